Context: an optimization exercise on an open-source flow, tuned for small area. The choices shown serve that exercise and are no tape-out recipe.
RTL that was checked went through simulation tests only; none was proved equivalent to the original.
Runs are listed by start time; runs that overlapped did not see each other's results, and the first one shown may already differ from the original design.
The series may have gaps, and a smaller design here may also do less where the tests do not look.
Only the layout flow was run in runs 8 and 12 to 14; the RTL was not checked for function there.
Power is estimated from default activity; no workload was simulated.

**run.sh**
```bash
#!/bin/bash
# synth_recipe.tcl (not shown) runs the flow's synth.tcl, then flattens the netlist and writes it again
# the make line also repeats each setting of config.mk as NAME=value (left out here)
make -C /OpenROAD-flow-scripts/flow DESIGN_CONFIG=/design/flow/config.mk WORK_HOME=/design/flow/orfs CLKGATE_MAP_FILE= SYNTH_SCRIPT=/design/flow/synth_recipe.tcl finish
```
**config.mk**
```make
export PLATFORM = sky130hd
export DESIGN_NAME = fifo
export DESIGN_NICKNAME = fifo
export VERILOG_FILES = /design/flow/design.v
export SDC_FILE = /design/flow/constraint.sdc
export NUM_CORES = 4
export LEC_CHECK = 0
export CAP_MARGIN = 20
export CORE_MARGIN = 2
export CORE_UTILIZATION = 40
export SLEW_MARGIN = 20
```
**constraint.sdc**
```tcl
create_clock -name core_clock -period 5.0 [get_ports {clk}]
set_input_delay 1.0000 -clock core_clock [delete_from_list [all_inputs] [get_ports {clk}]]
set_output_delay 1.0000 -clock core_clock [all_outputs]
set_load 0.01 [all_outputs]
```
**design.v**
```verilog
module fifo#(parameter DEPTH = 16,
             parameter WIDTH = 16)(
  	input logic clk,
  	input logic rst,
  	input logic push_i,
    input logic [WIDTH-1:0] push_data_i,
  	input logic pop_i,
    output logic [WIDTH-1:0] pop_data_i,
    output logic fifo_full,
    output logic fifo_empty);
  localparam addr_bits = $clog2(DEPTH);
  localparam PUSH_ONLY = 2'b10;
  localparam POP_ONLY = 2'b01;
  localparam PUSH_AND_POP = 2'b11;
  logic [DEPTH-1:0][WIDTH-1:0] mem_queue;
  logic [addr_bits:0] rd_ptr, wr_ptr, nxt_rd_ptr, nxt_wr_ptr;
  logic [addr_bits:0] max_index_ptr, min_index_ptr;
  assign max_index_ptr = {1'b1,{addr_bits{1'b0}}};
  assign min_index_ptr = {addr_bits+1{1'b0}};
  assign fifo_full = (rd_ptr[addr_bits] != wr_ptr[addr_bits] ) && (rd_ptr[addr_bits-1:0] == wr_ptr[addr_bits-1:0] );
  assign fifo_empty = (rd_ptr == wr_ptr);
  assign nxt_rd_ptr = rd_ptr + {{addr_bits{1'b0}},1'b1};
  assign nxt_wr_ptr = wr_ptr + {{addr_bits{1'b0}},1'b1};
  always@(posedge clk) begin
    if (rst) begin
      rd_ptr <= {addr_bits+1{1'b0}};
      wr_ptr <= {addr_bits+1{1'b0}};
    end
    else begin
      case({push_i,pop_i})
        PUSH_ONLY: begin
          mem_queue[wr_ptr[addr_bits-1:0]] <= push_data_i;          
		  wr_ptr <= nxt_wr_ptr;
        end
        POP_ONLY: begin 
          pop_data_i <= mem_queue[rd_ptr[addr_bits-1:0]];
          rd_ptr <= nxt_rd_ptr;
        end
        PUSH_AND_POP: begin
          mem_queue[wr_ptr[addr_bits-1:0]] <= push_data_i;
          pop_data_i <= mem_queue[rd_ptr[addr_bits-1:0]];
          wr_ptr <= nxt_wr_ptr;
          rd_ptr <= nxt_rd_ptr;
        end
      endcase
    end
  end
endmodule
```
==> impl_results.md, run 1 <==
* Largest area contributor in the netlist: edfxtp_1
* Top-area cell type share of the netlist area at between 50% and 60%
* Total core area at roughly 0.035 sq mm
* Unrepaired setup endpoints after global routing: false
* Vias in the first global route at about 7300
* Reg2Reg Capture Point: mem_queue[98]$_DFFE_PP_
* Power per cell area at approximately 340 mW/mm^2
* FF-to-FF Start: wr_ptr[0]$_SDFFE_PP0N_
* Worst setup EP type: flop
* Final Cycle Share at between 60% and 70%
* Drt first pass iters at 4
* Critical Path AT at approximately 3700 ps
* Detailed Place HPWL at around 17000 um
* Crit. Startpoint: wr_ptr[0]$_SDFFE_PP0N_
* Root buf cell: clkbuf_16
* Clock latency (worst-skew pair) at roughly 560 ps
* Die W at between 150 and 200 um
* Worst R2R Setup Slack at about 1600 ps
* Asr flop ratio synth at 0%
* Hold_sp: wr_ptr[4]$_SDFFE_PP0N_
* CTS HTree Levels at 1
* Ant. Diodes at 0
* Crit path launch type: flop
* Status: timing/DRC/antenna clean
* Fin. max-slew vios at 0
* First-pass GRT wire length at 46900 um
* Most frequent cells after synthesis: 272 x edfxtp_1, 246 x mux2_2, 64 x mux4_2
* GRT Overall Usage at 17.3%
* Post-cts sizing count at 0
* Static leakage power at 5.10 nW
* Final Critical Period at 3360 ps
* Most frequent cell after synthesis: edfxtp_1
* Slowest stage delay, CP at 920 ps
* Leading post-synthesis cells by cell area: edfxtp_1 58%, mux2_2 20%, mux4_2 10%
* DR iter-0 viols at ~620
* Post-synth EDFFs at 272
* Fill count at just over 3000
* Nets@finish at approximately 830
* Die area at 0.0367 sq mm
* VDD IR max at 0.264 mV
* Post-Route Skew at approximately 19 ps
* Top_reg_cell synth: edfxtp_1
* DR vias/cell at ~5.7
* IO buf count at 37
* CP Buf/Inv Count at 2
* Post-route insts no fill at around 1300
* # rows at 68
* Worst path cell trace: inv_6, ha_1, inv_1, a2111oi_4, and2_1, mux2_2
* Peak fanout along the critical path at 16
* Distinct cells, synth at 40
* Gr ovfl total at 0
* Routed WL per cell at 24.2 um
* Ratio of cells with drive above 1 in the final layout at 47.2%
* Register area share after synthesis at slightly below 60%
* Post-CTS Setup Inserts at 0
* Initial Util at about two fifths
* Initial antenna violation count at 0
* Num ports at 38
* Vias at between 7000 and 8000
* Worst EP required at ~5300 ps
* Measured slew at the worst slew-check pin at 1120 ps
* Placed insts at around 1200
* CP Class: flop to flop
* Worst Hold Class: flop to flop
* Hold Violations, Final at 0
* # DRC at 0
* Critical path's slowest cell: and2_1
* Drt total wl at a little over 30000 um
* CTS sink count at roughly 280
* Final setup fails at 0
* ANT nets after route at 0
* Hold Crit Endpoint: wr_ptr[4]$_SDFFE_PP0N_
* Achievable Freq at ~300 MHz
* Die Height at 191 um
* Hold depth at 2
* TritonCTS clock tree: built
* Slew HR at 25.3%
* Crit path max-delay family: simple AND/OR/NAND/NOR gates
* Flop and latch count out of synthesis at around 280
* Largest net degree at the start of global routing at 107
* Max Cap Viol at 0
* Yosys warns at 1
* Synth-to-layout area growth at 11.4%
* Clock Pin Slew Worst Setup and Hold Paths at ~60 ps
* Longest Clk Path Bufs at 3
* Cells after synthesis at 798
* Mean instance size in the synthesized netlist at 17.6 sq um
* RD Place Congestion at around 0.72
* Levels on crit path at 6
* Hold Slack at 542 ps
* CTS buffer count at 30
* Post-Syn Area at about 0.014 sq mm
* Hold bufs inserted after CTS at 0
* Worst reg2reg path depth at 6
-- cell families (layout without fill, tap and decap cells) --
logic type	after synthesis	in the layout	synth area share, %
AO/OA/AOI/OAI	36	36	2.19
flip-flops	282	282	59.5
multiplexers	322	322	31.2
buffers and inverters	73	105	2.82
XOR/XNOR	14	14	0.926
adder cells (fa/ha/maj)	4	4	0.356
AND/OR/NAND/NOR	67	67	2.99
-- per-layer routing --
layer	up-vias	share of wire, %	global-route usage [%]
li1	3216	-	-
met1	3891	48	25.9
met2	143	46	27.1
met3	33	4.4	2.66
met4	0	1.4	2.90
met5	-	0	0
-- power by group --
part	leakage (nW)	switching, W	internal, W
Sequential	2.64	0.0000663	0.00271
Combinational	2.03	0.000244	0.000258
Clock	0.435	0.000890	0.00120
Total	5.10	0.00120	0.00417
-- registers in the layout (all words and copies together) (netlist names) --
register and cells:
mem_queue 256, pop_data_i 16, rd_ptr 5, wr_ptr 5
-- layout by cell type (no fill, tap or decap), types with 3 or more instances in the layout --
cell type	instances
nand2_4	3
buf_4	7
nand2_2	6
nand4_1	5
nor2_1	11
mux4_2	64
clkinv_1	4
xor2_1	6
mux2_4	10
and3_1	3
ha_1	4
inv_1	3
clkbuf_16	31
clkbuf_1	15
edfxtp_1	272
nand2_1	18
clkdlybuf4s50_1	37
a22oi_1	32
and2_1	3
mux2_2	246
dfxtp_1	8
xnor2_1	7
-- how the worst max path moves through the flow --
stage,endpoint,slack [ps]
after floorplan,mem_queue[0]$_DFFE_PP_,-390
after global placement,mem_queue[106]$_DFFE_PP_,1710
after detailed placement,mem_queue[111]$_DFFE_PP_,1650
after CTS,fifo_full,1620
after global routing,mem_queue[98]$_DFFE_PP_,1470
final,mem_queue[98]$_DFFE_PP_,1640
-- per-stage QoR --
step                      area [sq um]  setup TNS, ps  worst slack (ps)  utilization [%]  total power (W)
final                            15700              0              1640             45.3          0.00537
after global routing             15700              0              1470             45.3          0.00556
after CTS                        15700              0              1620             45.3          0.00542
after detailed placement         14800              0              1650             42.7          0.00333
after global placement           14700              0              1710             42.7          0.00332
after floorplan                  14100         -98870              -386                -          0.00319
-- cell type report --
class / count / area [sq um] / share of cell area [%]
Tap cell: 455 / 569 / 3.64
Inverter: 4 / 20.0 / 0.128
Multi-Input combinational cell: 443 / 5310 / 33.9
Timing Repair Buffer: 47 / 478 / 3.05
Clock inverter: 7 / 55.1 / 0.352
Sequential cell: 282 / 8380 / 53.5
Clock buffer: 47 / 846 / 5.40
-- worst reg2reg max path, delay by kind of cell (launching register included) --
kind | cells | cell delay, ps
compound gates | 1 | 400
buf+inv | 2 | 250
simple gates | 1 | 920
flops | 1 | 680
mux | 1 | 420
fa+ha+maj | 1 | 440
==> inputs of run 2 (changes only) <==
==> design.v (replaced) <==
module fifo#(parameter DEPTH = 16,
             parameter WIDTH = 16)(
    input logic clk,
    input logic rst,
    input logic push_i,
    input logic [WIDTH-1:0] push_data_i,
    input logic pop_i,
    output logic [WIDTH-1:0] pop_data_i,
    output logic fifo_full,
    output logic fifo_empty);
  localparam AW = $clog2(DEPTH);
  logic [DEPTH-1:0][WIDTH-1:0] mem_queue;
  logic [AW:0] rd_ptr, wr_ptr;
  logic low_eq;
  assign low_eq     = (rd_ptr[AW-1:0] == wr_ptr[AW-1:0]);
  assign fifo_full  = low_eq & (rd_ptr[AW] ^ wr_ptr[AW]);
  assign fifo_empty = low_eq & ~(rd_ptr[AW] ^ wr_ptr[AW]);
  logic push, pop;
  assign push = push_i & ~rst;
  assign pop  = pop_i & ~rst;
  always_ff @(posedge clk) begin
    if (rst) begin
      rd_ptr <= '0;
      wr_ptr <= '0;
    end else begin
      if (push_i) wr_ptr <= wr_ptr + 1'b1;
      if (pop_i)  rd_ptr <= rd_ptr + 1'b1;
    end
  end
  logic [DEPTH-1:0] wsel, we, keep;
  always_comb begin
    for (int w = 0; w < DEPTH; w++) begin
      wsel[w] = (wr_ptr[AW-1:0] == w[AW-1:0]);
      we[w]   = wsel[w] & push;
      keep[w] = ~wsel[w] | (fifo_full & ~push);
    end
  end
  always_ff @(posedge clk) begin
    for (int w = 0; w < DEPTH; w++)
      mem_queue[w] <= (mem_queue[w] & {WIDTH{keep[w]}}) |
                      (push_data_i & {WIDTH{we[w]}});
  end
  logic [DEPTH-1:0] rsel;
  logic [WIDTH-1:0] rdata;
  always_comb begin
    rdata = pop_data_i & {WIDTH{~pop}};
    for (int w = 0; w < DEPTH; w++) begin
      rsel[w] = (rd_ptr[AW-1:0] == w[AW-1:0]) & pop;
      rdata   = rdata | (mem_queue[w] & {WIDTH{rsel[w]}});
    end
  end
  always_ff @(posedge clk)
    pop_data_i <= rdata;
endmodule
--- a/config.mk
+++ b/config.mk
@@ -5,6 +5,7 @@
 export SDC_FILE = /design/flow/constraint.sdc
 export NUM_CORES = 4
 export LEC_CHECK = 0
+export ABC_AREA = 1
 export CAP_MARGIN = 20
 export CORE_MARGIN = 2
 export CORE_UTILIZATION = 40
==> impl_results.md, run 2 <==
* Vias at between 10000 and 15000
* Worst reg2reg path depth at 5
* # rows at 63
* Fill count at roughly 3000
* Clock latency (worst-skew pair) at between 500 and 600 ps
* Yosys warns at 1
* DR iter-0 viols at around 1100
* First-pass GRT wire length at roughly 56000 um
* VDD IR max at ~0.21 mV
* Initial Util at about two fifths
* Asr flop ratio synth at 0%
* Most frequent cells in the layout: 1018 x nand2_1, 282 x dfxtp_1, 148 x nand3_1, 116 x nor2_1, 40 x inv_1
* Leading post-synthesis cells by cell area: dfxtp_1 47%, nand2_1 32%, nand3_1 6.2%
* Initial antenna violation count at 1
* Total core area at 0.0296 sq mm
* Post-Route Skew at around 12 ps
* Distinct cells, synth at 28
* Flop and latch count out of synthesis at roughly 280
* Drt total wl at between 30000 and 40000 um
* Post-CTS Setup Inserts at 0
* Worst EP required at 5490 ps
* CTS buffer count at 30
* Fin Setup TNS at 0 ps
* Commonest non-fill, non-tap cell in the layout: nand2_1
* Status: timing/DRC/antenna clean
* Hold bufs inserted after CTS at 0
* FF-to-FF Start: rd_ptr[3]$_SDFFE_PP0P_
* Detailed Place HPWL at ~24000 um
* Num ports at 38
* Nets@finish at between 1500 and 2000
* Final setup fails at 0
* Static leakage power at between 6 and 7 nW
* Routed WL per cell at between 15 and 20 um
* Clock Pin Slew Worst Setup and Hold Paths at 60 ps
* Unrepaired setup endpoints after global routing: false
* Worst setup EP type: flop
* CTS sink count at about 280
* Achievable Freq at just over 300 MHz
* Most frequent cell after synthesis: nand2_1
* Root buf cell: clkbuf_16
* Register area share after synthesis at a little under half
* Slew HR at 25.7%
* Final Critical Period at around 3300 ps
* Final Cycle Share at between 60% and 70%
* Measured slew at the worst slew-check pin at 1110 ps
* Fin. max-slew vios at 0
* Largest net degree at the start of global routing at between 40 and 50
* Top-area cell type share of the netlist area at 47.0%
* RD Place Congestion at ~0.87
* Cells after synthesis at ~1800
* Worst R2R Setup Slack at about 2500 ps
* Worst Hold Class: flop to flop
* Hold depth at 2
* Critical Path AT at 3770 ps
* Vias in the first global route at ~9400
* Synth-to-layout area growth at 12.6%
* Ant. Diodes at 0
* Top_reg_cell synth: dfxtp_1
* Drt first pass iters at 5
* DR vias/cell at 4.90
* Longest Clk Path Bufs at 3
* Power per cell area at between 300 and 400 mW/mm^2
* Max Cap Viol at 0
* Final Power at 0.00519 W
* IO buf count at 37
* Mean instance size in the synthesized netlist at around 6.7 sq um
* CP Class: primary input to flop
* Largest area contributor in the netlist: dfxtp_1
* Die Height at about 180 um
* Hold Crit Endpoint: mem_queue[124]$_DFF_P_
* Post-cts sizing count at 0
* Hold_sp: mem_queue[124]$_DFF_P_
* Hold Violations, Final at 0
* # DRC at 0
* Crit path launch type: primary input
* ANT nets after route at 0
* Post-Syn Area at 0.0120 sq mm
* Peak fanout along the critical path at 16
* Ratio of cells with drive above 1 in the final layout at 5.64%
* CTS HTree Levels at 1
* Most frequent cells after synthesis: 1018 x nand2_1, 282 x dfxtp_1, 148 x nand3_1
* Die W at ~180 um
* Max FFs per register at approximately 260
* Reg2Reg Capture Point: pop_data_i[14]$_DFF_P_
* Area of the multi-input gates at between 0.005 and 0.006 sq mm
* Post-synth EDFFs at 0
* Die area at 0.0314 sq mm
* TritonCTS clock tree: built
* Gr ovfl total at 0
* GRT Overall Usage at 23.3%
* Register area at between 0.005 and 0.006 sq mm
[run 2: cell types whose count changed in the layout (fill, tap and decap cells not counted), sizes merged, moves of 39 or more]
cell    delta
nand2   +1003
mux2     -256
dfxtp    +272
edfxtp   -272
inv       +39
nand3    +146
mux4      -64
nor2     +110
[run 2: kinds of logic (layout without fill, tap and decap cells)]
family	after synthesis	count (layout)	synth area share, %
flip-flops	282	282	47.0
buffers and inverters	139	148	5.43
adder cells (fa/ha/maj)	8	8	0.834
XOR/XNOR	3	3	0.219
AO/OA/AOI/OAI	13	13	0.583
AND/OR/NAND/NOR	1337	1337	45.9
[run 2: where the power goes]
group / switching, W / internal, W
logic: 0.000244 / 0.000138
clock network: 0.000933 / 0.00136
registers: 0.0000984 / 0.00243
[run 2: how the worst max path moves through the flow]
stage                            from                endpoint
5_1_grt                           rst   mem_queue[89]$_DFF_P_
3_5_place_dp                      rst   mem_queue[94]$_DFF_P_
2_1_floorplan                     rst  mem_queue[229]$_DFF_P_
4_1_cts        rd_ptr[1]$_SDFFE_PP0P_               fifo_full
6_report                          rst   mem_queue[94]$_DFF_P_
3_3_place_gp                      rst   mem_queue[82]$_DFF_P_
[run 2: per-layer routing]
| metal | vias to the layer above | global-route usage [%] | wire length (um) |
|---|---|---|---|
| met5 | - | 0 | 0 |
| met4 | 0 | 5.19 | 625 |
| met3 | 42 | 3.87 | 2400 |
| met2 | 324 | 35.2 | 15500 |
| met1 | 4867 | 34.6 | 17800 |
| li1 | 5453 | - | - |
[run 2: metrics by stage]
step | setup slack, ps | hold WS, ps | instance area, sq um | std cells | util [%]
after detailed placement | 1180 | 432 | 12500 | 2125 | 42.1
after floorplan | 2800 | 419 | 12000 | 1782 | -
after global placement | 1250 | 427 | 12500 | 2125 | 42.1
after CTS | 1750 | 447 | 13500 | 2180 | 45.6
final | 1720 | 443 | 13500 | 2181 | 45.6
after global routing | 1490 | 458 | 13500 | 2181 | 45.6
[run 2: area by class of cell]
| type | count | area share [%] |
|---|---|---|
| Clock inverter | 11 | 0.879 |
| Inverter | 42 | 1.17 |
| Timing Repair Buffer | 51 | 3.54 |
| Sequential cell | 282 | 41.7 |
| Multi-Input combinational cell | 1361 | 42.4 |
| Clock buffer | 44 | 6.69 |
| Tap cell | 390 | 3.61 |
[run 2: critical path, cell delays in order]
cell	delay, ps
clkdlybuf4s50_1	790
inv_2	180
nand2_4	370
nand4_2	500
nand2_1	700
nand2_1	120
nand2_1	80
==> inputs of run 3 (changes only) <==
--- a/config.mk
+++ b/config.mk
@@ -5,8 +5,8 @@
 export SDC_FILE = /design/flow/constraint.sdc
 export NUM_CORES = 4
 export LEC_CHECK = 0
-export ABC_AREA = 1
 export CAP_MARGIN = 20
 export CORE_MARGIN = 2
 export CORE_UTILIZATION = 40
+export CTS_BUF_LIST = sky130_fd_sc_hd__clkbuf_4
 export SLEW_MARGIN = 20
==> impl_results.md, run 3 <==
* Fill count at 2522
* Gr ovfl total at 0
* RD Place Congestion at between 0.8 and 0.9
* Root buf cell: clkbuf_4
* Post-CTS Setup Inserts at 0
* Register area share after synthesis at between 50% and 60%
* Achievable Freq at roughly 270 MHz
* CTS HTree Levels at 3
* Hold Violations, Final at 0
* Max FFs per register at around 260
* Total core area at ~0.027 sq mm
* Post-Syn Area at ~0.011 sq mm
* Max Cap Viol at 0
* Vias in the first global route at 8684
* DR vias/cell at between 6 and 7
* ANT nets after route at 0
* DR iter-0 viols at 1105
* Largest area contributor in the netlist: dfxtp_1
* Distinct cells, synth at 45
* CTS buffer count at 72
* Worst R2R Setup Slack at slightly above 2000 ps
* Hold_sp: mem_queue[169]$_DFF_P_
* Initial antenna violation count at 1
* Critical path's slowest cell: dfxtp_1
* Post-Route Skew at 30.2 ps
* Measured slew at the worst slew-check pin at 1080 ps
* VDD IR max at 0.173 mV
* Slew HR at between 20 and 30%
* Asr flop ratio synth at 0%
* Peak fanout along the critical path at 17
* Worst setup EP type: output port
* Clock latency (worst-skew pair) at approximately 700 ps
* # rows at 60
* Top-area cell type share of the netlist area at between 50% and 60%
* Worst path cell trace: xnor2_1, nand4_1, nand2b_4, inv_1, clkdlybuf4s50_1
* Top_reg_cell synth: dfxtp_1
* Most frequent cells after synthesis: 282 x dfxtp_1, 245 x o2bb2ai_1, 58 x a22oi_1
* Worst reg2reg path depth at 6
* GRT Overall Usage at a little over a quarter
* Final Cycle Share at 74.0%
* Commonest non-fill, non-tap cell in the layout: dfxtp_1
* Critical Path AT at 2700 ps
* Unrepaired setup endpoints after global routing: false
* Num ports at 38
* # DRC at 0
* Post-synth EDFFs at 0
* Reg2Reg Capture Point: pop_data_i[7]$_DFF_P_
* Most frequent cells in the layout: 282 x dfxtp_1, 245 x o2bb2ai_1, 112 x clkbuf_4, 58 x a22oi_1, 37 x clkdlybuf4s50_1
* First-pass GRT wire length at 56500 um
* Hold bufs inserted after CTS at 0
* Flop and latch count out of synthesis at ~280
* Final setup fails at 0
* Post-cts sizing count at 0
* Drt first pass iters at 8
* Die W at roughly 170 um
* Slowest stage delay, CP at around 630 ps
* Clock Pin Slew Worst Setup and Hold Paths at around 70 ps
* Routed WL per cell at about 28 um
* IO buf count at 37
* Synth-to-layout area growth at 13.5%
* Drt total wl at approximately 38000 um
* Yosys warns at 1
* Ratio of cells with drive above 1 in the final layout at about 18%
* TritonCTS clock tree: built
* Die area at ~0.028 sq mm
* Static leakage power at between 4 and 5 nW
* Hold depth at 1
* FF-to-FF Start: rd_ptr[1]$_SDFFE_PP0P_
* Status: timing/DRC/antenna clean
* Largest net degree at the start of global routing at 24
* Setup WS pre-CTS at ~1300 ps
* Crit path max-delay family: buffers and inverters
* Worst Hold Class: flop to flop
* Crit path launch type: flop
* Cells after synthesis at 930
* Mean instance size in the synthesized netlist at 11.6 sq um
* Vias at just under 9000
* Fin Setup TNS at 0 ps
* Leading post-synthesis cells by cell area: dfxtp_1 52%, o2bb2ai_1 20%, a22oi_1 4.0%
* Detailed Place HPWL at about 22000 um
* Worst EP required at approximately 4000 ps
* Fin. max-slew vios at 0
* Hold Crit Endpoint: mem_queue[169]$_DFF_P_
* Die Height at ~170 um
* Nets@finish at about 1000
* Final Critical Period at 3700 ps
* CTS sink count at ~280
* CP Buf/Inv Count at 2
* Final worst slack at 1300 ps
* Initial Util at around 40%
* Longest Clk Path Bufs at 3
* Power per cell area at between 400 and 500 mW/mm^2
* Most frequent cell after synthesis: dfxtp_1
* CP Class: flop to output port
-- run 3: cell count changes after synthesis, sizes merged, moves of 8 or more --
| cell | change |
|---|---|
| a221oi | +12 |
| a222oi | +25 |
| a22o | +20 |
| a22oi | +58 |
| and2 | +12 |
| buf | -12 |
| inv | -35 |
| mux2i | +8 |
| nand2 | -995 |
| nand3 | -143 |
| nor2 | -109 |
| nor3 | -17 |
| o21bai | +16 |
| o2bb2ai | +259 |
-- run 3: layout make-up --
type	count	area [sq um]	share of cell area, %
flip-flops and latches	282	5650	46.1
multi-input cells	550	4670	38.1
clock buffers	112	841	6.86
repair buffers	61	551	4.49
well taps	341	427	3.48
clock inverters	12	90.1	0.735
inverters	7	26.3	0.214
diodes	1	2.50	0.0204
-- run 3: worst max-delay path by stage --
stage                                 startpoint                endpoint  slack (ps)  cells past startpoint
after CTS                 rd_ptr[2]$_SDFFE_PP0P_               fifo_full        1310                      5
after detailed placement                     rst   pop_data_i[7]$_DFF_P_        1250                      6
after floorplan                            pop_i  pop_data_i[10]$_DFF_P_        2570                      8
after global routing      rd_ptr[2]$_SDFFE_PP0P_               fifo_full        1170                      5
final                     rd_ptr[2]$_SDFFE_PP0P_               fifo_full        1300                      5
after global placement                     pop_i   pop_data_i[7]$_DFF_P_        1290                      7
-- run 3: through the flow --
step | hold slack (ps) | total power [W] | cell area, sq um | cells | util, %
finish | 464 | 0.00505 | 12300 | 1366 | 45.8
global route | 474 | 0.00525 | 12300 | 1366 | 45.8
floorplan | 424 | 0.00286 | 10800 | 930 | -
CTS | 462 | 0.00506 | 12200 | 1365 | 45.8
detailed placement | 444 | 0.00307 | 11300 | 1241 | 42.3
global placement | 440 | 0.00306 | 11300 | 1241 | 42.3
-- run 3: kinds of logic after synthesis --
family | synth area share [%]
adder cells (fa/ha/maj) | 0.927
multiplexers | 1.16
buffers and inverters | 4.71
AO/OA/AOI/OAI | 33.6
flip-flops | 52.3
XOR/XNOR | 1.05
AND/OR/NAND/NOR | 6.29
-- run 3: report_power, final --
group / switching, W / internal [W] / leakage (nW)
sequential: 0.000131 / 0.00244 / 2.31
combinational: 0.000231 / 0.000232 / 1.26
clock: 0.000949 / 0.00107 / 0.542
total: 0.00131 / 0.00374 / 4.12
-- run 3: routing by layer --
layer  up-vias  wire (um)  share of wire, %  global-route usage (%)
li1       3839          -                 -                       -
met1      4460      16900                45                    37.1
met2       471      16700                44                    40.4
met3        85       3420               9.0                    6.63
met4         0        935               2.5                    9.03
met5         -          0                 0                       0
==> inputs of run 4 (changes only) <==
--- a/config.mk
+++ b/config.mk
@@ -7,6 +7,8 @@
 export LEC_CHECK = 0
 export CAP_MARGIN = 20
 export CORE_MARGIN = 2
-export CORE_UTILIZATION = 40
-export CTS_BUF_LIST = sky130_fd_sc_hd__clkbuf_4
+export CORE_UTILIZATION = 65
+export CTS_BUF_LIST = sky130_fd_sc_hd__clkbuf_16
+export CTS_CLUSTER_DIAMETER = 60
+export CTS_CLUSTER_SIZE = 30
 export SLEW_MARGIN = 20
==> impl_results.md, run 4 <==
* Slew HR at between 10% and 20%
* Detailed Place HPWL at 21300 um
* Drt total wl at between 30000 and 40000 um
* Commonest non-fill, non-tap cell in the layout: dfxtp_1
* Critical Path AT at approximately 2700 ps
* Longest Clk Path Bufs at 3
* Leading post-synthesis cells by cell area: dfxtp_1 52%, o2bb2ai_1 20%, a22oi_1 4.0%
* Routed WL per cell at between 30 and 40 um
* Initial Util at between 60% and 70%
* Power share of the combinational group at 10.3%
* Worst path cell trace: xnor2_1, nand4_1, nand2b_4, inv_1, clkdlybuf4s50_1
* Placed insts at 1115
* Post-route insts no fill at between 1000 and 1500
* # rows at 47
* Nets@finish at approximately 940
* Initial antenna violation count at 0
* Top_reg_cell synth: dfxtp_1
* Gr ovfl total at 0
* Hold bufs inserted after CTS at 0
* Synth-to-layout area growth at 7.88%
* Status: timing/DRC/antenna clean
* Measured slew at the worst slew-check pin at 1280 ps
* Max Cap Viol at 0
* Achievable Freq at 273 MHz
* Final Critical Period at around 3700 ps
* Most frequent cells in the layout: 282 x dfxtp_1, 245 x o2bb2ai_1, 58 x a22oi_1, 37 x clkdlybuf4s50_1, 35 x nand2_1
* Asr flop ratio synth at 0%
* First-pass GRT wire length at about 56000 um
* Worst Hold Class: flop to flop
* ANT nets after route at 0
* Post-Syn Area at around 0.011 sq mm
* Clock latency (worst-skew pair) at about 500 ps
* CTS buffer count at 17
* CP Class: flop to output port
* Total core area at 0.0164 sq mm
* Die area at ~0.018 sq mm
* Cells after synthesis at between 900 and 1000
* Dpl cell area at 0.0111 sq mm
* Register area share after synthesis at a little over half
* Sw power at around 0.0012 W
* Vias at approximately 9000
* Top-area cell type share of the netlist area at between 50% and 60%
* Fill count at between 1000 and 1500
* IO buf count at 37
* Ratio of cells with drive above 1 in the final layout at under 10%
* Post-CTS Setup Inserts at 0
* Unrepaired setup endpoints after global routing: false
* CTS HTree Levels at 1
* RD Place Congestion at ~0.91
* Clock Pin Slew Worst Setup and Hold Paths at 80 ps
* Max FFs per register at roughly 260
* DR vias/cell at 7.87
* Peak fanout along the critical path at 17
* Cell area after layout at about 0.012 sq mm
* Post-cts sizing count at 0
* Clock power share at 32.6%
* Post-synth EDFFs at 0
* Fin Setup TNS at 0 ps
* Crit path max-delay family: buffers and inverters
* Sw Share at a little over a quarter
* Drt first pass iters at 8
* Crit path launch type: flop
* Die Height at 133 um
* Final setup fails at 0
* Power Internal at roughly 0.0033 W
* Mean instance size in the synthesized netlist at around 12 sq um
* Num ports at 38
* Worst setup EP type: output port
* Largest area contributor in the netlist: dfxtp_1
* Vias in the first global route at about 8900
* DR iter-0 viols at 1296
* Post-Route Skew at approximately 17 ps
* Die W at roughly 130 um
* Worst EP required at ~4000 ps
* Static leakage power at approximately 3.8 nW
* Distinct cells, synth at between 40 and 50
* Yosys warns at 1
* Critical path's slowest cell: dfxtp_1
* Largest net degree at the start of global routing at 27
* VDD IR max at about 0.4 mV
* CP Buf/Inv Count at 2
* Slowest stage delay, CP at 690 ps
* GRT Overall Usage at approximately 43%
* CTS sink count at roughly 280
* Root buf cell: clkbuf_16
* Fin. max-slew vios at 0
* Hold Violations, Final at 0
* Most frequent cells after synthesis: 282 x dfxtp_1, 245 x o2bb2ai_1, 58 x a22oi_1
* # DRC at 0
* Seq pwr share at a little under three fifths
* Power per cell area at roughly 390 mW/mm^2
* Final Cycle Share at 73.3%
* Most frequent cell after synthesis: dfxtp_1
* TritonCTS clock tree: built
* Ant. Diodes at 0
* Flop and latch count out of synthesis at 282
[run 4: cell counts after synthesis]
No cell type changed its count.
[run 4: worst paths after layout]
path                          start                    end  slack (ps)  cells past startpoint
min reg2reg   mem_queue[59]$_DFF_P_  mem_queue[59]$_DFF_P_         470                      1
min           mem_queue[59]$_DFF_P_  mem_queue[59]$_DFF_P_         470                      1
max          rd_ptr[2]$_SDFFE_PP0P_              fifo_full        1340                      5
max reg2reg  wr_ptr[2]$_SDFFE_PP0P_  mem_queue[94]$_DFF_P_        2090                      4
[run 4: layout make-up]
class / instances / area (sq um) / area share [%]
Sequential cell: 282 / 5650 / 48.5
Clock buffer: 17 / 425 / 3.65
Tap cell: 220 / 275 / 2.36
Inverter: 7 / 26.3 / 0.226
Timing Repair Buffer: 56 / 513 / 4.40
Clock inverter: 11 / 97.6 / 0.838
Multi-Input combinational cell: 550 / 4660 / 40.0
[run 4: routing by layer]
metal  routed length [um]  up-vias  global-route usage [%]
li1                     -     3665                       -
met1                14100     4333                    55.3
met4                 2710        0                    24.9
met5                    0        -                       0
met2                16100      770                    63.2
met3                 5480      226                    13.9
[run 4: logic make-up after synthesis]
group	Yosys count	synth area share [%]
AO/OA/AOI/OAI	399	33.6
buffers and inverters	98	4.71
flip-flops	282	52.3
adder cells (fa/ha/maj)	8	0.927
multiplexers	12	1.16
AND/OR/NAND/NOR	118	6.29
XOR/XNOR	13	1.05
[run 4: power groups by stage]
stage / combinational [W] / clock, W / sequential (W)
5_1_grt: 0.000481 / 0.00153 / 0.00258
3_5_place_dp: 0.000446 / 0 / 0.00260
2_1_floorplan: 0.000281 / 0 / 0.00258
4_1_cts: 0.000448 / 0.00145 / 0.00255
6_report: 0.000460 / 0.00146 / 0.00256
3_3_place_gp: 0.000431 / 0 / 0.00260
[run 4: through the flow]
stage	utilization (%)	hold WS, ps	worst slack [ps]	total power [W]
after floorplan	-	424	2570	0.00286
after global placement	67.7	437	1130	0.00303
after detailed placement	67.8	443	1020	0.00305
after CTS	71.0	468	1370	0.00446
after global routing	71.0	482	1270	0.00458
final	71.0	468	1340	0.00449
==> inputs of run 5 (changes only) <==
--- a/config.mk
+++ b/config.mk
@@ -8,7 +8,7 @@
 export CAP_MARGIN = 20
 export CORE_MARGIN = 2
 export CORE_UTILIZATION = 65
-export CTS_BUF_LIST = sky130_fd_sc_hd__clkbuf_16
-export CTS_CLUSTER_DIAMETER = 60
-export CTS_CLUSTER_SIZE = 30
+export CTS_BUF_LIST = sky130_fd_sc_hd__clkbuf_8
+export CTS_CLUSTER_DIAMETER = 50
+export CTS_CLUSTER_SIZE = 16
 export SLEW_MARGIN = 20
==> impl_results.md, run 5 <==
* Max FFs per register at 256
* Peak fanout along the critical path at 17
* Most frequent cell after synthesis: dfxtp_1
* Vias at slightly above 9000
* Hold Violations, Final at 0
* Slew HR at between 10% and 20%
* Distinct cells, synth at 45
* VDD IR max at 0.298 mV
* Register area share after synthesis at 52.3%
* Root buf cell: clkbuf_8
* Detailed Place HPWL at around 21000 um
* IO buf count at 37
* DR vias/cell at between 7 and 8
* Initial Util at 65.8%
* Nets@finish at 954
* Final Util at 72.0%
* Worst EP required at roughly 4000 ps
* Levels on crit path at 5
* Largest net degree at the start of global routing at 25
* # DRC at 0
* Final Cycle Share at roughly 75%
* Num ports at 38
* Final setup fails at 0
* Multiplexer share of the synthesized area at ~1.2%
* TritonCTS clock tree: built
* Die area at ~0.018 sq mm
* Flop and latch count out of synthesis at between 200 and 300
* Gr ovfl total at 0
* Mean instance size in the synthesized netlist at between 10 and 15 sq um
* CP Class: flop to output port
* Status: timing/DRC/antenna clean
* Vias in the first global route at around 9000
* Clock latency (worst-skew pair) at approximately 610 ps
* Final Critical Period at around 3700 ps
* GRT Overall Usage at 43.1%
* Asr flop ratio synth at 0%
* Slowest stage delay, CP at 690 ps
* CTS buffer count at 29
* Worst Hold Class: flop to flop
* Clock Pin Slew Worst Setup and Hold Paths at ~80 ps
* Initial antenna violation count at 1
* Die Height at 133 um
* Post-synth EDFFs at 0
* Most frequent cells in the layout: 282 x dfxtp_1, 245 x o2bb2ai_1, 58 x a22oi_1, 37 x clkdlybuf4s50_1, 35 x nand2_1
* Fin Setup TNS at 0 ps
* Hold bufs inserted after CTS at 0
* Critical Path AT at approximately 2800 ps
* Longest Clk Path Bufs at 3
* Area of the multi-input gates at roughly 0.0047 sq mm
* Worst setup EP type: output port
* Most frequent cells after synthesis: 282 x dfxtp_1, 245 x o2bb2ai_1, 58 x a22oi_1
* Cells after synthesis at between 900 and 1000
* CTS sink count at ~280
* Crit path launch type: flop
* Critical path's slowest cell: dfxtp_1
* Largest family of logic cells by synthesized area: compound AO/OA/AOI/OAI gates
* Total core area at about 0.016 sq mm
* Largest area contributor in the netlist: dfxtp_1
* DR iter-0 viols at ~1400
* Synth-to-layout area growth at 9.49%
* Ratio of cells with drive above 1 in the final layout at 11.3%
* Commonest non-fill, non-tap cell in the layout: dfxtp_1
* Post-CTS Setup Inserts at 0
* Drt total wl at 38600 um
* Fin. max-slew vios at 0
* Max Cap Viol at 0
* Register area at 0.00565 sq mm
* CTS HTree Levels at 1
* Die W at between 100 and 150 um
* Power per cell area at about 400 mW/mm^2
* Post-cts sizing count at 0
* RD Place Congestion at 0.912
* Fill count at 1157
* Measured slew at the worst slew-check pin at between 1000 and 1500 ps
* Routed WL per cell at about 33 um
* Unrepaired setup endpoints after global routing: false
* Static leakage power at between 3 and 4 nW
* First-pass GRT wire length at between 50000 and 60000 um
* CP Buf/Inv Count at 2
* Leading post-synthesis cells by cell area: dfxtp_1 52%, o2bb2ai_1 20%, a22oi_1 4.0%
* Synth Area in Compound Gates at 33.6%
* Xor/xnor share of the synthesized area at around 1.1%
* Post-Syn Area at 0.0108 sq mm
* Adder-cell share of the synthesized area at less than 1%
* Worst path cell trace: xnor2_1, nand4_1, nand2b_4, inv_1, clkdlybuf4s50_1
* Top_reg_cell synth: dfxtp_1
* Post-Synth Simple-Gate Area at approximately 6.3%
* Drt first pass iters at 8
* ANT nets after route at 0
* Yosys warns at 1
* # rows at 47
* Top-area cell type share of the netlist area at 52.3%
* Worst reg2reg path depth at 6
* Ant. Diodes at 0
* Hold depth at 1
* Achievable Freq at between 200 and 300 MHz
* Crit path max-delay family: buffers and inverters
* Post-Route Skew at 25.7 ps
-- run 5: cell counts after synthesis --
Identical to the previous run, type by type.
-- run 5: stage by stage --
step / setup WS [ps] / hold WS (ps) / area [sq um] / instances / total power [W]
global placement: 1130 / 437 / 11100 / 1115 / 0.00303
floorplan: 2570 / 424 / 10800 / 930 / 0.00286
global route: 1190 / 482 / 11800 / 1163 / 0.00489
detailed placement: 1020 / 443 / 11100 / 1115 / 0.00305
CTS: 1280 / 467 / 11800 / 1163 / 0.00474
finish: 1250 / 467 / 11800 / 1163 / 0.00478
-- run 5: cell families (layout without fill, tap and decap cells) --
family / after synthesis / after routing
compound gates: 399 / 399
xor+xnor: 13 / 13
fa+ha+maj: 8 / 8
buf+inv: 98 / 111
flops: 282 / 282
mux: 12 / 12
simple gates: 118 / 118
-- run 5: worst paths after layout --
kind / slack, ps / from / to
max: 1250 / rd_ptr[2]$_SDFFE_PP0P_ / fifo_full
min: 470 / mem_queue[35]$_DFF_P_ / mem_queue[35]$_DFF_P_
max reg2reg: 2150 / rd_ptr[1]$_SDFFE_PP0P_ / pop_data_i[15]$_DFF_P_
min reg2reg: 470 / mem_queue[35]$_DFF_P_ / mem_queue[35]$_DFF_P_
-- run 5: power breakdown --
group / switching [W] / internal, W
logic: 0.000235 / 0.000226
registers: 0.000123 / 0.00244
clock network: 0.000855 / 0.000900
-- run 5: area by class of cell --
type | count | share of cell area, %
clock buffer | 31 | 3.61
clock inverter | 17 | 2.29
inverter | 7 | 0.222
multi-input combinational | 550 | 39.5
sequential | 282 | 47.8
tap | 220 | 2.33
timing repair buffer | 56 | 4.34
-- run 5: worst reg2reg max path: stages (launching register included) --
cell and delay, ps:
dfxtp_1 460, ha_1 860, and2_1 680, buf_4 360, a222oi_1 140, a21boi_1 200
nand4_1 90
-- run 5: layer usage --
| layer | wire length (um) | vias to the layer above | global-route usage [%] | part of all wire, % |
|---|---|---|---|---|
| met4 | 2750 | 0 | 25.9 | 7.1 |
| met3 | 5450 | 223 | 13.9 | 14 |
| met5 | 0 | - | 0 | 0 |
| met2 | 16200 | 844 | 63.0 | 42 |
| met1 | 14200 | 4367 | 55.7 | 37 |
| li1 | - | 3689 | - | - |
==> inputs of run 6 (changes only) <==
==> flow/run.sh (new file) <==
#!/bin/bash
set -e
export BUFFER_PORTS_ARGS="-buffer_cell sky130_fd_sc_hd__buf_1"
export CTS_ARGS="-sink_clustering_enable -repair_clock_nets -dont_use_dummy_load -buf_list sky130_fd_sc_hd__clkbuf_8 -sink_clustering_size 16 -sink_clustering_max_diameter 50"
bash standard.sh > standard.log 2>&1
==> standard.sh (new file) <==
#!/bin/bash
# synth_recipe.tcl (not shown) runs the flow's synth.tcl, then flattens the netlist and writes it again
# the make line also repeats each setting of config.mk as NAME=value (left out here)
make -C /OpenROAD-flow-scripts/flow DESIGN_CONFIG=/design/flow/config.mk WORK_HOME=/design/flow/orfs CLKGATE_MAP_FILE= SYNTH_SCRIPT=/design/flow/synth_recipe.tcl "${@:-finish}"
--- a/config.mk
+++ b/config.mk
@@ -8,7 +8,4 @@
 export CAP_MARGIN = 20
 export CORE_MARGIN = 2
 export CORE_UTILIZATION = 65
-export CTS_BUF_LIST = sky130_fd_sc_hd__clkbuf_8
-export CTS_CLUSTER_DIAMETER = 50
-export CTS_CLUSTER_SIZE = 16
 export SLEW_MARGIN = 20
removed: run.sh
==> impl_results.md, run 6 <==
* Crit path launch type: flop
* Slew HR at 14.5%
* Peak fanout along the critical path at 17
* Final Util at between 60% and 70%
* Critical Path AT at 2390 ps
* Distinct cells, synth at 45
* Hold Violations, Final at 0
* CTS sink count at approximately 280
* Sw Share at between 20% and 30%
* # rows at 47
* Measured slew at the worst slew-check pin at about 1300 ps
* DR vias/cell at roughly 8
* Largest area contributor in the netlist: dfxtp_1
* Max FFs per register at between 200 and 300
* Clock power share at between 20 and 30%
* # DRC at 0
* Post-Syn Area at 0.0108 sq mm
* Total core area at roughly 0.016 sq mm
* CTS HTree Levels at 1
* Seq pwr share at ~63%
* Longest Clk Path Bufs at 3
* Power share of the combinational group at 10.0%
* Power per cell area at 367 mW/mm^2
* Post-cts sizing count at 0
* TritonCTS clock tree: built
* Most frequent cell after synthesis: dfxtp_1
* Synth-to-layout area growth at 3.41%
* Reg2Reg Capture Point: pop_data_i[7]$_DFF_P_
* Asr flop ratio synth at 0%
* Worst R2R Setup Slack at roughly 2000 ps
* Worst Hold Class: flop to flop
* Most frequent cells after synthesis: 282 x dfxtp_1, 245 x o2bb2ai_1, 58 x a22oi_1
* ANT nets after route at 0
* Root buf cell: clkbuf_8
* Worst reg2reg path depth at 7
* Leading post-synthesis cells by cell area: dfxtp_1 52%, o2bb2ai_1 20%, a22oi_1 4.0%
* Vias in the first global route at around 8600
* Cells after synthesis at between 900 and 1000
* Ant. Diodes at 0
* Fin. max-slew vios at 0
* Fin Setup TNS at 0 ps
* RD Place Congestion at a little under 0.9
* Detailed Place HPWL at roughly 21000 um
* Commonest non-fill, non-tap cell in the layout: dfxtp_1
* Status: timing/DRC/antenna clean
* GRT Overall Usage at roughly two fifths
* Final setup fails at 0
* Post-Route Skew at around 48 ps
* Power Internal at 0.00304 W
* Ratio of cells with drive above 1 in the final layout at under 10%
* Most frequent cells in the layout: 282 x dfxtp_1, 245 x o2bb2ai_1, 58 x a22oi_1, 37 x buf_1, 35 x nand2_1
* Final Cycle Share at about 68%
* Final Critical Period at between 3000 and 4000 ps
* Clock latency (worst-skew pair) at between 500 and 600 ps
* Post-synth EDFFs at 0
* Hold bufs inserted after CTS at 0
* Initial antenna violation count at 0
* Vias at 8902
* Flop and latch count out of synthesis at 282
* Register area share after synthesis at about 52%
* Post-CTS Setup Inserts at 0
* First-pass GRT wire length at between 50000 and 60000 um
* VDD IR max at 0.278 mV
* Critical Path End: fifo_full
* Worst EP required at about 4000 ps
* Worst setup EP type: output port
* FF-to-FF Start: rd_ptr[3]$_SDFFE_PP0P_
* Initial Util at 65.8%
* Largest net degree at the start of global routing at 24
* Yosys warns at 1
* Routed WL per cell at 33.0 um
* Top_reg_cell synth: dfxtp_1
* Top-area cell type share of the netlist area at between 50% and 60%
* Nets@finish at roughly 940
* Num ports at 38
* Gr ovfl total at 0
* Achievable Freq at slightly below 300 MHz
* Static leakage power at roughly 3.6 nW
* Die Height at 133 um
* Drt total wl at between 30000 and 40000 um
* CTS buffer count at 23
* Die area at ~0.018 sq mm
* Mean instance size in the synthesized netlist at ~12 sq um
* Drt first pass iters at 8
* CP Class: flop to output port
* Unrepaired setup endpoints after global routing: false
* Sw power at approximately 0.0011 W
* Max Cap Viol at 0
* DR iter-0 viols at about 1300
* Die W at 133 um
* Clock Pin Slew Worst Setup and Hold Paths at approximately 70 ps
* Crit. Startpoint: rd_ptr[3]$_SDFFE_PP0P_
* IO buf count at 37
## run 6: stage by stage
stage	area (sq um)	hold WS, ps	cells	worst slack [ps]	total power (W)
2_1_floorplan	10800	424	930	2570	0.00286
3_3_place_gp	10800	438	1110	1600	0.00298
3_5_place_dp	10800	446	1110	1500	0.00300
4_1_cts	11200	467	1133	1590	0.00407
5_1_grt	11200	478	1133	1570	0.00420
6_report	11200	468	1133	1610	0.00410
## run 6: worst min-delay path by stage
| stage | startpoint | endpoint | cells after the start |
|---|---|---|---|
| 2_1_floorplan | mem_queue[70]$_DFF_P_ | mem_queue[70]$_DFF_P_ | 1 |
| 3_3_place_gp | mem_queue[228]$_DFF_P_ | mem_queue[228]$_DFF_P_ | 1 |
| 3_5_place_dp | mem_queue[116]$_DFF_P_ | mem_queue[116]$_DFF_P_ | 1 |
| 4_1_cts | mem_queue[22]$_DFF_P_ | mem_queue[22]$_DFF_P_ | 1 |
| 5_1_grt | mem_queue[22]$_DFF_P_ | mem_queue[22]$_DFF_P_ | 1 |
| 6_report | mem_queue[70]$_DFF_P_ | mem_queue[70]$_DFF_P_ | 1 |
## run 6: power groups by stage
| stage | registers [W] | logic (W) | clock network (W) |
|---|---|---|---|
| 2_1_floorplan | 0.00258 | 0.000281 | 0 |
| 3_3_place_gp | 0.00260 | 0.000386 | 0 |
| 3_5_place_dp | 0.00260 | 0.000400 | 0 |
| 4_1_cts | 0.00255 | 0.000401 | 0.00111 |
| 5_1_grt | 0.00258 | 0.000433 | 0.00119 |
| 6_report | 0.00256 | 0.000411 | 0.00112 |
## run 6: kinds of logic after synthesis
| family | Yosys count | synth area share (%) |
|---|---|---|
| simple gates | 118 | 6.29 |
| fa+ha+maj | 8 | 0.927 |
| compound gates | 399 | 33.6 |
| buf+inv | 98 | 4.71 |
| flops | 282 | 52.3 |
| mux | 12 | 1.16 |
| xor+xnor | 13 | 1.05 |
## run 6: layer usage
layer  global-route usage [%]  wire length (um)  vias to the layer above
li1                         -                 -                     3643
met1                     56.7             14000                     4343
met2                     62.5             16200                      740
met3                     10.8              4850                      176
met4                     20.0              2310                        0
met5                        0                 0                        -
## run 6: layout make-up
cell class	count	area, sq um
sequential	282	5650
clock buffer	23	317
inverter	7	26.3
fill	1267	5240
tap	220	275
timing repair buffer	51	244
multi-input combinational	550	4660
## run 6: critical path: stages (launching register included)
cell and delay (ps):
dfxtp_1 810, xnor2_1 200, nand4_1 150, nand2b_4 380
inv_1 150, buf_1 160
==> inputs of run 7 (changes only) <==
==> flow/run.sh (replaced) <==
#!/bin/bash
set -e
export BUFFER_PORTS_ARGS="-buffer_cell sky130_fd_sc_hd__buf_1"
export RECOVER_POWER=100
export CTS_ARGS="-sink_clustering_enable -repair_clock_nets -dont_use_dummy_load -buf_list sky130_fd_sc_hd__clkbuf_8 -sink_clustering_size 16 -sink_clustering_max_diameter 50"
bash standard.sh > standard.log 2>&1
==> impl_results.md, run 7 <==
* FF-to-FF Start: rd_ptr[3]$_SDFFE_PP0P_
* Unrepaired setup endpoints after global routing: false
* Hold bufs inserted after CTS at 0
* Distinct cells, synth at 45
* Hold_sp: mem_queue[216]$_DFF_P_
* Post-synth EDFFs at 0
* Worst setup EP type: flop
* Most frequent cell after synthesis: dfxtp_1
* Worst reg2reg path depth at 5
* Gr ovfl total at 0
* Clock Pin Slew Worst Setup and Hold Paths at roughly 100 ps
* Vias at about 9000
* Fin. max-slew vios at roughly 140
* Fin Setup TNS at 0 ps
* Hold Crit Endpoint: mem_queue[216]$_DFF_P_
* Flop and latch count out of synthesis at roughly 280
* Critical Path AT at around 4700 ps
* RD Place Congestion at a little under 0.9
* DR vias/cell at 7.80
* Die W at roughly 130 um
* Post-Route Skew at 47.1 ps
* Leading post-synthesis cells by cell area: dfxtp_1 52%, o2bb2ai_1 20%, a22oi_1 4.0%
* Post-cts sizing count at 0
* Top_reg_cell synth: dfxtp_1
* CP Class: primary input to flop
* Sw Share at approximately 26%
* Worst EP required at around 5500 ps
* Initial Util at ~66%
* Reg2Reg Capture Point: mem_queue[0]$_DFF_P_
* Final setup fails at 0
* Cells after synthesis at 930
* CP Buf/Inv Count at 2
* GRT Overall Usage at between 40% and 50%
* Die Height at around 130 um
* Worst path cell trace: clkbuf_1, nor2b_1, clkbuf_2, o21bai_1, o2bb2ai_1
* Ant. Diodes at 0
* DR iter-0 viols at roughly 1300
* Slew HR at -46.8%
* Post-CTS Setup Inserts at 0
* CTS buffer count at 23
* Crit path max-delay family: compound AO/OA/AOI/OAI gates
* Longest Clk Path Bufs at 3
* Yosys warns at 1
* Detailed Place HPWL at between 20000 and 25000 um
* Status: complete, but fails checks
* Clock power share at between 20% and 30%
* Vias in the first global route at around 8600
* Hold depth at 1
* TritonCTS clock tree: built
* ANT nets after route at 0
* Violated checks: max-capacitance violations, max-slew violations
* Measured slew at the worst slew-check pin at 2200 ps
* # DRC at 0
* # rows at 47
* Max FFs per register at approximately 260
* Worst R2R Setup Slack at ~840 ps
* Levels on crit path at 5
* Final Cycle Share at ~84%
* Fill count at approximately 1300
* Hold Violations, Final at 0
* Most frequent cells after synthesis: 282 x dfxtp_1, 245 x o2bb2ai_1, 58 x a22oi_1
* Seq pwr share at approximately 63%
* Clock latency (worst-skew pair) at between 500 and 600 ps
* Final Critical Period at 4200 ps
* Largest area contributor in the netlist: dfxtp_1
* CTS HTree Levels at 1
* Routed WL per cell at 33.1 um
* Register area share after synthesis at a little over half
* First-pass GRT wire length at ~55000 um
* Num ports at 38
* Synth-to-layout area growth at 2.24%
* Total core area at ~0.016 sq mm
* Drt total wl at approximately 37000 um
* Peak fanout along the critical path at 23
* VDD IR max at 0.274 mV
* Max Cap Viol at 8
* CTS sink count at 282
* Die area at between 0.015 and 0.02 sq mm
* Initial antenna violation count at 0
* Sw power at roughly 0.0011 W
* Root buf cell: clkbuf_8
* Top-area cell type share of the netlist area at between 50% and 60%
* Power per cell area at roughly 370 mW/mm^2
* Power share of the combinational group at 9.9%
* Final Power at between 0.004 and 0.005 W
* Most frequent cells in the layout: 282 x dfxtp_1, 251 x o2bb2ai_1, 58 x a22oi_1, 36 x buf_1, 35 x nand2_1
* IO buf count at 37
* Asr flop ratio synth at 0%
* Achievable Freq at between 200 and 250 MHz
* Nets@finish at between 900 and 1000
* Crit path launch type: primary input
* Worst Hold Class: flop to flop
* Drt first pass iters at 5
* Ratio of cells with drive above 1 in the final layout at around 6.4%
* Mean instance size in the synthesized netlist at roughly 12 sq um
* Critical path's slowest cell: o21bai_1
* Static leakage power at roughly 3.5 nW
* Power Internal at between 0.003 and 0.004 W
* Commonest non-fill, non-tap cell in the layout: dfxtp_1
* Slowest stage delay, CP at about 1900 ps
* Largest net degree at the start of global routing at 24
* Post-Syn Area at 0.0108 sq mm
## run 7: cell families (layout without fill, tap and decap cells)
kind of cell	Yosys count	count (layout)	synth area share [%]
multiplexers	12	12	1.16
AND/OR/NAND/NOR	118	118	6.29
buffers and inverters	98	81	4.71
AO/OA/AOI/OAI	399	399	33.6
XOR/XNOR	13	13	1.05
adder cells (fa/ha/maj)	8	8	0.927
flip-flops	282	282	52.3
## run 7: through the flow
| step | cells | utilization, % | hold slack, ps | instance area [sq um] | worst slack [ps] |
|---|---|---|---|---|---|
| floorplan | 930 | - | 424 | 10800 | 2570 |
| global placement | 1110 | 66.1 | 438 | 10800 | 1600 |
| detailed placement | 1110 | 66.1 | 446 | 10800 | 1500 |
| CTS | 1133 | 68.0 | 467 | 11200 | 1590 |
| global route | 1133 | 67.3 | 478 | 11000 | 810 |
| finish | 1133 | 67.3 | 466 | 11000 | 800 |
## run 7: worst max path at each step
stage                                       from                endpoint  slack (ps)
after detailed placement                     rst   pop_data_i[7]$_DFF_P_        1500
after global placement                       rst  pop_data_i[10]$_DFF_P_        1600
after floorplan                            pop_i  pop_data_i[10]$_DFF_P_        2570
after global routing                         rst   mem_queue[11]$_DFF_P_         810
after CTS                 rd_ptr[3]$_SDFFE_PP0P_               fifo_full        1590
final                                        rst    mem_queue[0]$_DFF_P_         800
## run 7: layout make-up
cell class	count	area [sq um]	share of cell area, %
clock buffers	23	317	2.87
inverters	7	26.3	0.238
multi-input cells	550	4540	41.2
flip-flops and latches	282	5650	51.2
well taps	220	275	2.49
repair buffers	51	230	2.09
## run 7: power by group through the flow
| stage | Sequential [W] | Combinational, W | Clock, W |
|---|---|---|---|
| floorplan | 0.00258 | 0.000281 | 0 |
| global placement | 0.00260 | 0.000386 | 0 |
| detailed placement | 0.00260 | 0.000400 | 0 |
| CTS | 0.00255 | 0.000401 | 0.00111 |
| global route | 0.00258 | 0.000427 | 0.00119 |
| finish | 0.00256 | 0.000404 | 0.00112 |
## run 7: routing by layer
| metal | GRT usage [%] | share of wire, % | up-vias |
|---|---|---|---|
| met1 | 56.7 | 38 | 4319 |
| met5 | 0 | 0 | - |
| met2 | 62.5 | 43 | 720 |
| met4 | 20.0 | 5.9 | 0 |
| li1 | - | - | 3648 |
| met3 | 10.8 | 13 | 151 |
==> inputs of run 8 (changes only) <==
==> design.v (replaced) <==
module fifo#(parameter DEPTH = 16,
             parameter WIDTH = 16)(
    input logic clk,
    input logic rst,
    input logic push_i,
    input logic [WIDTH-1:0] push_data_i,
    input logic pop_i,
    output logic [WIDTH-1:0] pop_data_i,
    output logic fifo_full,
    output logic fifo_empty);
  logic [15:0][WIDTH-1:0] mem_queue;
  logic [4:0] rd_ptr, wr_ptr;
  logic low_eq;
  assign low_eq     = (rd_ptr[3:0] == wr_ptr[3:0]);
  assign fifo_full  = low_eq & (rd_ptr[4] ^ wr_ptr[4]);
  assign fifo_empty = low_eq & ~(rd_ptr[4] ^ wr_ptr[4]);
  logic push, pop, hold_full;
  assign push = push_i & ~rst;
  assign pop  = pop_i & ~rst;
  assign hold_full = fifo_full & ~push;
  always_ff @(posedge clk) begin
    if (rst) begin
      rd_ptr <= '0;
      wr_ptr <= '0;
    end else begin
      if (push_i) wr_ptr <= wr_ptr + 1'b1;
      if (pop_i)  rd_ptr <= rd_ptr + 1'b1;
    end
  end
  logic [3:0] wa, wb, ra, rb, wa_we, wa_clr, ra_rd;
  always_comb begin
    for (int j = 0; j < 4; j++) begin
      wa[j] = (wr_ptr[1:0] == j[1:0]);
      wb[j] = (wr_ptr[3:2] == j[1:0]);
      ra[j] = (rd_ptr[1:0] == j[1:0]);
      rb[j] = (rd_ptr[3:2] == j[1:0]);
      wa_we[j]  = wa[j] & push;
      wa_clr[j] = wa[j] & ~hold_full;
      ra_rd[j]  = ra[j] & pop;
    end
  end
  logic [15:0] we, keep, rsel;
  always_comb begin
    for (int w = 0; w < 16; w++) begin
      we[w]   = wa_we[w % 4] & wb[w / 4];
      keep[w] = ~(wa_clr[w % 4] & wb[w / 4]);
      rsel[w] = ra_rd[w % 4] & rb[w / 4];
    end
  end
  always_ff @(posedge clk) begin
    for (int w = 0; w < 16; w++)
      mem_queue[w] <= (mem_queue[w] & {WIDTH{keep[w]}}) |
                      (push_data_i & {WIDTH{we[w]}});
  end
  logic [WIDTH-1:0] rdata;
  always_comb begin
    rdata = pop_data_i & {WIDTH{~pop}};
    for (int w = 0; w < 16; w++)
      rdata = rdata | (mem_queue[w] & {WIDTH{rsel[w]}});
  end
  always_ff @(posedge clk)
    pop_data_i <= rdata;
endmodule
==> impl_results.md, run 8 <==
* Num ports at 38
* Longest Clk Path Bufs at 3
* Top-area cell type share of the netlist area at between 40% and 50%
* Clock power share at 29.2%
* CP Class: primary input to flop
* Asr flop ratio synth at 0%
* Flop and latch count out of synthesis at ~280
* Die Height at ~140 um
* Final Cycle Share at between 70% and 80%
* TritonCTS clock tree: built
* Worst reg2reg path depth at 6
* Dpl cell area at approximately 0.011 sq mm
* Drt total wl at 39400 um
* Total core area at between 0.015 and 0.02 sq mm
* Worst R2R Setup Slack at 1960 ps
* Achievable Freq at 260 MHz
* RD Place Congestion at around 0.92
* Nets@finish at between 900 and 1000
* CTS sink count at around 280
* ANT nets after route at 0
* Mean instance size in the synthesized netlist at ~12 sq um
* # rows at 48
* Hold bufs inserted after CTS at 0
* VDD IR max at between 0.2 and 0.3 mV
* Met3 Use GR at 12.8%
* DR iter-0 viols at 1206
* Most frequent cells after synthesis: 282 x dfxtp_1, 186 x o2bb2ai_1, 70 x o2bb2ai_2
* Clock latency (worst-skew pair) at 600 ps
* Distinct cells, synth at between 50 and 60
* Ratio of cells with drive above 1 in the final layout at between 9 and 10%
* Hold Violations, Final at 0
* Seq pwr share at roughly three fifths
* Worst setup EP type: flop
* Worst Hold Class: flop to flop
* Cell area after layout at roughly 0.011 sq mm
* Worst EP required at about 5400 ps
* CTS buffer count at 28
* Crit path launch type: primary input
* Final setup fails at 0
* Fill count at about 1400
* Final Critical Period at between 3000 and 4000 ps
* GRT Overall Usage at between 40% and 50%
* Root buf cell: clkbuf_8
* Sw power at roughly 0.0011 W
* Largest area contributor in the netlist: dfxtp_1
* Sw Share at between 20% and 30%
* Commonest non-fill, non-tap cell in the layout: dfxtp_1
* Leading post-synthesis cells by cell area: dfxtp_1 50%, o2bb2ai_1 14%, o2bb2ai_2 9.3%
* Power share of the combinational group at 10.5%
* Die area at 0.0185 sq mm
* Routed WL per cell at ~33 um
* Most frequent cells in the layout: 282 x dfxtp_1, 214 x o2bb2ai_1, 51 x a22oi_1, 42 x o2bb2ai_2, 39 x nand2_1
* Top_reg_cell synth: dfxtp_1
* Hold_sp: mem_queue[71]$_DFF_P_
* Unrepaired setup endpoints after global routing: false
* Die W at roughly 140 um
* Clock Pin Slew Worst Setup and Hold Paths at 70 ps
* Largest net degree at the start of global routing at 34
* Final Power at approximately 0.0043 W
* Critical Path AT at between 4000 and 5000 ps
* Max FFs per register at about 260
* Register area share after synthesis at between 40% and 50%
* Static leakage power at approximately 3.6 nW
* Violated checks: max-capacitance violations, max-slew violations
* Status: complete, but fails checks
* Post-CTS Setup Inserts at 0
* Peak fanout along the critical path at 26
* Gr ovfl total at 0
* GRT busiest layer: met2
* Yosys warns at 1
* Synth-to-layout area growth at 0.938%
* DR vias/cell at ~7.8
* Hold depth at 1
* Power per cell area at between 300 and 400 mW/mm^2
* Max Cap Viol at 2
* Slew HR at -1.11%
* Most frequent cell after synthesis: dfxtp_1
* Fin. max-slew vios at 34
* Vias at roughly 9200
* FF-to-FF Start: rd_ptr[2]$_SDFFE_PP0P_
* Initial Util at 66.0%
* Drt first pass iters at 6
* Hold Crit Endpoint: mem_queue[71]$_DFF_P_
* Post-Syn Area at ~0.011 sq mm
* Post-Route Skew at between 70 and 80 ps
* First-pass GRT wire length at between 50000 and 60000 um
* # DRC at 0
* Post-synth EDFFs at 0
* Fin Setup TNS at 0 ps
* Measured slew at the worst slew-check pin at between 1500 and 2000 ps
* Post-cts sizing count at 0
* Met2 Use GR at between 60 and 70%
* IO buf count at 37
* Initial antenna violation count at 0
* CTS HTree Levels at 1
* Power Internal at 0.00312 W
* Reg2Reg Capture Point: pop_data_i[2]$_DFF_P_
* Vias in the first global route at ~9100
* Ant. Diodes at 0
* Global routing met1 resource utilization at 58.5%
* Cells after synthesis at about 970
* Detailed Place HPWL at ~23000 um
==> run 8: kinds of logic (layout without fill, tap and decap cells) <==
family	after synthesis	in the layout	synth area share (%)
xor gates and xnor gates	13	13	1.07
muxes	14	14	1.24
DFF	282	282	49.8
AOI/OAI and AO/OA	406	406	34.0
buffers and inverters	102	87	4.96
and+or+nand+nor	146	146	8.06
adders and majority gates	8	8	0.883
==> run 8: per-stage QoR <==
step | util (%) | worst slack, ps | hold WS, ps | cells
after floorplan | - | 2670 | 428 | 971
after global placement | 66.0 | 1330 | 442 | 1152
after detailed placement | 66.2 | 1290 | 442 | 1153
after CTS | 68.5 | 1880 | 466 | 1181
after global routing | 66.6 | 1100 | 479 | 1181
final | 66.6 | 1150 | 467 | 1181
==> run 8: layout make-up <==
cell class,count,area [sq um],area share (%)
sequential,282,5650,49.3
timing repair buffer,54,283,2.47
multi-input combinational,587,4830,42.2
tap,225,282,2.46
inverter,5,18.8,0.164
clock buffer,28,385,3.37
==> run 8: power groups by stage <==
stage | Clock [W] | Combinational, W | Sequential [W]
finish | 0.00124 | 0.000449 | 0.00256
global placement | 0 | 0.000434 | 0.00260
detailed placement | 0 | 0.000448 | 0.00260
floorplan | 0 | 0.000312 | 0.00258
CTS | 0.00123 | 0.000450 | 0.00256
global route | 0.00133 | 0.000474 | 0.00258
==> run 8: layer usage <==
metal  part of all wire (%)  up-vias
met5                      0        -
met4                    5.6        0
met3                     13      176
met2                     42      772
met1                     40     4507
li1                       -     3788
==> run 8: worst max-delay path, cell delays in order <==
cell and delay (ps):
buf_1 70, buf_4 220, nor2b_1 140, clkbuf_1 830, or3b_1 230, buf_4 210, nand3_1 1090, o2bb2ai_1 460
==> run 8: worst max path at each step <==
stage                                         to  cells past startpoint  slack, ps    from
after global placement     pop_data_i[2]$_DFF_P_                      6       1330   pop_i
after floorplan            pop_data_i[9]$_DFF_P_                      7       2670     rst
after detailed placement   pop_data_i[2]$_DFF_P_                      6       1290   pop_i
after CTS                  pop_data_i[2]$_DFF_P_                      6       1880   pop_i
final                     mem_queue[155]$_DFF_P_                      8       1150     rst
after global routing      mem_queue[154]$_DFF_P_                      7       1100  push_i
==> inputs of run 9 (changes only) <==
==> design.v (replaced) <==
module fifo#(parameter DEPTH = 16,
             parameter WIDTH = 16)(
    input logic clk,
    input logic rst,
    input logic push_i,
    input logic [WIDTH-1:0] push_data_i,
    input logic pop_i,
    output logic [WIDTH-1:0] pop_data_i,
    output logic fifo_full,
    output logic fifo_empty);
  localparam AW = $clog2(DEPTH);
  logic [DEPTH-1:0][WIDTH-1:0] mem_queue;
  logic [AW:0] rd_ptr, wr_ptr;
  logic low_eq;
  assign low_eq     = (rd_ptr[AW-1:0] == wr_ptr[AW-1:0]);
  assign fifo_full  = low_eq & (rd_ptr[AW] ^ wr_ptr[AW]);
  assign fifo_empty = low_eq & ~(rd_ptr[AW] ^ wr_ptr[AW]);
  logic push, pop;
  assign push = push_i & ~rst;
  assign pop  = pop_i & ~rst;
  always_ff @(posedge clk) begin
    if (rst) begin
      rd_ptr <= '0;
      wr_ptr <= '0;
    end else begin
      if (push_i) wr_ptr <= wr_ptr + 1'b1;
      if (pop_i)  rd_ptr <= rd_ptr + 1'b1;
    end
  end
  logic [DEPTH-1:0] wsel, we, keep;
  always_comb begin
    for (int w = 0; w < DEPTH; w++) begin
      wsel[w] = (wr_ptr[AW-1:0] == w[AW-1:0]);
      we[w]   = wsel[w] & push;
      keep[w] = ~wsel[w] | (fifo_full & ~push);
    end
  end
  always_ff @(posedge clk) begin
    for (int w = 0; w < DEPTH; w++)
      mem_queue[w] <= (mem_queue[w] & {WIDTH{keep[w]}}) |
                      (push_data_i & {WIDTH{we[w]}});
  end
  logic [DEPTH-1:0] rsel;
  logic [WIDTH-1:0] rdata;
  always_comb begin
    rdata = pop_data_i & {WIDTH{~pop}};
    for (int w = 0; w < DEPTH; w++) begin
      rsel[w] = (rd_ptr[AW-1:0] == w[AW-1:0]) & pop;
      rdata   = rdata | (mem_queue[w] & {WIDTH{rsel[w]}});
    end
  end
  always_ff @(posedge clk)
    pop_data_i <= rdata;
endmodule
==> flow/run.sh (replaced) <==
#!/bin/bash
set -e
here=$(pwd)
export BUFFER_PORTS_ARGS="-buffer_cell sky130_fd_sc_hd__buf_1"
export PRE_RESIZE_TCL="$here/flow/downsize.tcl"
export CTS_ARGS="-sink_clustering_enable -repair_clock_nets -dont_use_dummy_load -buf_list sky130_fd_sc_hd__clkbuf_8 -sink_clustering_size 16 -sink_clustering_max_diameter 50"
bash standard.sh > standard.log 2>&1
==> flow/downsize.tcl (new file) <==
# Before placement repair: set every combinational cell to its smallest
# drive strength. repair_design (run right after this by ORFS) and the
# later timing repair size up only what slew, capacitance or timing need.
set db [ord::get_db]
set n 0
foreach inst [[ord::get_db_block] getInsts] {
  set m [$inst getMaster]
  set name [$m getName]
  if {[$m getType] ne "CORE"} { continue }
  if {![regexp {^(sky130_fd_sc_hd__[a-z0-9]+)_([0-9]+)$} $name -> base size]} { continue }
  if {$size <= 1} { continue }
  if {[regexp {^sky130_fd_sc_hd__(df|edf|sdf|dl|clk)} $name]} { continue }
  set small [$db findMaster ${base}_1]
  if {$small eq "NULL" || $small eq ""} { continue }
  if {[$small getWidth] >= [$m getWidth]} { continue }
  $inst swapMaster $small
  incr n
}
puts "downsize.tcl: $n cells set to drive strength 1"
==> impl_results.md, run 9 <==
* Ratio of cells with drive above 1 in the final layout at between 7 and 8%
* Total core area at about 0.016 sq mm
* Top_reg_cell synth: dfxtp_1
* Crit. Startpoint: rd_ptr[3]$_SDFFE_PP0P_
* First-pass GRT wire length at 55100 um
* Top-area cell type share of the netlist area at 52.3%
* Die Height at 133 um
* Hold Crit Endpoint: mem_queue[228]$_DFF_P_
* Hold_sp: mem_queue[228]$_DFF_P_
* Largest area contributor in the netlist: dfxtp_1
* Worst R2R Setup Slack at roughly 1200 ps
* Final Util at roughly two thirds
* Post-Syn Area at 0.0108 sq mm
* Worst setup EP type: flop
* Nets@finish at approximately 960
* Achievable Freq at approximately 260 MHz
* Distinct cells, synth at 45
* Power per cell area at approximately 370 mW/mm^2
* Post-Route Skew at roughly 45 ps
* Register area share after synthesis at a little over half
* RD Place Congestion at just under 0.9
* GRT Overall Usage at 41.5%
* Die W at ~130 um
* Mean instance size in the synthesized netlist at 11.6 sq um
* Final Power at 0.00412 W
* Reg2Reg Capture Point: pop_data_i[7]$_DFF_P_
* Most frequent cells in the layout: 282 x dfxtp_1, 259 x o2bb2ai_1, 58 x a22oi_1, 41 x buf_1, 35 x nand2_1
* Max Cap Viol at 0
* CP Class: flop to flop
* Final Cycle Share at about three quarters
* Critical Path AT at ~4200 ps
* Synth-to-layout area growth at 3.48%
* Worst EP required at around 5400 ps
* Fin Setup TNS at 0 ps
* TritonCTS clock tree: built
* IO buf count at 37
* Final Critical Period at between 3000 and 4000 ps
* # rows at 47
* Max FFs per register at 256
* CTS HTree Levels at 1
* Post-cts sizing count at 0
* Post-CTS Setup Inserts at 0
* Cells after synthesis at 930
* Measured slew at the worst slew-check pin at between 1000 and 1500 ps
* Vias at between 8000 and 9000
* DR vias/cell at approximately 7.7
* Unrepaired setup endpoints after global routing: false
* Most frequent cell after synthesis: dfxtp_1
* CTS sink count at 282
* Flop and latch count out of synthesis at ~280
* Post-route insts no fill at 1147
* Hold depth at 1
* Hold Violations, Final at 0
* Most frequent cells after synthesis: 282 x dfxtp_1, 245 x o2bb2ai_1, 58 x a22oi_1
* Cell area after layout at around 0.011 sq mm
* Clock latency (worst-skew pair) at around 580 ps
* # DRC at 0
* Initial Util at ~66%
* ANT nets after route at 0
* Drt total wl at around 37000 um
* Worst Hold Class: flop to flop
* Static leakage power at approximately 3.6 nW
* Longest Clk Path Bufs at 3
* Num ports at 38
* Dpl cell area at between 0.01 and 0.015 sq mm
* Vias in the first global route at 8562
* Clock Pin Slew Worst Setup and Hold Paths at 90 ps
* Placed insts at roughly 1100
* Largest net degree at the start of global routing at 24
* Peak fanout along the critical path at 15
* Ant. Diodes at 0
* Final setup fails at 0
* Yosys warns at 1
* Fin. max-slew vios at 0
* CTS buffer count at 24
* Die area at 0.0177 sq mm
* Gr ovfl total at 0
* Status: timing/DRC/antenna clean
* Hold bufs inserted after CTS at 0
* Slew HR at between 20% and 30%
* Routed WL per cell at roughly 32 um
* Commonest non-fill, non-tap cell in the layout: dfxtp_1
* Asr flop ratio synth at 0%
* Worst reg2reg path depth at 7
* FF-to-FF Start: rd_ptr[3]$_SDFFE_PP0P_
* Drt first pass iters at 6
* Initial antenna violation count at 0
* VDD IR max at between 0.2 and 0.3 mV
* DR iter-0 viols at approximately 1300
* Post-synth EDFFs at 0
* Detailed Place HPWL at approximately 22000 um
* Leading post-synthesis cells by cell area: dfxtp_1 52%, o2bb2ai_1 20%, a22oi_1 4.0%
* Crit path launch type: flop
* Root buf cell: clkbuf_8
## run 9: changes by cell type in the layout (fill, tap and decap cells not counted), moves of 11 or more
cell,delta
a222oi_1,+23
o2bb2ai_2,-42
o21bai_2,+11
nand3_1,-19
buf_4,-15
a221oi_1,-15
o2bb2ai_1,+45
o22ai_1,-13
## run 9: area by class of cell
class | count | area (sq um)
fill | 1275 | 5240
tap | 220 | 275
timing repair buffer | 64 | 385
sequential | 282 | 5650
clock buffer | 24 | 330
inverter | 7 | 26.3
multi-input combinational | 550 | 4510
## run 9: through the flow
stage	hold slack, ps	setup slack [ps]
5_1_grt	476	1200
2_1_floorplan	424	2570
4_1_cts	462	1410
3_3_place_gp	438	1600
6_report	460	1230
3_5_place_dp	445	1200
## run 9: cell families after synthesis
kind of cell,synth area share [%]
fa+ha+maj,0.927
simple gates,6.29
mux,1.16
compound gates,33.6
buf+inv,4.71
flops,52.3
xor+xnor,1.05
## run 9: how the worst max path moves through the flow
stage	to	cells after the start
2_1_floorplan	pop_data_i[10]$_DFF_P_	8
3_3_place_gp	pop_data_i[10]$_DFF_P_	7
3_5_place_dp	mem_queue[115]$_DFF_P_	5
4_1_cts	fifo_full	5
5_1_grt	pop_data_i[7]$_DFF_P_	7
6_report	pop_data_i[7]$_DFF_P_	7
## run 9: per-layer routing
layer | global-route usage (%) | up-vias | wire, um
met3 | 10.9 | 178 | 4800
met5 | 0 | - | 0
met1 | 55.4 | 4318 | 14100
met4 | 22.6 | 0 | 2340
li1 | - | 3673 | -
met2 | 61.8 | 694 | 15900
## run 9: power breakdown
part | leakage (nW) | total (W) | switching [W] | internal, W
Sequential | 2.31 | 0.00256 | 0.000122 | 0.00244
Clock | 0.173 | 0.00114 | 0.000713 | 0.000429
Combinational | 1.15 | 0.000413 | 0.000227 | 0.000186
## run 9: critical path: stages, from the launching register on
cell	delay, ps
dfxtp_1	860
buf_1	680
nor4bb_1	160
buf_1	390
and2_1	540
a22o_1	330
a2111oi_0	490
nand4_1	170
==> inputs of run 10 (changes only) <==
==> design.v (replaced) <==
module fifo#(parameter DEPTH = 16,
             parameter WIDTH = 16)(
    input logic clk,
    input logic rst,
    input logic push_i,
    input logic [WIDTH-1:0] push_data_i,
    input logic pop_i,
    output logic [WIDTH-1:0] pop_data_i,
    output logic fifo_full,
    output logic fifo_empty);
  logic [15:0][WIDTH-1:0] mem_queue, mem_next;
  logic [4:0] rd_ptr, wr_ptr, rd_next, wr_next;
  logic [15:0] we, keep, rsel;
  logic hold_out;
  logic [WIDTH-1:0] rdata;
  fifo_ctrl u_ctrl (
    .rst(rst), .push_i(push_i), .pop_i(pop_i),
    .rd_ptr(rd_ptr), .wr_ptr(wr_ptr),
    .rd_next(rd_next), .wr_next(wr_next),
    .we(we), .keep(keep), .rsel(rsel), .hold_out(hold_out),
    .fifo_full(fifo_full), .fifo_empty(fifo_empty));
  for (genvar w = 0; w < 16; w++) begin : g_word
    for (genvar b = 0; b < WIDTH; b++) begin : g_bit
      fifo_store_bit u_bit (
        .q(mem_queue[w][b]), .keep(keep[w]), .d(push_data_i[b]), .we(we[w]),
        .n(mem_next[w][b]));
    end
  end
  for (genvar b = 0; b < WIDTH; b++) begin : g_rd
    logic [15:0] col;
    for (genvar w = 0; w < 16; w++) begin : g_col
      assign col[w] = mem_queue[w][b];
    end
    fifo_read_bit u_rd (
      .m(col), .sel(rsel), .q(pop_data_i[b]), .hold(hold_out), .n(rdata[b]));
  end
  always_ff @(posedge clk) begin
    rd_ptr <= rd_next;
    wr_ptr <= wr_next;
    mem_queue <= mem_next;
    pop_data_i <= rdata;
  end
endmodule
module fifo_store_bit (
    input logic q, keep, d, we,
    output logic n);
  assign n = (q & keep) | (d & we);
endmodule
module fifo_read_bit (
    input logic [15:0] m,
    input logic [15:0] sel,
    input logic q, hold,
    output logic n);
  logic [5:0] t;
  for (genvar k = 0; k < 5; k++) begin : g_aoi
    fifo_aoi222 u_aoi (
      .a1(m[3*k]), .a2(sel[3*k]), .b1(m[3*k+1]), .b2(sel[3*k+1]),
      .c1(m[3*k+2]), .c2(sel[3*k+2]), .y(t[k]));
  end
  fifo_aoi22 u_aoi5 (.a1(m[15]), .a2(sel[15]), .b1(q), .b2(hold), .y(t[5]));
  assign n = ~(t[0] & t[1] & t[2]) | ~(t[3] & t[4] & t[5]);
endmodule
module fifo_aoi222 (
    input logic a1, a2, b1, b2, c1, c2,
    output logic y);
  assign y = ~((a1 & a2) | (b1 & b2) | (c1 & c2));
endmodule
module fifo_aoi22 (
    input logic a1, a2, b1, b2,
    output logic y);
  assign y = ~((a1 & a2) | (b1 & b2));
endmodule
module fifo_ctrl (
    input logic rst, push_i, pop_i,
    input logic [4:0] rd_ptr, wr_ptr,
    output logic [4:0] rd_next, wr_next,
    output logic [15:0] we, keep, rsel,
    output logic hold_out,
    output logic fifo_full, fifo_empty);
  logic low_eq, push, pop, hold_full;
  assign low_eq     = (rd_ptr[3:0] == wr_ptr[3:0]);
  assign fifo_full  = low_eq & (rd_ptr[4] ^ wr_ptr[4]);
  assign fifo_empty = low_eq & ~(rd_ptr[4] ^ wr_ptr[4]);
  assign push = push_i & ~rst;
  assign pop  = pop_i & ~rst;
  assign hold_full = fifo_full & ~push;
  assign hold_out = ~pop;
  fifo_count u_wr (.rst(rst), .inc(push_i), .p(wr_ptr), .n(wr_next));
  fifo_count u_rd (.rst(rst), .inc(pop_i), .p(rd_ptr), .n(rd_next));
  logic [3:0] w_lo_we_n, w_hi_n, w_lo_clr, w_hi, r_lo_n, r_hi_n;
  always_comb begin
    for (int j = 0; j < 4; j++) begin
      w_lo_we_n[j] = ~((wr_ptr[1:0] == j[1:0]) & push);
      w_hi_n[j]    = ~(wr_ptr[3:2] == j[1:0]);
      w_lo_clr[j]  = (wr_ptr[1:0] == j[1:0]) & ~hold_full;
      w_hi[j]      = (wr_ptr[3:2] == j[1:0]);
      r_lo_n[j]    = ~((rd_ptr[1:0] == j[1:0]) & pop);
      r_hi_n[j]    = ~(rd_ptr[3:2] == j[1:0]);
    end
  end
  for (genvar w = 0; w < 16; w++) begin : g_sel
    fifo_nor2 u_we (.a(w_lo_we_n[w % 4]), .b(w_hi_n[w / 4]), .y(we[w]));
    fifo_nand2 u_keep (.a(w_lo_clr[w % 4]), .b(w_hi[w / 4]), .y(keep[w]));
    fifo_nor2 u_rs (.a(r_lo_n[w % 4]), .b(r_hi_n[w / 4]), .y(rsel[w]));
  end
endmodule
module fifo_count (
    input logic rst, inc,
    input logic [4:0] p,
    output logic [4:0] n);
  assign n = rst ? 5'd0 : p + {4'd0, inc};
endmodule
module fifo_nor2 (
    input logic a, b,
    output logic y);
  assign y = ~(a | b);
endmodule
module fifo_nand2 (
    input logic a, b,
    output logic y);
  assign y = ~(a & b);
endmodule
--- a/config.mk
+++ b/config.mk
@@ -9,3 +9,4 @@
 export CORE_MARGIN = 2
 export CORE_UTILIZATION = 65
 export SLEW_MARGIN = 20
+export SYNTH_HIERARCHICAL = 1
==> impl_results.md, run 10 <==
* Status: timing/DRC/antenna clean
* Post-CTS Setup Inserts at 0
* Post-Syn Area at 0.00980 sq mm
* Num ports at 38
* Die W at 127 um
* Routed WL per cell at between 20 and 30 um
* Leading post-synthesis cells by cell area: dfxtp_1 58%, a22o_1 23%, a222oi_1 8.2%
* Power per cell area at between 300 and 400 mW/mm^2
* Fill count at approximately 1000
* Gr ovfl total at 0
* Drt total wl at approximately 28000 um
* Most frequent cells after synthesis: 282 x dfxtp_1, 256 x a22o_1, 80 x a222oi_1
* Final Cycle Share at a little under 70%
* Slowest stage delay, CP at 780 ps
* Most frequent cell after synthesis: dfxtp_1
* Yosys warns at 8
* Power share of the combinational group at between 7 and 8%
* Critical Path AT at ~3800 ps
* Die Height at between 100 and 150 um
* Detailed Place HPWL at about 20000 um
* GRT Overall Usage at a little over a third
* Measured slew at the worst slew-check pin at 1130 ps
* Post-route insts no fill at 1041
* Root buf cell: clkbuf_8
* # DRC at 0
* Hold bufs inserted after CTS at 0
* Max FFs per register at approximately 260
* Largest family of logic cells by synthesized area: compound AO/OA/AOI/OAI gates
* Distinct cells, synth at 27
* Most used cell, CP: buf_1
* Final Critical Period at 3400 ps
* CTS buffer count at 23
* IO buf count at 37
* Mean instance size in the synthesized netlist at around 12 sq um
* Final setup fails at 0
* Most frequent cells in the layout: 282 x dfxtp_1, 256 x a22o_1, 80 x a222oi_1, 48 x buf_1, 26 x nor2_1
* Multiplexer share of the synthesized area at less than 1%
* Post-cts sizing count at 0
* Static leakage power at ~3.8 nW
* # rows at between 40 and 50
* Largest net degree at the start of global routing at 19
* Register area share after synthesis at between 50 and 60%
* Worst path cell trace: buf_1, nor2b_1, inv_1, or3_1, nor2_1, buf_1, a222oi_1, nand3_1
* DR vias/cell at 7.69
* Cells after synthesis at about 800
* Fin. max-slew vios at 0
* Metal-1 WL at around 12000 um
* Worst EP required at between 5000 and 6000 ps
* CTS HTree Levels at 1
* Nets@finish at about 880
* Crit path launch type: primary input
* CTS sink count at between 200 and 300
* Xor/xnor share of the synthesized area at less than 1%
* Adder-cell share of the synthesized area at less than 1%
* Sw power at around 0.00092 W
* Seq pwr share at ~64%
* VDD IR max at ~0.27 mV
* RD Place Congestion at 1.07
* Die area at between 0.015 and 0.02 sq mm
* Asr flop ratio synth at 0%
* Clock Pin Slew Worst Setup and Hold Paths at 90 ps
* Initial Util at roughly 67%
* Worst setup EP type: flop
* Initial antenna violation count at 0
* Hold Violations, Final at 0
* Max Cap Viol at 0
* Flop and latch count out of synthesis at roughly 280
* Worst R2R Setup Slack at ~2400 ps
* Achievable Freq at 294 MHz
* Critical path's slowest cell: a222oi_1
* Ratio of cells with drive above 1 in the final layout at roughly 5.0%
* Power Internal at 0.00291 W
* Longest Clk Path Bufs at 3
* ANT nets after route at 0
* Met2 Wirelength at roughly 12000 um
* DR iter-0 viols at 1429
* Synth Area in Compound Gates at 33.3%
* Peak fanout along the critical path at 18
* Ant. Diodes at 0
* Sw Share at roughly a quarter
* DR top layer: met4
* CP Class: primary input to flop
* Top_reg_cell synth: dfxtp_1
* Post-Synth Simple-Gate Area at just under 7%
* Total core area at about 0.015 sq mm
* Slew HR at between 20 and 25%
* Clock power share at approximately 28%
* Fin Setup TNS at 0 ps
* Met3 WL at just over 4000 um
* Top-area cell type share of the netlist area at between 50% and 60%
* Clock latency (worst-skew pair) at roughly 560 ps
* Synth-to-layout area growth at 6.57%
* Vias in the first global route at ~7300
* Vias at approximately 8000
* TritonCTS clock tree: built
* Worst Hold Class: flop to flop
* Post-synth EDFFs at 0
* Largest area contributor in the netlist: dfxtp_1
* Commonest non-fill, non-tap cell in the layout: dfxtp_1
* Drt first pass iters at 8
* First-pass GRT wire length at between 40000 and 50000 um
* Post-Route Skew at ~72 ps
* Unrepaired setup endpoints after global routing: false
* Placed insts at around 1000
==> run 10: cell types whose count changed in the layout (fill, tap and decap cells not counted), moves of 14 or more <==
cell,delta
a22o_1,+236
nand2_1,-14
a222oi_1,+55
o2bb2ai_1,-259
nand3_1,+17
nor2_2,+15
a22oi_1,-42
nand4_1,-19
==> run 10: routing by layer <==
layer  track usage, %  up-vias
li1                 -     3454
met1             54.1     3848
met2             48.6      652
met3             9.19       48
met4             7.18        0
met5                0        -
==> run 10: power by group through the flow <==
stage                     Sequential (W)  Combinational, W  Clock [W]
after global placement           0.00250          0.000282          0
after floorplan                  0.00248          0.000182          0
after detailed placement         0.00250          0.000283          0
after global routing             0.00247          0.000310    0.00117
final                            0.00246          0.000288    0.00108
after CTS                        0.00245          0.000283    0.00109
==> run 10: cell families after synthesis <==
family,Yosys count
and+or+nand+nor,125
DFF,282
buffers and inverters,7
muxes,4
xor gates and xnor gates,7
AOI/OAI and AO/OA,356
adders and majority gates,4
==> run 10: per-module statistics from Yosys (local to each module, per instance) <==
module	area, sq um	flip-flops and latches
fifo_aoi22	12.5	0
fifo_aoi222	10.0	0
fifo_ctrl	287	0
fifo_read_bit	13.8	0
fifo_nor2	3.75	0
fifo_nand2	3.75	0
fifo	5650	282
fifo_count	110	0
fifo_store_bit	8.76	0
==> run 10: cell type report <==
| class | count | area, sq um | area share (%) |
|---|---|---|---|
| timing repair buffer | 51 | 203 | 1.94 |
| sequential | 282 | 5650 | 54.1 |
| clock buffer | 23 | 317 | 3.03 |
| tap | 184 | 230 | 2.21 |
| multi-input combinational | 496 | 4030 | 38.6 |
| inverter | 5 | 18.8 | 0.180 |
==> run 10: worst paths after layout <==
path	from	end	cells past startpoint
worst max-delay path	rst	pop_data_i[10]$_DFF_P_	8
worst max register to register	wr_ptr[3]$_DFF_P_	mem_queue[17]$_DFF_P_	5
worst min-delay path	mem_queue[71]$_DFF_P_	mem_queue[71]$_DFF_P_	1
worst min register to register	mem_queue[71]$_DFF_P_	mem_queue[71]$_DFF_P_	1
==> run 10: worst max-delay path, delay by kind of cell <==
family | cells | cell delay (ps)
buffers and inverters | 3 | 1360
and+or+nand+nor | 4 | 640
AOI/OAI and AO/OA | 1 | 780
==> run 10: through the flow <==
stage	util, %	total power [W]	worst slack, ps	hold WS [ps]	area, sq um
5_1_grt	71.3	0.00395	1470	502	10400
2_1_floorplan	-	0.00266	2030	453	9800
3_3_place_gp	69.9	0.00278	1320	465	10200
3_5_place_dp	68.8	0.00278	1200	471	10100
6_report	71.3	0.00383	1600	492	10400
4_1_cts	71.0	0.00383	1730	492	10400
==> inputs of run 11 (changes only) <==
==> flow/run.sh (replaced) <==
#!/bin/bash
set -e
here=$(pwd)
export BUFFER_PORTS_ARGS="-buffer_cell sky130_fd_sc_hd__buf_1"
export PRE_RESIZE_TCL="$here/flow/downsize.tcl"
export CTS_ARGS="-sink_clustering_enable -repair_clock_nets -dont_use_dummy_load -buf_list sky130_fd_sc_hd__clkbuf_16 -sink_clustering_size 30 -sink_clustering_max_diameter 60"
bash standard.sh > standard.log 2>&1
==> impl_results.md, run 11 <==
* Status: timing/DRC/antenna clean
* Slowest stage delay, CP at between 800 and 900 ps
* Worst path cell trace: buf_1, nor2b_1, inv_1, or3_1, nor2_1, a222oi_1, and4_1, nand3_1
* Max FFs per register at roughly 260
* Fin. max-slew vios at 0
* Gr ovfl total at 0
* Detailed Place HPWL at 19600 um
* RD Place Congestion at 1.07
* Sw Share at a little under a quarter
* Post-CTS Setup Inserts at 0
* CTS buffer count at 15
* Asr flop ratio synth at 0%
* Die Height at about 130 um
* FF-to-FF Start: wr_ptr[3]$_DFF_P_
* Vias in the first global route at approximately 7400
* Crit path launch type: primary input
* Sw power at ~0.00093 W
* Die W at between 100 and 150 um
* Die area at ~0.016 sq mm
* Commonest non-fill, non-tap cell in the layout: dfxtp_1
* Synth-to-layout area growth at 7.04%
* Most frequent cells after synthesis: 282 x dfxtp_1, 256 x a22o_1, 80 x a222oi_1
* Drt first pass iters at 9
* Clock Pin Slew Worst Setup and Hold Paths at 80 ps
* Met3 WL at between 3000 and 4000 um
* DR iter-0 viols at about 1200
* Top_reg_cell synth: dfxtp_1
* Ratio of cells with drive above 1 in the final layout at 4.01%
* Register area share after synthesis at 57.6%
* Worst EP required at 5400 ps
* Clock power share at between 30% and 40%
* TritonCTS clock tree: built
* Measured slew at the worst slew-check pin at around 1200 ps
* Most frequent cell after synthesis: dfxtp_1
* Peak fanout along the critical path at 18
* CP Class: primary input to flop
* Power Internal at roughly 0.0030 W
* Seq pwr share at between 60% and 70%
* Power share of the combinational group at 7.3%
* Achievable Freq at 291 MHz
* Post-Route Skew at ~33 ps
* Top-area cell type share of the netlist area at 57.6%
* Clock latency (worst-skew pair) at ~500 ps
* Unrepaired setup endpoints after global routing: false
* Worst Hold Class: flop to flop
* Critical Path AT at around 3800 ps
* Longest Clk Path Bufs at 3
* VDD IR max at between 0.3 and 0.4 mV
* Drt total wl at roughly 29000 um
* Distinct cells, synth at 27
* Flop and latch count out of synthesis at around 280
* Initial Util at roughly two thirds
* Fin Setup TNS at 0 ps
* Largest area contributor in the netlist: dfxtp_1
* Slew HR at roughly a fifth
* Critical path's slowest cell: nor2_1
* DR vias/cell at between 7 and 8
* Yosys warns at 8
* Cell area after layout at ~0.010 sq mm
* Mean instance size in the synthesized netlist at roughly 12 sq um
* Vias at about 7900
* Hold Violations, Final at 0
* IO buf count at 37
* Post-synth EDFFs at 0
* # rows at 44
* Cells after synthesis at 785
* Largest net degree at the start of global routing at 31
* Post-cts sizing count at 0
* Post-Syn Area at 0.00980 sq mm
* Total core area at ~0.015 sq mm
* Final setup fails at 0
* Num ports at 38
* Post-route insts no fill at roughly 1000
* Nets@finish at 873
* Final Cycle Share at around 69%
* GRT Overall Usage at a little over a third
* Hold_sp: mem_queue[154]$_DFF_P_
* Static leakage power at around 3.8 nW
* # DRC at 0
* Ant. Diodes at 0
* Power per cell area at around 380 mW/mm^2
* Max Cap Viol at 0
* Routed WL per cell at between 20 and 30 um
* ANT nets after route at 0
* CTS HTree Levels at 1
* Dpl cell area at between 0.01 and 0.015 sq mm
* CTS sink count at between 200 and 300
* Root buf cell: clkbuf_16
* Hold Slack at around 500 ps
* Placed insts at 1015
* Initial antenna violation count at 0
* Final Critical Period at about 3400 ps
* Crit. Startpoint: rst
* DR top layer: met4
* First-pass GRT wire length at 44600 um
* Leading post-synthesis cells by cell area: dfxtp_1 58%, a22o_1 23%, a222oi_1 8.2%
* Hold bufs inserted after CTS at 0
* Worst setup EP type: flop
* Met2 Wirelength at approximately 12000 um
* Metal-1 WL at ~12000 um
* Most frequent cells in the layout: 282 x dfxtp_1, 256 x a22o_1, 80 x a222oi_1, 48 x buf_1, 25 x nor2_1
[run 11: layout make-up]
type / count / area, sq um
Sequential cell: 282 / 5650
Fill cell: 1038 / 4160
Multi-Input combinational cell: 496 / 4030
Clock buffer: 15 / 375
Tap cell: 184 / 230
Timing Repair Buffer: 49 / 188
Inverter: 5 / 18.8
[run 11: cells by family after synthesis]
| family | Yosys count | synth area share, % |
|---|---|---|
| buffers and inverters | 7 | 0.383 |
| AO/OA/AOI/OAI | 356 | 33.3 |
| XOR/XNOR | 7 | 0.779 |
| flip-flops | 282 | 57.6 |
| multiplexers | 4 | 0.613 |
| adder cells (fa/ha/maj) | 4 | 0.511 |
| AND/OR/NAND/NOR | 125 | 6.74 |
[run 11: power groups by stage]
stage | sequential (W) | clock (W) | combinational (W)
detailed placement | 0.00250 | 0 | 0.000283
floorplan | 0.00248 | 0 | 0.000182
global placement | 0.00250 | 0 | 0.000282
finish | 0.00246 | 0.00122 | 0.000289
global route | 0.00247 | 0.00130 | 0.000311
CTS | 0.00245 | 0.00122 | 0.000283
[run 11: routing by layer]
metal  track usage, %  vias to the layer above
li1                 -                     3428
met1             54.1                     3856
met2             48.7                      611
met3             10.2                       44
met4             8.34                        0
met5                0                        -
[run 11: modules after synthesis, one instance, submodules excluded, excerpt]
module / cells inside / flip-flops and latches / copies in the design
fifo_nand2: 1 / 0 / 16
fifo_aoi222: 1 / 0 / 80
fifo_read_bit: 2 / 0 / 16
fifo_ctrl: 43 / 0 / 1
fifo_aoi22: 1 / 0 / 16
fifo_count: 14 / 0 / 2
fifo: 282 / 282 / 1
fifo_store_bit: 1 / 0 / 256
[run 11: path summary, 6_finish.rpt]
path | end | slack, ps | cells past startpoint
worst max-delay path | pop_data_i[5]$_DFF_P_ | 1560 | 8
worst min-delay path | mem_queue[154]$_DFF_P_ | 490 | 1
worst max register to register | mem_queue[139]$_DFF_P_ | 2320 | 5
worst min register to register | mem_queue[154]$_DFF_P_ | 490 | 1
[run 11: through the flow]
step                utilization [%]  setup WS [ps]  total power, W
global route                   71.6           1440         0.00408
CTS                            71.4           1700         0.00395
finish                         71.6           1560         0.00396
global placement               69.9           1320         0.00278
floorplan                         -           2030         0.00266
detailed placement             68.8           1200         0.00278
[run 11: critical path, delay by kind of cell]
kind	cells	cell delay (ps)
AO/OA/AOI/OAI	1	340
buffers and inverters	2	570
AND/OR/NAND/NOR	5	1940
==> inputs of run 12 (changes only) <==
--- a/design.v
+++ b/design.v
@@ -77,30 +77,27 @@
     output logic [15:0] we, keep, rsel,
     output logic hold_out,
     output logic fifo_full, fifo_empty);
-  logic low_eq, push, pop, hold_full;
+  logic low_eq, push, pop;
   assign low_eq     = (rd_ptr[3:0] == wr_ptr[3:0]);
   assign fifo_full  = low_eq & (rd_ptr[4] ^ wr_ptr[4]);
   assign fifo_empty = low_eq & ~(rd_ptr[4] ^ wr_ptr[4]);
   assign push = push_i & ~rst;
   assign pop  = pop_i & ~rst;
-  assign hold_full = fifo_full & ~push;
   assign hold_out = ~pop;
   fifo_count u_wr (.rst(rst), .inc(push_i), .p(wr_ptr), .n(wr_next));
   fifo_count u_rd (.rst(rst), .inc(pop_i), .p(rd_ptr), .n(rd_next));
-  logic [3:0] w_lo_we_n, w_hi_n, w_lo_clr, w_hi, r_lo_n, r_hi_n;
+  logic [3:0] w_lo_we_n, w_hi_n, r_lo_n, r_hi_n;
   always_comb begin
     for (int j = 0; j < 4; j++) begin
       w_lo_we_n[j] = ~((wr_ptr[1:0] == j[1:0]) & push);
       w_hi_n[j]    = ~(wr_ptr[3:2] == j[1:0]);
-      w_lo_clr[j]  = (wr_ptr[1:0] == j[1:0]) & ~hold_full;
-      w_hi[j]      = (wr_ptr[3:2] == j[1:0]);
       r_lo_n[j]    = ~((rd_ptr[1:0] == j[1:0]) & pop);
       r_hi_n[j]    = ~(rd_ptr[3:2] == j[1:0]);
     end
   end
   for (genvar w = 0; w < 16; w++) begin : g_sel
     fifo_nor2 u_we (.a(w_lo_we_n[w % 4]), .b(w_hi_n[w / 4]), .y(we[w]));
-    fifo_nand2 u_keep (.a(w_lo_clr[w % 4]), .b(w_hi[w / 4]), .y(keep[w]));
+    fifo_inv u_keep (.a(we[w]), .y(keep[w]));
     fifo_nor2 u_rs (.a(r_lo_n[w % 4]), .b(r_hi_n[w / 4]), .y(rsel[w]));
   end
 endmodule
@@ -115,8 +112,8 @@
     output logic y);
   assign y = ~(a | b);
 endmodule
-module fifo_nand2 (
-    input logic a, b,
+module fifo_inv (
+    input logic a,
     output logic y);
-  assign y = ~(a & b);
+  assign y = ~a;
 endmodule
==> flow/run.sh (replaced) <==
#!/bin/bash
set -e
here=$(pwd)
export BUFFER_PORTS_ARGS="-buffer_cell sky130_fd_sc_hd__buf_1"
export PRE_RESIZE_TCL="$here/flow/downsize.tcl"
export CTS_ARGS="-sink_clustering_enable -repair_clock_nets -dont_use_dummy_load -buf_list sky130_fd_sc_hd__clkbuf_8 -sink_clustering_size 20 -sink_clustering_max_diameter 60"
bash standard.sh > standard.log 2>&1
==> impl_results.md, run 12 <==
* Status: timing/DRC/antenna clean
* Post-CTS Setup Inserts at 0
* Slowest stage delay, CP at between 700 and 800 ps
* Final Util at a little under three quarters
* Final setup fails at 0
* ANT nets after route at 0
* Worst path cell trace: buf_1, nand2b_1, or3_1, nor2_1, buf_1, inv_1, a22o_1
* Final Power at around 0.004 W
* Die Height at between 100 and 150 um
* CTS sink count at roughly 280
* # rows at 44
* Distinct cells, synth at 24
* Top_reg_cell synth: dfxtp_1
* RD Place Congestion at 0.985
* Register area share after synthesis at about three fifths
* Post-Syn Area at 0.00970 sq mm
* Vias at slightly below 8000
* Vias in the first global route at ~7300
* Critical path's slowest cell: buf_1
* Final Cycle Share at about two thirds
* Worst EP required at about 5400 ps
* IO buf count at 37
* Worst R2R Setup Slack at 2200 ps
* Post-cts sizing count at 0
* Clock Pin Slew Worst Setup and Hold Paths at approximately 110 ps
* Total core area at between 0.01 and 0.015 sq mm
* # DRC at 0
* Initial antenna violation count at 0
* Hold Violations, Final at 0
* FF-to-FF Start: wr_ptr[0]$_DFF_P_
* Most used cell, CP: buf_1
* Most frequent cells in the layout: 282 x dfxtp_1, 256 x a22o_1, 80 x a222oi_1, 58 x buf_1, 32 x nor2_1
* Post-Route Skew at between 30 and 40 ps
* Hold depth at 1
* Die area at around 0.016 sq mm
* Static leakage power at approximately 3.8 nW
* Drt total wl at roughly 28000 um
* Die W at ~130 um
* Leading post-synthesis cells by cell area: dfxtp_1 58%, a22o_1 23%, a222oi_1 8.3%
* GRT Overall Usage at between 30 and 40%
* Num ports at 38
* Longest Clk Path Bufs at 3
* Hold_sp: mem_queue[57]$_DFF_P_
* Largest area contributor in the netlist: dfxtp_1
* Fill count at around 1100
* Met2 Wirelength at approximately 12000 um
* Peak fanout along the critical path at 17
* TritonCTS clock tree: built
* Largest net degree at the start of global routing at 21
* Worst reg2reg path depth at 5
* CTS HTree Levels at 1
* Crit. Startpoint: rst
* Ratio of cells with drive above 1 in the final layout at 3.54%
* DR top layer: met4
* Most frequent cell after synthesis: dfxtp_1
* Fin. max-slew vios at 0
* Final Critical Period at about 3400 ps
* Drt first pass iters at 11
* Setup WS pre-CTS at 1140 ps
* Measured slew at the worst slew-check pin at 1140 ps
* Asr flop ratio synth at 0%
* Slew HR at a little under a quarter
* Metal-1 WL at 12300 um
* Final worst slack at 1580 ps
* Achievable Freq at about 300 MHz
* CP Class: primary input to flop
* Clock latency (worst-skew pair) at roughly 540 ps
* Flop and latch count out of synthesis at ~280
* Fin Setup TNS at 0 ps
* Post-synth EDFFs at 0
* Cells after synthesis at 771
* Worst Hold Class: flop to flop
* First-pass GRT wire length at between 40000 and 50000 um
* Met3 WL at ~2900 um
* DR iter-0 viols at 1258
* Worst setup EP type: flop
* Mean instance size in the synthesized netlist at between 10 and 15 sq um
* Commonest non-fill, non-tap cell in the layout: dfxtp_1
* Max Cap Viol at 0
* Most frequent cells after synthesis: 282 x dfxtp_1, 256 x a22o_1, 80 x a222oi_1
* Synth-to-layout area growth at 6.29%
* Yosys warns at 8
* Detailed Place HPWL at 18800 um
* Top-area cell type share of the netlist area at 58.2%
* DR vias/cell at 7.58
* Root buf cell: clkbuf_8
* Nets@finish at 873
* CTS buffer count at 18
* Initial Util at roughly 67%
* Routed WL per cell at roughly 27 um
* Max FFs per register at between 200 and 300
* Reg2Reg Capture Point: mem_queue[128]$_DFF_P_
* Unrepaired setup endpoints after global routing: false
* Cell area after layout at slightly above 0.01 sq mm
* VDD IR max at 0.268 mV
* Power per cell area at a little under 400 mW/mm^2
* Crit path launch type: primary input
* Hold Crit Endpoint: mem_queue[57]$_DFF_P_
* Gr ovfl total at 0
* Critical Path AT at 3830 ps
* Dpl cell area at between 0.01 and 0.015 sq mm
* Hold bufs inserted after CTS at 0
==> run 12: cell types whose count changed after synthesis, sizes merged, moves of 2 or more <==
cell,before,now
inv,5,17
nand3b,3,1
xor2,4,1
xnor2,3,6
nand2,21,4
buf,2,0
a21oi,3,0
==> run 12: cell type report <==
type / count / area (sq um) / area share (%)
antenna: 1 / 2.50 / 0.0243
clock buffer: 18 / 248 / 2.40
inverter: 17 / 63.8 / 0.619
multi-input combinational: 472 / 3910 / 37.9
sequential: 282 / 5650 / 54.7
tap: 184 / 230 / 2.23
timing repair buffer: 58 / 218 / 2.11
==> run 12: through the flow <==
stage / cells / hold slack (ps)
global route: 1031 / 508
CTS: 1031 / 496
global placement: 1013 / 465
finish: 1032 / 499
detailed placement: 1013 / 471
floorplan: 771 / 453
==> run 12: logic make-up (layout without fill, tap and decap cells) <==
kind of cell	Yosys count	after routing	synth area share, %
AO/OA/AOI/OAI	352	352	33.4
flip-flops	282	282	58.2
AND/OR/NAND/NOR	105	105	5.97
buffers and inverters	17	93	0.658
XOR/XNOR	7	7	0.632
adder cells (fa/ha/maj)	4	4	0.516
multiplexers	4	4	0.619
other	0	1	0
==> run 12: critical path, delay by kind of cell <==
family | cells | cell delay, ps
compound gates | 1 | 340
buf+inv | 3 | 1640
simple gates | 3 | 830
==> run 12: power by group <==
| part | switching [W] | leakage, nW | internal, W |
|---|---|---|---|
| sequential | 0.000152 | 2.30 | 0.00247 |
| clock | 0.000659 | 0.129 | 0.000328 |
| combinational | 0.000190 | 1.32 | 0.000220 |
| total | 0.00100 | 3.75 | 0.00302 |
==> run 12: worst max-delay path by stage <==
stage                             endpoint  slack (ps)  depth (start not counted)
floorplan           mem_queue[208]$_DFF_P_        2150                          5
global placement     pop_data_i[3]$_DFF_P_        1310                          8
detailed placement  mem_queue[139]$_DFF_P_        1140                          7
CTS                 mem_queue[135]$_DFF_P_        1690                          7
global route        mem_queue[128]$_DFF_P_        1460                          7
finish              mem_queue[128]$_DFF_P_        1580                          7
==> run 12: Yosys stat by module (local to each module, per instance) <==
| module | area [sq um] | flip-flops and latches |
|---|---|---|
| fifo | 5650 | 282 |
| fifo_ctrl | 194 | 0 |
| fifo_count | 110 | 0 |
| fifo_read_bit | 13.8 | 0 |
| fifo_aoi22 | 12.5 | 0 |
| fifo_aoi222 | 10.0 | 0 |
| fifo_store_bit | 8.76 | 0 |
| fifo_inv | 3.75 | 0 |
| fifo_nor2 | 3.75 | 0 |
==> run 12: metal layers <==
| layer | global-route usage [%] | vias to the layer above |
|---|---|---|
| met5 | 0 | - |
| met4 | 6.40 | 0 |
| met3 | 6.71 | 46 |
| met2 | 50.4 | 474 |
| met1 | 52.1 | 3900 |
| li1 | - | 3405 |
==> inputs of run 13 (changes only) <==
==> flow/run.sh (replaced) <==
#!/bin/bash
set -e
here=$(pwd)
export BUFFER_PORTS_ARGS="-buffer_cell sky130_fd_sc_hd__buf_1"
export PRE_RESIZE_TCL="$here/flow/downsize.tcl"
export CTS_ARGS="-sink_clustering_enable -repair_clock_nets -dont_use_dummy_load -buf_list sky130_fd_sc_hd__clkbuf_8 -sink_clustering_size 16 -sink_clustering_max_diameter 50"
bash standard.sh > standard.log 2>&1
==> impl_results.md, run 13 <==
* Worst setup EP type: flop
* Most frequent cells in the layout: 282 x dfxtp_1, 256 x a22o_1, 80 x a222oi_1, 58 x buf_1, 32 x nor2_1
* Drt total wl at about 28000 um
* Critical Path AT at around 3900 ps
* DR iter-0 viols at roughly 1400
* Hold bufs inserted after CTS at 0
* Initial antenna violation count at 0
* Clock Pin Slew Worst Setup and Hold Paths at around 70 ps
* Ratio of cells with drive above 1 in the final layout at 4.44%
* Leading post-synthesis cells by cell area: dfxtp_1 58%, a22o_1 23%, a222oi_1 8.3%
* Max Cap Viol at 0
* CTS sink count at 282
* Achievable Freq at approximately 290 MHz
* Fin Setup TNS at 0 ps
* Measured slew at the worst slew-check pin at 1170 ps
* Asr flop ratio synth at 0%
* Hold_sp: mem_queue[18]$_DFF_P_
* Top_reg_cell synth: dfxtp_1
* Clock latency (worst-skew pair) at ~550 ps
* # rows at 44
* Post-Route Skew at 52.9 ps
* Post-CTS Setup Inserts at 0
* Vias at 7823
* Die W at 126 um
* First-pass GRT wire length at roughly 44000 um
* Largest area contributor in the netlist: dfxtp_1
* Yosys warns at 8
* Static leakage power at 3.81 nW
* Critical path's slowest cell: buf_1
* Cells after synthesis at roughly 770
* Unrepaired setup endpoints after global routing: false
* Distinct cells, synth at 24
* Initial Util at around two thirds
* Fin. max-slew vios at 0
* ANT nets after route at 0
* Crit path launch type: primary input
* Hold Violations, Final at 0
* Crit. Startpoint: rst
* Final Util at a little under three quarters
* Worst Hold Class: flop to flop
* Reg2Reg Capture Point: mem_queue[129]$_DFF_P_
* Post-route insts no fill at 1039
* Setup WS pre-CTS at about 1100 ps
* Fill count at 1103
* Nets@finish at a little under 900
* Worst reg2reg path depth at 5
* Status: timing/DRC/antenna clean
* Post-synth EDFFs at 0
* Root buf cell: clkbuf_8
* Routed WL per cell at between 20 and 30 um
* # DRC at 0
* Critical Path End: mem_queue[129]$_DFF_P_
* Final Cycle Share at between 60% and 70%
* CTS buffer count at 25
* Synth-to-layout area growth at 7.34%
* Drt first pass iters at 13
* Power per cell area at 400 mW/mm^2
* Most frequent cells after synthesis: 282 x dfxtp_1, 256 x a22o_1, 80 x a222oi_1
* RD Place Congestion at between 0.9 and 1
* Slowest stage delay, CP at approximately 750 ps
* Most frequent cell after synthesis: dfxtp_1
* Die area at approximately 0.016 sq mm
* DR vias/cell at 7.53
* Die Height at 126 um
* Peak fanout along the critical path at 17
* Hold depth at 1
* Worst EP required at between 5000 and 6000 ps
* Worst R2R Setup Slack at 2180 ps
* IO buf count at 37
* Longest Clk Path Bufs at 3
* Flop and latch count out of synthesis at roughly 280
* Total core area at roughly 0.015 sq mm
* CP Class: primary input to flop
* GRT Overall Usage at between 30% and 40%
* Most used cell, CP: buf_1
* Placed insts at approximately 1000
* Final worst slack at 1540 ps
* Max FFs per register at between 200 and 300
* Commonest non-fill, non-tap cell in the layout: dfxtp_1
* Final Critical Period at about 3500 ps
* Detailed Place HPWL at approximately 19000 um
* CTS HTree Levels at 1
* Mean instance size in the synthesized netlist at around 13 sq um
* Final setup fails at 0
* FF-to-FF Start: wr_ptr[0]$_DFF_P_
* Slew HR at between 20% and 30%
* Post-cts sizing count at 0
* Num ports at 38
* Worst path cell trace: buf_1, nand2b_1, or3_1, nor2_1, buf_1, inv_1, a22o_1
* Gr ovfl total at 0
* VDD IR max at roughly 0.23 mV
* Top-area cell type share of the netlist area at between 50% and 60%
* Ant. Diodes at 0
* TritonCTS clock tree: built
* Hold Slack at between 400 and 500 ps
* Vias in the first global route at around 7400
* Largest net degree at the start of global routing at 19
* Register area share after synthesis at 58.2%
* Post-Syn Area at 0.00970 sq mm
==> run 13: cell counts after synthesis <==
Identical to the previous run, type by type.
==> run 13: cell type report <==
type / instances / area [sq um] / share of cell area (%)
clock buffers: 25 / 344 / 3.30
inverters: 17 / 63.8 / 0.613
repair buffers: 59 / 225 / 2.16
multi-input cells: 472 / 3910 / 37.5
well taps: 184 / 230 / 2.21
flip-flops and latches: 282 / 5650 / 54.2
==> run 13: modules after synthesis (local to each module, per instance) <==
| module | cell area [sq um] | cells |
|---|---|---|
| fifo_ctrl | 194 | 29 |
| fifo_inv | 3.75 | 1 |
| fifo_count | 110 | 14 |
| fifo_read_bit | 13.8 | 2 |
| fifo | 5650 | 282 |
| fifo_aoi22 | 12.5 | 1 |
| fifo_nor2 | 3.75 | 1 |
| fifo_store_bit | 8.76 | 1 |
| fifo_aoi222 | 10.0 | 1 |
==> run 13: metal layers <==
| metal | share of wire (%) | wire (um) | track usage [%] |
|---|---|---|---|
| met5 | 0 | 0 | 0 |
| met4 | 2.1 | 578 | 7.63 |
| met3 | 10 | 2900 | 5.95 |
| met2 | 44 | 12100 | 50.8 |
| met1 | 44 | 12200 | 52.4 |
==> run 13: worst min path at each step <==
stage,end
after floorplan,pop_data_i[0]$_DFF_P_
after global placement,mem_queue[101]$_DFF_P_
after detailed placement,mem_queue[2]$_DFF_P_
after CTS,mem_queue[76]$_DFF_P_
after global routing,mem_queue[76]$_DFF_P_
final,mem_queue[18]$_DFF_P_
==> run 13: where the power goes <==
| group | internal (W) | switching (W) | leakage (nW) |
|---|---|---|---|
| sequential | 0.00247 | 0.000153 | 2.30 |
| combinational | 0.000220 | 0.000190 | 1.32 |
| clock | 0.000445 | 0.000692 | 0.180 |
==> run 13: cell families after synthesis <==
logic type                 share of synthesized area [%]
AOI/OAI and AO/OA                                   33.4
muxes                                              0.619
buffers and inverters                              0.658
xor gates and xnor gates                           0.632
and+or+nand+nor                                     5.97
adders and majority gates                          0.516
DFF                                                 58.2
==> run 13: stage by stage <==
step / cell area, sq um / total power [W]
after floorplan: 9700 / 0.00290
after global placement: 10200 / 0.00305
after detailed placement: 10100 / 0.00307
after CTS: 10400 / 0.00417
after global routing: 10400 / 0.00431
final: 10400 / 0.00417
==> run 13: critical path: cells and delay by family <==
family / cells / cell delay, ps
buffers and inverters: 3 / 1670
and+or+nand+nor: 3 / 830
AOI/OAI and AO/OA: 1 / 340
==> inputs of run 14 (changes only) <==
==> design.v (replaced) <==
module fifo#(parameter DEPTH = 16,
             parameter WIDTH = 16)(
    input logic clk,
    input logic rst,
    input logic push_i,
    input logic [WIDTH-1:0] push_data_i,
    input logic pop_i,
    output logic [WIDTH-1:0] pop_data_i,
    output logic fifo_full,
    output logic fifo_empty);
  logic [15:0][WIDTH-1:0] mem_queue, mem_next, mem_prev;
  logic [4:0] cnt, cnt_next;
  logic shift, hold;
  logic [15:0] rsel;
  logic hold_out;
  logic [WIDTH-1:0] rdata;
  fifo_ctrl u_ctrl (
    .rst(rst), .push_i(push_i), .pop_i(pop_i),
    .cnt(cnt), .cnt_next(cnt_next),
    .shift(shift), .hold(hold), .rsel(rsel), .hold_out(hold_out),
    .fifo_full(fifo_full), .fifo_empty(fifo_empty));
  assign mem_prev[0] = push_data_i;
  for (genvar w = 1; w < 16; w++) begin : g_prev
    assign mem_prev[w] = mem_queue[w-1];
  end
  for (genvar w = 0; w < 16; w++) begin : g_word
    fifo_store_word #(.WIDTH(WIDTH)) u_word (
      .q(mem_queue[w]), .keep(hold), .d(mem_prev[w]), .we(shift),
      .n(mem_next[w]));
  end
  for (genvar b = 0; b < WIDTH; b++) begin : g_rd
    logic [15:0] col;
    for (genvar w = 0; w < 16; w++) begin : g_col
      assign col[w] = mem_queue[w][b];
    end
    fifo_read_bit u_rd (
      .m(col), .sel(rsel), .q(pop_data_i[b]), .hold(hold_out), .n(rdata[b]));
  end
  always_ff @(posedge clk) begin
    cnt <= cnt_next;
    mem_queue <= mem_next;
    pop_data_i <= rdata;
  end
endmodule
module fifo_store_word #(parameter WIDTH = 16) (
    input logic [WIDTH-1:0] q, d,
    input logic keep, we,
    output logic [WIDTH-1:0] n);
  assign n = (q & {WIDTH{keep}}) | (d & {WIDTH{we}});
endmodule
module fifo_read_bit (
    input logic [15:0] m,
    input logic [15:0] sel,
    input logic q, hold,
    output logic n);
  logic [5:0] t;
  for (genvar k = 0; k < 5; k++) begin : g_aoi
    fifo_aoi222 u_aoi (
      .a1(m[3*k]), .a2(sel[3*k]), .b1(m[3*k+1]), .b2(sel[3*k+1]),
      .c1(m[3*k+2]), .c2(sel[3*k+2]), .y(t[k]));
  end
  fifo_aoi22 u_aoi5 (.a1(m[15]), .a2(sel[15]), .b1(q), .b2(hold), .y(t[5]));
  assign n = ~(t[0] & t[1] & t[2]) | ~(t[3] & t[4] & t[5]);
endmodule
module fifo_aoi222 (
    input logic a1, a2, b1, b2, c1, c2,
    output logic y);
  assign y = ~((a1 & a2) | (b1 & b2) | (c1 & c2));
endmodule
module fifo_aoi22 (
    input logic a1, a2, b1, b2,
    output logic y);
  assign y = ~((a1 & a2) | (b1 & b2));
endmodule
module fifo_ctrl (
    input logic rst, push_i, pop_i,
    input logic [4:0] cnt,
    output logic [4:0] cnt_next,
    output logic shift, hold,
    output logic [15:0] rsel,
    output logic hold_out,
    output logic fifo_full, fifo_empty);
  logic push, pop;
  assign push = push_i & ~rst;
  assign pop  = pop_i & ~rst;
  assign fifo_full  = cnt[4];
  assign fifo_empty = (cnt == 5'd0);
  assign shift    = push;
  assign hold     = ~push;
  assign hold_out = ~pop;
  always_comb begin
    if (rst)
      cnt_next = 5'd0;
    else if (push_i & ~pop_i)
      cnt_next = cnt + 5'd1;
    else if (pop_i & ~push_i)
      cnt_next = cnt - 5'd1;
    else
      cnt_next = cnt;
  end
  logic [3:0] lo_n, hi_n;
  for (genvar j = 0; j < 4; j++) begin : g_pre
    assign lo_n[j] = ~((cnt[1:0] == j) & pop);
    assign hi_n[j] = ~(cnt[3:2] == j);
  end
  for (genvar w = 0; w < 16; w++) begin : g_sel
    localparam logic [3:0] C = 4'(w + 1);
    fifo_nor2 u_rs (.a(lo_n[C[1:0]]), .b(hi_n[C[3:2]]), .y(rsel[w]));
  end
endmodule
module fifo_nor2 (
    input logic a, b,
    output logic y);
  assign y = ~(a | b);
endmodule
==> impl_results.md, run 14 <==
* Register area share after synthesis at approximately 54%
* Synth-to-layout area growth at 0.961%
* Final worst slack at around 1900 ps
* IO buf count at 37
* Vias at slightly above 7000
* Achievable Freq at 321 MHz
* CTS buffer count at 25
* Post-Syn Area at slightly above 0.01 sq mm
* Gr ovfl total at 0
* Final Critical Period at just over 3000 ps
* DR vias/cell at just over 7
* Slew HR at around 27%
* Unrepaired setup endpoints after global routing: false
* CTS HTree Levels at 1
* Detailed Place HPWL at roughly 15000 um
* Die area at approximately 0.017 sq mm
* Measured slew at the worst slew-check pin at 1090 ps
* Die W at approximately 130 um
* Largest net degree at the start of global routing at 84
* Cells after synthesis at slightly below 800
* VDD IR max at around 0.3 mV
* Hold bufs inserted after CTS at 0
* Power per cell area at ~470 mW/mm^2
* Post-synth EDFFs at 0
* Worst setup EP type: flop
* Ratio of cells with drive above 1 in the final layout at 7.30%
* Cell area after layout at 0.0104 sq mm
* Drt total wl at about 23000 um
* Dpl cell area at 0.0100 sq mm
* Max FFs per register at between 200 and 300
* Worst Hold Class: flop to flop
* Yosys warns at 8
* Static leakage power at a little under 4 nW
* Mean instance size in the synthesized netlist at 13.1 sq um
* Num ports at 38
* Peak fanout along the critical path at slightly above 80
* Longest Clk Path Bufs at 3
* RD Place Congestion at 0.786
* Largest area contributor in the netlist: dfxtp_1
* # DRC at 0
* # rows at between 40 and 50
* GRT Overall Usage at a little over a quarter
* Hold_sp: mem_queue[122]$_DFF_P_
* Setup WS pre-CTS at ~1400 ps
* Vias in the first global route at approximately 6700
* Max Cap Viol at 0
* Commonest non-fill, non-tap cell in the layout: dfxtp_1
* Crit path launch type: primary input
* Crit. Startpoint: push_i
* Fin Setup TNS at 0 ps
* Distinct cells, synth at 32
* Clock latency (worst-skew pair) at 560 ps
* DR iter-0 viols at 1016
* Top_reg_cell synth: dfxtp_1
* Placed insts at 994
* Fin. max-slew vios at 0
* Most frequent cell after synthesis: dfxtp_1
* Die Height at ~130 um
* Post-cts sizing count at 0
* Top-area cell type share of the netlist area at between 50% and 60%
* Critical Path AT at 3580 ps
* Drt first pass iters at 8
* Final Cycle Share at 62.2%
* FF-to-FF Start: cnt[0]$_DFF_P_
* CP Class: primary input to flop
* Flop and latch count out of synthesis at 277
* CTS sink count at between 200 and 300
* Leading post-synthesis cells by cell area: dfxtp_1 54%, a22o_1 14%, a22o_2 9.3%
* First-pass GRT wire length at about 36000 um
* Initial Util at between 60% and 70%
* ANT nets after route at 0
* Clock Pin Slew Worst Setup and Hold Paths at roughly 90 ps
* Post-CTS Setup Inserts at 0
* Post-route insts no fill at between 1000 and 1500
* Most frequent cells after synthesis: 277 x dfxtp_1, 160 x a22o_1, 96 x a22o_2
* Routed WL per cell at approximately 23 um
* Nets@finish at around 840
* Worst EP required at about 5500 ps
* Final setup fails at 0
* Post-Route Skew at around 62 ps
* Hold Violations, Final at 0
* Initial antenna violation count at 0
* Total core area at 0.0153 sq mm
* Most frequent cells in the layout: 277 x dfxtp_1, 256 x a22o_1, 80 x a222oi_1, 42 x buf_1, 25 x clkbuf_8
* TritonCTS clock tree: built
* Root buf cell: clkbuf_8
* Status: timing/DRC/antenna clean
* Ant. Diodes at 0
* Asr flop ratio synth at 0%
[run 14: changes by cell type after synthesis, sizes merged, moves of 3 or more]
cell and delta:
nor2 -22, nand2b -3, buf +65, dfxtp -5
inv -12, xnor2 -4, nor2b -6, nand3 -5
[run 14: critical path, stage by stage]
cell     delay [ps]
buf_1           280
nand2_2         320
buf_12          280
inv_4           210
buf_16          320
buf_1           810
a22o_1          260
[run 14: per-module statistics from Yosys, one instance, submodules excluded, a selection]
module / flip-flops and latches / area (sq um) / cells
fifo_ctrl: 0 / 318 / 45
fifo_read_bit: 0 / 13.8 / 2
fifo_nor2: 0 / 3.75 / 1
fifo_aoi22: 0 / 12.5 / 1
fifo_aoi222: 0 / 10.0 / 1
fifo: 277 / 5550 / 277
[run 14: kinds of logic (layout without fill, tap and decap cells)]
family                   count (synthesis)  in the layout  synth area share, %
multiplexers                             2              2                0.255
adder cells (fa/ha/maj)                  5              5                0.608
AO/OA/AOI/OAI                          357            357                 33.1
flip-flops                             277            277                 53.9
buffers and inverters                   70             92                 7.84
XOR/XNOR                                 2              2                0.170
AND/OR/NAND/NOR                         73             73                 4.14
[run 14: stage by stage]
stage / util, % / total power [W] / hold WS (ps)
after floorplan: - / 0.00360 / 463
after global placement: 65.6 / 0.00373 / 473
after detailed placement: 65.6 / 0.00375 / 475
after CTS: 67.8 / 0.00485 / 480
after global routing: 67.8 / 0.00506 / 489
final: 67.8 / 0.00484 / 478
[run 14: layer usage]
layer	up-vias	share of wire [%]	global-route usage (%)
li1	3302	-	-
met1	3537	44	38.7
met2	348	45	40.9
met3	40	9.0	5.74
met4	0	2.1	7.59
met5	-	0	0
[run 14: path summary, 6_finish.rpt]
path	end	cells after the start	slack [ps]
max reg2reg	pop_data_i[2]$_DFF_P_	7	2510
max	mem_queue[129]$_DFF_P_	7	1890
min	mem_queue[138]$_DFF_P_	1	480
min reg2reg	mem_queue[138]$_DFF_P_	1	480
[run 14: cell type report]
class	instances	area [sq um]
Multi-Input combinational cell	439	3760
Timing Repair Buffer	62	450
Inverter	5	21.3
Sequential cell	277	5550
Fill cell	1209	4930
Clock buffer	25	344
Tap cell	211	264
[run 14: report_power, final]
part,internal (W),leakage (nW),total (W),switching (W)
logic,0.000415,1.42,0.000692,0.000277
registers,0.00266,2.27,0.00303,0.000374
clock network,0.000446,0.180,0.00111,0.000666
total,0.00352,3.88,0.00484,0.00132
==> inputs of run 15 (changes only) <==
--- a/design.v
+++ b/design.v
@@ -10,14 +10,14 @@
     output logic fifo_empty);
   logic [15:0][WIDTH-1:0] mem_queue, mem_next, mem_prev;
   logic [4:0] cnt, cnt_next;
-  logic shift, hold;
+  logic push_n;
   logic [15:0] rsel;
   logic hold_out;
   logic [WIDTH-1:0] rdata;
   fifo_ctrl u_ctrl (
     .rst(rst), .push_i(push_i), .pop_i(pop_i),
     .cnt(cnt), .cnt_next(cnt_next),
-    .shift(shift), .hold(hold), .rsel(rsel), .hold_out(hold_out),
+    .push_n(push_n), .rsel(rsel), .hold_out(hold_out),
     .fifo_full(fifo_full), .fifo_empty(fifo_empty));
   assign mem_prev[0] = push_data_i;
   for (genvar w = 1; w < 16; w++) begin : g_prev
@@ -25,7 +25,7 @@
   end
   for (genvar w = 0; w < 16; w++) begin : g_word
     fifo_store_word #(.WIDTH(WIDTH)) u_word (
-      .q(mem_queue[w]), .keep(hold), .d(mem_prev[w]), .we(shift),
+      .q(mem_queue[w]), .push_n(push_n), .d(mem_prev[w]),
       .n(mem_next[w]));
   end
   for (genvar b = 0; b < WIDTH; b++) begin : g_rd
@@ -44,9 +44,17 @@
 endmodule
 module fifo_store_word #(parameter WIDTH = 16) (
     input logic [WIDTH-1:0] q, d,
-    input logic keep, we,
+    input logic push_n,
     output logic [WIDTH-1:0] n);
+  logic keep, we;
+  fifo_inv u_we (.a(push_n), .y(we));
+  fifo_inv u_keep (.a(we), .y(keep));
   assign n = (q & {WIDTH{keep}}) | (d & {WIDTH{we}});
+endmodule
+module fifo_inv (
+    input logic a,
+    output logic y);
+  assign y = ~a;
 endmodule
 module fifo_read_bit (
     input logic [15:0] m,
@@ -76,7 +84,7 @@
     input logic rst, push_i, pop_i,
     input logic [4:0] cnt,
     output logic [4:0] cnt_next,
-    output logic shift, hold,
+    output logic push_n,
     output logic [15:0] rsel,
     output logic hold_out,
     output logic fifo_full, fifo_empty);
@@ -85,8 +93,7 @@
   assign pop  = pop_i & ~rst;
   assign fifo_full  = cnt[4];
   assign fifo_empty = (cnt == 5'd0);
-  assign shift    = push;
-  assign hold     = ~push;
+  assign push_n   = ~push_i;
   assign hold_out = ~pop;
   always_comb begin
     if (rst)
==> impl_results.md, run 15 <==
* Root buf cell: clkbuf_8
* Hold Slack at 484 ps
* Commonest non-fill, non-tap cell in the layout: dfxtp_1
* Clock Pin Slew Worst Setup and Hold Paths at roughly 100 ps
* Drt total wl at around 25000 um
* Clock latency (worst-skew pair) at 570 ps
* Post-synth EDFFs at 0
* Cells after synthesis at ~820
* Die Height at 131 um
* Final setup fails at 0
* Largest area contributor in the netlist: dfxtp_1
* Crit path launch type: primary input
* CTS sink count at 277
* Distinct cells, synth at 32
* Initial Util at 66.0%
* Vias in the first global route at 6833
* Worst Hold Class: flop to flop
* Ant. Diodes at 0
* CTS HTree Levels at 1
* CP Class: primary input to flop
* Unrepaired setup endpoints after global routing: false
* Power per cell area at roughly 460 mW/mm^2
* Largest net degree at the start of global routing at 19
* # rows at 46
* Post-cts sizing count at 0
* Fill count at around 1300
* Ratio of cells with drive above 1 in the final layout at under 10%
* ANT nets after route at 0
* Top_reg_cell synth: dfxtp_1
* # DRC at 0
* Die area at roughly 0.017 sq mm
* Final Power at roughly 0.0047 W
* Drt first pass iters at 7
* Num ports at 38
* FF-to-FF Start: cnt[0]$_DFF_P_
* TritonCTS clock tree: built
* Final Critical Period at approximately 2900 ps
* Initial antenna violation count at 0
* Vias at 7357
* Crit. Startpoint: pop_i
* Detailed Place HPWL at around 17000 um
* Gr ovfl total at 0
* Slew HR at 25.9%
* VDD IR max at about 0.25 mV
* RD Place Congestion at roughly 0.87
* Nets@finish at roughly 850
* Routed WL per cell at roughly 24 um
* Achievable Freq at between 300 and 400 MHz
* First-pass GRT wire length at roughly 39000 um
* Hold_sp: mem_queue[35]$_DFF_P_
* Status: timing/DRC/antenna clean
* Measured slew at the worst slew-check pin at between 1000 and 1500 ps
* Final Cycle Share at 57.8%
* Hold Violations, Final at 0
* Post-Route Skew at ~44 ps
* Mean instance size in the synthesized netlist at 12.8 sq um
* Max Cap Viol at 0
* Fin. max-slew vios at 0
* Hold bufs inserted after CTS at 0
* Register area share after synthesis at about 53%
* GRT Overall Usage at 29.0%
* Asr flop ratio synth at 0%
* Longest Clk Path Bufs at 3
* DR vias/cell at around 7.1
* Peak fanout along the critical path at 16
* Yosys warns at 8
* Post-CTS Setup Inserts at 0
* CTS buffer count at 26
* Fin Setup TNS at 0 ps
* Max FFs per register at approximately 260
* DR iter-0 viols at around 950
* Die W at between 100 and 150 um
* Total core area at approximately 0.016 sq mm
* Worst setup EP type: flop
* Top-area cell type share of the netlist area at between 50% and 60%
* IO buf count at 37
* Synth-to-layout area growth at -1.82%
* Flop and latch count out of synthesis at ~280
* Most frequent cells after synthesis: 277 x dfxtp_1, 160 x a22o_1, 96 x a22o_2
* Worst EP required at roughly 5500 ps
* Post-Syn Area at 0.0104 sq mm
* Leading post-synthesis cells by cell area: dfxtp_1 53%, a22o_1 13%, a22o_2 9.2%
* Most frequent cells in the layout: 277 x dfxtp_1, 256 x a22o_1, 80 x a222oi_1, 42 x buf_1, 36 x inv_1
* Static leakage power at about 4.0 nW
* Critical Path AT at 3360 ps
* Most frequent cell after synthesis: dfxtp_1
-- run 15: cell type report --
cell class | instances | area, sq um | area share, %
clock buffer | 26 | 358 | 3.50
multi-input combinational | 438 | 3740 | 36.6
sequential | 277 | 5550 | 54.3
timing repair buffer | 44 | 173 | 1.69
tap | 216 | 270 | 2.65
inverter | 36 | 135 | 1.32
-- run 15: critical path, cell delays in order --
cell and delay (ps):
buf_1 250, nor2b_1 350, nand2_1 180, nor2_1 220, buf_1 640, a222oi_1 340, and4_1 290, nand3_1 70
-- run 15: Yosys stat by module, one instance, submodules excluded, excerpt --
module / copies in the design / flops+latches / cells inside / cell area, sq um
fifo: 1 / 277 / 277 / 5550
fifo_aoi22: 16 / 0 / 1 / 12.5
fifo_aoi222: 80 / 0 / 1 / 10.0
fifo_ctrl: 1 / 0 / 43 / 317
fifo_inv: 32 / 0 / 1 / 3.75
fifo_nor2: 16 / 0 / 1 / 3.75
fifo_read_bit: 16 / 0 / 2 / 13.8
-- run 15: final timing paths --
check	cells past startpoint	end	slack [ps]
max	8	pop_data_i[6]$_DFF_P_	2110
min	1	mem_queue[51]$_DFF_P_	480
max reg2reg	8	pop_data_i[6]$_DFF_P_	2440
min reg2reg	1	mem_queue[51]$_DFF_P_	480
-- run 15: cell families after synthesis --
logic type,synth area share (%)
AO/OA/AOI/OAI,32.7
flip-flops,53.3
buffers and inverters,8.87
AND/OR/NAND/NOR,3.97
adder cells (fa/ha/maj),0.709
XOR/XNOR,0.168
multiplexers,0.252
-- run 15: layer usage --
metal	up-vias	share of wire [%]	global-route usage [%]
li1	3317	-	-
met1	3653	44	41.6
met2	344	46	45.6
met3	43	7.9	5.42
met4	0	1.9	7.20
met5	-	0	0
-- run 15: report_power, final --
group	switching [W]	internal (W)	leakage (nW)
sequential	0.000341	0.00259	2.29
combinational	0.000291	0.000339	1.52
clock	0.000682	0.000463	0.187
-- run 15: per-stage QoR --
step           std cells  instance area, sq um  utilization, %  setup slack [ps]
6_report            1037                 10200            64.8              2110
4_1_cts             1036                 10200            64.7              2240
5_1_grt             1037                 10200            64.8              1940
2_1_floorplan        816                 10400               -              2200
3_3_place_gp        1009                 10100            63.8              1670
3_5_place_dp        1010                  9850            62.5              1680
==> inputs of run 16 (changes only) <==
==> flow/run.sh (replaced) <==
#!/bin/bash
set -e
here=$(pwd)
export BUFFER_PORTS_ARGS="-buffer_cell sky130_fd_sc_hd__buf_1"
export PRE_RESIZE_TCL="$here/flow/downsize.tcl"
export CTS_ARGS="-sink_clustering_enable -repair_clock_nets -dont_use_dummy_load -buf_list sky130_fd_sc_hd__clkbuf_8 -sink_clustering_size 18 -sink_clustering_max_diameter 45"
bash standard.sh > standard.log 2>&1
--- a/config.mk
+++ b/config.mk
@@ -7,6 +7,6 @@
 export LEC_CHECK = 0
 export CAP_MARGIN = 20
 export CORE_MARGIN = 2
-export CORE_UTILIZATION = 65
+export CORE_UTILIZATION = 75
 export SLEW_MARGIN = 20
 export SYNTH_HIERARCHICAL = 1
==> impl_results.md, run 16 <==
* DR vias/cell at roughly 7.6
* Mean instance size in the synthesized netlist at ~13 sq um
* Most frequent cells after synthesis: 277 x dfxtp_1, 160 x a22o_1, 96 x a22o_2
* Vias in the first global route at ~7100
* Synth-to-layout area growth at -2.51%
* ANT nets after route at 0
* GRT Overall Usage at approximately a third
* Achievable Freq at roughly 350 MHz
* Initial Util at around three quarters
* Die W at roughly 120 um
* Root buf cell: clkbuf_8
* Post-Route Skew at about 48 ps
* Die Height at 122 um
* Worst Hold Class: flop to flop
* Fin Setup TNS at 0 ps
* Hold Violations, Final at 0
* Status: timing/DRC/antenna clean
* Final setup fails at 0
* CTS HTree Levels at 1
* Vias at about 7600
* CP Class: primary input to flop
* Hold bufs inserted after CTS at 0
* Measured slew at the worst slew-check pin at 1140 ps
* Top_reg_cell synth: dfxtp_1
* First-pass GRT wire length at between 30000 and 40000 um
* Post-synth EDFFs at 0
* Leading post-synthesis cells by cell area: dfxtp_1 53%, a22o_1 13%, a22o_2 9.2%
* Post-cts sizing count at 0
* Yosys warns at 8
* CTS buffer count at 25
* Register area at roughly 0.0055 sq mm
* DR iter-0 viols at between 1000 and 1500
* Final Critical Period at roughly 2800 ps
* Fin. max-slew vios at 0
* Initial antenna violation count at 1
* Nets@finish at 844
* Final Cycle Share at 56.9%
* Gr ovfl total at 0
* Ant. Diodes at 0
* CTS sink count at between 200 and 300
* Longest Clk Path Bufs at 3
* Largest area contributor in the netlist: dfxtp_1
* Area of the multi-input gates at 0.00374 sq mm
* Peak fanout along the critical path at 16
* Commonest non-fill, non-tap cell in the layout: dfxtp_1
* Setup WS pre-CTS at 1600 ps
* VDD IR max at 0.370 mV
* Unrepaired setup endpoints after global routing: false
* Fill count at slightly below 1000
* Largest net degree at the start of global routing at 19
* Flop and latch count out of synthesis at roughly 280
* Drt total wl at about 25000 um
* Worst setup EP type: flop
* Final worst slack at around 2200 ps
* # DRC at 0
* Most frequent cell after synthesis: dfxtp_1
* Total core area at about 0.014 sq mm
* Cells after synthesis at approximately 820
* Top-area cell type share of the netlist area at a little over half
* Asr flop ratio synth at 0%
* Clock latency (worst-skew pair) at about 550 ps
* Critical Path AT at ~3300 ps
* Max Cap Viol at 0
* Worst EP required at about 5500 ps
* Num ports at 38
* Post-CTS Setup Inserts at 0
* Die area at about 0.015 sq mm
* IO buf count at 37
* TritonCTS clock tree: built
* Power per cell area at 462 mW/mm^2
* Distinct cells, synth at 32
* Most frequent cells in the layout: 277 x dfxtp_1, 256 x a22o_1, 80 x a222oi_1, 41 x buf_1, 36 x inv_1
* # rows at 43
* Drt first pass iters at 10
* Slew HR at a little under a quarter
* RD Place Congestion at a little under 0.9
* Post-Syn Area at between 0.01 and 0.015 sq mm
* Ratio of cells with drive above 1 in the final layout at under 10%
* Final Power at between 0.004 and 0.005 W
* Detailed Place HPWL at around 17000 um
* Clock Pin Slew Worst Setup and Hold Paths at 80 ps
* Routed WL per cell at between 20 and 25 um
* Static leakage power at between 3 and 4 nW
* Register area share after synthesis at 53.3%
* Crit path launch type: primary input
* Max FFs per register at ~260
-- run 16: logic make-up after synthesis --
logic type      share of synthesized area (%)
flops                                    53.3
xor+xnor                                0.168
mux                                     0.252
fa+ha+maj                               0.709
simple gates                             3.97
buf+inv                                  8.87
compound gates                           32.7
-- run 16: modules after synthesis, one instance, submodules excluded, excerpt --
module         area [sq um]  flip-flops and latches  times used  cells inside
fifo                   5550                     277           1           277
fifo_aoi22             12.5                       0          16             1
fifo_aoi222            10.0                       0          80             1
fifo_ctrl               317                       0           1            43
fifo_inv               3.75                       0          32             1
fifo_nor2              3.75                       0          16             1
fifo_read_bit          13.8                       0          16             2
-- run 16: layer usage --
| metal | vias up | global-route usage (%) | routed length [um] | part of all wire [%] |
|---|---|---|---|---|
| met5 | - | 0 | 0 | 0 |
| met2 | 471 | 51.1 | 11300 | 46 |
| met3 | 63 | 7.26 | 2660 | 11 |
| li1 | 3311 | - | - | - |
| met1 | 3711 | 44.5 | 9980 | 41 |
| met4 | 0 | 10.1 | 684 | 2.8 |
-- run 16: final timing paths --
path                                            start                    end  slack (ps)  depth (start not counted)
worst max-delay path                            pop_i  pop_data_i[5]$_DFF_P_        2160                          8
worst min-delay path            mem_queue[68]$_DFF_P_  mem_queue[84]$_DFF_P_         480                          1
worst max register to register         cnt[0]$_DFF_P_  pop_data_i[5]$_DFF_P_        2400                          8
worst min register to register  mem_queue[68]$_DFF_P_  mem_queue[84]$_DFF_P_         480                          1
-- run 16: stage by stage --
stage	utilization [%]	hold WS (ps)	cells	area (sq um)
6_report	73.9	484	997	10100
5_1_grt	73.9	507	997	10100
4_1_cts	73.8	484	997	10100
3_5_place_dp	71.3	473	972	9790
3_3_place_gp	73.0	473	972	10000
2_1_floorplan	-	463	816	10400
-- run 16: cell type report --
class,count,share of cell area (%)
clock buffers,25,3.39
well taps,180,2.22
flip-flops and latches,277,54.7
multi-input cells,438,36.9
inverters,36,1.33
repair buffers,41,1.52
-- run 16: critical path, stage by stage --
cell	delay (ps)
buf_1	240
nor2b_1	350
nand2_1	200
nor2_1	140
buf_1	660
a222oi_1	360
and4_1	290
nand3_1	70
-- run 16: power breakdown --
part           switching, W  internal [W]
combinational      0.000291      0.000339
clock              0.000669      0.000446
sequential         0.000348       0.00259
==> inputs of run 17 (changes only) <==
==> design.v (replaced) <==
module fifo#(parameter DEPTH = 16,
             parameter WIDTH = 16)(
    input logic clk,
    input logic rst,
    input logic push_i,
    input logic [WIDTH-1:0] push_data_i,
    input logic pop_i,
    output logic [WIDTH-1:0] pop_data_i,
    output logic fifo_full,
    output logic fifo_empty);
  logic [15:0][WIDTH-1:0] mem_queue, mem_next;
  logic [WIDTH-1:0] din, rdata;
  logic [4:0] cnt, cnt_next;
  logic phase;
  logic [15:0] h, s, l;
  logic pop, pop_n;
  fifo_ctrl u_ctrl (
    .rst(rst), .push_i(push_i), .pop_i(pop_i),
    .cnt(cnt), .cnt_next(cnt_next),
    .h(h), .s(s), .l(l), .pop(pop), .pop_n(pop_n),
    .fifo_full(fifo_full), .fifo_empty(fifo_empty));
  fifo_xor_word #(.WIDTH(WIDTH)) u_din (
    .a(push_data_i), .b(phase), .y(din));
  for (genvar w = 0; w < 15; w++) begin : g_word
    fifo_store_word #(.WIDTH(WIDTH)) u_word (
      .q(mem_queue[w]), .up(mem_queue[w+1]), .d(din),
      .h(h[w]), .s(s[w]), .l(l[w]), .n(mem_next[w]));
  end
  fifo_store_top #(.WIDTH(WIDTH)) u_word15 (
    .q(mem_queue[15]), .d(din), .h(h[15]), .l(l[15]), .n(mem_next[15]));
  fifo_out_word #(.WIDTH(WIDTH)) u_out (
    .m(mem_queue[0]), .phase(phase), .q(pop_data_i), .pop(pop),
    .pop_n(pop_n), .n(rdata));
  always_ff @(posedge clk) begin
    phase <= ~(phase | rst);
    cnt <= cnt_next;
    mem_queue <= mem_next;
    pop_data_i <= rdata;
  end
endmodule
module fifo_store_word #(parameter WIDTH = 16) (
    input logic [WIDTH-1:0] q, up, d,
    input logic h, s, l,
    output logic [WIDTH-1:0] n);
  assign n = ~((q & {WIDTH{h}}) | (up & {WIDTH{s}}) | (d & {WIDTH{l}}));
endmodule
module fifo_store_top #(parameter WIDTH = 16) (
    input logic [WIDTH-1:0] q, d,
    input logic h, l,
    output logic [WIDTH-1:0] n);
  assign n = ~((q & {WIDTH{h}}) | (d & {WIDTH{l}}));
endmodule
module fifo_xor_word #(parameter WIDTH = 16) (
    input logic [WIDTH-1:0] a,
    input logic b,
    output logic [WIDTH-1:0] y);
  assign y = a ^ {WIDTH{b}};
endmodule
module fifo_out_word #(parameter WIDTH = 16) (
    input logic [WIDTH-1:0] m, q,
    input logic phase, pop, pop_n,
    output logic [WIDTH-1:0] n);
  assign n = ((m ^ {WIDTH{phase}}) & {WIDTH{pop}}) | (q & {WIDTH{pop_n}});
endmodule
module fifo_ctrl (
    input logic rst, push_i, pop_i,
    input logic [4:0] cnt,
    output logic [4:0] cnt_next,
    output logic [15:0] h, s, l,
    output logic pop, pop_n,
    output logic fifo_full, fifo_empty);
  logic push;
  assign push  = push_i & ~rst;
  assign pop   = pop_i & ~rst;
  assign pop_n = ~pop;
  assign fifo_full  = cnt[4];
  assign fifo_empty = (cnt == 5'd0);
  always_comb begin
    if (rst)
      cnt_next = 5'd0;
    else if (push_i & ~pop_i)
      cnt_next = cnt + 5'd1;
    else if (pop_i & ~push_i)
      cnt_next = cnt - 5'd1;
    else
      cnt_next = cnt;
  end
  logic [3:0] pa, pb, hi;
  for (genvar j = 0; j < 4; j++) begin : g_pre
    assign pa[j] = (cnt[1:0] == j) & push & ~pop;
    assign pb[j] = (cnt[1:0] == j) & push & pop;
    assign hi[j] = (cnt[3:2] == j);
  end
  for (genvar w = 0; w < 16; w++) begin : g_sel
    localparam int N = w + 1;
    logic pbs, his;
    if (w == 15) begin : g_last
      assign pbs = push & pop;
      assign his = cnt[4];
    end else begin : g_mid
      assign pbs = pb[N % 4];
      assign his = hi[N / 4];
    end
    fifo_wsel u_sel (
      .pa(pa[w % 4]), .ha(hi[w / 4]), .pb(pbs), .hb(his),
      .pop(pop), .pop_n(pop_n), .h(h[w]), .s(s[w]), .l(l[w]));
  end
endmodule
module fifo_wsel (
    input logic pa, ha, pb, hb, pop, pop_n,
    output logic h, s, l);
  fifo_ao22 u_l (.a1(pa), .a2(ha), .b1(pb), .b2(hb), .y(l));
  fifo_nor2 u_s (.a(pop_n), .b(l), .y(s));
  fifo_nor2 u_h (.a(pop), .b(l), .y(h));
endmodule
module fifo_ao22 (
    input logic a1, a2, b1, b2,
    output logic y);
  assign y = (a1 & a2) | (b1 & b2);
endmodule
module fifo_nor2 (
    input logic a, b,
    output logic y);
  assign y = ~(a | b);
endmodule
==> impl_results.md, run 17 <==
* Die W at about 120 um
* Worst path cell trace: buf_1, nand2b_1, buf_2, inv_1, buf_2, and2_1, a22o_1, nor2_1, buf_1, a22oi_1
* Sw power at about 0.0014 W
* Yosys warns at 8
* Clock power share at about a fifth
* Routed WL per cell at 26.3 um
* DR vias/cell at 8.20
* Critical path's slowest cell: buf_2
* GRT Overall Usage at 34.1%
* Longest Clk Path Bufs at 3
* Synth-to-layout area growth at 1.93%
* Final Cycle Share at 81.6%
* Hold Slack at 424 ps
* Hold bufs inserted after CTS at 0
* Achievable Freq at 245 MHz
* ANT nets after route at 0
* Initial Util at a little under 80%
* Ratio of cells with drive above 1 in the final layout at roughly 4.9%
* Hold depth at 1
* CTS HTree Levels at 1
* Worst reg2reg path depth at 6
* Levels on crit path at 10
* Worst EP required at 5300 ps
* Worst Hold Class: flop to flop
* Commonest non-fill, non-tap cell in the layout: dfxtp_1
* Setup WS pre-CTS at around 570 ps
* Slowest stage delay, CP at 600 ps
* Final setup fails at 0
* Crit path max-delay family: buffers and inverters
* Detailed Place HPWL at 15600 um
* Hold_sp: mem_queue[64]$_DFF_P_
* Final worst slack at 920 ps
* Total core area at between 0.01 and 0.015 sq mm
* DR iter-0 viols at roughly 1900
* Post-CTS Setup Inserts at 0
* Nets@finish at around 790
* Die area at 0.0139 sq mm
* Crit path launch type: primary input
* Clock latency (worst-skew pair) at approximately 540 ps
* # rows at 41
* Gr ovfl total at 0
* Peak fanout along the critical path at 33
* Seq pwr share at 61.6%
* Sw Share at approximately 28%
* Most frequent cells in the layout: 277 x dfxtp_1, 240 x a222oi_1, 54 x buf_1, 32 x a22o_1, 32 x xor2_1
* CP Class: primary input to flop
* FF-to-FF Start: cnt[0]$_DFF_P_
* Post-cts sizing count at 0
* Max Cap Viol at 0
* Fill count at 830
* First-pass GRT wire length at around 38000 um
* CTS buffer count at 24
* Hold Crit Endpoint: mem_queue[48]$_DFF_P_
* Worst setup EP type: flop
* RD Place Congestion at roughly 0.84
* Reg2Reg Capture Point: mem_queue[90]$_DFF_P_
* Root buf cell: clkbuf_8
* Clock Pin Slew Worst Setup and Hold Paths at 100 ps
* Unrepaired setup endpoints after global routing: false
* Measured slew at the worst slew-check pin at roughly 1200 ps
* Post-Route Skew at between 40 and 50 ps
* Hold Violations, Final at 0
* Ant. Diodes at 0
* Dpl cell area at 0.00953 sq mm
* Num ports at 38
* Mean instance size in the synthesized netlist at ~13 sq um
* VDD IR max at between 0.3 and 0.4 mV
* IO buf count at 37
* Fin. max-slew vios at 0
* Final Critical Period at approximately 4000 ps
* CP Buf/Inv Count at 5
* Drt first pass iters at 14
* Post-Syn Area at around 0.01 sq mm
* Vias in the first global route at ~7300
* Worst R2R Setup Slack at ~2100 ps
* Max FFs per register at roughly 260
* Status: timing/DRC/antenna clean
* Power Internal at 0.00364 W
* Die Height at approximately 120 um
* # DRC at 0
* TritonCTS clock tree: built
* Drt total wl at ~25000 um
* Critical Path AT at approximately 4400 ps
* Vias at roughly 7700
* Largest net degree at the start of global routing at 34
* Cell area after layout at between 0.009 and 0.01 sq mm
* Fin Setup TNS at 0 ps
* Static leakage power at between 3 and 4 nW
* CTS sink count at roughly 280
* Initial antenna violation count at 0
* Cells after synthesis at between 700 and 800
* Power per cell area at 510 mW/mm^2
* Slew HR at between 10% and 20%
* Power share of the combinational group at between 10% and 20%
## run 17: cell count changes in the layout (fill, tap and decap cells not counted), moves of 13 or more
cell | before | now
a222oi_1 | 80 | 240
a22o_1 | 256 | 32
and4_1 | 16 | 0
buf_1 | 41 | 54
inv_1 | 36 | 5
nand3_1 | 16 | 0
nor2_1 | 13 | 30
xor2_1 | 0 | 32
## run 17: power by group through the flow
stage / logic [W] / registers [W] / clock network (W)
after floorplan: 0.000687 / 0.00303 / 0
after global placement: 0.000818 / 0.00313 / 0
after detailed placement: 0.000843 / 0.00315 / 0
after CTS: 0.000842 / 0.00310 / 0.00109
after global routing: 0.000924 / 0.00316 / 0.00116
final: 0.000862 / 0.00312 / 0.00108
## run 17: through the flow
stage	util [%]	std cells	power [W]
after CTS	78.1	930	0.00503
after global routing	78.5	934	0.00525
after floorplan	-	738	0.00372
after detailed placement	75.5	906	0.00399
final	78.5	934	0.00506
after global placement	76.5	906	0.00394
## run 17: layout make-up
class                           instances  area [sq um]  area share [%]
Sequential cell                       278          5570            56.2
Inverter                                5          18.8           0.189
Clock buffer                           24           330            3.33
Timing Repair Buffer                   60           254            2.56
Multi-Input combinational cell        395          3520            35.6
Tap cell                              172           215            2.17
## run 17: worst max-delay path by stage
stage / startpoint / endpoint / slack [ps]
after floorplan: rst / mem_queue[101]$_DFF_P_ / 1710
after global placement: rst / mem_queue[26]$_DFF_P_ / 1130
after detailed placement: rst / mem_queue[252]$_DFF_P_ / 570
after CTS: rst / mem_queue[250]$_DFF_P_ / 1090
after global routing: rst / mem_queue[250]$_DFF_P_ / 730
final: rst / mem_queue[250]$_DFF_P_ / 920
## run 17: layer usage
layer | share of wire [%] | track usage, % | vias up
met3 | 11 | 6.40 | 74
met1 | 37 | 43.6 | 3757
met2 | 50 | 58.0 | 512
li1 | - | - | 3314
met5 | 0 | 0 | -
met4 | 3.2 | 11.8 | 0
==> inputs of run 18 (changes only) <==
==> flow/run.sh (replaced) <==
#!/bin/bash
set -e
here=$(pwd)
export BUFFER_PORTS_ARGS="-buffer_cell sky130_fd_sc_hd__buf_1"
export REMOVE_ABC_BUFFERS=1
export PRE_RESIZE_TCL="$here/flow/downsize.tcl"
export CTS_ARGS="-sink_clustering_enable -repair_clock_nets -dont_use_dummy_load -buf_list sky130_fd_sc_hd__clkbuf_8 -sink_clustering_size 19 -sink_clustering_max_diameter 80"
bash standard.sh > standard.log 2>&1
--- a/config.mk
+++ b/config.mk
@@ -8,5 +8,6 @@
 export CAP_MARGIN = 20
 export CORE_MARGIN = 2
 export CORE_UTILIZATION = 75
+export GPL_TIMING_DRIVEN = 0
 export SLEW_MARGIN = 20
 export SYNTH_HIERARCHICAL = 1
==> impl_results.md, run 18 <==
* Status: timing/DRC/antenna clean
* Sw power at around 0.0014 W
* Cells after synthesis at about 740
* Fill count at about 780
* Yosys warns at 8
* Power share of the combinational group at ~18%
* FF-to-FF Start: cnt[0]$_DFF_P_
* Total core area at 0.0126 sq mm
* Die area at about 0.014 sq mm
* Drt first pass iters at 14
* Mean instance size in the synthesized netlist at between 10 and 15 sq um
* Detailed Place HPWL at 16100 um
* Slowest stage delay, CP at 940 ps
* Hold depth at 1
* Reg2Reg Capture Point: mem_queue[159]$_DFF_P_
* CP Class: primary input to flop
* Die Height at 118 um
* CP Buf/Inv Count at 2
* Final setup fails at 0
* Achievable Freq at around 230 MHz
* CTS sink count at between 200 and 300
* Cell area after layout at ~0.01 sq mm
* First-pass GRT wire length at between 30000 and 40000 um
* DR iter-0 viols at about 1800
* Num ports at 38
* Fin Setup TNS at 0 ps
* Critical path's slowest cell: nor2_1
* Commonest non-fill, non-tap cell in the layout: dfxtp_1
* Post-Syn Area at between 0.009 and 0.01 sq mm
* Clock latency (worst-skew pair) at 510 ps
* # DRC at 0
* ANT nets after route at 0
* Worst R2R Setup Slack at 2090 ps
* RD Place Congestion at 0.983
* Worst reg2reg path depth at 6
* Drt total wl at 24600 um
* Initial Util at 77.0%
* IO buf count at 37
* Worst Hold Class: flop to flop
* Seq pwr share at between 60% and 70%
* Crit path launch type: primary input
* Static leakage power at 3.56 nW
* Post-cts sizing count at 0
* Worst setup EP type: flop
* Root buf cell: clkbuf_8
* Routed WL per cell at 26.9 um
* Slew HR at 23.9%
* Unrepaired setup endpoints after global routing: false
* Post-CTS Setup Inserts at 0
* Gr ovfl total at 0
* Post-Route Skew at ~30 ps
* Hold_sp: mem_queue[238]$_DFF_P_
* Ratio of cells with drive above 1 in the final layout at about 7.5%
* Fin. max-slew vios at 0
* Sw Share at roughly 28%
* Synth-to-layout area growth at 2.69%
* TritonCTS clock tree: built
* Clock power share at approximately a fifth
* Dpl cell area at around 0.0097 sq mm
* Ant. Diodes at 0
* Final Cycle Share at about 87%
* Final Critical Period at between 4000 and 5000 ps
* CTS HTree Levels at 1
* VDD IR max at ~0.39 mV
* Worst path cell trace: buf_1, nand2b_2, inv_2, and3_1, a22o_1, nor2_1, a222oi_1
* Critical Path AT at 4680 ps
* Initial antenna violation count at 0
* Clock Pin Slew Worst Setup and Hold Paths at around 100 ps
* Power per cell area at 496 mW/mm^2
* Nets@finish at between 700 and 800
* Setup WS pre-CTS at -95.4 ps
* Longest Clk Path Bufs at 3
* GRT Overall Usage at between 30% and 40%
* # rows at ~40
* Worst EP required at between 5000 and 6000 ps
* Hold Crit Endpoint: mem_queue[222]$_DFF_P_
* Hold Violations, Final at 0
* Max FFs per register at around 260
* Die W at 118 um
* Crit path max-delay family: simple AND/OR/NAND/NOR gates
* Vias at 7578
* Vias in the first global route at 7268
* Max Cap Viol at 0
* Measured slew at the worst slew-check pin at around 1100 ps
* CTS buffer count at 18
* Final worst slack at approximately 650 ps
* Peak fanout along the critical path at 37
* Hold bufs inserted after CTS at 0
* DR vias/cell at between 8 and 9
* Most frequent cells in the layout: 277 x dfxtp_1, 240 x a222oi_1, 37 x buf_1, 32 x a22o_1, 27 x nor2_1
* Power Internal at 0.00355 W
* Largest net degree at the start of global routing at 38
run 18: power by group through the flow:
stage          combinational, W  sequential, W  clock (W)
2_1_floorplan          0.000632        0.00303          0
3_3_place_gp           0.000797        0.00312          0
3_5_place_dp           0.000867        0.00315          0
4_1_cts                0.000868        0.00310   0.000957
5_1_grt                0.000950        0.00316    0.00104
6_report               0.000886        0.00311   0.000952
run 18: worst max-delay path by stage:
stage	to	startpoint	cells after the start	slack [ps]
6_report	mem_queue[159]$_DFF_P_	rst	7	650
5_1_grt	mem_queue[20]$_DFF_P_	rst	7	440
4_1_cts	mem_queue[72]$_DFF_P_	rst	7	440
3_5_place_dp	mem_queue[72]$_DFF_P_	rst	7	-100
3_3_place_gp	mem_queue[241]$_DFF_P_	rst	7	-700
2_1_floorplan	mem_queue[240]$_DFF_P_	rst	6	840
run 18: layer usage:
| layer | GRT usage, % | vias up | part of all wire [%] | wire (um) |
|---|---|---|---|---|
| met5 | 0 | - | 0 | 0 |
| li1 | - | 3259 | - | - |
| met4 | 16.9 | 0 | 4.0 | 977 |
| met3 | 4.80 | 79 | 8.7 | 2150 |
| met1 | 44.9 | 3741 | 38 | 9290 |
| met2 | 56.9 | 499 | 50 | 12200 |
run 18: per-stage QoR:
| step | hold slack (ps) | util (%) | power [W] | cells |
|---|---|---|---|---|
| after floorplan | 420 | - | 0.00367 | 678 |
| after global placement | 430 | 75.4 | 0.00391 | 887 |
| after detailed placement | 430 | 76.9 | 0.00402 | 895 |
| after CTS | 443 | 78.8 | 0.00492 | 913 |
| after global routing | 466 | 79.1 | 0.00515 | 915 |
| final | 439 | 79.1 | 0.00495 | 915 |
run 18: layout make-up:
class	instances	area (sq um)	area share, %
flip-flops and latches	278	5570	55.8
multi-input cells	395	3680	36.8
clock buffers	18	248	2.48
inverters	5	18.8	0.188
well taps	172	215	2.16
repair buffers	47	255	2.56
==> inputs of run 19 (changes only) <==
==> flow/run.sh (replaced) <==
#!/bin/bash
set -e
here=$(pwd)
export BUFFER_PORTS_ARGS="-buffer_cell sky130_fd_sc_hd__buf_1"
export PRE_RESIZE_TCL="$here/flow/downsize.tcl"
export CTS_ARGS="-sink_clustering_enable -repair_clock_nets -dont_use_dummy_load -buf_list sky130_fd_sc_hd__clkbuf_8 -sink_clustering_size 20 -sink_clustering_max_diameter 80"
bash standard.sh > standard.log 2>&1
--- a/config.mk
+++ b/config.mk
@@ -8,6 +8,5 @@
 export CAP_MARGIN = 20
 export CORE_MARGIN = 2
 export CORE_UTILIZATION = 75
-export GPL_TIMING_DRIVEN = 0
 export SLEW_MARGIN = 20
 export SYNTH_HIERARCHICAL = 1
==> impl_results.md, run 19 <==
* Status: timing/DRC/antenna clean
* # DRC at 0
* Mean instance size in the synthesized netlist at approximately 13 sq um
* Initial antenna violation count at 0
* ANT nets after route at 0
* Hold depth at 1
* Seq pwr share at a little under two thirds
* Most frequent cells in the layout: 277 x dfxtp_1, 240 x a222oi_1, 54 x buf_1, 32 x a22o_1, 32 x xor2_1
* Post-Syn Area at between 0.009 and 0.01 sq mm
* Static leakage power at 3.52 nW
* Drt first pass iters at 17
* Num ports at 38
* CTS sink count at ~280
* Clock Pin Slew Worst Setup and Hold Paths at roughly 110 ps
* Peak fanout along the critical path at 33
* Achievable Freq at approximately 250 MHz
* DR iter-0 viols at between 1500 and 2000
* Measured slew at the worst slew-check pin at 1240 ps
* Worst Hold Class: flop to flop
* Cells after synthesis at 738
* Worst reg2reg path depth at 6
* Clock power share at 18.9%
* Root buf cell: clkbuf_8
* Yosys warns at 8
* Max Cap Viol at 0
* Sw power at between 0.001 and 0.0015 W
* Vias at around 7600
* Power Internal at 0.00352 W
* Critical Path AT at 4390 ps
* Die W at approximately 120 um
* Fin. max-slew vios at 0
* Final worst slack at between 900 and 1000 ps
* VDD IR max at approximately 0.38 mV
* Detailed Place HPWL at between 15000 and 20000 um
* Power per cell area at between 400 and 500 mW/mm^2
* Synth-to-layout area growth at 1.04%
* Hold bufs inserted after CTS at 0
* Final Cycle Share at 81.6%
* Final setup fails at 0
* Longest Clk Path Bufs at 3
* First-pass GRT wire length at approximately 38000 um
* Cell area after layout at approximately 0.0098 sq mm
* Hold Violations, Final at 0
* Final Critical Period at 4080 ps
* Post-CTS Setup Inserts at 0
* Dpl cell area at roughly 0.0095 sq mm
* Nets@finish at slightly below 800
* CTS buffer count at 17
* Worst EP required at 5310 ps
* Die Height at 118 um
* Die area at around 0.014 sq mm
* Total core area at roughly 0.013 sq mm
* TritonCTS clock tree: built
* Ant. Diodes at 0
* Post-Route Skew at ~23 ps
* DR vias/cell at between 8 and 9
* Power share of the combinational group at between 10% and 20%
* Gr ovfl total at 0
* IO buf count at 37
* RD Place Congestion at between 0.8 and 0.9
* Initial Util at 77.0%
* Drt total wl at about 25000 um
* Worst setup EP type: flop
* Crit path launch type: primary input
* Post-cts sizing count at 0
* Max FFs per register at approximately 260
* # rows at between 40 and 50
* Vias in the first global route at 7220
* Unrepaired setup endpoints after global routing: false
* Clock latency (worst-skew pair) at just over 500 ps
* CP Class: primary input to flop
* GRT Overall Usage at 34.0%
* Slew HR at about 17%
* Fin Setup TNS at 0 ps
* Largest net degree at the start of global routing at 34
* Setup WS pre-CTS at 572 ps
* Routed WL per cell at 26.6 um
* Ratio of cells with drive above 1 in the final layout at under 10%
* CTS HTree Levels at 1
* Commonest non-fill, non-tap cell in the layout: dfxtp_1
* Sw Share at between 20% and 30%
## run 19: final timing paths
| kind | from | to | slack (ps) |
|---|---|---|---|
| worst max-delay path | rst | mem_queue[250]$_DFF_P_ | 920 |
| worst min-delay path | mem_queue[94]$_DFF_P_ | mem_queue[78]$_DFF_P_ | 450 |
| worst max register to register | cnt[0]$_DFF_P_ | mem_queue[131]$_DFF_P_ | 2080 |
| worst min register to register | mem_queue[94]$_DFF_P_ | mem_queue[78]$_DFF_P_ | 450 |
## run 19: critical path, cell delays in order
cell and delay [ps]:
buf_1 300, nand2b_1 150, buf_2 610, inv_1 200, buf_2 430, and2_1 290, a22o_1 430, nor2_1 170
buf_1 580, a22oi_1 200
## run 19: per-stage QoR
step	std cells	util, %	total power [W]	hold slack, ps
final	928	77.8	0.00491	451
after CTS	923	77.3	0.00488	451
after global placement	906	76.5	0.00394	431
after floorplan	738	-	0.00372	420
after detailed placement	906	75.5	0.00399	435
after global routing	928	77.8	0.00510	467
## run 19: layer usage
metal,share of wire (%),wire [um],global-route usage (%),up-vias
li1,-,-,-,3293
met1,37,9180,44.0,3740
met2,49,12200,57.7,487
met3,11,2600,5.96,62
met4,2.8,690,12.2,0
met5,0,0,0,-
## run 19: power by group through the flow
stage                     logic [W]  clock network, W  registers [W]
after floorplan            0.000687                 0        0.00303
after CTS                  0.000843          0.000938        0.00310
final                      0.000867          0.000928        0.00311
after global routing       0.000928           0.00102        0.00316
after global placement     0.000818                 0        0.00313
after detailed placement   0.000843                 0        0.00315
## run 19: area by class of cell
class	instances	area, sq um
Sequential cell	278	5570
Multi-Input combinational cell	395	3530
Fill cell	845	2800
Timing Repair Buffer	61	262
Clock buffer	17	234
Tap cell	172	215
Inverter	5	18.8
==> inputs of run 20 (changes only) <==
==> flow/run.sh (replaced) <==
#!/bin/bash
set -e
here=$(pwd)
export BUFFER_PORTS_ARGS="-buffer_cell sky130_fd_sc_hd__buf_1"
export PRE_RESIZE_TCL="$here/flow/downsize.tcl"
export CTS_ARGS="-sink_clustering_enable -repair_clock_nets -dont_use_dummy_load -buf_list sky130_fd_sc_hd__clkbuf_8 -sink_clustering_size 18 -sink_clustering_max_diameter 80"
bash standard.sh > standard.log 2>&1
--- a/config.mk
+++ b/config.mk
@@ -5,8 +5,8 @@
 export SDC_FILE = /design/flow/constraint.sdc
 export NUM_CORES = 4
 export LEC_CHECK = 0
-export CAP_MARGIN = 20
+export CAP_MARGIN = 5
 export CORE_MARGIN = 2
 export CORE_UTILIZATION = 75
-export SLEW_MARGIN = 20
+export SLEW_MARGIN = 5
 export SYNTH_HIERARCHICAL = 1
==> impl_results.md, run 20 <==
* Worst EP required at between 5000 and 6000 ps
* Achievable Freq at between 200 and 250 MHz
* CTS buffer count at 19
* Power per cell area at between 500 and 600 mW/mm^2
* Ant. Diodes at 0
* First-pass GRT wire length at roughly 38000 um
* Critical Path AT at between 4000 and 5000 ps
* Measured slew at the worst slew-check pin at 1260 ps
* Drt total wl at around 25000 um
* Nets@finish at a little under 800
* Sw Share at ~28%
* Seq pwr share at between 60 and 70%
* Routed WL per cell at about 27 um
* Max Cap Viol at 0
* Cells after synthesis at about 740
* Hold Slack at around 420 ps
* Setup WS pre-CTS at between 500 and 600 ps
* Post-CTS Setup Inserts at 0
* Vias in the first global route at about 7300
* RD Place Congestion at around 0.84
* Worst path cell trace: buf_1, nand2b_1, buf_2, inv_1, buf_2, and2_1, a22o_1, nor2_1, buf_1, a22oi_1
* Sw power at about 0.0014 W
* Hold bufs inserted after CTS at 0
* Initial antenna violation count at 0
* Post-Route Skew at 57.4 ps
* Fin. max-slew vios at 0
* Largest net degree at the start of global routing at 34
* Mean instance size in the synthesized netlist at ~13 sq um
* Die area at 0.0139 sq mm
* Clock Pin Slew Worst Setup and Hold Paths at 110 ps
* Initial Util at about 77%
* CTS sink count at about 280
* Vias at 7649
* DR iter-0 viols at between 1500 and 2000
* # DRC at 0
* Status: timing/DRC/antenna clean
* Final Cycle Share at 81.8%
* DR vias/cell at 8.27
* Total core area at around 0.013 sq mm
* IO buf count at 37
* Unrepaired setup endpoints after global routing: false
* Root buf cell: clkbuf_8
* Die W at around 120 um
* # rows at 41
* Die Height at around 120 um
* Final setup fails at 0
* Worst setup EP type: flop
* Slowest stage delay, CP at a little under 600 ps
* Post-cts sizing count at 0
* Fin Setup TNS at 0 ps
* Peak fanout along the critical path at 33
* TritonCTS clock tree: built
* Final worst slack at 909 ps
* Crit path launch type: primary input
* Power share of the combinational group at roughly 17%
* Power Internal at 0.00355 W
* Slew HR at about 16%
* Max FFs per register at approximately 260
* Gr ovfl total at 0
* ANT nets after route at 0
* Clock latency (worst-skew pair) at between 500 and 600 ps
* Synth-to-layout area growth at 0.669%
* Final Critical Period at about 4100 ps
* Most frequent cells in the layout: 277 x dfxtp_1, 240 x a222oi_1, 54 x buf_1, 35 x nor2_1
* Register area at 0.00557 sq mm
* Longest Clk Path Bufs at 3
* Post-Syn Area at a little under 0.01 sq mm
* Commonest non-fill, non-tap cell in the layout: dfxtp_1
* Num ports at 38
* Yosys warns at 8
* CP Class: primary input to flop
* Critical path's slowest cell: buf_2
* Detailed Place HPWL at 15600 um
* Worst Hold Class: flop to flop
* Drt first pass iters at 13
* Static leakage power at roughly 3.5 nW
* Hold Violations, Final at 0
* VDD IR max at between 0.3 and 0.4 mV
* Area of the multi-input gates at around 0.0035 sq mm
* Ratio of cells with drive above 1 in the final layout at under 10%
* Clock power share at between 10% and 20%
* Fill count at between 800 and 900
* CTS HTree Levels at 1
* GRT Overall Usage at between 30% and 40%
-- run 20: worst paths after layout --
check	start	end	slack (ps)	depth (start not counted)
max	rst	mem_queue[250]$_DFF_P_	910	10
min	mem_queue[240]$_DFF_P_	mem_queue[224]$_DFF_P_	420	1
max reg2reg	cnt[0]$_DFF_P_	mem_queue[229]$_DFF_P_	2100	6
min reg2reg	mem_queue[240]$_DFF_P_	mem_queue[224]$_DFF_P_	420	1
-- run 20: through the flow --
stage          power (W)  instances  utilization, %  cell area, sq um
2_1_floorplan    0.00372        738               -              9720
3_3_place_gp     0.00394        906            76.5              9650
3_5_place_dp     0.00399        906            75.5              9530
4_1_cts          0.00493        925            77.6              9790
5_1_grt          0.00514        925            77.6              9790
6_report         0.00494        925            77.6              9790
-- run 20: cell type report --
type,instances,area share (%)
well taps,172,2.20
clock buffers,19,2.67
flip-flops and latches,278,56.9
multi-input cells,395,35.9
repair buffers,56,2.17
inverters,5,0.192
-- run 20: worst max-delay path, delay by kind of cell --
kind / cells / cell delay, ps
AND/OR/NAND/NOR: 3 / 610
buffers and inverters: 5 / 2080
AO/OA/AOI/OAI: 2 / 630
-- run 20: metal layers --
layer  vias to the layer above  track usage, %  routed length (um)
met1                      3747            43.5                8930
li1                       3301               -                   -
met5                         -               0                   0
met2                       512            58.0               12200
met4                         0            12.8                 910
met3                        89            5.91                2610
-- run 20: power groups by stage --
stage                     registers (W)  clock network [W]  logic (W)
after global placement          0.00313                  0   0.000818
after floorplan                 0.00303                  0   0.000687
final                           0.00312           0.000970   0.000858
after global routing            0.00316            0.00106   0.000917
after CTS                       0.00310           0.000984   0.000843
after detailed placement        0.00315                  0   0.000843
==> inputs of run 21 (changes only) <==
--- a/config.mk
+++ b/config.mk
@@ -7,6 +7,6 @@
 export LEC_CHECK = 0
 export CAP_MARGIN = 5
 export CORE_MARGIN = 2
-export CORE_UTILIZATION = 75
+export CORE_UTILIZATION = 85
 export SLEW_MARGIN = 5
 export SYNTH_HIERARCHICAL = 1
==> impl_results.md, run 21 <==
* Num ports at 38
* Post-Route Skew at slightly above 40 ps
* VDD IR max at about 0.39 mV
* Vias in the first global route at approximately 7400
* Cells after synthesis at approximately 740
* Hold Violations, Final at 0
* Yosys warns at 8
* Post-cts sizing count at 0
* Setup WS pre-CTS at 713 ps
* Max Cap Viol at 0
* Worst Hold Class: flop to flop
* Die W at roughly 110 um
* DR vias/cell at slightly below 9
* Root buf cell: clkbuf_8
* Seq pwr share at roughly 63%
* TritonCTS clock tree: built
* Worst reg2reg path depth at 6
* Routed WL per cell at between 20 and 30 um
* FF-to-FF Start: cnt[0]$_DFF_P_
* Die area at 0.0123 sq mm
* Post-Syn Area at 0.00972 sq mm
* Static leakage power at approximately 3.5 nW
* Gr ovfl total at 0
* Detailed Place HPWL at around 16000 um
* DR iter-0 viols at between 2000 and 2500
* Worst EP required at between 5000 and 6000 ps
* Hold depth at 1
* Ratio of cells with drive above 1 in the final layout at under 10%
* Initial antenna violation count at 0
* Die Height at between 100 and 150 um
* Hold_sp: mem_queue[233]$_DFF_P_
* Power Internal at about 0.0036 W
* Synth-to-layout area growth at 0.399%
* CTS buffer count at 19
* Max FFs per register at ~260
* Final setup fails at 0
* Largest net degree at the start of global routing at 38
* Final worst slack at between 1000 and 1500 ps
* Worst R2R Setup Slack at just over 2000 ps
* Peak fanout along the critical path at 37
* Mean instance size in the synthesized netlist at between 10 and 15 sq um
* IO buf count at 37
* Sw Share at about 28%
* Unrepaired setup endpoints after global routing: false
* Hold bufs inserted after CTS at 0
* Ant. Diodes at 0
* Initial Util at a little under nine tenths
* Measured slew at the worst slew-check pin at ~1200 ps
* Vias at about 7800
* Fin. max-slew vios at 0
* Final Cycle Share at between 70% and 80%
* CTS HTree Levels at 1
* Clock latency (worst-skew pair) at between 500 and 600 ps
* Commonest non-fill, non-tap cell in the layout: dfxtp_1
* Power per cell area at ~510 mW/mm^2
* Drt first pass iters at 13
* Most frequent cells in the layout: 277 x dfxtp_1, 240 x a222oi_1, 53 x buf_1, 35 x nor2_1, 32 x a22o_1
* Clock Pin Slew Worst Setup and Hold Paths at roughly 100 ps
* Achievable Freq at roughly 250 MHz
* Hold Crit Endpoint: mem_queue[217]$_DFF_P_
* Drt total wl at roughly 25000 um
* ANT nets after route at 0
* Sw power at ~0.0014 W
* Worst setup EP type: flop
* Longest Clk Path Bufs at 3
* RD Place Congestion at ~0.82
* Final Critical Period at between 3000 and 4000 ps
* Slew HR at a little under a fifth
* Post-CTS Setup Inserts at 0
* Nets@finish at just under 800
* Crit path launch type: primary input
* Status: timing/DRC/antenna clean
* # DRC at 0
* Critical Path AT at between 4000 and 5000 ps
* Reg2Reg Capture Point: mem_queue[55]$_DFF_P_
* Clock power share at 19.7%
* Final Power at just under 0.005 W
* # rows at 39
* CTS sink count at 278
* Fin Setup TNS at 0 ps
* CP Class: primary input to flop
* Power share of the combinational group at around 18%
* Total core area at 0.0113 sq mm
* GRT Overall Usage at around two fifths
* First-pass GRT wire length at 38700 um
-- run 21: per-layer routing --
metal | global-route usage, % | share of wire [%] | up-vias
met5 | 0 | 0 | -
met4 | 17.2 | 5.1 | 0
met3 | 5.03 | 9.7 | 107
met2 | 66.4 | 49 | 568
met1 | 48.9 | 36 | 3771
li1 | - | - | 3305
-- run 21: how the worst max path moves through the flow --
| stage | end | slack [ps] | from |
|---|---|---|---|
| finish | mem_queue[6]$_DFF_P_ | 1060 | rst |
| global route | mem_queue[66]$_DFF_P_ | 890 | rst |
| CTS | mem_queue[55]$_DFF_P_ | 1210 | rst |
| detailed placement | mem_queue[235]$_DFF_P_ | 710 | rst |
| global placement | mem_queue[79]$_DFF_P_ | 870 | rst |
| floorplan | mem_queue[101]$_DFF_P_ | 1710 | rst |
-- run 21: through the flow --
step | utilization, % | cell area, sq um | instances | hold WS (ps)
floorplan | - | 9720 | 738 | 420
finish | 86.6 | 9760 | 895 | 447
global route | 86.6 | 9760 | 895 | 442
global placement | 85.2 | 9610 | 875 | 431
detailed placement | 84.3 | 9500 | 876 | 435
CTS | 86.6 | 9760 | 895 | 443
-- run 21: layout make-up --
cell class,count,area (sq um)
fillers,578,1510
flip-flops and latches,278,5570
inverters,5,18.8
repair buffers,55,215
well taps,143,179
multi-input cells,395,3520
clock buffers,19,262
-- run 21: worst max-delay path, stage by stage --
cell      delay, ps
buf_1           200
nand2b_1        220
inv_1           880
and3_1          380
a22o_1          660
nor2_1          470
a222oi_1        480
-- run 21: power groups by stage --
| stage | clock network, W | logic [W] | registers [W] |
|---|---|---|---|
| after floorplan | 0 | 0.000687 | 0.00303 |
| after global placement | 0 | 0.000806 | 0.00312 |
| after detailed placement | 0 | 0.000848 | 0.00315 |
| after CTS | 0.000974 | 0.000852 | 0.00310 |
| after global routing | 0.00105 | 0.000927 | 0.00316 |
| final | 0.000976 | 0.000867 | 0.00312 |
==> inputs of run 22 (changes only) <==
==> flow/run.sh (replaced) <==
#!/bin/bash
set -e
here=$(pwd)
export BUFFER_PORTS_ARGS="-buffer_cell sky130_fd_sc_hd__buf_1"
export PRE_RESIZE_TCL="$here/flow/downsize.tcl"
export CTS_ARGS="-sink_clustering_enable -repair_clock_nets -dont_use_dummy_load -buf_list sky130_fd_sc_hd__clkbuf_8 -root_buf sky130_fd_sc_hd__clkbuf_4 -tree_buf sky130_fd_sc_hd__clkbuf_4 -sink_clustering_size 18 -sink_clustering_max_diameter 80"
bash standard.sh > standard.log 2>&1
--- a/config.mk
+++ b/config.mk
@@ -7,6 +7,6 @@
 export LEC_CHECK = 0
 export CAP_MARGIN = 5
 export CORE_MARGIN = 2
-export CORE_UTILIZATION = 85
+export CORE_UTILIZATION = 80
 export SLEW_MARGIN = 5
 export SYNTH_HIERARCHICAL = 1
==> impl_results.md, run 22 <==
* Status: timing/DRC/antenna clean
* Detailed Place HPWL at around 16000 um
* Die area at between 0.01 and 0.015 sq mm
* Hold bufs inserted after CTS at 0
* CP Class: primary input to flop
* Worst EP required at ~5500 ps
* Post-cts sizing count at 0
* Crit path launch type: primary input
* Fin Setup TNS at 0 ps
* Hold Violations, Final at 0
* Fill count at about 730
* Static leakage power at 3.50 nW
* Post-CTS Setup Inserts at 0
* Longest Clk Path Bufs at 3
* Clock Pin Slew Worst Setup and Hold Paths at about 110 ps
* Measured slew at the worst slew-check pin at 1250 ps
* Post-route insts no fill at 897
* Vias in the first global route at around 7300
* Slew HR at between 10% and 20%
* DR iter-0 viols at about 1800
* Commonest non-fill, non-tap cell in the layout: dfxtp_1
* Root buf cell: clkbuf_4
* Vias at about 7600
* Drt first pass iters at 15
* Critical path's slowest cell: inv_1
* DR vias/cell at ~8.4
* Post-Route Skew at between 40 and 50 ps
* Ratio of cells with drive above 1 in the final layout at under 10%
* TritonCTS clock tree: built
* Final Cycle Share at between 70% and 80%
* Yosys warns at 8
* Reg2Reg Capture Point: mem_queue[59]$_DFF_P_
* Critical Path End: mem_queue[164]$_DFF_P_
* Worst reg2reg path depth at 6
* Critical Path AT at ~4300 ps
* Gr ovfl total at 0
* Cells after synthesis at ~740
* Worst path cell trace: buf_1, nand2b_1, inv_1, and3_1, a22o_1, nor2_1, a222oi_1
* Post-Syn Area at 0.00972 sq mm
* Routed WL per cell at around 26 um
* Drt total wl at about 24000 um
* ANT nets after route at 0
* Power per cell area at roughly 500 mW/mm^2
* Final Critical Period at about 3800 ps
* Die Height at approximately 110 um
* Mean instance size in the synthesized netlist at about 13 sq um
* Nets@finish at around 780
* First-pass GRT wire length at about 37000 um
* Register area at about 0.0056 sq mm
* Max FFs per register at 256
* Largest net degree at the start of global routing at 38
* Num ports at 38
* CTS HTree Levels at 1
* CTS buffer count at 19
* # rows at 40
* Worst Hold Class: flop to flop
* Total core area at between 0.01 and 0.015 sq mm
* Clock latency (worst-skew pair) at around 630 ps
* Worst R2R Setup Slack at ~2100 ps
* # DRC at 0
* RD Place Congestion at approximately 0.9
* Die W at 114 um
* IO buf count at 37
* Unrepaired setup endpoints after global routing: false
* Synth-to-layout area growth at 0.245%
* Final setup fails at 0
* VDD IR max at roughly 0.36 mV
* Area of the multi-input gates at roughly 0.0035 sq mm
* Most frequent cells in the layout: 277 x dfxtp_1, 240 x a222oi_1, 51 x buf_1, 35 x nor2_1, 32 x a22o_1
* Worst setup EP type: flop
* Fin. max-slew vios at 0
* Final Util at approximately four fifths
* GRT Overall Usage at between 30% and 40%
* Initial antenna violation count at 1
* Crit. Startpoint: rst
* Max Cap Viol at 0
* Achievable Freq at roughly 270 MHz
* Slowest stage delay, CP at 910 ps
* Peak fanout along the critical path at 37
* CTS sink count at approximately 280
* Initial Util at about 80%
* Placed insts at around 880
* FF-to-FF Start: cnt[0]$_DFF_P_
[run 22: final cells by class]
| class | count | share of cell area, % |
|---|---|---|
| clock buffers | 19 | 2.49 |
| diodes | 1 | 0.0257 |
| flip-flops and latches | 278 | 57.1 |
| repair buffers | 52 | 2.02 |
| inverters | 5 | 0.193 |
| well taps | 147 | 1.89 |
| multi-input cells | 395 | 36.3 |
[run 22: per-stage QoR]
stage	setup WS, ps	total power, W	instance area [sq um]	hold slack (ps)
2_1_floorplan	1710	0.00372	9720	420
3_3_place_gp	936	0.00392	9610	430
3_5_place_dp	707	0.00398	9500	438
4_1_cts	1350	0.00487	9740	421
5_1_grt	1060	0.00509	9750	454
6_report	1230	0.00490	9750	412
[run 22: critical path, delay by kind of cell]
kind | cells | cell delay [ps]
compound gates | 2 | 1150
buf+inv | 2 | 1090
simple gates | 3 | 1010
[run 22: layer usage]
| layer | wire, um | vias up | global-route usage [%] |
|---|---|---|---|
| met2 | 11700 | 451 | 61.0 |
| met1 | 8640 | 3727 | 43.9 |
| met3 | 2160 | 89 | 4.76 |
| met5 | 0 | - | 0 |
| met4 | 1070 | 0 | 18.9 |
| li1 | - | 3301 | - |
[run 22: worst min-delay path by stage]
stage	start	endpoint	slack [ps]	cells after the start
global placement	mem_queue[126]$_DFF_P_	mem_queue[110]$_DFF_P_	430	1
global route	mem_queue[245]$_DFF_P_	mem_queue[229]$_DFF_P_	450	1
detailed placement	mem_queue[110]$_DFF_P_	mem_queue[94]$_DFF_P_	440	1
finish	mem_queue[253]$_DFF_P_	mem_queue[237]$_DFF_P_	410	1
CTS	mem_queue[253]$_DFF_P_	mem_queue[237]$_DFF_P_	420	1
floorplan	mem_queue[126]$_DFF_P_	mem_queue[110]$_DFF_P_	420	1
[run 22: power by group]
part	switching [W]	total, W	internal, W
sequential	0.000352	0.00311	0.00275
clock	0.000627	0.000940	0.000313
combinational	0.000397	0.000848	0.000452
total	0.00138	0.00490	0.00352

## static timing again, ports no longer ideal
How much do the figures lean on ideal ports? The routed layouts below were timed once more, with nothing changed but the port constraints. Step 1 sets driving cells, clkbuf_16 on the clock port and buf_2 on the other inputs (assumed; they add their load-dependent delay and slew). Step 2 also shifts input and output timing later by t, the mid clock arrival at the registers, as if the neighbouring blocks saw the same clock. Three values: no drivers, after step 1, after step 2; two values: the first two.
run | t, ns | slack for setup (ns) | worst hold slack (ns) | slew at the worst register clock pin (ns) | worst slew at a driven data input, ns
run 1 | 0.595 | 1.640 / 1.602 / 1.640 | 0.542 / 0.542 / 0.542 | 0.06 / 0.06 | 0.09
run 2 | 0.595 | 1.720 / 1.695 / 1.149 | 0.443 / 0.443 / 0.443 | 0.07 / 0.07 | 0.03
run 3 | 0.734 | 1.300 / 1.258 / 1.091 | 0.464 / 0.464 / 0.464 | 0.08 / 0.08 | 0.03
run 4 | 0.552 | 1.336 / 1.288 / 0.883 | 0.468 / 0.468 / 0.468 | 0.10 / 0.10 | 0.04
run 5 | 0.634 | 1.253 / 1.211 / 0.917 | 0.467 / 0.467 / 0.467 | 0.10 / 0.10 | 0.05
run 6 | 0.587 | 1.610 / 1.568 / 1.401 | 0.468 / 0.468 / 0.468 | 0.10 / 0.10 | 0.04
run 7 | 0.588 | 0.800 / 0.812 / 0.224 | 0.466 / 0.466 / 0.466 | 0.10 / 0.10 | 0.04
run 8 | 0.607 | 1.150 / 1.170 / 0.563 | 0.467 / 0.467 / 0.467 | 0.10 / 0.10 | 0.04
run 9 | 0.603 | 1.225 / 1.225 / 1.158 | 0.460 / 0.460 / 0.460 | 0.10 / 0.10 | 0.04
run 10 | 0.564 | 1.599 / 1.614 / 1.050 | 0.492 / 0.492 / 0.492 | 0.10 / 0.10 | 0.04
run 11 | 0.523 | 1.565 / 1.586 / 1.063 | 0.493 / 0.493 / 0.493 | 0.11 / 0.11 | 0.04
run 12 | 0.564 | 1.579 / 1.589 / 1.025 | 0.499 / 0.499 / 0.499 | 0.12 / 0.12 | 0.08
run 13 | 0.568 | 1.540 / 1.549 / 0.981 | 0.491 / 0.491 / 0.491 | 0.10 / 0.10 | 0.07
run 14 | 0.567 | 1.888 / 1.907 / 1.340 | 0.478 / 0.478 / 0.478 | 0.10 / 0.10 | 0.03
run 15 | 0.592 | 2.110 / 2.125 / 1.533 | 0.484 / 0.484 / 0.484 | 0.10 / 0.10 | 0.03
run 16 | 0.565 | 2.156 / 2.168 / 1.604 | 0.484 / 0.484 / 0.484 | 0.10 / 0.10 | 0.03
run 17 | 0.568 | 0.920 / 0.935 / 0.368 | 0.424 / 0.424 / 0.424 | 0.10 / 0.10 | 0.04
run 18 | 0.532 | 0.647 / 0.662 / 0.130 | 0.439 / 0.439 / 0.439 | 0.12 / 0.12 | 0.04
run 19 | 0.542 | 0.920 / 0.935 / 0.393 | 0.451 / 0.451 / 0.451 | 0.12 / 0.12 | 0.04
run 20 | 0.534 | 0.909 / 0.921 / 0.387 | 0.420 / 0.420 / 0.420 | 0.11 / 0.11 | 0.04
run 21 | 0.536 | 1.061 / 1.065 / 0.529 | 0.447 / 0.447 / 0.447 | 0.11 / 0.11 | 0.03
run 22 | 0.645 | 1.233 / 1.251 / 0.606 | 0.412 / 0.412 / 0.412 | 0.11 / 0.11 | 0.04
For run 22, which loses most, drivers alone change the setup slack by +0.018 ns; drivers and shift together by -0.627 ns.
